Background: an optimization exercise with open tools, aiming at small area. Do not read the settings as production practice. Where RTL was checked, it was by simulation tests only, not by an equivalence proof against the original. Order is by start time. A run may have started before the one above it ended, and the first run may already hold edits. The series may have gaps, and a smaller design here may also do less where the tests do not look. The RTL of runs 2 to 4, 11 and 12 was laid out without a check of its function. The flow treats the clock pin as an ideal source, which a real chip does not have. No activity file was given, so power comes from the tool's default toggle rates.

## design.v

```verilog
module SERDESDECODE_1(
    input [64*NSLOT-1:0] DATA,
    output [24:0] WFMSUM,
    output ANYNOTPED,
    output [3:0] MAXID,
    output [20:0] MAXWAVEFORM,
    output [7:0] TDCSUM,
    output [4:0] TDCNUM,
    output [15:0] TDCHIT,
    output [3*16-1:0] TDCVAL,
    output [15:0] DISCRSTATE
    );
    parameter SLOT=0;
    parameter NSLOT=1;
    assign WFMSUM = DATA[64*SLOT+:25];
    assign ANYNOTPED = DATA[64*SLOT+63];
    assign MAXID = DATA[64*SLOT+25+:4];
    assign MAXWAVEFORM = DATA[64*SLOT+29+:21];
    assign TDCSUM = DATA[64*SLOT+50+:8];    
    assign TDCNUM = DATA[64*SLOT+58+:5];    
    assign TDCHIT = DATA[64*SLOT+:16];    
    assign TDCVAL = DATA[64*SLOT+16+:3*16];
    assign DISCRSTATE = DATA[64*SLOT+29+:16];
endmodule
module LYCALOBLOCK(
    input CLK,
    input [1023:0] DATA,
    input signed [31:0] LYCALOTHR,
    input [255:0] LYCALOMASK,
    output reg LYCALOTRG,
    output reg LYCALOORTRG,
    output reg signed [(25+4)-1:0] LYCALOQSUM
    );
    wire [25*16-1:0] WFSUM_BOARD;
    wire [255:0] DISCR_BOARD;
    genvar iSlot;
    generate
    for (iSlot = 0; iSlot < 16; iSlot = iSlot + 1) begin
        SERDESDECODE_1 #(
            .SLOT(iSlot),
            .NSLOT(16)
        ) slot_decode (
            .DATA(DATA),
            .WFMSUM(WFSUM_BOARD[iSlot*25+:25]),
            .ANYNOTPED(),
            .MAXID(),
            .MAXWAVEFORM(),
            .TDCSUM(),
            .TDCNUM(),
            .TDCHIT(),
            .TDCVAL(),
            .DISCRSTATE(DISCR_BOARD[iSlot*16+:16])
        );
    end
    endgenerate
    reg [(25+1)*8-1:0] SUM_1;
    reg [(25+2)*4-1:0] SUM_2;
    reg [(25+3)*2-1:0] SUM_3;
    integer i;
    always @ (posedge CLK) begin
        for (i=0; i<8; i=i+1) begin
            SUM_1[i*(25+1)+:25+1] <= $signed(WFSUM_BOARD[i*(25)+:25]) + $signed(WFSUM_BOARD[(i+8)*(25)+:25]);
        end
        for (i=0; i<4; i=i+1) begin
            SUM_2[i*(25+2)+:25+2] <= $signed(SUM_1[i*(25+1)+:25+1]) + $signed(SUM_1[(i+4)*(25+1)+:25+1]);
        end
        for (i=0; i<2; i=i+1) begin
            SUM_3[i*(25+3)+:25+3] <= $signed(SUM_2[i*(25+2)+:25+2]) + $signed(SUM_2[(i+2)*(25+2)+:25+2]);
        end
        LYCALOQSUM <= $signed(SUM_3[0+:25+3]) + $signed(SUM_3[25+3+:25+3]);      
        LYCALOTRG <= (LYCALOQSUM > LYCALOTHR) ? 1 : 0;
        LYCALOORTRG <= |(DISCR_BOARD[255:0]&LYCALOMASK[255:0]);
    end
endmodule 
```

## run.sh

```bash
#!/bin/bash
# synth_recipe.tcl (not shown) runs the flow's synth.tcl, then flattens the netlist and writes it again
# the make line also repeats each setting of config.mk as NAME=value (left out here)
make -C /OpenROAD-flow-scripts/flow DESIGN_CONFIG=/design/flow/config.mk WORK_HOME=/design/flow/orfs CLKGATE_MAP_FILE= SYNTH_SCRIPT=/design/flow/synth_recipe.tcl finish
```

## config.mk

```make
export PLATFORM = sky130hd
export DESIGN_NAME = LYCALOBLOCK
export DESIGN_NICKNAME = LYCALOBLOCK
export VERILOG_FILES = /design/flow/design.v
export SDC_FILE = /design/flow/constraint.sdc
export NUM_CORES = 4
export LEC_CHECK = 0
export CAP_MARGIN = 20
export CORE_AREA = 10 10 470 470
export DIE_AREA = 0 0 480 480
export SLEW_MARGIN = 20
```

## constraint.sdc

```tcl
create_clock -name core_clock -period 4.5 [get_ports {CLK}]
set_input_delay 0.9000 -clock core_clock [delete_from_list [all_inputs] [get_ports {CLK}]]
set_output_delay 0.9000 -clock core_clock [all_outputs]
set_load 0.01 [all_outputs]
```

==> summary.md, run 1 <==
| Metric | Value |
|---|---|
| Outcome | complete, no violations |
| Pre-CTS setup slack | 0.0504 ns |
| Number of flops mapped to enable cells by yosys | 0 |
| Final layout net count | 5,825 |
| Chip width | 480 um |
| Biggest area contributors in the synthesized netlist | dfxtp_1 (29%), ha_1 (19%), xnor2_1 (6.9%), a21o_1 (4.8%), a21oi_1 (4.6%) |
| Synthesized netlist cell count | 3,015 |
| Power Density | 533 mW/mm^2 |
| Clock transition at the registers of the reported paths | 0.06 ns |
| Mapped Nets | 4,761 |
| CP startpoint kind | input port |
| Worst-skew pair later-pin latency | 0.63 ns |
| Number of hold-slack violations in the final timing report | 0 |
| Primary flip-flop cell chosen by synthesis mapping | dfxtp_1 |
| Largest family of logic cells by synthesized area | compound AO/OA/AOI/OAI gates |
| Total core area | 0.210 mm^2 |
| Number of nets with antenna violations after routing | 0 |
| P&R area growth vs syn | 56.4% |
| Synth warnings | 1 |
| Count of cells resized by post-cts repair | 0 |
| Adder-cell share of the synthesized area | 20.1% |
| Area share of xor/xnor cells in the synthesized design | 10.1% |
| Mux cell area share after synthesis | 0.150% |
| Count of unresolved DRC violations after routing | 0 |
| Iteration-0 DRC Markers | 1,290 |
| Remaining Overflow, GRT | 0 |
| Final setup violation count | 0 |
| End point of the critical path | SUM_1[48] |
| Cells on worst reg2reg path | 10 |
| Design Area, Final | 0.0430 mm^2 |
| Htree depth | 2 |
| Total die area | 0.230 mm^2 |
| RD Place Congestion | 0.938 |
| Classification of the worst-slack hold path | flop to flop |
| Global-route wire length before repair | 229,000 um |
| Post-synth top area share | 29.4% |
| Cell taking the most area after synthesis | dfxtp_1 |
| Total power | 22.9 mW |
| Critical path type | input port to flop |
| Hold Crit Depth | 1 |
| Chip height | 480 um |
| Via density per instance | 3.98 |
| Final Skew | 0.0302 ns |
| First-pass iteration count of the detailed router | 5 |
| Basic-gate share of the synthesized area counting and, or, nand and nor cells | 12.5% |
| Clock Sinks | 403 |
| # rows | 168 |
| Fillers | 23,100 |
| Capturing point of the worst reg2reg path | LYCALOQSUM[27] |
| Drt wl/cell | 25.2 um |
| Synth Area in Compound Gates | 26.2% |
| Max cap viols | 0 |
| Synth cell types | 68 |
| Period Utilization, post-route | 84.4% |
| Placed cell areas | 0.0411 mm^2 |
| CP Max Fanout | 3 |
| Flip-flop and latch count after synthesis | 403 |
| Fraction of synthesis flops using an asynchronous set or reset pin | 0% |
| Pin count of the biggest net entering global routing | 16 |
| Post-Synthesis Cell Area | 0.0275 mm^2 |
| Max-slew violation count | 0 |
| Slew at the pin with the worst max-slew slack | 1.04 ns |
| Vias in the first global route | 27,700 |
| Proportion of synthesized chip area in sequential cells | 29.4% |
| Antenna violations before repair | 157 |
| Library cell with the highest instance count after synthesis | ha_1 |
| Number of post-CTS setup repair buffers | 0 |
| Post-Syn Area per Cell | 9.11 um^2 |
| Setup TNS Final | 0 ns |
| Internal reg-to-reg setup slack | 0.90 ns |
| Maximum ir drop on the vdd rail | 0.000372 V |
| Total via count after detailed routing | 27,800 |
| Initial core utilization | 13.1% |
| CTS tree | done |
| Top-Level Pins | 1,344 |
| Worst-case clock buffer depth | 3 |
| Relative max-transition margin | 29.6% |
| Worst path arrival time | 4.35 ns |
| Critical path endpoint category | flop |
| Total routing resource utilization after global routing | 14.3% |
| Hold-fix buffer count after cts | 0 |
| HPWL after detailed placement | 161,000 um |
| Layout cell share with drive strength beyond 1 | 3.93% |
| Total clock buffers created by CTS | 48 |
| Data required, critical path | 5.05 ns |
| PortBufs | 975 |
| Wirelength, routed | 176,000 um |
| Cell at the root of the clock tree | clkbuf_16 |
| Total leakage power | 17.8 nW |
| List of most frequent post-synthesis cells | ha_1 (418), dfxtp_1 (403), a21oi_1 (251) |
| Maximum frequency from static timing analysis | 263 MHz |
| Critical Path Start | DATA[64] |
| Final worst path period need | 3.80 ns |
| Unrepaired setup endpoints after global routing | no |
| Setup slack after layout | 0.701 ns |
| Reg-to-reg startpoint | SUM_3[28] |
==> kinds of logic after synthesis <==
group	count (synthesis)
fa+ha+maj	433
flops	403
mux	4
buf+inv	118
simple gates	684
xor+xnor	316
compound gates	1057
==> layout make-up <==
class	count	area, um^2	area share (%)
diodes	54	135	0.314
clock inverters	30	427	0.992
inverters	104	390	0.908
flip-flops and latches	403	8070	18.8
multi-input cells	2494	19000	44.1
well taps	2805	3510	8.16
clock buffers	60	1320	3.06
repair buffers	1028	10200	23.7
==> cells in the final DEF (no fill, tap or decap), types with 9 or more instances in the layout <==
cell type / n
clkdlybuf4s50_1: 975
nand2_1: 125
o21bai_1: 44
a21oi_1: 251
nor4_1: 10
fa_1: 15
xor2_1: 98
o21a_1: 56
a41o_1: 9
o31ai_1: 15
a2111oi_0: 12
diode_2: 54
or3_1: 24
nor2b_1: 42
and2_1: 13
dfxtp_1: 403
a221oi_1: 49
a31oi_1: 43
or2_2: 12
o21ai_0: 144
nor3_1: 61
a21o_1: 177
xnor2_1: 218
a22o_1: 47
nand2b_1: 35
buf_4: 52
and3_1: 36
nand4_1: 56
nor2_1: 179
a211o_1: 11
o22ai_1: 10
nand3_1: 56
ha_1: 418
inv_1: 104
a211oi_1: 33
a21boi_0: 15
o211ai_1: 16
clkbuf_16: 49
and4_1: 9
a22oi_1: 41
==> critical path, stage by stage <==
cell and delay (ns):
clkdlybuf4s50_1 0.41, ha_1 0.23, fa_1 0.36, buf_4 0.18, a211oi_1 0.24, buf_4 0.16
o211ai_1 0.08, and2_1 0.16, a221o_1 0.33, a41oi_1 0.30, a21oi_1 0.14, a41o_1 0.30
o41ai_1 0.28, buf_4 0.17, xnor2_1 0.10
==> sequential cells by signal, summed over array words and instances (netlist names) <==
signal,cells
SUM_1,208
SUM_2,108
SUM_3,56
LYCALOQSUM,29
LYCALOORTRG,1
LYCALOTRG,1
==> worst min-delay path by stage <==
stage	from	endpoint
2_1_floorplan	SUM_3[28]	LYCALOQSUM[0]
3_3_place_gp	SUM_1[156]	SUM_2[54]
3_5_place_dp	SUM_2[54]	SUM_3[0]
4_1_cts	SUM_2[54]	SUM_3[0]
5_1_grt	SUM_1[156]	SUM_2[54]
6_report	SUM_2[54]	SUM_3[0]
==> per-layer routing <==
layer / vias up / GRT usage, % / share of wire [%]
met5: - / 0 / 0.45
met4: 124 / 4.89 / 5.1
met3: 371 / 5.00 / 8.3
met2: 1015 / 27.7 / 52
met1: 12700 / 14.0 / 35
li1: 13600 / - / -
==> where the power goes <==
| group | total, mW | leakage, nW | switching (mW) | internal (mW) |
|---|---|---|---|---|
| Sequential | 6.13 | 3.40 | 1.06 | 5.07 |
| Combinational | 12.5 | 13.5 | 6.76 | 5.75 |
| Clock | 4.27 | 0.843 | 1.74 | 2.53 |
==> metrics by stage <==
step	instances	hold slack, ns	util (%)
after floorplan	3015	0.420	-
after global placement	6834	0.433	19.6
after detailed placement	6834	0.439	19.6
after CTS	6924	0.460	20.4
after global routing	6940	0.478	20.4
final	6978	0.454	20.5
==> inputs of run 2 (changes only) <==
==> design.v (replaced) <==
module SERDESDECODE_1(
    input [64*NSLOT-1:0] DATA,
    output [24:0] WFMSUM,
    output ANYNOTPED,
    output [3:0] MAXID,
    output [20:0] MAXWAVEFORM,
    output [7:0] TDCSUM,
    output [4:0] TDCNUM,
    output [15:0] TDCHIT,
    output [3*16-1:0] TDCVAL,
    output [15:0] DISCRSTATE
    );
    parameter SLOT=0;
    parameter NSLOT=1;
    assign WFMSUM = DATA[64*SLOT+:25];
    assign ANYNOTPED = DATA[64*SLOT+63];
    assign MAXID = DATA[64*SLOT+25+:4];
    assign MAXWAVEFORM = DATA[64*SLOT+29+:21];
    assign TDCSUM = DATA[64*SLOT+50+:8];    
    assign TDCNUM = DATA[64*SLOT+58+:5];    
    assign TDCHIT = DATA[64*SLOT+:16];    
    assign TDCVAL = DATA[64*SLOT+16+:3*16];
    assign DISCRSTATE = DATA[64*SLOT+29+:16];
endmodule
module LYCALOBLOCK(
    input CLK,
    input [1023:0] DATA,
    input signed [31:0] LYCALOTHR,
    input [255:0] LYCALOMASK,
    output reg LYCALOTRG,
    output reg LYCALOORTRG,
    output reg signed [(25+4)-1:0] LYCALOQSUM
    );
  reg r1_0_0;
  reg r1_0_1;
  reg r1_1_0;
  reg r1_2_0;
  reg r1_3_0;
  reg r1_4_0;
  reg r1_4_1;
  reg r1_5_0;
  reg r1_5_1;
  reg r1_6_0;
  reg r1_6_1;
  reg r1_7_0;
  reg r1_7_1;
  reg r1_8_0;
  reg r1_8_1;
  reg r1_9_0;
  reg r1_9_1;
  reg r1_10_0;
  reg r1_10_1;
  reg r1_11_0;
  reg r1_11_1;
  reg r1_12_0;
  reg r1_12_1;
  reg r1_13_0;
  reg r1_13_1;
  reg r1_14_0;
  reg r1_14_1;
  reg r1_15_0;
  reg r1_15_1;
  reg r1_16_0;
  reg r1_16_1;
  reg r1_17_0;
  reg r1_17_1;
  reg r1_18_0;
  reg r1_18_1;
  reg r1_19_0;
  reg r1_19_1;
  reg r1_20_0;
  reg r1_20_1;
  reg r1_21_0;
  reg r1_21_1;
  reg r1_22_0;
  reg r1_22_1;
  reg r1_23_0;
  reg r1_23_1;
  reg r1_24_0;
  reg r1_24_1;
  reg r1_25_0;
  reg r1_25_1;
  reg r1_26_0;
  reg r1_26_1;
  reg r1_27_0;
  reg r1_27_1;
  reg r2_0_0;
  reg r2_1_0;
  reg r2_2_0;
  reg r2_3_0;
  reg r2_4_0;
  reg r2_5_0;
  reg r2_6_0;
  reg r2_7_0;
  reg r2_8_0;
  reg r2_9_0;
  reg r2_10_0;
  reg r2_10_1;
  reg r2_11_0;
  reg r2_12_0;
  reg r2_13_0;
  reg r2_14_0;
  reg r2_15_0;
  reg r2_16_0;
  reg r2_17_0;
  reg r2_18_0;
  reg r2_19_0;
  reg r2_19_1;
  reg r2_20_0;
  reg r2_21_0;
  reg r2_22_0;
  reg r2_23_0;
  reg r2_24_0;
  reg r2_25_0;
  reg r2_26_0;
  reg r2_27_0;
  reg r2_28_0;
  reg r3_0_0;
  reg r3_1_0;
  reg r3_2_0;
  reg r3_3_0;
  reg r3_4_0;
  reg r3_5_0;
  reg r3_6_0;
  reg r3_7_0;
  reg r3_8_0;
  reg r3_9_0;
  reg r3_10_0;
  reg r3_11_0;
  reg r3_12_0;
  reg r3_13_0;
  reg r3_14_0;
  reg r3_15_0;
  reg r3_16_0;
  reg r3_17_0;
  reg r3_18_0;
  reg r3_19_0;
  reg r3_20_0;
  reg r3_21_0;
  reg r3_21_1;
  reg r3_22_0;
  reg r3_23_0;
  reg r3_24_0;
  reg r3_25_0;
  reg r3_26_0;
  reg r3_27_0;
  reg r3_28_0;
  wire s1, c2;
  assign s1 = DATA[0] ^ DATA[64] ^ DATA[128];
  assign c2 = (DATA[0] & DATA[64]) | (DATA[0] & DATA[128]) | (DATA[64] & DATA[128]);
  wire s3, c4;
  assign s3 = DATA[192] ^ DATA[256] ^ DATA[320];
  assign c4 = (DATA[192] & DATA[256]) | (DATA[192] & DATA[320]) | (DATA[256] & DATA[320]);
  wire s5, c6;
  assign s5 = DATA[384] ^ DATA[448] ^ DATA[512];
  assign c6 = (DATA[384] & DATA[448]) | (DATA[384] & DATA[512]) | (DATA[448] & DATA[512]);
  wire s7, c8;
  assign s7 = DATA[576] ^ DATA[640] ^ DATA[704];
  assign c8 = (DATA[576] & DATA[640]) | (DATA[576] & DATA[704]) | (DATA[640] & DATA[704]);
  wire s9, c10;
  assign s9 = DATA[768] ^ DATA[832] ^ DATA[896];
  assign c10 = (DATA[768] & DATA[832]) | (DATA[768] & DATA[896]) | (DATA[832] & DATA[896]);
  wire s11, c12;
  assign s11 = DATA[960] ^ s1 ^ s3;
  assign c12 = (DATA[960] & s1) | (DATA[960] & s3) | (s1 & s3);
  wire s13, c14;
  assign s13 = s5 ^ s7 ^ s9;
  assign c14 = (s5 & s7) | (s5 & s9) | (s7 & s9);
  wire s15, c16;
  assign s15 = DATA[1] ^ DATA[65] ^ DATA[129];
  assign c16 = (DATA[1] & DATA[65]) | (DATA[1] & DATA[129]) | (DATA[65] & DATA[129]);
  wire s17, c18;
  assign s17 = DATA[193] ^ DATA[257] ^ DATA[321];
  assign c18 = (DATA[193] & DATA[257]) | (DATA[193] & DATA[321]) | (DATA[257] & DATA[321]);
  wire s19, c20;
  assign s19 = DATA[385] ^ DATA[449] ^ DATA[513];
  assign c20 = (DATA[385] & DATA[449]) | (DATA[385] & DATA[513]) | (DATA[449] & DATA[513]);
  wire s21, c22;
  assign s21 = DATA[577] ^ DATA[641] ^ DATA[705];
  assign c22 = (DATA[577] & DATA[641]) | (DATA[577] & DATA[705]) | (DATA[641] & DATA[705]);
  wire s23, c24;
  assign s23 = DATA[769] ^ DATA[833] ^ DATA[897];
  assign c24 = (DATA[769] & DATA[833]) | (DATA[769] & DATA[897]) | (DATA[833] & DATA[897]);
  wire s25, c26;
  assign s25 = DATA[961] ^ c2 ^ c4;
  assign c26 = (DATA[961] & c2) | (DATA[961] & c4) | (c2 & c4);
  wire s27, c28;
  assign s27 = c6 ^ c8 ^ c10;
  assign c28 = (c6 & c8) | (c6 & c10) | (c8 & c10);
  wire s29, c30;
  assign s29 = s15 ^ s17 ^ s19;
  assign c30 = (s15 & s17) | (s15 & s19) | (s17 & s19);
  wire s31, c32;
  assign s31 = s21 ^ s23 ^ c12;
  assign c32 = (s21 & s23) | (s21 & c12) | (s23 & c12);
  wire s33, c34;
  assign s33 = s25 ^ c14 ^ s27;
  assign c34 = (s25 & c14) | (s25 & s27) | (c14 & s27);
  wire s35, c36;
  assign s35 = s29 ^ s31 ^ s33;
  assign c36 = (s29 & s31) | (s29 & s33) | (s31 & s33);
  wire s37, c38;
  assign s37 = DATA[2] ^ DATA[66] ^ DATA[130];
  assign c38 = (DATA[2] & DATA[66]) | (DATA[2] & DATA[130]) | (DATA[66] & DATA[130]);
  wire s39, c40;
  assign s39 = DATA[194] ^ DATA[258] ^ DATA[322];
  assign c40 = (DATA[194] & DATA[258]) | (DATA[194] & DATA[322]) | (DATA[258] & DATA[322]);
  wire s41, c42;
  assign s41 = DATA[386] ^ DATA[450] ^ DATA[514];
  assign c42 = (DATA[386] & DATA[450]) | (DATA[386] & DATA[514]) | (DATA[450] & DATA[514]);
  wire s43, c44;
  assign s43 = DATA[578] ^ DATA[642] ^ DATA[706];
  assign c44 = (DATA[578] & DATA[642]) | (DATA[578] & DATA[706]) | (DATA[642] & DATA[706]);
  wire s45, c46;
  assign s45 = DATA[770] ^ DATA[834] ^ DATA[898];
  assign c46 = (DATA[770] & DATA[834]) | (DATA[770] & DATA[898]) | (DATA[834] & DATA[898]);
  wire s47, c48;
  assign s47 = DATA[962] ^ c16 ^ c18;
  assign c48 = (DATA[962] & c16) | (DATA[962] & c18) | (c16 & c18);
  wire s49, c50;
  assign s49 = c20 ^ c22 ^ c24;
  assign c50 = (c20 & c22) | (c20 & c24) | (c22 & c24);
  wire s51, c52;
  assign s51 = s37 ^ s39 ^ s41;
  assign c52 = (s37 & s39) | (s37 & s41) | (s39 & s41);
  wire s53, c54;
  assign s53 = s43 ^ s45 ^ c26;
  assign c54 = (s43 & s45) | (s43 & c26) | (s45 & c26);
  wire s55, c56;
  assign s55 = c28 ^ s47 ^ c30;
  assign c56 = (c28 & s47) | (c28 & c30) | (s47 & c30);
  wire s57, c58;
  assign s57 = s49 ^ s51 ^ c32;
  assign c58 = (s49 & s51) | (s49 & c32) | (s51 & c32);
  wire s59, c60;
  assign s59 = s53 ^ c34 ^ s55;
  assign c60 = (s53 & c34) | (s53 & s55) | (c34 & s55);
  wire s61, c62;
  assign s61 = s57 ^ c36 ^ s59;
  assign c62 = (s57 & c36) | (s57 & s59) | (c36 & s59);
  wire s63, c64;
  assign s63 = DATA[3] ^ DATA[67] ^ DATA[131];
  assign c64 = (DATA[3] & DATA[67]) | (DATA[3] & DATA[131]) | (DATA[67] & DATA[131]);
  wire s65, c66;
  assign s65 = DATA[195] ^ DATA[259] ^ DATA[323];
  assign c66 = (DATA[195] & DATA[259]) | (DATA[195] & DATA[323]) | (DATA[259] & DATA[323]);
  wire s67, c68;
  assign s67 = DATA[387] ^ DATA[451] ^ DATA[515];
  assign c68 = (DATA[387] & DATA[451]) | (DATA[387] & DATA[515]) | (DATA[451] & DATA[515]);
  wire s69, c70;
  assign s69 = DATA[579] ^ DATA[643] ^ DATA[707];
  assign c70 = (DATA[579] & DATA[643]) | (DATA[579] & DATA[707]) | (DATA[643] & DATA[707]);
  wire s71, c72;
  assign s71 = DATA[771] ^ DATA[835] ^ DATA[899];
  assign c72 = (DATA[771] & DATA[835]) | (DATA[771] & DATA[899]) | (DATA[835] & DATA[899]);
  wire s73, c74;
  assign s73 = DATA[963] ^ c38 ^ c40;
  assign c74 = (DATA[963] & c38) | (DATA[963] & c40) | (c38 & c40);
  wire s75, c76;
  assign s75 = c42 ^ c44 ^ c46;
  assign c76 = (c42 & c44) | (c42 & c46) | (c44 & c46);
  wire s77, c78;
  assign s77 = s63 ^ s65 ^ s67;
  assign c78 = (s63 & s65) | (s63 & s67) | (s65 & s67);
  wire s79, c80;
  assign s79 = s69 ^ s71 ^ c48;
  assign c80 = (s69 & s71) | (s69 & c48) | (s71 & c48);
  wire s81, c82;
  assign s81 = c50 ^ s73 ^ c52;
  assign c82 = (c50 & s73) | (c50 & c52) | (s73 & c52);
  wire s83, c84;
  assign s83 = s75 ^ s77 ^ c54;
  assign c84 = (s75 & s77) | (s75 & c54) | (s77 & c54);
  wire s85, c86;
  assign s85 = s79 ^ c56 ^ s81;
  assign c86 = (s79 & c56) | (s79 & s81) | (c56 & s81);
  wire s87, c88;
  assign s87 = c58 ^ s83 ^ c60;
  assign c88 = (c58 & s83) | (c58 & c60) | (s83 & c60);
  wire s89, c90;
  assign s89 = s85 ^ c62 ^ s87;
  assign c90 = (s85 & c62) | (s85 & s87) | (c62 & s87);
  wire s91, c92;
  assign s91 = DATA[4] ^ DATA[68] ^ DATA[132];
  assign c92 = (DATA[4] & DATA[68]) | (DATA[4] & DATA[132]) | (DATA[68] & DATA[132]);
  wire s93, c94;
  assign s93 = DATA[196] ^ DATA[260] ^ DATA[324];
  assign c94 = (DATA[196] & DATA[260]) | (DATA[196] & DATA[324]) | (DATA[260] & DATA[324]);
  wire s95, c96;
  assign s95 = DATA[388] ^ DATA[452] ^ DATA[516];
  assign c96 = (DATA[388] & DATA[452]) | (DATA[388] & DATA[516]) | (DATA[452] & DATA[516]);
  wire s97, c98;
  assign s97 = DATA[580] ^ DATA[644] ^ DATA[708];
  assign c98 = (DATA[580] & DATA[644]) | (DATA[580] & DATA[708]) | (DATA[644] & DATA[708]);
  wire s99, c100;
  assign s99 = DATA[772] ^ DATA[836] ^ DATA[900];
  assign c100 = (DATA[772] & DATA[836]) | (DATA[772] & DATA[900]) | (DATA[836] & DATA[900]);
  wire s101, c102;
  assign s101 = DATA[964] ^ c64 ^ c66;
  assign c102 = (DATA[964] & c64) | (DATA[964] & c66) | (c64 & c66);
  wire s103, c104;
  assign s103 = c68 ^ c70 ^ c72;
  assign c104 = (c68 & c70) | (c68 & c72) | (c70 & c72);
  wire s105, c106;
  assign s105 = s91 ^ s93 ^ s95;
  assign c106 = (s91 & s93) | (s91 & s95) | (s93 & s95);
  wire s107, c108;
  assign s107 = s97 ^ s99 ^ c74;
  assign c108 = (s97 & s99) | (s97 & c74) | (s99 & c74);
  wire s109, c110;
  assign s109 = c76 ^ s101 ^ c78;
  assign c110 = (c76 & s101) | (c76 & c78) | (s101 & c78);
  wire s111, c112;
  assign s111 = s103 ^ s105 ^ c80;
  assign c112 = (s103 & s105) | (s103 & c80) | (s105 & c80);
  wire s113, c114;
  assign s113 = s107 ^ c82 ^ s109;
  assign c114 = (s107 & c82) | (s107 & s109) | (c82 & s109);
  wire s115, c116;
  assign s115 = c84 ^ s111 ^ c86;
  assign c116 = (c84 & s111) | (c84 & c86) | (s111 & c86);
  wire s117, c118;
  assign s117 = s113 ^ c88 ^ s115;
  assign c118 = (s113 & c88) | (s113 & s115) | (c88 & s115);
  wire s119, c120;
  assign s119 = DATA[5] ^ DATA[69] ^ DATA[133];
  assign c120 = (DATA[5] & DATA[69]) | (DATA[5] & DATA[133]) | (DATA[69] & DATA[133]);
  wire s121, c122;
  assign s121 = DATA[197] ^ DATA[261] ^ DATA[325];
  assign c122 = (DATA[197] & DATA[261]) | (DATA[197] & DATA[325]) | (DATA[261] & DATA[325]);
  wire s123, c124;
  assign s123 = DATA[389] ^ DATA[453] ^ DATA[517];
  assign c124 = (DATA[389] & DATA[453]) | (DATA[389] & DATA[517]) | (DATA[453] & DATA[517]);
  wire s125, c126;
  assign s125 = DATA[581] ^ DATA[645] ^ DATA[709];
  assign c126 = (DATA[581] & DATA[645]) | (DATA[581] & DATA[709]) | (DATA[645] & DATA[709]);
  wire s127, c128;
  assign s127 = DATA[773] ^ DATA[837] ^ DATA[901];
  assign c128 = (DATA[773] & DATA[837]) | (DATA[773] & DATA[901]) | (DATA[837] & DATA[901]);
  wire s129, c130;
  assign s129 = DATA[965] ^ c92 ^ c94;
  assign c130 = (DATA[965] & c92) | (DATA[965] & c94) | (c92 & c94);
  wire s131, c132;
  assign s131 = c96 ^ c98 ^ c100;
  assign c132 = (c96 & c98) | (c96 & c100) | (c98 & c100);
  wire s133, c134;
  assign s133 = s119 ^ s121 ^ s123;
  assign c134 = (s119 & s121) | (s119 & s123) | (s121 & s123);
  wire s135, c136;
  assign s135 = s125 ^ s127 ^ c102;
  assign c136 = (s125 & s127) | (s125 & c102) | (s127 & c102);
  wire s137, c138;
  assign s137 = c104 ^ s129 ^ c106;
  assign c138 = (c104 & s129) | (c104 & c106) | (s129 & c106);
  wire s139, c140;
  assign s139 = s131 ^ s133 ^ c108;
  assign c140 = (s131 & s133) | (s131 & c108) | (s133 & c108);
  wire s141, c142;
  assign s141 = s135 ^ c110 ^ s137;
  assign c142 = (s135 & c110) | (s135 & s137) | (c110 & s137);
  wire s143, c144;
  assign s143 = c112 ^ s139 ^ c114;
  assign c144 = (c112 & s139) | (c112 & c114) | (s139 & c114);
  wire s145, c146;
  assign s145 = s141 ^ c116 ^ s143;
  assign c146 = (s141 & c116) | (s141 & s143) | (c116 & s143);
  wire s147, c148;
  assign s147 = DATA[6] ^ DATA[70] ^ DATA[134];
  assign c148 = (DATA[6] & DATA[70]) | (DATA[6] & DATA[134]) | (DATA[70] & DATA[134]);
  wire s149, c150;
  assign s149 = DATA[198] ^ DATA[262] ^ DATA[326];
  assign c150 = (DATA[198] & DATA[262]) | (DATA[198] & DATA[326]) | (DATA[262] & DATA[326]);
  wire s151, c152;
  assign s151 = DATA[390] ^ DATA[454] ^ DATA[518];
  assign c152 = (DATA[390] & DATA[454]) | (DATA[390] & DATA[518]) | (DATA[454] & DATA[518]);
  wire s153, c154;
  assign s153 = DATA[582] ^ DATA[646] ^ DATA[710];
  assign c154 = (DATA[582] & DATA[646]) | (DATA[582] & DATA[710]) | (DATA[646] & DATA[710]);
  wire s155, c156;
  assign s155 = DATA[774] ^ DATA[838] ^ DATA[902];
  assign c156 = (DATA[774] & DATA[838]) | (DATA[774] & DATA[902]) | (DATA[838] & DATA[902]);
  wire s157, c158;
  assign s157 = DATA[966] ^ c120 ^ c122;
  assign c158 = (DATA[966] & c120) | (DATA[966] & c122) | (c120 & c122);
  wire s159, c160;
  assign s159 = c124 ^ c126 ^ c128;
  assign c160 = (c124 & c126) | (c124 & c128) | (c126 & c128);
  wire s161, c162;
  assign s161 = s147 ^ s149 ^ s151;
  assign c162 = (s147 & s149) | (s147 & s151) | (s149 & s151);
  wire s163, c164;
  assign s163 = s153 ^ s155 ^ c130;
  assign c164 = (s153 & s155) | (s153 & c130) | (s155 & c130);
  wire s165, c166;
  assign s165 = c132 ^ s157 ^ c134;
  assign c166 = (c132 & s157) | (c132 & c134) | (s157 & c134);
  wire s167, c168;
  assign s167 = s159 ^ s161 ^ c136;
  assign c168 = (s159 & s161) | (s159 & c136) | (s161 & c136);
  wire s169, c170;
  assign s169 = s163 ^ c138 ^ s165;
  assign c170 = (s163 & c138) | (s163 & s165) | (c138 & s165);
  wire s171, c172;
  assign s171 = c140 ^ s167 ^ c142;
  assign c172 = (c140 & s167) | (c140 & c142) | (s167 & c142);
  wire s173, c174;
  assign s173 = s169 ^ c144 ^ s171;
  assign c174 = (s169 & c144) | (s169 & s171) | (c144 & s171);
  wire s175, c176;
  assign s175 = DATA[7] ^ DATA[71] ^ DATA[135];
  assign c176 = (DATA[7] & DATA[71]) | (DATA[7] & DATA[135]) | (DATA[71] & DATA[135]);
  wire s177, c178;
  assign s177 = DATA[199] ^ DATA[263] ^ DATA[327];
  assign c178 = (DATA[199] & DATA[263]) | (DATA[199] & DATA[327]) | (DATA[263] & DATA[327]);
  wire s179, c180;
  assign s179 = DATA[391] ^ DATA[455] ^ DATA[519];
  assign c180 = (DATA[391] & DATA[455]) | (DATA[391] & DATA[519]) | (DATA[455] & DATA[519]);
  wire s181, c182;
  assign s181 = DATA[583] ^ DATA[647] ^ DATA[711];
  assign c182 = (DATA[583] & DATA[647]) | (DATA[583] & DATA[711]) | (DATA[647] & DATA[711]);
  wire s183, c184;
  assign s183 = DATA[775] ^ DATA[839] ^ DATA[903];
  assign c184 = (DATA[775] & DATA[839]) | (DATA[775] & DATA[903]) | (DATA[839] & DATA[903]);
  wire s185, c186;
  assign s185 = DATA[967] ^ c148 ^ c150;
  assign c186 = (DATA[967] & c148) | (DATA[967] & c150) | (c148 & c150);
  wire s187, c188;
  assign s187 = c152 ^ c154 ^ c156;
  assign c188 = (c152 & c154) | (c152 & c156) | (c154 & c156);
  wire s189, c190;
  assign s189 = s175 ^ s177 ^ s179;
  assign c190 = (s175 & s177) | (s175 & s179) | (s177 & s179);
  wire s191, c192;
  assign s191 = s181 ^ s183 ^ c158;
  assign c192 = (s181 & s183) | (s181 & c158) | (s183 & c158);
  wire s193, c194;
  assign s193 = c160 ^ s185 ^ c162;
  assign c194 = (c160 & s185) | (c160 & c162) | (s185 & c162);
  wire s195, c196;
  assign s195 = s187 ^ s189 ^ c164;
  assign c196 = (s187 & s189) | (s187 & c164) | (s189 & c164);
  wire s197, c198;
  assign s197 = s191 ^ c166 ^ s193;
  assign c198 = (s191 & c166) | (s191 & s193) | (c166 & s193);
  wire s199, c200;
  assign s199 = c168 ^ s195 ^ c170;
  assign c200 = (c168 & s195) | (c168 & c170) | (s195 & c170);
  wire s201, c202;
  assign s201 = s197 ^ c172 ^ s199;
  assign c202 = (s197 & c172) | (s197 & s199) | (c172 & s199);
  wire s203, c204;
  assign s203 = DATA[8] ^ DATA[72] ^ DATA[136];
  assign c204 = (DATA[8] & DATA[72]) | (DATA[8] & DATA[136]) | (DATA[72] & DATA[136]);
  wire s205, c206;
  assign s205 = DATA[200] ^ DATA[264] ^ DATA[328];
  assign c206 = (DATA[200] & DATA[264]) | (DATA[200] & DATA[328]) | (DATA[264] & DATA[328]);
  wire s207, c208;
  assign s207 = DATA[392] ^ DATA[456] ^ DATA[520];
  assign c208 = (DATA[392] & DATA[456]) | (DATA[392] & DATA[520]) | (DATA[456] & DATA[520]);
  wire s209, c210;
  assign s209 = DATA[584] ^ DATA[648] ^ DATA[712];
  assign c210 = (DATA[584] & DATA[648]) | (DATA[584] & DATA[712]) | (DATA[648] & DATA[712]);
  wire s211, c212;
  assign s211 = DATA[776] ^ DATA[840] ^ DATA[904];
  assign c212 = (DATA[776] & DATA[840]) | (DATA[776] & DATA[904]) | (DATA[840] & DATA[904]);
  wire s213, c214;
  assign s213 = DATA[968] ^ c176 ^ c178;
  assign c214 = (DATA[968] & c176) | (DATA[968] & c178) | (c176 & c178);
  wire s215, c216;
  assign s215 = c180 ^ c182 ^ c184;
  assign c216 = (c180 & c182) | (c180 & c184) | (c182 & c184);
  wire s217, c218;
  assign s217 = s203 ^ s205 ^ s207;
  assign c218 = (s203 & s205) | (s203 & s207) | (s205 & s207);
  wire s219, c220;
  assign s219 = s209 ^ s211 ^ c186;
  assign c220 = (s209 & s211) | (s209 & c186) | (s211 & c186);
  wire s221, c222;
  assign s221 = c188 ^ s213 ^ c190;
  assign c222 = (c188 & s213) | (c188 & c190) | (s213 & c190);
  wire s223, c224;
  assign s223 = s215 ^ s217 ^ c192;
  assign c224 = (s215 & s217) | (s215 & c192) | (s217 & c192);
  wire s225, c226;
  assign s225 = s219 ^ c194 ^ s221;
  assign c226 = (s219 & c194) | (s219 & s221) | (c194 & s221);
  wire s227, c228;
  assign s227 = c196 ^ s223 ^ c198;
  assign c228 = (c196 & s223) | (c196 & c198) | (s223 & c198);
  wire s229, c230;
  assign s229 = s225 ^ c200 ^ s227;
  assign c230 = (s225 & c200) | (s225 & s227) | (c200 & s227);
  wire s231, c232;
  assign s231 = DATA[9] ^ DATA[73] ^ DATA[137];
  assign c232 = (DATA[9] & DATA[73]) | (DATA[9] & DATA[137]) | (DATA[73] & DATA[137]);
  wire s233, c234;
  assign s233 = DATA[201] ^ DATA[265] ^ DATA[329];
  assign c234 = (DATA[201] & DATA[265]) | (DATA[201] & DATA[329]) | (DATA[265] & DATA[329]);
  wire s235, c236;
  assign s235 = DATA[393] ^ DATA[457] ^ DATA[521];
  assign c236 = (DATA[393] & DATA[457]) | (DATA[393] & DATA[521]) | (DATA[457] & DATA[521]);
  wire s237, c238;
  assign s237 = DATA[585] ^ DATA[649] ^ DATA[713];
  assign c238 = (DATA[585] & DATA[649]) | (DATA[585] & DATA[713]) | (DATA[649] & DATA[713]);
  wire s239, c240;
  assign s239 = DATA[777] ^ DATA[841] ^ DATA[905];
  assign c240 = (DATA[777] & DATA[841]) | (DATA[777] & DATA[905]) | (DATA[841] & DATA[905]);
  wire s241, c242;
  assign s241 = DATA[969] ^ c204 ^ c206;
  assign c242 = (DATA[969] & c204) | (DATA[969] & c206) | (c204 & c206);
  wire s243, c244;
  assign s243 = c208 ^ c210 ^ c212;
  assign c244 = (c208 & c210) | (c208 & c212) | (c210 & c212);
  wire s245, c246;
  assign s245 = s231 ^ s233 ^ s235;
  assign c246 = (s231 & s233) | (s231 & s235) | (s233 & s235);
  wire s247, c248;
  assign s247 = s237 ^ s239 ^ c214;
  assign c248 = (s237 & s239) | (s237 & c214) | (s239 & c214);
  wire s249, c250;
  assign s249 = c216 ^ s241 ^ c218;
  assign c250 = (c216 & s241) | (c216 & c218) | (s241 & c218);
  wire s251, c252;
  assign s251 = s243 ^ s245 ^ c220;
  assign c252 = (s243 & s245) | (s243 & c220) | (s245 & c220);
  wire s253, c254;
  assign s253 = s247 ^ c222 ^ s249;
  assign c254 = (s247 & c222) | (s247 & s249) | (c222 & s249);
  wire s255, c256;
  assign s255 = c224 ^ s251 ^ c226;
  assign c256 = (c224 & s251) | (c224 & c226) | (s251 & c226);
  wire s257, c258;
  assign s257 = s253 ^ c228 ^ s255;
  assign c258 = (s253 & c228) | (s253 & s255) | (c228 & s255);
  wire s259, c260;
  assign s259 = DATA[10] ^ DATA[74] ^ DATA[138];
  assign c260 = (DATA[10] & DATA[74]) | (DATA[10] & DATA[138]) | (DATA[74] & DATA[138]);
  wire s261, c262;
  assign s261 = DATA[202] ^ DATA[266] ^ DATA[330];
  assign c262 = (DATA[202] & DATA[266]) | (DATA[202] & DATA[330]) | (DATA[266] & DATA[330]);
  wire s263, c264;
  assign s263 = DATA[394] ^ DATA[458] ^ DATA[522];
  assign c264 = (DATA[394] & DATA[458]) | (DATA[394] & DATA[522]) | (DATA[458] & DATA[522]);
  wire s265, c266;
  assign s265 = DATA[586] ^ DATA[650] ^ DATA[714];
  assign c266 = (DATA[586] & DATA[650]) | (DATA[586] & DATA[714]) | (DATA[650] & DATA[714]);
  wire s267, c268;
  assign s267 = DATA[778] ^ DATA[842] ^ DATA[906];
  assign c268 = (DATA[778] & DATA[842]) | (DATA[778] & DATA[906]) | (DATA[842] & DATA[906]);
  wire s269, c270;
  assign s269 = DATA[970] ^ c232 ^ c234;
  assign c270 = (DATA[970] & c232) | (DATA[970] & c234) | (c232 & c234);
  wire s271, c272;
  assign s271 = c236 ^ c238 ^ c240;
  assign c272 = (c236 & c238) | (c236 & c240) | (c238 & c240);
  wire s273, c274;
  assign s273 = s259 ^ s261 ^ s263;
  assign c274 = (s259 & s261) | (s259 & s263) | (s261 & s263);
  wire s275, c276;
  assign s275 = s265 ^ s267 ^ c242;
  assign c276 = (s265 & s267) | (s265 & c242) | (s267 & c242);
  wire s277, c278;
  assign s277 = c244 ^ s269 ^ c246;
  assign c278 = (c244 & s269) | (c244 & c246) | (s269 & c246);
  wire s279, c280;
  assign s279 = s271 ^ s273 ^ c248;
  assign c280 = (s271 & s273) | (s271 & c248) | (s273 & c248);
  wire s281, c282;
  assign s281 = s275 ^ c250 ^ s277;
  assign c282 = (s275 & c250) | (s275 & s277) | (c250 & s277);
  wire s283, c284;
  assign s283 = c252 ^ s279 ^ c254;
  assign c284 = (c252 & s279) | (c252 & c254) | (s279 & c254);
  wire s285, c286;
  assign s285 = s281 ^ c256 ^ s283;
  assign c286 = (s281 & c256) | (s281 & s283) | (c256 & s283);
  wire s287, c288;
  assign s287 = DATA[11] ^ DATA[75] ^ DATA[139];
  assign c288 = (DATA[11] & DATA[75]) | (DATA[11] & DATA[139]) | (DATA[75] & DATA[139]);
  wire s289, c290;
  assign s289 = DATA[203] ^ DATA[267] ^ DATA[331];
  assign c290 = (DATA[203] & DATA[267]) | (DATA[203] & DATA[331]) | (DATA[267] & DATA[331]);
  wire s291, c292;
  assign s291 = DATA[395] ^ DATA[459] ^ DATA[523];
  assign c292 = (DATA[395] & DATA[459]) | (DATA[395] & DATA[523]) | (DATA[459] & DATA[523]);
  wire s293, c294;
  assign s293 = DATA[587] ^ DATA[651] ^ DATA[715];
  assign c294 = (DATA[587] & DATA[651]) | (DATA[587] & DATA[715]) | (DATA[651] & DATA[715]);
  wire s295, c296;
  assign s295 = DATA[779] ^ DATA[843] ^ DATA[907];
  assign c296 = (DATA[779] & DATA[843]) | (DATA[779] & DATA[907]) | (DATA[843] & DATA[907]);
  wire s297, c298;
  assign s297 = DATA[971] ^ c260 ^ c262;
  assign c298 = (DATA[971] & c260) | (DATA[971] & c262) | (c260 & c262);
  wire s299, c300;
  assign s299 = c264 ^ c266 ^ c268;
  assign c300 = (c264 & c266) | (c264 & c268) | (c266 & c268);
  wire s301, c302;
  assign s301 = s287 ^ s289 ^ s291;
  assign c302 = (s287 & s289) | (s287 & s291) | (s289 & s291);
  wire s303, c304;
  assign s303 = s293 ^ s295 ^ c270;
  assign c304 = (s293 & s295) | (s293 & c270) | (s295 & c270);
  wire s305, c306;
  assign s305 = c272 ^ s297 ^ c274;
  assign c306 = (c272 & s297) | (c272 & c274) | (s297 & c274);
  wire s307, c308;
  assign s307 = s299 ^ s301 ^ c276;
  assign c308 = (s299 & s301) | (s299 & c276) | (s301 & c276);
  wire s309, c310;
  assign s309 = s303 ^ c278 ^ s305;
  assign c310 = (s303 & c278) | (s303 & s305) | (c278 & s305);
  wire s311, c312;
  assign s311 = c280 ^ s307 ^ c282;
  assign c312 = (c280 & s307) | (c280 & c282) | (s307 & c282);
  wire s313, c314;
  assign s313 = s309 ^ c284 ^ s311;
  assign c314 = (s309 & c284) | (s309 & s311) | (c284 & s311);
  wire s315, c316;
  assign s315 = DATA[12] ^ DATA[76] ^ DATA[140];
  assign c316 = (DATA[12] & DATA[76]) | (DATA[12] & DATA[140]) | (DATA[76] & DATA[140]);
  wire s317, c318;
  assign s317 = DATA[204] ^ DATA[268] ^ DATA[332];
  assign c318 = (DATA[204] & DATA[268]) | (DATA[204] & DATA[332]) | (DATA[268] & DATA[332]);
  wire s319, c320;
  assign s319 = DATA[396] ^ DATA[460] ^ DATA[524];
  assign c320 = (DATA[396] & DATA[460]) | (DATA[396] & DATA[524]) | (DATA[460] & DATA[524]);
  wire s321, c322;
  assign s321 = DATA[588] ^ DATA[652] ^ DATA[716];
  assign c322 = (DATA[588] & DATA[652]) | (DATA[588] & DATA[716]) | (DATA[652] & DATA[716]);
  wire s323, c324;
  assign s323 = DATA[780] ^ DATA[844] ^ DATA[908];
  assign c324 = (DATA[780] & DATA[844]) | (DATA[780] & DATA[908]) | (DATA[844] & DATA[908]);
  wire s325, c326;
  assign s325 = DATA[972] ^ c288 ^ c290;
  assign c326 = (DATA[972] & c288) | (DATA[972] & c290) | (c288 & c290);
  wire s327, c328;
  assign s327 = c292 ^ c294 ^ c296;
  assign c328 = (c292 & c294) | (c292 & c296) | (c294 & c296);
  wire s329, c330;
  assign s329 = s315 ^ s317 ^ s319;
  assign c330 = (s315 & s317) | (s315 & s319) | (s317 & s319);
  wire s331, c332;
  assign s331 = s321 ^ s323 ^ c298;
  assign c332 = (s321 & s323) | (s321 & c298) | (s323 & c298);
  wire s333, c334;
  assign s333 = c300 ^ s325 ^ c302;
  assign c334 = (c300 & s325) | (c300 & c302) | (s325 & c302);
  wire s335, c336;
  assign s335 = s327 ^ s329 ^ c304;
  assign c336 = (s327 & s329) | (s327 & c304) | (s329 & c304);
  wire s337, c338;
  assign s337 = s331 ^ c306 ^ s333;
  assign c338 = (s331 & c306) | (s331 & s333) | (c306 & s333);
  wire s339, c340;
  assign s339 = c308 ^ s335 ^ c310;
  assign c340 = (c308 & s335) | (c308 & c310) | (s335 & c310);
  wire s341, c342;
  assign s341 = s337 ^ c312 ^ s339;
  assign c342 = (s337 & c312) | (s337 & s339) | (c312 & s339);
  wire s343, c344;
  assign s343 = DATA[13] ^ DATA[77] ^ DATA[141];
  assign c344 = (DATA[13] & DATA[77]) | (DATA[13] & DATA[141]) | (DATA[77] & DATA[141]);
  wire s345, c346;
  assign s345 = DATA[205] ^ DATA[269] ^ DATA[333];
  assign c346 = (DATA[205] & DATA[269]) | (DATA[205] & DATA[333]) | (DATA[269] & DATA[333]);
  wire s347, c348;
  assign s347 = DATA[397] ^ DATA[461] ^ DATA[525];
  assign c348 = (DATA[397] & DATA[461]) | (DATA[397] & DATA[525]) | (DATA[461] & DATA[525]);
  wire s349, c350;
  assign s349 = DATA[589] ^ DATA[653] ^ DATA[717];
  assign c350 = (DATA[589] & DATA[653]) | (DATA[589] & DATA[717]) | (DATA[653] & DATA[717]);
  wire s351, c352;
  assign s351 = DATA[781] ^ DATA[845] ^ DATA[909];
  assign c352 = (DATA[781] & DATA[845]) | (DATA[781] & DATA[909]) | (DATA[845] & DATA[909]);
  wire s353, c354;
  assign s353 = DATA[973] ^ c316 ^ c318;
  assign c354 = (DATA[973] & c316) | (DATA[973] & c318) | (c316 & c318);
  wire s355, c356;
  assign s355 = c320 ^ c322 ^ c324;
  assign c356 = (c320 & c322) | (c320 & c324) | (c322 & c324);
  wire s357, c358;
  assign s357 = s343 ^ s345 ^ s347;
  assign c358 = (s343 & s345) | (s343 & s347) | (s345 & s347);
  wire s359, c360;
  assign s359 = s349 ^ s351 ^ c326;
  assign c360 = (s349 & s351) | (s349 & c326) | (s351 & c326);
  wire s361, c362;
  assign s361 = c328 ^ s353 ^ c330;
  assign c362 = (c328 & s353) | (c328 & c330) | (s353 & c330);
  wire s363, c364;
  assign s363 = s355 ^ s357 ^ c332;
  assign c364 = (s355 & s357) | (s355 & c332) | (s357 & c332);
  wire s365, c366;
  assign s365 = s359 ^ c334 ^ s361;
  assign c366 = (s359 & c334) | (s359 & s361) | (c334 & s361);
  wire s367, c368;
  assign s367 = c336 ^ s363 ^ c338;
  assign c368 = (c336 & s363) | (c336 & c338) | (s363 & c338);
  wire s369, c370;
  assign s369 = s365 ^ c340 ^ s367;
  assign c370 = (s365 & c340) | (s365 & s367) | (c340 & s367);
  wire s371, c372;
  assign s371 = DATA[14] ^ DATA[78] ^ DATA[142];
  assign c372 = (DATA[14] & DATA[78]) | (DATA[14] & DATA[142]) | (DATA[78] & DATA[142]);
  wire s373, c374;
  assign s373 = DATA[206] ^ DATA[270] ^ DATA[334];
  assign c374 = (DATA[206] & DATA[270]) | (DATA[206] & DATA[334]) | (DATA[270] & DATA[334]);
  wire s375, c376;
  assign s375 = DATA[398] ^ DATA[462] ^ DATA[526];
  assign c376 = (DATA[398] & DATA[462]) | (DATA[398] & DATA[526]) | (DATA[462] & DATA[526]);
  wire s377, c378;
  assign s377 = DATA[590] ^ DATA[654] ^ DATA[718];
  assign c378 = (DATA[590] & DATA[654]) | (DATA[590] & DATA[718]) | (DATA[654] & DATA[718]);
  wire s379, c380;
  assign s379 = DATA[782] ^ DATA[846] ^ DATA[910];
  assign c380 = (DATA[782] & DATA[846]) | (DATA[782] & DATA[910]) | (DATA[846] & DATA[910]);
  wire s381, c382;
  assign s381 = DATA[974] ^ c344 ^ c346;
  assign c382 = (DATA[974] & c344) | (DATA[974] & c346) | (c344 & c346);
  wire s383, c384;
  assign s383 = c348 ^ c350 ^ c352;
  assign c384 = (c348 & c350) | (c348 & c352) | (c350 & c352);
  wire s385, c386;
  assign s385 = s371 ^ s373 ^ s375;
  assign c386 = (s371 & s373) | (s371 & s375) | (s373 & s375);
  wire s387, c388;
  assign s387 = s377 ^ s379 ^ c354;
  assign c388 = (s377 & s379) | (s377 & c354) | (s379 & c354);
  wire s389, c390;
  assign s389 = c356 ^ s381 ^ c358;
  assign c390 = (c356 & s381) | (c356 & c358) | (s381 & c358);
  wire s391, c392;
  assign s391 = s383 ^ s385 ^ c360;
  assign c392 = (s383 & s385) | (s383 & c360) | (s385 & c360);
  wire s393, c394;
  assign s393 = s387 ^ c362 ^ s389;
  assign c394 = (s387 & c362) | (s387 & s389) | (c362 & s389);
  wire s395, c396;
  assign s395 = c364 ^ s391 ^ c366;
  assign c396 = (c364 & s391) | (c364 & c366) | (s391 & c366);
  wire s397, c398;
  assign s397 = s393 ^ c368 ^ s395;
  assign c398 = (s393 & c368) | (s393 & s395) | (c368 & s395);
  wire s399, c400;
  assign s399 = DATA[15] ^ DATA[79] ^ DATA[143];
  assign c400 = (DATA[15] & DATA[79]) | (DATA[15] & DATA[143]) | (DATA[79] & DATA[143]);
  wire s401, c402;
  assign s401 = DATA[207] ^ DATA[271] ^ DATA[335];
  assign c402 = (DATA[207] & DATA[271]) | (DATA[207] & DATA[335]) | (DATA[271] & DATA[335]);
  wire s403, c404;
  assign s403 = DATA[399] ^ DATA[463] ^ DATA[527];
  assign c404 = (DATA[399] & DATA[463]) | (DATA[399] & DATA[527]) | (DATA[463] & DATA[527]);
  wire s405, c406;
  assign s405 = DATA[591] ^ DATA[655] ^ DATA[719];
  assign c406 = (DATA[591] & DATA[655]) | (DATA[591] & DATA[719]) | (DATA[655] & DATA[719]);
  wire s407, c408;
  assign s407 = DATA[783] ^ DATA[847] ^ DATA[911];
  assign c408 = (DATA[783] & DATA[847]) | (DATA[783] & DATA[911]) | (DATA[847] & DATA[911]);
  wire s409, c410;
  assign s409 = DATA[975] ^ c372 ^ c374;
  assign c410 = (DATA[975] & c372) | (DATA[975] & c374) | (c372 & c374);
  wire s411, c412;
  assign s411 = c376 ^ c378 ^ c380;
  assign c412 = (c376 & c378) | (c376 & c380) | (c378 & c380);
  wire s413, c414;
  assign s413 = s399 ^ s401 ^ s403;
  assign c414 = (s399 & s401) | (s399 & s403) | (s401 & s403);
  wire s415, c416;
  assign s415 = s405 ^ s407 ^ c382;
  assign c416 = (s405 & s407) | (s405 & c382) | (s407 & c382);
  wire s417, c418;
  assign s417 = c384 ^ s409 ^ c386;
  assign c418 = (c384 & s409) | (c384 & c386) | (s409 & c386);
  wire s419, c420;
  assign s419 = s411 ^ s413 ^ c388;
  assign c420 = (s411 & s413) | (s411 & c388) | (s413 & c388);
  wire s421, c422;
  assign s421 = s415 ^ c390 ^ s417;
  assign c422 = (s415 & c390) | (s415 & s417) | (c390 & s417);
  wire s423, c424;
  assign s423 = c392 ^ s419 ^ c394;
  assign c424 = (c392 & s419) | (c392 & c394) | (s419 & c394);
  wire s425, c426;
  assign s425 = s421 ^ c396 ^ s423;
  assign c426 = (s421 & c396) | (s421 & s423) | (c396 & s423);
  wire s427, c428;
  assign s427 = DATA[16] ^ DATA[80] ^ DATA[144];
  assign c428 = (DATA[16] & DATA[80]) | (DATA[16] & DATA[144]) | (DATA[80] & DATA[144]);
  wire s429, c430;
  assign s429 = DATA[208] ^ DATA[272] ^ DATA[336];
  assign c430 = (DATA[208] & DATA[272]) | (DATA[208] & DATA[336]) | (DATA[272] & DATA[336]);
  wire s431, c432;
  assign s431 = DATA[400] ^ DATA[464] ^ DATA[528];
  assign c432 = (DATA[400] & DATA[464]) | (DATA[400] & DATA[528]) | (DATA[464] & DATA[528]);
  wire s433, c434;
  assign s433 = DATA[592] ^ DATA[656] ^ DATA[720];
  assign c434 = (DATA[592] & DATA[656]) | (DATA[592] & DATA[720]) | (DATA[656] & DATA[720]);
  wire s435, c436;
  assign s435 = DATA[784] ^ DATA[848] ^ DATA[912];
  assign c436 = (DATA[784] & DATA[848]) | (DATA[784] & DATA[912]) | (DATA[848] & DATA[912]);
  wire s437, c438;
  assign s437 = DATA[976] ^ c400 ^ c402;
  assign c438 = (DATA[976] & c400) | (DATA[976] & c402) | (c400 & c402);
  wire s439, c440;
  assign s439 = c404 ^ c406 ^ c408;
  assign c440 = (c404 & c406) | (c404 & c408) | (c406 & c408);
  wire s441, c442;
  assign s441 = s427 ^ s429 ^ s431;
  assign c442 = (s427 & s429) | (s427 & s431) | (s429 & s431);
  wire s443, c444;
  assign s443 = s433 ^ s435 ^ c410;
  assign c444 = (s433 & s435) | (s433 & c410) | (s435 & c410);
  wire s445, c446;
  assign s445 = c412 ^ s437 ^ c414;
  assign c446 = (c412 & s437) | (c412 & c414) | (s437 & c414);
  wire s447, c448;
  assign s447 = s439 ^ s441 ^ c416;
  assign c448 = (s439 & s441) | (s439 & c416) | (s441 & c416);
  wire s449, c450;
  assign s449 = s443 ^ c418 ^ s445;
  assign c450 = (s443 & c418) | (s443 & s445) | (c418 & s445);
  wire s451, c452;
  assign s451 = c420 ^ s447 ^ c422;
  assign c452 = (c420 & s447) | (c420 & c422) | (s447 & c422);
  wire s453, c454;
  assign s453 = s449 ^ c424 ^ s451;
  assign c454 = (s449 & c424) | (s449 & s451) | (c424 & s451);
  wire s455, c456;
  assign s455 = DATA[17] ^ DATA[81] ^ DATA[145];
  assign c456 = (DATA[17] & DATA[81]) | (DATA[17] & DATA[145]) | (DATA[81] & DATA[145]);
  wire s457, c458;
  assign s457 = DATA[209] ^ DATA[273] ^ DATA[337];
  assign c458 = (DATA[209] & DATA[273]) | (DATA[209] & DATA[337]) | (DATA[273] & DATA[337]);
  wire s459, c460;
  assign s459 = DATA[401] ^ DATA[465] ^ DATA[529];
  assign c460 = (DATA[401] & DATA[465]) | (DATA[401] & DATA[529]) | (DATA[465] & DATA[529]);
  wire s461, c462;
  assign s461 = DATA[593] ^ DATA[657] ^ DATA[721];
  assign c462 = (DATA[593] & DATA[657]) | (DATA[593] & DATA[721]) | (DATA[657] & DATA[721]);
  wire s463, c464;
  assign s463 = DATA[785] ^ DATA[849] ^ DATA[913];
  assign c464 = (DATA[785] & DATA[849]) | (DATA[785] & DATA[913]) | (DATA[849] & DATA[913]);
  wire s465, c466;
  assign s465 = DATA[977] ^ c428 ^ c430;
  assign c466 = (DATA[977] & c428) | (DATA[977] & c430) | (c428 & c430);
  wire s467, c468;
  assign s467 = c432 ^ c434 ^ c436;
  assign c468 = (c432 & c434) | (c432 & c436) | (c434 & c436);
  wire s469, c470;
  assign s469 = s455 ^ s457 ^ s459;
  assign c470 = (s455 & s457) | (s455 & s459) | (s457 & s459);
  wire s471, c472;
  assign s471 = s461 ^ s463 ^ c438;
  assign c472 = (s461 & s463) | (s461 & c438) | (s463 & c438);
  wire s473, c474;
  assign s473 = c440 ^ s465 ^ c442;
  assign c474 = (c440 & s465) | (c440 & c442) | (s465 & c442);
  wire s475, c476;
  assign s475 = s467 ^ s469 ^ c444;
  assign c476 = (s467 & s469) | (s467 & c444) | (s469 & c444);
  wire s477, c478;
  assign s477 = s471 ^ c446 ^ s473;
  assign c478 = (s471 & c446) | (s471 & s473) | (c446 & s473);
  wire s479, c480;
  assign s479 = c448 ^ s475 ^ c450;
  assign c480 = (c448 & s475) | (c448 & c450) | (s475 & c450);
  wire s481, c482;
  assign s481 = s477 ^ c452 ^ s479;
  assign c482 = (s477 & c452) | (s477 & s479) | (c452 & s479);
  wire s483, c484;
  assign s483 = DATA[18] ^ DATA[82] ^ DATA[146];
  assign c484 = (DATA[18] & DATA[82]) | (DATA[18] & DATA[146]) | (DATA[82] & DATA[146]);
  wire s485, c486;
  assign s485 = DATA[210] ^ DATA[274] ^ DATA[338];
  assign c486 = (DATA[210] & DATA[274]) | (DATA[210] & DATA[338]) | (DATA[274] & DATA[338]);
  wire s487, c488;
  assign s487 = DATA[402] ^ DATA[466] ^ DATA[530];
  assign c488 = (DATA[402] & DATA[466]) | (DATA[402] & DATA[530]) | (DATA[466] & DATA[530]);
  wire s489, c490;
  assign s489 = DATA[594] ^ DATA[658] ^ DATA[722];
  assign c490 = (DATA[594] & DATA[658]) | (DATA[594] & DATA[722]) | (DATA[658] & DATA[722]);
  wire s491, c492;
  assign s491 = DATA[786] ^ DATA[850] ^ DATA[914];
  assign c492 = (DATA[786] & DATA[850]) | (DATA[786] & DATA[914]) | (DATA[850] & DATA[914]);
  wire s493, c494;
  assign s493 = DATA[978] ^ c456 ^ c458;
  assign c494 = (DATA[978] & c456) | (DATA[978] & c458) | (c456 & c458);
  wire s495, c496;
  assign s495 = c460 ^ c462 ^ c464;
  assign c496 = (c460 & c462) | (c460 & c464) | (c462 & c464);
  wire s497, c498;
  assign s497 = s483 ^ s485 ^ s487;
  assign c498 = (s483 & s485) | (s483 & s487) | (s485 & s487);
  wire s499, c500;
  assign s499 = s489 ^ s491 ^ c466;
  assign c500 = (s489 & s491) | (s489 & c466) | (s491 & c466);
  wire s501, c502;
  assign s501 = c468 ^ s493 ^ c470;
  assign c502 = (c468 & s493) | (c468 & c470) | (s493 & c470);
  wire s503, c504;
  assign s503 = s495 ^ s497 ^ c472;
  assign c504 = (s495 & s497) | (s495 & c472) | (s497 & c472);
  wire s505, c506;
  assign s505 = s499 ^ c474 ^ s501;
  assign c506 = (s499 & c474) | (s499 & s501) | (c474 & s501);
  wire s507, c508;
  assign s507 = c476 ^ s503 ^ c478;
  assign c508 = (c476 & s503) | (c476 & c478) | (s503 & c478);
  wire s509, c510;
  assign s509 = s505 ^ c480 ^ s507;
  assign c510 = (s505 & c480) | (s505 & s507) | (c480 & s507);
  wire s511, c512;
  assign s511 = DATA[19] ^ DATA[83] ^ DATA[147];
  assign c512 = (DATA[19] & DATA[83]) | (DATA[19] & DATA[147]) | (DATA[83] & DATA[147]);
  wire s513, c514;
  assign s513 = DATA[211] ^ DATA[275] ^ DATA[339];
  assign c514 = (DATA[211] & DATA[275]) | (DATA[211] & DATA[339]) | (DATA[275] & DATA[339]);
  wire s515, c516;
  assign s515 = DATA[403] ^ DATA[467] ^ DATA[531];
  assign c516 = (DATA[403] & DATA[467]) | (DATA[403] & DATA[531]) | (DATA[467] & DATA[531]);
  wire s517, c518;
  assign s517 = DATA[595] ^ DATA[659] ^ DATA[723];
  assign c518 = (DATA[595] & DATA[659]) | (DATA[595] & DATA[723]) | (DATA[659] & DATA[723]);
  wire s519, c520;
  assign s519 = DATA[787] ^ DATA[851] ^ DATA[915];
  assign c520 = (DATA[787] & DATA[851]) | (DATA[787] & DATA[915]) | (DATA[851] & DATA[915]);
  wire s521, c522;
  assign s521 = DATA[979] ^ c484 ^ c486;
  assign c522 = (DATA[979] & c484) | (DATA[979] & c486) | (c484 & c486);
  wire s523, c524;
  assign s523 = c488 ^ c490 ^ c492;
  assign c524 = (c488 & c490) | (c488 & c492) | (c490 & c492);
  wire s525, c526;
  assign s525 = s511 ^ s513 ^ s515;
  assign c526 = (s511 & s513) | (s511 & s515) | (s513 & s515);
  wire s527, c528;
  assign s527 = s517 ^ s519 ^ c494;
  assign c528 = (s517 & s519) | (s517 & c494) | (s519 & c494);
  wire s529, c530;
  assign s529 = c496 ^ s521 ^ c498;
  assign c530 = (c496 & s521) | (c496 & c498) | (s521 & c498);
  wire s531, c532;
  assign s531 = s523 ^ s525 ^ c500;
  assign c532 = (s523 & s525) | (s523 & c500) | (s525 & c500);
  wire s533, c534;
  assign s533 = s527 ^ c502 ^ s529;
  assign c534 = (s527 & c502) | (s527 & s529) | (c502 & s529);
  wire s535, c536;
  assign s535 = c504 ^ s531 ^ c506;
  assign c536 = (c504 & s531) | (c504 & c506) | (s531 & c506);
  wire s537, c538;
  assign s537 = s533 ^ c508 ^ s535;
  assign c538 = (s533 & c508) | (s533 & s535) | (c508 & s535);
  wire s539, c540;
  assign s539 = DATA[20] ^ DATA[84] ^ DATA[148];
  assign c540 = (DATA[20] & DATA[84]) | (DATA[20] & DATA[148]) | (DATA[84] & DATA[148]);
  wire s541, c542;
  assign s541 = DATA[212] ^ DATA[276] ^ DATA[340];
  assign c542 = (DATA[212] & DATA[276]) | (DATA[212] & DATA[340]) | (DATA[276] & DATA[340]);
  wire s543, c544;
  assign s543 = DATA[404] ^ DATA[468] ^ DATA[532];
  assign c544 = (DATA[404] & DATA[468]) | (DATA[404] & DATA[532]) | (DATA[468] & DATA[532]);
  wire s545, c546;
  assign s545 = DATA[596] ^ DATA[660] ^ DATA[724];
  assign c546 = (DATA[596] & DATA[660]) | (DATA[596] & DATA[724]) | (DATA[660] & DATA[724]);
  wire s547, c548;
  assign s547 = DATA[788] ^ DATA[852] ^ DATA[916];
  assign c548 = (DATA[788] & DATA[852]) | (DATA[788] & DATA[916]) | (DATA[852] & DATA[916]);
  wire s549, c550;
  assign s549 = DATA[980] ^ c512 ^ c514;
  assign c550 = (DATA[980] & c512) | (DATA[980] & c514) | (c512 & c514);
  wire s551, c552;
  assign s551 = c516 ^ c518 ^ c520;
  assign c552 = (c516 & c518) | (c516 & c520) | (c518 & c520);
  wire s553, c554;
  assign s553 = s539 ^ s541 ^ s543;
  assign c554 = (s539 & s541) | (s539 & s543) | (s541 & s543);
  wire s555, c556;
  assign s555 = s545 ^ s547 ^ c522;
  assign c556 = (s545 & s547) | (s545 & c522) | (s547 & c522);
  wire s557, c558;
  assign s557 = c524 ^ s549 ^ c526;
  assign c558 = (c524 & s549) | (c524 & c526) | (s549 & c526);
  wire s559, c560;
  assign s559 = s551 ^ s553 ^ c528;
  assign c560 = (s551 & s553) | (s551 & c528) | (s553 & c528);
  wire s561, c562;
  assign s561 = s555 ^ c530 ^ s557;
  assign c562 = (s555 & c530) | (s555 & s557) | (c530 & s557);
  wire s563, c564;
  assign s563 = c532 ^ s559 ^ c534;
  assign c564 = (c532 & s559) | (c532 & c534) | (s559 & c534);
  wire s565, c566;
  assign s565 = s561 ^ c536 ^ s563;
  assign c566 = (s561 & c536) | (s561 & s563) | (c536 & s563);
  wire s567, c568;
  assign s567 = DATA[21] ^ DATA[85] ^ DATA[149];
  assign c568 = (DATA[21] & DATA[85]) | (DATA[21] & DATA[149]) | (DATA[85] & DATA[149]);
  wire s569, c570;
  assign s569 = DATA[213] ^ DATA[277] ^ DATA[341];
  assign c570 = (DATA[213] & DATA[277]) | (DATA[213] & DATA[341]) | (DATA[277] & DATA[341]);
  wire s571, c572;
  assign s571 = DATA[405] ^ DATA[469] ^ DATA[533];
  assign c572 = (DATA[405] & DATA[469]) | (DATA[405] & DATA[533]) | (DATA[469] & DATA[533]);
  wire s573, c574;
  assign s573 = DATA[597] ^ DATA[661] ^ DATA[725];
  assign c574 = (DATA[597] & DATA[661]) | (DATA[597] & DATA[725]) | (DATA[661] & DATA[725]);
  wire s575, c576;
  assign s575 = DATA[789] ^ DATA[853] ^ DATA[917];
  assign c576 = (DATA[789] & DATA[853]) | (DATA[789] & DATA[917]) | (DATA[853] & DATA[917]);
  wire s577, c578;
  assign s577 = DATA[981] ^ c540 ^ c542;
  assign c578 = (DATA[981] & c540) | (DATA[981] & c542) | (c540 & c542);
  wire s579, c580;
  assign s579 = c544 ^ c546 ^ c548;
  assign c580 = (c544 & c546) | (c544 & c548) | (c546 & c548);
  wire s581, c582;
  assign s581 = s567 ^ s569 ^ s571;
  assign c582 = (s567 & s569) | (s567 & s571) | (s569 & s571);
  wire s583, c584;
  assign s583 = s573 ^ s575 ^ c550;
  assign c584 = (s573 & s575) | (s573 & c550) | (s575 & c550);
  wire s585, c586;
  assign s585 = c552 ^ s577 ^ c554;
  assign c586 = (c552 & s577) | (c552 & c554) | (s577 & c554);
  wire s587, c588;
  assign s587 = s579 ^ s581 ^ c556;
  assign c588 = (s579 & s581) | (s579 & c556) | (s581 & c556);
  wire s589, c590;
  assign s589 = s583 ^ c558 ^ s585;
  assign c590 = (s583 & c558) | (s583 & s585) | (c558 & s585);
  wire s591, c592;
  assign s591 = c560 ^ s587 ^ c562;
  assign c592 = (c560 & s587) | (c560 & c562) | (s587 & c562);
  wire s593, c594;
  assign s593 = s589 ^ c564 ^ s591;
  assign c594 = (s589 & c564) | (s589 & s591) | (c564 & s591);
  wire s595, c596;
  assign s595 = DATA[22] ^ DATA[86] ^ DATA[150];
  assign c596 = (DATA[22] & DATA[86]) | (DATA[22] & DATA[150]) | (DATA[86] & DATA[150]);
  wire s597, c598;
  assign s597 = DATA[214] ^ DATA[278] ^ DATA[342];
  assign c598 = (DATA[214] & DATA[278]) | (DATA[214] & DATA[342]) | (DATA[278] & DATA[342]);
  wire s599, c600;
  assign s599 = DATA[406] ^ DATA[470] ^ DATA[534];
  assign c600 = (DATA[406] & DATA[470]) | (DATA[406] & DATA[534]) | (DATA[470] & DATA[534]);
  wire s601, c602;
  assign s601 = DATA[598] ^ DATA[662] ^ DATA[726];
  assign c602 = (DATA[598] & DATA[662]) | (DATA[598] & DATA[726]) | (DATA[662] & DATA[726]);
  wire s603, c604;
  assign s603 = DATA[790] ^ DATA[854] ^ DATA[918];
  assign c604 = (DATA[790] & DATA[854]) | (DATA[790] & DATA[918]) | (DATA[854] & DATA[918]);
  wire s605, c606;
  assign s605 = DATA[982] ^ c568 ^ c570;
  assign c606 = (DATA[982] & c568) | (DATA[982] & c570) | (c568 & c570);
  wire s607, c608;
  assign s607 = c572 ^ c574 ^ c576;
  assign c608 = (c572 & c574) | (c572 & c576) | (c574 & c576);
  wire s609, c610;
  assign s609 = s595 ^ s597 ^ s599;
  assign c610 = (s595 & s597) | (s595 & s599) | (s597 & s599);
  wire s611, c612;
  assign s611 = s601 ^ s603 ^ c578;
  assign c612 = (s601 & s603) | (s601 & c578) | (s603 & c578);
  wire s613, c614;
  assign s613 = c580 ^ s605 ^ c582;
  assign c614 = (c580 & s605) | (c580 & c582) | (s605 & c582);
  wire s615, c616;
  assign s615 = s607 ^ s609 ^ c584;
  assign c616 = (s607 & s609) | (s607 & c584) | (s609 & c584);
  wire s617, c618;
  assign s617 = s611 ^ c586 ^ s613;
  assign c618 = (s611 & c586) | (s611 & s613) | (c586 & s613);
  wire s619, c620;
  assign s619 = c588 ^ s615 ^ c590;
  assign c620 = (c588 & s615) | (c588 & c590) | (s615 & c590);
  wire s621, c622;
  assign s621 = s617 ^ c592 ^ s619;
  assign c622 = (s617 & c592) | (s617 & s619) | (c592 & s619);
  wire s623, c624;
  assign s623 = DATA[23] ^ DATA[87] ^ DATA[151];
  assign c624 = (DATA[23] & DATA[87]) | (DATA[23] & DATA[151]) | (DATA[87] & DATA[151]);
  wire s625, c626;
  assign s625 = DATA[215] ^ DATA[279] ^ DATA[343];
  assign c626 = (DATA[215] & DATA[279]) | (DATA[215] & DATA[343]) | (DATA[279] & DATA[343]);
  wire s627, c628;
  assign s627 = DATA[407] ^ DATA[471] ^ DATA[535];
  assign c628 = (DATA[407] & DATA[471]) | (DATA[407] & DATA[535]) | (DATA[471] & DATA[535]);
  wire s629, c630;
  assign s629 = DATA[599] ^ DATA[663] ^ DATA[727];
  assign c630 = (DATA[599] & DATA[663]) | (DATA[599] & DATA[727]) | (DATA[663] & DATA[727]);
  wire s631, c632;
  assign s631 = DATA[791] ^ DATA[855] ^ DATA[919];
  assign c632 = (DATA[791] & DATA[855]) | (DATA[791] & DATA[919]) | (DATA[855] & DATA[919]);
  wire s633, c634;
  assign s633 = DATA[983] ^ c596 ^ c598;
  assign c634 = (DATA[983] & c596) | (DATA[983] & c598) | (c596 & c598);
  wire s635, c636;
  assign s635 = c600 ^ c602 ^ c604;
  assign c636 = (c600 & c602) | (c600 & c604) | (c602 & c604);
  wire s637, c638;
  assign s637 = s623 ^ s625 ^ s627;
  assign c638 = (s623 & s625) | (s623 & s627) | (s625 & s627);
  wire s639, c640;
  assign s639 = s629 ^ s631 ^ c606;
  assign c640 = (s629 & s631) | (s629 & c606) | (s631 & c606);
  wire s641, c642;
  assign s641 = c608 ^ s633 ^ c610;
  assign c642 = (c608 & s633) | (c608 & c610) | (s633 & c610);
  wire s643, c644;
  assign s643 = s635 ^ s637 ^ c612;
  assign c644 = (s635 & s637) | (s635 & c612) | (s637 & c612);
  wire s645, c646;
  assign s645 = s639 ^ c614 ^ s641;
  assign c646 = (s639 & c614) | (s639 & s641) | (c614 & s641);
  wire s647, c648;
  assign s647 = c616 ^ s643 ^ c618;
  assign c648 = (c616 & s643) | (c616 & c618) | (s643 & c618);
  wire s649, c650;
  assign s649 = s645 ^ c620 ^ s647;
  assign c650 = (s645 & c620) | (s645 & s647) | (c620 & s647);
  wire s651, c652;
  assign s651 = ~DATA[24] ^ ~DATA[88] ^ ~DATA[152];
  assign c652 = (~DATA[24] & ~DATA[88]) | (~DATA[24] & ~DATA[152]) | (~DATA[88] & ~DATA[152]);
  wire s653, c654;
  assign s653 = ~DATA[216] ^ ~DATA[280] ^ ~DATA[344];
  assign c654 = (~DATA[216] & ~DATA[280]) | (~DATA[216] & ~DATA[344]) | (~DATA[280] & ~DATA[344]);
  wire s655, c656;
  assign s655 = ~DATA[408] ^ ~DATA[472] ^ ~DATA[536];
  assign c656 = (~DATA[408] & ~DATA[472]) | (~DATA[408] & ~DATA[536]) | (~DATA[472] & ~DATA[536]);
  wire s657, c658;
  assign s657 = ~DATA[600] ^ ~DATA[664] ^ ~DATA[728];
  assign c658 = (~DATA[600] & ~DATA[664]) | (~DATA[600] & ~DATA[728]) | (~DATA[664] & ~DATA[728]);
  wire s659, c660;
  assign s659 = ~DATA[792] ^ ~DATA[856] ^ ~DATA[920];
  assign c660 = (~DATA[792] & ~DATA[856]) | (~DATA[792] & ~DATA[920]) | (~DATA[856] & ~DATA[920]);
  wire s661, c662;
  assign s661 = ~DATA[984] ^ c624 ^ c626;
  assign c662 = (~DATA[984] & c624) | (~DATA[984] & c626) | (c624 & c626);
  wire s663, c664;
  assign s663 = c628 ^ c630 ^ c632;
  assign c664 = (c628 & c630) | (c628 & c632) | (c630 & c632);
  wire s665, c666;
  assign s665 = s651 ^ s653 ^ s655;
  assign c666 = (s651 & s653) | (s651 & s655) | (s653 & s655);
  wire s667, c668;
  assign s667 = s657 ^ s659 ^ c634;
  assign c668 = (s657 & s659) | (s657 & c634) | (s659 & c634);
  wire s669, c670;
  assign s669 = c636 ^ s661 ^ c638;
  assign c670 = (c636 & s661) | (c636 & c638) | (s661 & c638);
  wire s671, c672;
  assign s671 = s663 ^ s665 ^ c640;
  assign c672 = (s663 & s665) | (s663 & c640) | (s665 & c640);
  wire s673, c674;
  assign s673 = s667 ^ c642 ^ s669;
  assign c674 = (s667 & c642) | (s667 & s669) | (c642 & s669);
  wire s675, c676;
  assign s675 = c644 ^ s671 ^ c646;
  assign c676 = (c644 & s671) | (c644 & c646) | (s671 & c646);
  wire s677, c678;
  assign s677 = s673 ^ c648 ^ s675;
  assign c678 = (s673 & c648) | (s673 & s675) | (c648 & s675);
  wire s679, c680;
  assign s679 = c652 ^ c654 ^ c656;
  assign c680 = (c652 & c654) | (c652 & c656) | (c654 & c656);
  wire s681, c682;
  assign s681 = c658 ^ c660 ^ c662;
  assign c682 = (c658 & c660) | (c658 & c662) | (c660 & c662);
  wire s683, c684;
  assign s683 = c664 ^ c666 ^ s679;
  assign c684 = (c664 & c666) | (c664 & s679) | (c666 & s679);
  wire s685, c686;
  assign s685 = c668 ^ s681 ^ c670;
  assign c686 = (c668 & s681) | (c668 & c670) | (s681 & c670);
  wire s687, c688;
  assign s687 = s683 ^ c672 ^ c674;
  assign c688 = (s683 & c672) | (s683 & c674) | (c672 & c674);
  wire s689, c690;
  assign s689 = s685 ^ c676 ^ s687;
  assign c690 = (s685 & c676) | (s685 & s687) | (c676 & s687);
  wire s691, c692;
  assign s691 = c680 ^ c682 ^ c684;
  assign c692 = (c680 & c682) | (c680 & c684) | (c682 & c684);
  wire s693, c694;
  assign s693 = c686 ^ s691 ^ c688;
  assign c694 = (c686 & s691) | (c686 & c688) | (s691 & c688);
  wire s695, c696;
  assign s695 = r1_0_0 ^ r1_0_1;
  assign c696 = r1_0_0 & r1_0_1;
  wire s697, c698;
  assign s697 = r1_1_0 ^ c696;
  assign c698 = r1_1_0 & c696;
  wire s699, c700;
  assign s699 = r1_2_0 ^ c698;
  assign c700 = r1_2_0 & c698;
  wire s701, c702;
  assign s701 = r1_3_0 ^ c700;
  assign c702 = r1_3_0 & c700;
  wire s703, c704;
  assign s703 = r1_4_0 ^ r1_4_1 ^ c702;
  assign c704 = (r1_4_0 & r1_4_1) | (r1_4_0 & c702) | (r1_4_1 & c702);
  wire s705, c706;
  assign s705 = r1_5_0 ^ r1_5_1 ^ c704;
  assign c706 = (r1_5_0 & r1_5_1) | (r1_5_0 & c704) | (r1_5_1 & c704);
  wire s707, c708;
  assign s707 = r1_6_0 ^ r1_6_1 ^ c706;
  assign c708 = (r1_6_0 & r1_6_1) | (r1_6_0 & c706) | (r1_6_1 & c706);
  wire s709, c710;
  assign s709 = r1_7_0 ^ r1_7_1 ^ c708;
  assign c710 = (r1_7_0 & r1_7_1) | (r1_7_0 & c708) | (r1_7_1 & c708);
  wire s711, c712;
  assign s711 = r1_8_0 ^ r1_8_1 ^ c710;
  assign c712 = (r1_8_0 & r1_8_1) | (r1_8_0 & c710) | (r1_8_1 & c710);
  wire s713, c714;
  assign s713 = r1_9_0 ^ r1_9_1 ^ c712;
  assign c714 = (r1_9_0 & r1_9_1) | (r1_9_0 & c712) | (r1_9_1 & c712);
  wire s715, c716;
  assign s715 = r1_10_0 ^ r1_10_1;
  assign c716 = r1_10_0 & r1_10_1;
  wire s717, c718;
  assign s717 = r1_11_0 ^ r1_11_1 ^ c716;
  assign c718 = (r1_11_0 & r1_11_1) | (r1_11_0 & c716) | (r1_11_1 & c716);
  wire s719, c720;
  assign s719 = r1_12_0 ^ r1_12_1 ^ c718;
  assign c720 = (r1_12_0 & r1_12_1) | (r1_12_0 & c718) | (r1_12_1 & c718);
  wire s721, c722;
  assign s721 = r1_13_0 ^ r1_13_1 ^ c720;
  assign c722 = (r1_13_0 & r1_13_1) | (r1_13_0 & c720) | (r1_13_1 & c720);
  wire s723, c724;
  assign s723 = r1_14_0 ^ r1_14_1 ^ c722;
  assign c724 = (r1_14_0 & r1_14_1) | (r1_14_0 & c722) | (r1_14_1 & c722);
  wire s725, c726;
  assign s725 = r1_15_0 ^ r1_15_1 ^ c724;
  assign c726 = (r1_15_0 & r1_15_1) | (r1_15_0 & c724) | (r1_15_1 & c724);
  wire s727, c728;
  assign s727 = r1_16_0 ^ r1_16_1 ^ c726;
  assign c728 = (r1_16_0 & r1_16_1) | (r1_16_0 & c726) | (r1_16_1 & c726);
  wire s729, c730;
  assign s729 = r1_17_0 ^ r1_17_1 ^ c728;
  assign c730 = (r1_17_0 & r1_17_1) | (r1_17_0 & c728) | (r1_17_1 & c728);
  wire s731, c732;
  assign s731 = r1_18_0 ^ r1_18_1 ^ c730;
  assign c732 = (r1_18_0 & r1_18_1) | (r1_18_0 & c730) | (r1_18_1 & c730);
  wire s733, c734;
  assign s733 = r1_19_0 ^ r1_19_1;
  assign c734 = r1_19_0 & r1_19_1;
  wire s735, c736;
  assign s735 = r1_20_0 ^ r1_20_1 ^ c734;
  assign c736 = (r1_20_0 & r1_20_1) | (r1_20_0 & c734) | (r1_20_1 & c734);
  wire s737, c738;
  assign s737 = r1_21_0 ^ r1_21_1 ^ c736;
  assign c738 = (r1_21_0 & r1_21_1) | (r1_21_0 & c736) | (r1_21_1 & c736);
  wire s739, c740;
  assign s739 = r1_22_0 ^ r1_22_1 ^ c738;
  assign c740 = (r1_22_0 & r1_22_1) | (r1_22_0 & c738) | (r1_22_1 & c738);
  wire s741, c742;
  assign s741 = r1_23_0 ^ r1_23_1 ^ c740;
  assign c742 = (r1_23_0 & r1_23_1) | (r1_23_0 & c740) | (r1_23_1 & c740);
  wire s743, c744;
  assign s743 = r1_24_0 ^ r1_24_1 ^ c742;
  assign c744 = (r1_24_0 & r1_24_1) | (r1_24_0 & c742) | (r1_24_1 & c742);
  wire s745, c746;
  assign s745 = r1_25_0 ^ r1_25_1 ^ c744;
  assign c746 = (r1_25_0 & r1_25_1) | (r1_25_0 & c744) | (r1_25_1 & c744);
  wire s747, c748;
  assign s747 = r1_26_0 ^ r1_26_1 ^ c746;
  assign c748 = (r1_26_0 & r1_26_1) | (r1_26_0 & c746) | (r1_26_1 & c746);
  wire s749, c750;
  assign s749 = r1_27_0 ^ r1_27_1 ^ c748;
  assign c750 = (r1_27_0 & r1_27_1) | (r1_27_0 & c748) | (r1_27_1 & c748);
  wire s751, c752;
  assign s751 = r2_10_0 ^ r2_10_1;
  assign c752 = r2_10_0 & r2_10_1;
  wire s753, c754;
  assign s753 = r2_11_0 ^ c752;
  assign c754 = r2_11_0 & c752;
  wire s755, c756;
  assign s755 = r2_12_0 ^ c754;
  assign c756 = r2_12_0 & c754;
  wire s757, c758;
  assign s757 = r2_13_0 ^ c756;
  assign c758 = r2_13_0 & c756;
  wire s759, c760;
  assign s759 = r2_14_0 ^ c758;
  assign c760 = r2_14_0 & c758;
  wire s761, c762;
  assign s761 = r2_15_0 ^ c760;
  assign c762 = r2_15_0 & c760;
  wire s763, c764;
  assign s763 = r2_16_0 ^ c762;
  assign c764 = r2_16_0 & c762;
  wire s765, c766;
  assign s765 = r2_17_0 ^ c764;
  assign c766 = r2_17_0 & c764;
  wire s767, c768;
  assign s767 = r2_18_0 ^ c766;
  assign c768 = r2_18_0 & c766;
  wire s769, c770;
  assign s769 = r2_19_0 ^ r2_19_1 ^ c768;
  assign c770 = (r2_19_0 & r2_19_1) | (r2_19_0 & c768) | (r2_19_1 & c768);
  wire s771, c772;
  assign s771 = r2_20_0 ^ c770;
  assign c772 = r2_20_0 & c770;
  wire s773, c774;
  assign s773 = r3_21_0 ^ r3_21_1;
  assign c774 = r3_21_0 & r3_21_1;
  wire s775, c776;
  assign s775 = r3_22_0 ^ c774;
  assign c776 = r3_22_0 & c774;
  wire s777, c778;
  assign s777 = r3_23_0 ^ c776;
  assign c778 = r3_23_0 & c776;
  wire s779, c780;
  assign s779 = r3_24_0 ^ c778;
  assign c780 = r3_24_0 & c778;
  wire s781, c782;
  assign s781 = r3_25_0 ^ c780;
  assign c782 = r3_25_0 & c780;
  wire s783, c784;
  assign s783 = r3_26_0 ^ c782;
  assign c784 = r3_26_0 & c782;
  wire s785, c786;
  assign s785 = r3_27_0 ^ c784;
  assign c786 = r3_27_0 & c784;
  wire x787;
  assign x787 = r3_28_0 ^ c786;
  wire [255:0] DISCR;
  genvar g;
  generate
    for (g = 0; g < 16; g = g + 1) begin : discr
      assign DISCR[16*g +: 16] = DATA[64*g+29 +: 16];
    end
  endgenerate
  wire [31:0] CA = {~LYCALOQSUM[28], {3{LYCALOQSUM[28]}}, LYCALOQSUM[27:0]};
  wire [31:0] CB = ~{~LYCALOTHR[31], LYCALOTHR[30:0]};
  wire [32:0] CC;
  assign CC[0] = 1'b0;
  generate
    for (g = 0; g < 32; g = g + 1) begin : cmp
      assign CC[g+1] = (CA[g] & CB[g]) | (CA[g] & CC[g]) | (CB[g] & CC[g]);
    end
  endgenerate
  always @(posedge CLK) begin
    r1_0_0 <= s11;
    r1_0_1 <= s13;
    r1_1_0 <= s35;
    r1_2_0 <= s61;
    r1_3_0 <= s89;
    r1_4_0 <= c90;
    r1_4_1 <= s117;
    r1_5_0 <= c118;
    r1_5_1 <= s145;
    r1_6_0 <= c146;
    r1_6_1 <= s173;
    r1_7_0 <= c174;
    r1_7_1 <= s201;
    r1_8_0 <= c202;
    r1_8_1 <= s229;
    r1_9_0 <= c230;
    r1_9_1 <= s257;
    r1_10_0 <= c258;
    r1_10_1 <= s285;
    r1_11_0 <= c286;
    r1_11_1 <= s313;
    r1_12_0 <= c314;
    r1_12_1 <= s341;
    r1_13_0 <= c342;
    r1_13_1 <= s369;
    r1_14_0 <= c370;
    r1_14_1 <= s397;
    r1_15_0 <= c398;
    r1_15_1 <= s425;
    r1_16_0 <= c426;
    r1_16_1 <= s453;
    r1_17_0 <= c454;
    r1_17_1 <= s481;
    r1_18_0 <= c482;
    r1_18_1 <= s509;
    r1_19_0 <= c510;
    r1_19_1 <= s537;
    r1_20_0 <= c538;
    r1_20_1 <= s565;
    r1_21_0 <= c566;
    r1_21_1 <= s593;
    r1_22_0 <= c594;
    r1_22_1 <= s621;
    r1_23_0 <= c622;
    r1_23_1 <= s649;
    r1_24_0 <= c650;
    r1_24_1 <= s677;
    r1_25_0 <= c678;
    r1_25_1 <= s689;
    r1_26_0 <= c690;
    r1_26_1 <= s693;
    r1_27_0 <= c692;
    r1_27_1 <= c694;
    r2_0_0 <= s695;
    r2_1_0 <= s697;
    r2_2_0 <= s699;
    r2_3_0 <= s701;
    r2_4_0 <= s703;
    r2_5_0 <= s705;
    r2_6_0 <= s707;
    r2_7_0 <= s709;
    r2_8_0 <= s711;
    r2_9_0 <= s713;
    r2_10_0 <= s715;
    r2_10_1 <= c714;
    r2_11_0 <= s717;
    r2_12_0 <= s719;
    r2_13_0 <= s721;
    r2_14_0 <= s723;
    r2_15_0 <= s725;
    r2_16_0 <= s727;
    r2_17_0 <= s729;
    r2_18_0 <= s731;
    r2_19_0 <= s733;
    r2_19_1 <= c732;
    r2_20_0 <= s735;
    r2_21_0 <= s737;
    r2_22_0 <= s739;
    r2_23_0 <= s741;
    r2_24_0 <= s743;
    r2_25_0 <= s745;
    r2_26_0 <= s747;
    r2_27_0 <= s749;
    r2_28_0 <= c750;
    r3_0_0 <= r2_0_0;
    r3_1_0 <= r2_1_0;
    r3_2_0 <= r2_2_0;
    r3_3_0 <= r2_3_0;
    r3_4_0 <= r2_4_0;
    r3_5_0 <= r2_5_0;
    r3_6_0 <= r2_6_0;
    r3_7_0 <= r2_7_0;
    r3_8_0 <= r2_8_0;
    r3_9_0 <= r2_9_0;
    r3_10_0 <= s751;
    r3_11_0 <= s753;
    r3_12_0 <= s755;
    r3_13_0 <= s757;
    r3_14_0 <= s759;
    r3_15_0 <= s761;
    r3_16_0 <= s763;
    r3_17_0 <= s765;
    r3_18_0 <= s767;
    r3_19_0 <= s769;
    r3_20_0 <= s771;
    r3_21_0 <= r2_21_0;
    r3_21_1 <= c772;
    r3_22_0 <= r2_22_0;
    r3_23_0 <= r2_23_0;
    r3_24_0 <= r2_24_0;
    r3_25_0 <= r2_25_0;
    r3_26_0 <= r2_26_0;
    r3_27_0 <= r2_27_0;
    r3_28_0 <= r2_28_0;
    LYCALOQSUM[0] <= r3_0_0;
    LYCALOQSUM[1] <= r3_1_0;
    LYCALOQSUM[2] <= r3_2_0;
    LYCALOQSUM[3] <= r3_3_0;
    LYCALOQSUM[4] <= r3_4_0;
    LYCALOQSUM[5] <= r3_5_0;
    LYCALOQSUM[6] <= r3_6_0;
    LYCALOQSUM[7] <= r3_7_0;
    LYCALOQSUM[8] <= r3_8_0;
    LYCALOQSUM[9] <= r3_9_0;
    LYCALOQSUM[10] <= r3_10_0;
    LYCALOQSUM[11] <= r3_11_0;
    LYCALOQSUM[12] <= r3_12_0;
    LYCALOQSUM[13] <= r3_13_0;
    LYCALOQSUM[14] <= r3_14_0;
    LYCALOQSUM[15] <= r3_15_0;
    LYCALOQSUM[16] <= r3_16_0;
    LYCALOQSUM[17] <= r3_17_0;
    LYCALOQSUM[18] <= r3_18_0;
    LYCALOQSUM[19] <= r3_19_0;
    LYCALOQSUM[20] <= r3_20_0;
    LYCALOQSUM[21] <= s773;
    LYCALOQSUM[22] <= s775;
    LYCALOQSUM[23] <= s777;
    LYCALOQSUM[24] <= s779;
    LYCALOQSUM[25] <= s781;
    LYCALOQSUM[26] <= s783;
    LYCALOQSUM[27] <= s785;
    LYCALOQSUM[28] <= ~x787;
    LYCALOTRG <= CC[32];
    LYCALOORTRG <= |(DISCR & LYCALOMASK);
  end
endmodule
--- a/config.mk
+++ b/config.mk
@@ -7,5 +7,5 @@
 export LEC_CHECK = 0
 export CAP_MARGIN = 20
-export CORE_AREA = 10 10 470 470
-export DIE_AREA = 0 0 480 480
+export CORE_MARGIN = 2
+export CORE_UTILIZATION = 45
 export SLEW_MARGIN = 20
==> run 2 against run 1 <==
Effect of this change: the flow now stops in 3_2_place_iop; synthesized area decreased by 49%; synthesized cell count shrank 59%.
==> summary.md, run 2 <==
| Metric | Value |
|---|---|
| Outcome | aborted with a tool error |
| Last step reached | 3_2_place_iop |
| Stop Error | [ERROR PPL-0024] Number of IO pins (1344) exceeds maximum number of available positions (648). Increase the die perimeter from 724.92um to 1827.84um. |
| Synth Area in Compound Gates | 9.36% |
| Adder-cell share of the synthesized area | 54.7% |
| Post-Syn Area per Cell | 11.4 um^2 |
| Fraction of synthesis flops using an asynchronous set or reset pin | 0% |
| Mux cell area share after synthesis | 0% |
| List of most frequent post-synthesis cells | inv_1 (475), fa_1 (370), dfxtp_1 (145) |
| Post-Synthesis Cell Area | 0.0141 mm^2 |
| Proportion of synthesized chip area in sequential cells | 20.5% |
| # rows | 64 |
| Flip-flop and latch count after synthesis | 145 |
| Initial core utilization | 46.0% |
| Synthesized netlist cell count | 1,239 |
| Primary flip-flop cell chosen by synthesis mapping | dfxtp_1 |
| Chip height | 181 um |
| Number of flops mapped to enable cells by yosys | 0 |
| Post-synth top area share | 52.4% |
| Library cell with the highest instance count after synthesis | inv_1 |
| Area share of xor/xnor cells in the synthesized design | 0.0620% |
| Synth cell types | 35 |
| Largest family of logic cells by synthesized area | adder cells |
| Synth warnings | 1 |
| Mapped Nets | 2,945 |
| Chip width | 181 um |
| Basic-gate share of the synthesized area counting and, or, nand and nor cells | 2.57% |
| Biggest area contributors in the synthesized netlist | fa_1 (52%), dfxtp_1 (21%), inv_1 (13%), a22o_1 (2.8%), a221oi_1 (2.7%) |
| Cell taking the most area after synthesis | fa_1 |
[run 2: cell count changes after synthesis, moves of 177 or more]
| cell | change |
|---|---|
| inv_1 | +371 |
| xnor2_1 | -217 |
| a21o_1 | -177 |
| fa_1 | +355 |
| a21oi_1 | -247 |
| ha_1 | -395 |
| dfxtp_1 | -258 |
| nor2_1 | -179 |
[run 2: kinds of logic after synthesis]
group | Yosys count
fa+ha+maj | 397
buf+inv | 480
simple gates | 56
xor+xnor | 1
compound gates | 160
flops | 145
==> inputs of run 3 (changes only) <==
==> flow/run.sh (new file) <==
#!/bin/bash
# Standard ORFS layout, with single-strength port buffers and pins one track apart.
set -o pipefail
bash standard.sh \
  "BUFFER_PORTS_ARGS=-buffer_cell sky130_fd_sc_hd__buf_1" \
  "PLACE_PINS_ARGS=-min_distance 1 -min_distance_in_tracks" \
  finish > standard.log 2>&1
==> standard.sh (new file) <==
#!/bin/bash
# synth_recipe.tcl (not shown) runs the flow's synth.tcl, then flattens the netlist and writes it again
# the make line also repeats each setting of config.mk as NAME=value (left out here)
make -C /OpenROAD-flow-scripts/flow DESIGN_CONFIG=/design/flow/config.mk WORK_HOME=/design/flow/orfs CLKGATE_MAP_FILE= SYNTH_SCRIPT=/design/flow/synth_recipe.tcl "${@:-finish}"
--- a/config.mk
+++ b/config.mk
@@ -7,5 +7,5 @@
 export LEC_CHECK = 0
 export CAP_MARGIN = 20
-export CORE_MARGIN = 2
-export CORE_UTILIZATION = 45
+export CORE_AREA = 2 2 198 198
+export DIE_AREA = 0 0 200 200
 export SLEW_MARGIN = 20
removed: run.sh
==> run 3 against run 2 <==
Effect of this change: the run fails in 5_1_grt; synthesized cell count unchanged; synthesized area unchanged.
==> summary.md, run 3 <==
| Metric | Value |
|---|---|
| Largest family of logic cells by synthesized area | adder cells |
| Stop Error | [ERROR GRT-0116] Global routing finished with congestion. Check the congestion regions in the DRC Viewer. |
| Pin count of the biggest net entering global routing | 17 |
| Hold-fix buffer count after cts | 0 |
| Flip-flop and latch count after synthesis | 145 |
| Biggest area contributors in the synthesized netlist | fa_1 (52%), dfxtp_1 (21%), inv_1 (13%), a22o_1 (2.8%), a221oi_1 (2.7%) |
| HPWL after detailed placement | 80,500 um |
| Number of post-CTS setup repair buffers | 0 |
| Worst-case clock buffer depth | 2 |
| Post-Syn Area per Cell | 11.4 um^2 |
| Last step reached | 5_1_grt |
| Cell at the root of the clock tree | clkbuf_16 |
| Remaining Overflow, GRT | 26 |
| Library cell with the highest instance count after synthesis | inv_1 |
| Number of flops mapped to enable cells by yosys | 0 |
| Count of cells resized by post-cts repair | 0 |
| Chip width | 200 um |
| Outcome | aborted with a tool error |
| Fraction of synthesis flops using an asynchronous set or reset pin | 0% |
| Area share of xor/xnor cells in the synthesized design | 0.0620% |
| Basic-gate share of the synthesized area counting and, or, nand and nor cells | 2.57% |
| Post-synth top area share | 52.4% |
| Mux cell area share after synthesis | 0% |
| Synth warnings | 1 |
| Htree depth | 4 |
| Initial core utilization | 37.4% |
| Synth cell types | 35 |
| Mapped Nets | 2,945 |
| Synthesized netlist cell count | 1,239 |
| Chip height | 200 um |
| Pre-CTS setup slack | 0.246 ns |
| Primary flip-flop cell chosen by synthesis mapping | dfxtp_1 |
| Adder-cell share of the synthesized area | 54.7% |
| List of most frequent post-synthesis cells | inv_1 (475), fa_1 (370), dfxtp_1 (145) |
| Clock Sinks | 145 |
| Total clock buffers created by CTS | 17 |
| Synth Area in Compound Gates | 9.36% |
| Global-route wire length before repair | 128,000 um |
| RD Place Congestion | 1.13 |
| Post-Synthesis Cell Area | 0.0141 mm^2 |
| Vias in the first global route | 16,700 |
| # rows | 71 |
| Top-Level Pins | 1,344 |
| Cell taking the most area after synthesis | fa_1 |
| Proportion of synthesized chip area in sequential cells | 20.5% |
| PortBufs | 975 |
| Total routing resource utilization after global routing | 48.6% |
[run 3: cell counts after synthesis]
No cell type changed its count.
[run 3: worst max-delay path by stage]
stage                     startpoint       to  slack, ns  cells after the start
after floorplan            DATA[193]   r1_3_0       0.53                      8
after global placement     DATA[193]   r1_3_0       0.32                      9
after detailed placement   DATA[193]   r1_3_0       0.25                      9
after CTS                    r1_19_0  r2_27_0       0.57                     11
[run 3: logic make-up after synthesis]
kind of cell,after synthesis
AOI/OAI and AO/OA,160
DFF,145
xor gates and xnor gates,1
buffers and inverters,480
and+or+nand+nor,56
adders and majority gates,397
[run 3: metal layers]
| layer | GRT usage [%] | overflow |
|---|---|---|
| met1 | 50.5 | 0 |
| met3 | 31.5 | 0 |
| met2 | 69.4 | 21 |
| met5 | 9.75 | 1 |
| met4 | 36.5 | 4 |
[run 3: power by group through the flow]
stage          logic, mW  clock network (mW)  registers, mW
3_5_place_dp        5.36                   0           2.63
4_1_cts             5.41                1.44           2.62
3_3_place_gp        4.80                   0           2.62
2_1_floorplan       3.25                   0           2.47
[run 3: stage by stage]
stage | power, mW | instances | utilization (%) | cell area [um^2]
after CTS | 9.47 | 2757 | 50.4 | 19000
after detailed placement | 7.99 | 2725 | 48.8 | 18400
after global placement | 7.42 | 2725 | 48.8 | 18400
after floorplan | 5.72 | 1239 | - | 14100
==> inputs of run 4 (changes only) <==
==> design.v (replaced) <==
module SERDESDECODE_1(
    input [64*NSLOT-1:0] DATA,
    output [24:0] WFMSUM,
    output ANYNOTPED,
    output [3:0] MAXID,
    output [20:0] MAXWAVEFORM,
    output [7:0] TDCSUM,
    output [4:0] TDCNUM,
    output [15:0] TDCHIT,
    output [3*16-1:0] TDCVAL,
    output [15:0] DISCRSTATE
    );
    parameter SLOT=0;
    parameter NSLOT=1;
    assign WFMSUM = DATA[64*SLOT+:25];
    assign ANYNOTPED = DATA[64*SLOT+63];
    assign MAXID = DATA[64*SLOT+25+:4];
    assign MAXWAVEFORM = DATA[64*SLOT+29+:21];
    assign TDCSUM = DATA[64*SLOT+50+:8];    
    assign TDCNUM = DATA[64*SLOT+58+:5];    
    assign TDCHIT = DATA[64*SLOT+:16];    
    assign TDCVAL = DATA[64*SLOT+16+:3*16];
    assign DISCRSTATE = DATA[64*SLOT+29+:16];
endmodule
module LYCALOBLOCK(
    input CLK,
    input [1023:0] DATA,
    input signed [31:0] LYCALOTHR,
    input [255:0] LYCALOMASK,
    output reg LYCALOTRG,
    output reg LYCALOORTRG,
    output reg signed [(25+4)-1:0] LYCALOQSUM
    );
  reg r1_0_0;
  reg r1_0_1;
  reg r1_1_0;
  reg r1_2_0;
  reg r1_3_0;
  reg r1_4_0;
  reg r1_4_1;
  reg r1_5_0;
  reg r1_5_1;
  reg r1_6_0;
  reg r1_6_1;
  reg r1_7_0;
  reg r1_7_1;
  reg r1_8_0;
  reg r1_8_1;
  reg r1_9_0;
  reg r1_9_1;
  reg r1_10_0;
  reg r1_10_1;
  reg r1_11_0;
  reg r1_11_1;
  reg r1_12_0;
  reg r1_12_1;
  reg r1_13_0;
  reg r1_13_1;
  reg r1_14_0;
  reg r1_14_1;
  reg r1_15_0;
  reg r1_15_1;
  reg r1_16_0;
  reg r1_16_1;
  reg r1_17_0;
  reg r1_17_1;
  reg r1_18_0;
  reg r1_18_1;
  reg r1_19_0;
  reg r1_19_1;
  reg r1_20_0;
  reg r1_20_1;
  reg r1_21_0;
  reg r1_21_1;
  reg r1_22_0;
  reg r1_22_1;
  reg r1_23_0;
  reg r1_23_1;
  reg r1_24_0;
  reg r1_24_1;
  reg r1_25_0;
  reg r1_25_1;
  reg r1_26_0;
  reg r1_26_1;
  reg r1_27_0;
  reg r1_27_1;
  reg r2_0_0;
  reg r2_1_0;
  reg r2_2_0;
  reg r2_3_0;
  reg r2_4_0;
  reg r2_5_0;
  reg r2_6_0;
  reg r2_7_0;
  reg r2_8_0;
  reg r2_9_0;
  reg r2_10_0;
  reg r2_10_1;
  reg r2_11_0;
  reg r2_12_0;
  reg r2_13_0;
  reg r2_14_0;
  reg r2_15_0;
  reg r2_16_0;
  reg r2_17_0;
  reg r2_18_0;
  reg r2_19_0;
  reg r2_19_1;
  reg r2_20_0;
  reg r2_21_0;
  reg r2_22_0;
  reg r2_23_0;
  reg r2_24_0;
  reg r2_25_0;
  reg r2_26_0;
  reg r2_27_0;
  reg r2_28_0;
  reg r3_0_0;
  reg r3_1_0;
  reg r3_2_0;
  reg r3_3_0;
  reg r3_4_0;
  reg r3_5_0;
  reg r3_6_0;
  reg r3_7_0;
  reg r3_8_0;
  reg r3_9_0;
  reg r3_10_0;
  reg r3_11_0;
  reg r3_12_0;
  reg r3_13_0;
  reg r3_14_0;
  reg r3_15_0;
  reg r3_16_0;
  reg r3_17_0;
  reg r3_18_0;
  reg r3_19_0;
  reg r3_20_0;
  reg r3_21_0;
  reg r3_21_1;
  reg r3_22_0;
  reg r3_23_0;
  reg r3_24_0;
  reg r3_25_0;
  reg r3_26_0;
  reg r3_27_0;
  reg r3_28_0;
  wire s1, c2;
  LYFA us1 (.a(DATA[0]), .b(DATA[64]), .c(DATA[128]), .s(s1), .co(c2));
  wire s3, c4;
  LYFA us3 (.a(DATA[192]), .b(DATA[256]), .c(DATA[320]), .s(s3), .co(c4));
  wire s5, c6;
  LYFA us5 (.a(DATA[384]), .b(DATA[448]), .c(DATA[512]), .s(s5), .co(c6));
  wire s7, c8;
  LYFA us7 (.a(DATA[576]), .b(DATA[640]), .c(DATA[704]), .s(s7), .co(c8));
  wire s9, c10;
  LYFA us9 (.a(DATA[768]), .b(DATA[832]), .c(DATA[896]), .s(s9), .co(c10));
  wire s11, c12;
  LYFA us11 (.a(DATA[960]), .b(s1), .c(s3), .s(s11), .co(c12));
  wire s13, c14;
  LYFA us13 (.a(s5), .b(s7), .c(s9), .s(s13), .co(c14));
  wire s15, c16;
  LYFA us15 (.a(DATA[1]), .b(DATA[65]), .c(DATA[129]), .s(s15), .co(c16));
  wire s17, c18;
  LYFA us17 (.a(DATA[193]), .b(DATA[257]), .c(DATA[321]), .s(s17), .co(c18));
  wire s19, c20;
  LYFA us19 (.a(DATA[385]), .b(DATA[449]), .c(DATA[513]), .s(s19), .co(c20));
  wire s21, c22;
  LYFA us21 (.a(DATA[577]), .b(DATA[641]), .c(DATA[705]), .s(s21), .co(c22));
  wire s23, c24;
  LYFA us23 (.a(DATA[769]), .b(DATA[833]), .c(DATA[897]), .s(s23), .co(c24));
  wire s25, c26;
  LYFA us25 (.a(DATA[961]), .b(c2), .c(c4), .s(s25), .co(c26));
  wire s27, c28;
  LYFA us27 (.a(c6), .b(c8), .c(c10), .s(s27), .co(c28));
  wire s29, c30;
  LYFA us29 (.a(s15), .b(s17), .c(s19), .s(s29), .co(c30));
  wire s31, c32;
  LYFA us31 (.a(s21), .b(s23), .c(c12), .s(s31), .co(c32));
  wire s33, c34;
  LYFA us33 (.a(s25), .b(c14), .c(s27), .s(s33), .co(c34));
  wire s35, c36;
  LYFA us35 (.a(s29), .b(s31), .c(s33), .s(s35), .co(c36));
  wire s37, c38;
  LYFA us37 (.a(DATA[2]), .b(DATA[66]), .c(DATA[130]), .s(s37), .co(c38));
  wire s39, c40;
  LYFA us39 (.a(DATA[194]), .b(DATA[258]), .c(DATA[322]), .s(s39), .co(c40));
  wire s41, c42;
  LYFA us41 (.a(DATA[386]), .b(DATA[450]), .c(DATA[514]), .s(s41), .co(c42));
  wire s43, c44;
  LYFA us43 (.a(DATA[578]), .b(DATA[642]), .c(DATA[706]), .s(s43), .co(c44));
  wire s45, c46;
  LYFA us45 (.a(DATA[770]), .b(DATA[834]), .c(DATA[898]), .s(s45), .co(c46));
  wire s47, c48;
  LYFA us47 (.a(DATA[962]), .b(c16), .c(c18), .s(s47), .co(c48));
  wire s49, c50;
  LYFA us49 (.a(c20), .b(c22), .c(c24), .s(s49), .co(c50));
  wire s51, c52;
  LYFA us51 (.a(s37), .b(s39), .c(s41), .s(s51), .co(c52));
  wire s53, c54;
  LYFA us53 (.a(s43), .b(s45), .c(c26), .s(s53), .co(c54));
  wire s55, c56;
  LYFA us55 (.a(c28), .b(s47), .c(c30), .s(s55), .co(c56));
  wire s57, c58;
  LYFA us57 (.a(s49), .b(s51), .c(c32), .s(s57), .co(c58));
  wire s59, c60;
  LYFA us59 (.a(s53), .b(c34), .c(s55), .s(s59), .co(c60));
  wire s61, c62;
  LYFA us61 (.a(s57), .b(c36), .c(s59), .s(s61), .co(c62));
  wire s63, c64;
  LYFA us63 (.a(DATA[3]), .b(DATA[67]), .c(DATA[131]), .s(s63), .co(c64));
  wire s65, c66;
  LYFA us65 (.a(DATA[195]), .b(DATA[259]), .c(DATA[323]), .s(s65), .co(c66));
  wire s67, c68;
  LYFA us67 (.a(DATA[387]), .b(DATA[451]), .c(DATA[515]), .s(s67), .co(c68));
  wire s69, c70;
  LYFA us69 (.a(DATA[579]), .b(DATA[643]), .c(DATA[707]), .s(s69), .co(c70));
  wire s71, c72;
  LYFA us71 (.a(DATA[771]), .b(DATA[835]), .c(DATA[899]), .s(s71), .co(c72));
  wire s73, c74;
  LYFA us73 (.a(DATA[963]), .b(c38), .c(c40), .s(s73), .co(c74));
  wire s75, c76;
  LYFA us75 (.a(c42), .b(c44), .c(c46), .s(s75), .co(c76));
  wire s77, c78;
  LYFA us77 (.a(s63), .b(s65), .c(s67), .s(s77), .co(c78));
  wire s79, c80;
  LYFA us79 (.a(s69), .b(s71), .c(c48), .s(s79), .co(c80));
  wire s81, c82;
  LYFA us81 (.a(c50), .b(s73), .c(c52), .s(s81), .co(c82));
  wire s83, c84;
  LYFA us83 (.a(s75), .b(s77), .c(c54), .s(s83), .co(c84));
  wire s85, c86;
  LYFA us85 (.a(s79), .b(c56), .c(s81), .s(s85), .co(c86));
  wire s87, c88;
  LYFA us87 (.a(c58), .b(s83), .c(c60), .s(s87), .co(c88));
  wire s89, c90;
  LYFA us89 (.a(s85), .b(c62), .c(s87), .s(s89), .co(c90));
  wire s91, c92;
  LYFA us91 (.a(DATA[4]), .b(DATA[68]), .c(DATA[132]), .s(s91), .co(c92));
  wire s93, c94;
  LYFA us93 (.a(DATA[196]), .b(DATA[260]), .c(DATA[324]), .s(s93), .co(c94));
  wire s95, c96;
  LYFA us95 (.a(DATA[388]), .b(DATA[452]), .c(DATA[516]), .s(s95), .co(c96));
  wire s97, c98;
  LYFA us97 (.a(DATA[580]), .b(DATA[644]), .c(DATA[708]), .s(s97), .co(c98));
  wire s99, c100;
  LYFA us99 (.a(DATA[772]), .b(DATA[836]), .c(DATA[900]), .s(s99), .co(c100));
  wire s101, c102;
  LYFA us101 (.a(DATA[964]), .b(c64), .c(c66), .s(s101), .co(c102));
  wire s103, c104;
  LYFA us103 (.a(c68), .b(c70), .c(c72), .s(s103), .co(c104));
  wire s105, c106;
  LYFA us105 (.a(s91), .b(s93), .c(s95), .s(s105), .co(c106));
  wire s107, c108;
  LYFA us107 (.a(s97), .b(s99), .c(c74), .s(s107), .co(c108));
  wire s109, c110;
  LYFA us109 (.a(c76), .b(s101), .c(c78), .s(s109), .co(c110));
  wire s111, c112;
  LYFA us111 (.a(s103), .b(s105), .c(c80), .s(s111), .co(c112));
  wire s113, c114;
  LYFA us113 (.a(s107), .b(c82), .c(s109), .s(s113), .co(c114));
  wire s115, c116;
  LYFA us115 (.a(c84), .b(s111), .c(c86), .s(s115), .co(c116));
  wire s117, c118;
  LYFA us117 (.a(s113), .b(c88), .c(s115), .s(s117), .co(c118));
  wire s119, c120;
  LYFA us119 (.a(DATA[5]), .b(DATA[69]), .c(DATA[133]), .s(s119), .co(c120));
  wire s121, c122;
  LYFA us121 (.a(DATA[197]), .b(DATA[261]), .c(DATA[325]), .s(s121), .co(c122));
  wire s123, c124;
  LYFA us123 (.a(DATA[389]), .b(DATA[453]), .c(DATA[517]), .s(s123), .co(c124));
  wire s125, c126;
  LYFA us125 (.a(DATA[581]), .b(DATA[645]), .c(DATA[709]), .s(s125), .co(c126));
  wire s127, c128;
  LYFA us127 (.a(DATA[773]), .b(DATA[837]), .c(DATA[901]), .s(s127), .co(c128));
  wire s129, c130;
  LYFA us129 (.a(DATA[965]), .b(c92), .c(c94), .s(s129), .co(c130));
  wire s131, c132;
  LYFA us131 (.a(c96), .b(c98), .c(c100), .s(s131), .co(c132));
  wire s133, c134;
  LYFA us133 (.a(s119), .b(s121), .c(s123), .s(s133), .co(c134));
  wire s135, c136;
  LYFA us135 (.a(s125), .b(s127), .c(c102), .s(s135), .co(c136));
  wire s137, c138;
  LYFA us137 (.a(c104), .b(s129), .c(c106), .s(s137), .co(c138));
  wire s139, c140;
  LYFA us139 (.a(s131), .b(s133), .c(c108), .s(s139), .co(c140));
  wire s141, c142;
  LYFA us141 (.a(s135), .b(c110), .c(s137), .s(s141), .co(c142));
  wire s143, c144;
  LYFA us143 (.a(c112), .b(s139), .c(c114), .s(s143), .co(c144));
  wire s145, c146;
  LYFA us145 (.a(s141), .b(c116), .c(s143), .s(s145), .co(c146));
  wire s147, c148;
  LYFA us147 (.a(DATA[6]), .b(DATA[70]), .c(DATA[134]), .s(s147), .co(c148));
  wire s149, c150;
  LYFA us149 (.a(DATA[198]), .b(DATA[262]), .c(DATA[326]), .s(s149), .co(c150));
  wire s151, c152;
  LYFA us151 (.a(DATA[390]), .b(DATA[454]), .c(DATA[518]), .s(s151), .co(c152));
  wire s153, c154;
  LYFA us153 (.a(DATA[582]), .b(DATA[646]), .c(DATA[710]), .s(s153), .co(c154));
  wire s155, c156;
  LYFA us155 (.a(DATA[774]), .b(DATA[838]), .c(DATA[902]), .s(s155), .co(c156));
  wire s157, c158;
  LYFA us157 (.a(DATA[966]), .b(c120), .c(c122), .s(s157), .co(c158));
  wire s159, c160;
  LYFA us159 (.a(c124), .b(c126), .c(c128), .s(s159), .co(c160));
  wire s161, c162;
  LYFA us161 (.a(s147), .b(s149), .c(s151), .s(s161), .co(c162));
  wire s163, c164;
  LYFA us163 (.a(s153), .b(s155), .c(c130), .s(s163), .co(c164));
  wire s165, c166;
  LYFA us165 (.a(c132), .b(s157), .c(c134), .s(s165), .co(c166));
  wire s167, c168;
  LYFA us167 (.a(s159), .b(s161), .c(c136), .s(s167), .co(c168));
  wire s169, c170;
  LYFA us169 (.a(s163), .b(c138), .c(s165), .s(s169), .co(c170));
  wire s171, c172;
  LYFA us171 (.a(c140), .b(s167), .c(c142), .s(s171), .co(c172));
  wire s173, c174;
  LYFA us173 (.a(s169), .b(c144), .c(s171), .s(s173), .co(c174));
  wire s175, c176;
  LYFA us175 (.a(DATA[7]), .b(DATA[71]), .c(DATA[135]), .s(s175), .co(c176));
  wire s177, c178;
  LYFA us177 (.a(DATA[199]), .b(DATA[263]), .c(DATA[327]), .s(s177), .co(c178));
  wire s179, c180;
  LYFA us179 (.a(DATA[391]), .b(DATA[455]), .c(DATA[519]), .s(s179), .co(c180));
  wire s181, c182;
  LYFA us181 (.a(DATA[583]), .b(DATA[647]), .c(DATA[711]), .s(s181), .co(c182));
  wire s183, c184;
  LYFA us183 (.a(DATA[775]), .b(DATA[839]), .c(DATA[903]), .s(s183), .co(c184));
  wire s185, c186;
  LYFA us185 (.a(DATA[967]), .b(c148), .c(c150), .s(s185), .co(c186));
  wire s187, c188;
  LYFA us187 (.a(c152), .b(c154), .c(c156), .s(s187), .co(c188));
  wire s189, c190;
  LYFA us189 (.a(s175), .b(s177), .c(s179), .s(s189), .co(c190));
  wire s191, c192;
  LYFA us191 (.a(s181), .b(s183), .c(c158), .s(s191), .co(c192));
  wire s193, c194;
  LYFA us193 (.a(c160), .b(s185), .c(c162), .s(s193), .co(c194));
  wire s195, c196;
  LYFA us195 (.a(s187), .b(s189), .c(c164), .s(s195), .co(c196));
  wire s197, c198;
  LYFA us197 (.a(s191), .b(c166), .c(s193), .s(s197), .co(c198));
  wire s199, c200;
  LYFA us199 (.a(c168), .b(s195), .c(c170), .s(s199), .co(c200));
  wire s201, c202;
  LYFA us201 (.a(s197), .b(c172), .c(s199), .s(s201), .co(c202));
  wire s203, c204;
  LYFA us203 (.a(DATA[8]), .b(DATA[72]), .c(DATA[136]), .s(s203), .co(c204));
  wire s205, c206;
  LYFA us205 (.a(DATA[200]), .b(DATA[264]), .c(DATA[328]), .s(s205), .co(c206));
  wire s207, c208;
  LYFA us207 (.a(DATA[392]), .b(DATA[456]), .c(DATA[520]), .s(s207), .co(c208));
  wire s209, c210;
  LYFA us209 (.a(DATA[584]), .b(DATA[648]), .c(DATA[712]), .s(s209), .co(c210));
  wire s211, c212;
  LYFA us211 (.a(DATA[776]), .b(DATA[840]), .c(DATA[904]), .s(s211), .co(c212));
  wire s213, c214;
  LYFA us213 (.a(DATA[968]), .b(c176), .c(c178), .s(s213), .co(c214));
  wire s215, c216;
  LYFA us215 (.a(c180), .b(c182), .c(c184), .s(s215), .co(c216));
  wire s217, c218;
  LYFA us217 (.a(s203), .b(s205), .c(s207), .s(s217), .co(c218));
  wire s219, c220;
  LYFA us219 (.a(s209), .b(s211), .c(c186), .s(s219), .co(c220));
  wire s221, c222;
  LYFA us221 (.a(c188), .b(s213), .c(c190), .s(s221), .co(c222));
  wire s223, c224;
  LYFA us223 (.a(s215), .b(s217), .c(c192), .s(s223), .co(c224));
  wire s225, c226;
  LYFA us225 (.a(s219), .b(c194), .c(s221), .s(s225), .co(c226));
  wire s227, c228;
  LYFA us227 (.a(c196), .b(s223), .c(c198), .s(s227), .co(c228));
  wire s229, c230;
  LYFA us229 (.a(s225), .b(c200), .c(s227), .s(s229), .co(c230));
  wire s231, c232;
  LYFA us231 (.a(DATA[9]), .b(DATA[73]), .c(DATA[137]), .s(s231), .co(c232));
  wire s233, c234;
  LYFA us233 (.a(DATA[201]), .b(DATA[265]), .c(DATA[329]), .s(s233), .co(c234));
  wire s235, c236;
  LYFA us235 (.a(DATA[393]), .b(DATA[457]), .c(DATA[521]), .s(s235), .co(c236));
  wire s237, c238;
  LYFA us237 (.a(DATA[585]), .b(DATA[649]), .c(DATA[713]), .s(s237), .co(c238));
  wire s239, c240;
  LYFA us239 (.a(DATA[777]), .b(DATA[841]), .c(DATA[905]), .s(s239), .co(c240));
  wire s241, c242;
  LYFA us241 (.a(DATA[969]), .b(c204), .c(c206), .s(s241), .co(c242));
  wire s243, c244;
  LYFA us243 (.a(c208), .b(c210), .c(c212), .s(s243), .co(c244));
  wire s245, c246;
  LYFA us245 (.a(s231), .b(s233), .c(s235), .s(s245), .co(c246));
  wire s247, c248;
  LYFA us247 (.a(s237), .b(s239), .c(c214), .s(s247), .co(c248));
  wire s249, c250;
  LYFA us249 (.a(c216), .b(s241), .c(c218), .s(s249), .co(c250));
  wire s251, c252;
  LYFA us251 (.a(s243), .b(s245), .c(c220), .s(s251), .co(c252));
  wire s253, c254;
  LYFA us253 (.a(s247), .b(c222), .c(s249), .s(s253), .co(c254));
  wire s255, c256;
  LYFA us255 (.a(c224), .b(s251), .c(c226), .s(s255), .co(c256));
  wire s257, c258;
  LYFA us257 (.a(s253), .b(c228), .c(s255), .s(s257), .co(c258));
  wire s259, c260;
  LYFA us259 (.a(DATA[10]), .b(DATA[74]), .c(DATA[138]), .s(s259), .co(c260));
  wire s261, c262;
  LYFA us261 (.a(DATA[202]), .b(DATA[266]), .c(DATA[330]), .s(s261), .co(c262));
  wire s263, c264;
  LYFA us263 (.a(DATA[394]), .b(DATA[458]), .c(DATA[522]), .s(s263), .co(c264));
  wire s265, c266;
  LYFA us265 (.a(DATA[586]), .b(DATA[650]), .c(DATA[714]), .s(s265), .co(c266));
  wire s267, c268;
  LYFA us267 (.a(DATA[778]), .b(DATA[842]), .c(DATA[906]), .s(s267), .co(c268));
  wire s269, c270;
  LYFA us269 (.a(DATA[970]), .b(c232), .c(c234), .s(s269), .co(c270));
  wire s271, c272;
  LYFA us271 (.a(c236), .b(c238), .c(c240), .s(s271), .co(c272));
  wire s273, c274;
  LYFA us273 (.a(s259), .b(s261), .c(s263), .s(s273), .co(c274));
  wire s275, c276;
  LYFA us275 (.a(s265), .b(s267), .c(c242), .s(s275), .co(c276));
  wire s277, c278;
  LYFA us277 (.a(c244), .b(s269), .c(c246), .s(s277), .co(c278));
  wire s279, c280;
  LYFA us279 (.a(s271), .b(s273), .c(c248), .s(s279), .co(c280));
  wire s281, c282;
  LYFA us281 (.a(s275), .b(c250), .c(s277), .s(s281), .co(c282));
  wire s283, c284;
  LYFA us283 (.a(c252), .b(s279), .c(c254), .s(s283), .co(c284));
  wire s285, c286;
  LYFA us285 (.a(s281), .b(c256), .c(s283), .s(s285), .co(c286));
  wire s287, c288;
  LYFA us287 (.a(DATA[11]), .b(DATA[75]), .c(DATA[139]), .s(s287), .co(c288));
  wire s289, c290;
  LYFA us289 (.a(DATA[203]), .b(DATA[267]), .c(DATA[331]), .s(s289), .co(c290));
  wire s291, c292;
  LYFA us291 (.a(DATA[395]), .b(DATA[459]), .c(DATA[523]), .s(s291), .co(c292));
  wire s293, c294;
  LYFA us293 (.a(DATA[587]), .b(DATA[651]), .c(DATA[715]), .s(s293), .co(c294));
  wire s295, c296;
  LYFA us295 (.a(DATA[779]), .b(DATA[843]), .c(DATA[907]), .s(s295), .co(c296));
  wire s297, c298;
  LYFA us297 (.a(DATA[971]), .b(c260), .c(c262), .s(s297), .co(c298));
  wire s299, c300;
  LYFA us299 (.a(c264), .b(c266), .c(c268), .s(s299), .co(c300));
  wire s301, c302;
  LYFA us301 (.a(s287), .b(s289), .c(s291), .s(s301), .co(c302));
  wire s303, c304;
  LYFA us303 (.a(s293), .b(s295), .c(c270), .s(s303), .co(c304));
  wire s305, c306;
  LYFA us305 (.a(c272), .b(s297), .c(c274), .s(s305), .co(c306));
  wire s307, c308;
  LYFA us307 (.a(s299), .b(s301), .c(c276), .s(s307), .co(c308));
  wire s309, c310;
  LYFA us309 (.a(s303), .b(c278), .c(s305), .s(s309), .co(c310));
  wire s311, c312;
  LYFA us311 (.a(c280), .b(s307), .c(c282), .s(s311), .co(c312));
  wire s313, c314;
  LYFA us313 (.a(s309), .b(c284), .c(s311), .s(s313), .co(c314));
  wire s315, c316;
  LYFA us315 (.a(DATA[12]), .b(DATA[76]), .c(DATA[140]), .s(s315), .co(c316));
  wire s317, c318;
  LYFA us317 (.a(DATA[204]), .b(DATA[268]), .c(DATA[332]), .s(s317), .co(c318));
  wire s319, c320;
  LYFA us319 (.a(DATA[396]), .b(DATA[460]), .c(DATA[524]), .s(s319), .co(c320));
  wire s321, c322;
  LYFA us321 (.a(DATA[588]), .b(DATA[652]), .c(DATA[716]), .s(s321), .co(c322));
  wire s323, c324;
  LYFA us323 (.a(DATA[780]), .b(DATA[844]), .c(DATA[908]), .s(s323), .co(c324));
  wire s325, c326;
  LYFA us325 (.a(DATA[972]), .b(c288), .c(c290), .s(s325), .co(c326));
  wire s327, c328;
  LYFA us327 (.a(c292), .b(c294), .c(c296), .s(s327), .co(c328));
  wire s329, c330;
  LYFA us329 (.a(s315), .b(s317), .c(s319), .s(s329), .co(c330));
  wire s331, c332;
  LYFA us331 (.a(s321), .b(s323), .c(c298), .s(s331), .co(c332));
  wire s333, c334;
  LYFA us333 (.a(c300), .b(s325), .c(c302), .s(s333), .co(c334));
  wire s335, c336;
  LYFA us335 (.a(s327), .b(s329), .c(c304), .s(s335), .co(c336));
  wire s337, c338;
  LYFA us337 (.a(s331), .b(c306), .c(s333), .s(s337), .co(c338));
  wire s339, c340;
  LYFA us339 (.a(c308), .b(s335), .c(c310), .s(s339), .co(c340));
  wire s341, c342;
  LYFA us341 (.a(s337), .b(c312), .c(s339), .s(s341), .co(c342));
  wire s343, c344;
  LYFA us343 (.a(DATA[13]), .b(DATA[77]), .c(DATA[141]), .s(s343), .co(c344));
  wire s345, c346;
  LYFA us345 (.a(DATA[205]), .b(DATA[269]), .c(DATA[333]), .s(s345), .co(c346));
  wire s347, c348;
  LYFA us347 (.a(DATA[397]), .b(DATA[461]), .c(DATA[525]), .s(s347), .co(c348));
  wire s349, c350;
  LYFA us349 (.a(DATA[589]), .b(DATA[653]), .c(DATA[717]), .s(s349), .co(c350));
  wire s351, c352;
  LYFA us351 (.a(DATA[781]), .b(DATA[845]), .c(DATA[909]), .s(s351), .co(c352));
  wire s353, c354;
  LYFA us353 (.a(DATA[973]), .b(c316), .c(c318), .s(s353), .co(c354));
  wire s355, c356;
  LYFA us355 (.a(c320), .b(c322), .c(c324), .s(s355), .co(c356));
  wire s357, c358;
  LYFA us357 (.a(s343), .b(s345), .c(s347), .s(s357), .co(c358));
  wire s359, c360;
  LYFA us359 (.a(s349), .b(s351), .c(c326), .s(s359), .co(c360));
  wire s361, c362;
  LYFA us361 (.a(c328), .b(s353), .c(c330), .s(s361), .co(c362));
  wire s363, c364;
  LYFA us363 (.a(s355), .b(s357), .c(c332), .s(s363), .co(c364));
  wire s365, c366;
  LYFA us365 (.a(s359), .b(c334), .c(s361), .s(s365), .co(c366));
  wire s367, c368;
  LYFA us367 (.a(c336), .b(s363), .c(c338), .s(s367), .co(c368));
  wire s369, c370;
  LYFA us369 (.a(s365), .b(c340), .c(s367), .s(s369), .co(c370));
  wire s371, c372;
  LYFA us371 (.a(DATA[14]), .b(DATA[78]), .c(DATA[142]), .s(s371), .co(c372));
  wire s373, c374;
  LYFA us373 (.a(DATA[206]), .b(DATA[270]), .c(DATA[334]), .s(s373), .co(c374));
  wire s375, c376;
  LYFA us375 (.a(DATA[398]), .b(DATA[462]), .c(DATA[526]), .s(s375), .co(c376));
  wire s377, c378;
  LYFA us377 (.a(DATA[590]), .b(DATA[654]), .c(DATA[718]), .s(s377), .co(c378));
  wire s379, c380;
  LYFA us379 (.a(DATA[782]), .b(DATA[846]), .c(DATA[910]), .s(s379), .co(c380));
  wire s381, c382;
  LYFA us381 (.a(DATA[974]), .b(c344), .c(c346), .s(s381), .co(c382));
  wire s383, c384;
  LYFA us383 (.a(c348), .b(c350), .c(c352), .s(s383), .co(c384));
  wire s385, c386;
  LYFA us385 (.a(s371), .b(s373), .c(s375), .s(s385), .co(c386));
  wire s387, c388;
  LYFA us387 (.a(s377), .b(s379), .c(c354), .s(s387), .co(c388));
  wire s389, c390;
  LYFA us389 (.a(c356), .b(s381), .c(c358), .s(s389), .co(c390));
  wire s391, c392;
  LYFA us391 (.a(s383), .b(s385), .c(c360), .s(s391), .co(c392));
  wire s393, c394;
  LYFA us393 (.a(s387), .b(c362), .c(s389), .s(s393), .co(c394));
  wire s395, c396;
  LYFA us395 (.a(c364), .b(s391), .c(c366), .s(s395), .co(c396));
  wire s397, c398;
  LYFA us397 (.a(s393), .b(c368), .c(s395), .s(s397), .co(c398));
  wire s399, c400;
  LYFA us399 (.a(DATA[15]), .b(DATA[79]), .c(DATA[143]), .s(s399), .co(c400));
  wire s401, c402;
  LYFA us401 (.a(DATA[207]), .b(DATA[271]), .c(DATA[335]), .s(s401), .co(c402));
  wire s403, c404;
  LYFA us403 (.a(DATA[399]), .b(DATA[463]), .c(DATA[527]), .s(s403), .co(c404));
  wire s405, c406;
  LYFA us405 (.a(DATA[591]), .b(DATA[655]), .c(DATA[719]), .s(s405), .co(c406));
  wire s407, c408;
  LYFA us407 (.a(DATA[783]), .b(DATA[847]), .c(DATA[911]), .s(s407), .co(c408));
  wire s409, c410;
  LYFA us409 (.a(DATA[975]), .b(c372), .c(c374), .s(s409), .co(c410));
  wire s411, c412;
  LYFA us411 (.a(c376), .b(c378), .c(c380), .s(s411), .co(c412));
  wire s413, c414;
  LYFA us413 (.a(s399), .b(s401), .c(s403), .s(s413), .co(c414));
  wire s415, c416;
  LYFA us415 (.a(s405), .b(s407), .c(c382), .s(s415), .co(c416));
  wire s417, c418;
  LYFA us417 (.a(c384), .b(s409), .c(c386), .s(s417), .co(c418));
  wire s419, c420;
  LYFA us419 (.a(s411), .b(s413), .c(c388), .s(s419), .co(c420));
  wire s421, c422;
  LYFA us421 (.a(s415), .b(c390), .c(s417), .s(s421), .co(c422));
  wire s423, c424;
  LYFA us423 (.a(c392), .b(s419), .c(c394), .s(s423), .co(c424));
  wire s425, c426;
  LYFA us425 (.a(s421), .b(c396), .c(s423), .s(s425), .co(c426));
  wire s427, c428;
  LYFA us427 (.a(DATA[16]), .b(DATA[80]), .c(DATA[144]), .s(s427), .co(c428));
  wire s429, c430;
  LYFA us429 (.a(DATA[208]), .b(DATA[272]), .c(DATA[336]), .s(s429), .co(c430));
  wire s431, c432;
  LYFA us431 (.a(DATA[400]), .b(DATA[464]), .c(DATA[528]), .s(s431), .co(c432));
  wire s433, c434;
  LYFA us433 (.a(DATA[592]), .b(DATA[656]), .c(DATA[720]), .s(s433), .co(c434));
  wire s435, c436;
  LYFA us435 (.a(DATA[784]), .b(DATA[848]), .c(DATA[912]), .s(s435), .co(c436));
  wire s437, c438;
  LYFA us437 (.a(DATA[976]), .b(c400), .c(c402), .s(s437), .co(c438));
  wire s439, c440;
  LYFA us439 (.a(c404), .b(c406), .c(c408), .s(s439), .co(c440));
  wire s441, c442;
  LYFA us441 (.a(s427), .b(s429), .c(s431), .s(s441), .co(c442));
  wire s443, c444;
  LYFA us443 (.a(s433), .b(s435), .c(c410), .s(s443), .co(c444));
  wire s445, c446;
  LYFA us445 (.a(c412), .b(s437), .c(c414), .s(s445), .co(c446));
  wire s447, c448;
  LYFA us447 (.a(s439), .b(s441), .c(c416), .s(s447), .co(c448));
  wire s449, c450;
  LYFA us449 (.a(s443), .b(c418), .c(s445), .s(s449), .co(c450));
  wire s451, c452;
  LYFA us451 (.a(c420), .b(s447), .c(c422), .s(s451), .co(c452));
  wire s453, c454;
  LYFA us453 (.a(s449), .b(c424), .c(s451), .s(s453), .co(c454));
  wire s455, c456;
  LYFA us455 (.a(DATA[17]), .b(DATA[81]), .c(DATA[145]), .s(s455), .co(c456));
  wire s457, c458;
  LYFA us457 (.a(DATA[209]), .b(DATA[273]), .c(DATA[337]), .s(s457), .co(c458));
  wire s459, c460;
  LYFA us459 (.a(DATA[401]), .b(DATA[465]), .c(DATA[529]), .s(s459), .co(c460));
  wire s461, c462;
  LYFA us461 (.a(DATA[593]), .b(DATA[657]), .c(DATA[721]), .s(s461), .co(c462));
  wire s463, c464;
  LYFA us463 (.a(DATA[785]), .b(DATA[849]), .c(DATA[913]), .s(s463), .co(c464));
  wire s465, c466;
  LYFA us465 (.a(DATA[977]), .b(c428), .c(c430), .s(s465), .co(c466));
  wire s467, c468;
  LYFA us467 (.a(c432), .b(c434), .c(c436), .s(s467), .co(c468));
  wire s469, c470;
  LYFA us469 (.a(s455), .b(s457), .c(s459), .s(s469), .co(c470));
  wire s471, c472;
  LYFA us471 (.a(s461), .b(s463), .c(c438), .s(s471), .co(c472));
  wire s473, c474;
  LYFA us473 (.a(c440), .b(s465), .c(c442), .s(s473), .co(c474));
  wire s475, c476;
  LYFA us475 (.a(s467), .b(s469), .c(c444), .s(s475), .co(c476));
  wire s477, c478;
  LYFA us477 (.a(s471), .b(c446), .c(s473), .s(s477), .co(c478));
  wire s479, c480;
  LYFA us479 (.a(c448), .b(s475), .c(c450), .s(s479), .co(c480));
  wire s481, c482;
  LYFA us481 (.a(s477), .b(c452), .c(s479), .s(s481), .co(c482));
  wire s483, c484;
  LYFA us483 (.a(DATA[18]), .b(DATA[82]), .c(DATA[146]), .s(s483), .co(c484));
  wire s485, c486;
  LYFA us485 (.a(DATA[210]), .b(DATA[274]), .c(DATA[338]), .s(s485), .co(c486));
  wire s487, c488;
  LYFA us487 (.a(DATA[402]), .b(DATA[466]), .c(DATA[530]), .s(s487), .co(c488));
  wire s489, c490;
  LYFA us489 (.a(DATA[594]), .b(DATA[658]), .c(DATA[722]), .s(s489), .co(c490));
  wire s491, c492;
  LYFA us491 (.a(DATA[786]), .b(DATA[850]), .c(DATA[914]), .s(s491), .co(c492));
  wire s493, c494;
  LYFA us493 (.a(DATA[978]), .b(c456), .c(c458), .s(s493), .co(c494));
  wire s495, c496;
  LYFA us495 (.a(c460), .b(c462), .c(c464), .s(s495), .co(c496));
  wire s497, c498;
  LYFA us497 (.a(s483), .b(s485), .c(s487), .s(s497), .co(c498));
  wire s499, c500;
  LYFA us499 (.a(s489), .b(s491), .c(c466), .s(s499), .co(c500));
  wire s501, c502;
  LYFA us501 (.a(c468), .b(s493), .c(c470), .s(s501), .co(c502));
  wire s503, c504;
  LYFA us503 (.a(s495), .b(s497), .c(c472), .s(s503), .co(c504));
  wire s505, c506;
  LYFA us505 (.a(s499), .b(c474), .c(s501), .s(s505), .co(c506));
  wire s507, c508;
  LYFA us507 (.a(c476), .b(s503), .c(c478), .s(s507), .co(c508));
  wire s509, c510;
  LYFA us509 (.a(s505), .b(c480), .c(s507), .s(s509), .co(c510));
  wire s511, c512;
  LYFA us511 (.a(DATA[19]), .b(DATA[83]), .c(DATA[147]), .s(s511), .co(c512));
  wire s513, c514;
  LYFA us513 (.a(DATA[211]), .b(DATA[275]), .c(DATA[339]), .s(s513), .co(c514));
  wire s515, c516;
  LYFA us515 (.a(DATA[403]), .b(DATA[467]), .c(DATA[531]), .s(s515), .co(c516));
  wire s517, c518;
  LYFA us517 (.a(DATA[595]), .b(DATA[659]), .c(DATA[723]), .s(s517), .co(c518));
  wire s519, c520;
  LYFA us519 (.a(DATA[787]), .b(DATA[851]), .c(DATA[915]), .s(s519), .co(c520));
  wire s521, c522;
  LYFA us521 (.a(DATA[979]), .b(c484), .c(c486), .s(s521), .co(c522));
  wire s523, c524;
  LYFA us523 (.a(c488), .b(c490), .c(c492), .s(s523), .co(c524));
  wire s525, c526;
  LYFA us525 (.a(s511), .b(s513), .c(s515), .s(s525), .co(c526));
  wire s527, c528;
  LYFA us527 (.a(s517), .b(s519), .c(c494), .s(s527), .co(c528));
  wire s529, c530;
  LYFA us529 (.a(c496), .b(s521), .c(c498), .s(s529), .co(c530));
  wire s531, c532;
  LYFA us531 (.a(s523), .b(s525), .c(c500), .s(s531), .co(c532));
  wire s533, c534;
  LYFA us533 (.a(s527), .b(c502), .c(s529), .s(s533), .co(c534));
  wire s535, c536;
  LYFA us535 (.a(c504), .b(s531), .c(c506), .s(s535), .co(c536));
  wire s537, c538;
  LYFA us537 (.a(s533), .b(c508), .c(s535), .s(s537), .co(c538));
  wire s539, c540;
  LYFA us539 (.a(DATA[20]), .b(DATA[84]), .c(DATA[148]), .s(s539), .co(c540));
  wire s541, c542;
  LYFA us541 (.a(DATA[212]), .b(DATA[276]), .c(DATA[340]), .s(s541), .co(c542));
  wire s543, c544;
  LYFA us543 (.a(DATA[404]), .b(DATA[468]), .c(DATA[532]), .s(s543), .co(c544));
  wire s545, c546;
  LYFA us545 (.a(DATA[596]), .b(DATA[660]), .c(DATA[724]), .s(s545), .co(c546));
  wire s547, c548;
  LYFA us547 (.a(DATA[788]), .b(DATA[852]), .c(DATA[916]), .s(s547), .co(c548));
  wire s549, c550;
  LYFA us549 (.a(DATA[980]), .b(c512), .c(c514), .s(s549), .co(c550));
  wire s551, c552;
  LYFA us551 (.a(c516), .b(c518), .c(c520), .s(s551), .co(c552));
  wire s553, c554;
  LYFA us553 (.a(s539), .b(s541), .c(s543), .s(s553), .co(c554));
  wire s555, c556;
  LYFA us555 (.a(s545), .b(s547), .c(c522), .s(s555), .co(c556));
  wire s557, c558;
  LYFA us557 (.a(c524), .b(s549), .c(c526), .s(s557), .co(c558));
  wire s559, c560;
  LYFA us559 (.a(s551), .b(s553), .c(c528), .s(s559), .co(c560));
  wire s561, c562;
  LYFA us561 (.a(s555), .b(c530), .c(s557), .s(s561), .co(c562));
  wire s563, c564;
  LYFA us563 (.a(c532), .b(s559), .c(c534), .s(s563), .co(c564));
  wire s565, c566;
  LYFA us565 (.a(s561), .b(c536), .c(s563), .s(s565), .co(c566));
  wire s567, c568;
  LYFA us567 (.a(DATA[21]), .b(DATA[85]), .c(DATA[149]), .s(s567), .co(c568));
  wire s569, c570;
  LYFA us569 (.a(DATA[213]), .b(DATA[277]), .c(DATA[341]), .s(s569), .co(c570));
  wire s571, c572;
  LYFA us571 (.a(DATA[405]), .b(DATA[469]), .c(DATA[533]), .s(s571), .co(c572));
  wire s573, c574;
  LYFA us573 (.a(DATA[597]), .b(DATA[661]), .c(DATA[725]), .s(s573), .co(c574));
  wire s575, c576;
  LYFA us575 (.a(DATA[789]), .b(DATA[853]), .c(DATA[917]), .s(s575), .co(c576));
  wire s577, c578;
  LYFA us577 (.a(DATA[981]), .b(c540), .c(c542), .s(s577), .co(c578));
  wire s579, c580;
  LYFA us579 (.a(c544), .b(c546), .c(c548), .s(s579), .co(c580));
  wire s581, c582;
  LYFA us581 (.a(s567), .b(s569), .c(s571), .s(s581), .co(c582));
  wire s583, c584;
  LYFA us583 (.a(s573), .b(s575), .c(c550), .s(s583), .co(c584));
  wire s585, c586;
  LYFA us585 (.a(c552), .b(s577), .c(c554), .s(s585), .co(c586));
  wire s587, c588;
  LYFA us587 (.a(s579), .b(s581), .c(c556), .s(s587), .co(c588));
  wire s589, c590;
  LYFA us589 (.a(s583), .b(c558), .c(s585), .s(s589), .co(c590));
  wire s591, c592;
  LYFA us591 (.a(c560), .b(s587), .c(c562), .s(s591), .co(c592));
  wire s593, c594;
  LYFA us593 (.a(s589), .b(c564), .c(s591), .s(s593), .co(c594));
  wire s595, c596;
  LYFA us595 (.a(DATA[22]), .b(DATA[86]), .c(DATA[150]), .s(s595), .co(c596));
  wire s597, c598;
  LYFA us597 (.a(DATA[214]), .b(DATA[278]), .c(DATA[342]), .s(s597), .co(c598));
  wire s599, c600;
  LYFA us599 (.a(DATA[406]), .b(DATA[470]), .c(DATA[534]), .s(s599), .co(c600));
  wire s601, c602;
  LYFA us601 (.a(DATA[598]), .b(DATA[662]), .c(DATA[726]), .s(s601), .co(c602));
  wire s603, c604;
  LYFA us603 (.a(DATA[790]), .b(DATA[854]), .c(DATA[918]), .s(s603), .co(c604));
  wire s605, c606;
  LYFA us605 (.a(DATA[982]), .b(c568), .c(c570), .s(s605), .co(c606));
  wire s607, c608;
  LYFA us607 (.a(c572), .b(c574), .c(c576), .s(s607), .co(c608));
  wire s609, c610;
  LYFA us609 (.a(s595), .b(s597), .c(s599), .s(s609), .co(c610));
  wire s611, c612;
  LYFA us611 (.a(s601), .b(s603), .c(c578), .s(s611), .co(c612));
  wire s613, c614;
  LYFA us613 (.a(c580), .b(s605), .c(c582), .s(s613), .co(c614));
  wire s615, c616;
  LYFA us615 (.a(s607), .b(s609), .c(c584), .s(s615), .co(c616));
  wire s617, c618;
  LYFA us617 (.a(s611), .b(c586), .c(s613), .s(s617), .co(c618));
  wire s619, c620;
  LYFA us619 (.a(c588), .b(s615), .c(c590), .s(s619), .co(c620));
  wire s621, c622;
  LYFA us621 (.a(s617), .b(c592), .c(s619), .s(s621), .co(c622));
  wire s623, c624;
  LYFA us623 (.a(DATA[23]), .b(DATA[87]), .c(DATA[151]), .s(s623), .co(c624));
  wire s625, c626;
  LYFA us625 (.a(DATA[215]), .b(DATA[279]), .c(DATA[343]), .s(s625), .co(c626));
  wire s627, c628;
  LYFA us627 (.a(DATA[407]), .b(DATA[471]), .c(DATA[535]), .s(s627), .co(c628));
  wire s629, c630;
  LYFA us629 (.a(DATA[599]), .b(DATA[663]), .c(DATA[727]), .s(s629), .co(c630));
  wire s631, c632;
  LYFA us631 (.a(DATA[791]), .b(DATA[855]), .c(DATA[919]), .s(s631), .co(c632));
  wire s633, c634;
  LYFA us633 (.a(DATA[983]), .b(c596), .c(c598), .s(s633), .co(c634));
  wire s635, c636;
  LYFA us635 (.a(c600), .b(c602), .c(c604), .s(s635), .co(c636));
  wire s637, c638;
  LYFA us637 (.a(s623), .b(s625), .c(s627), .s(s637), .co(c638));
  wire s639, c640;
  LYFA us639 (.a(s629), .b(s631), .c(c606), .s(s639), .co(c640));
  wire s641, c642;
  LYFA us641 (.a(c608), .b(s633), .c(c610), .s(s641), .co(c642));
  wire s643, c644;
  LYFA us643 (.a(s635), .b(s637), .c(c612), .s(s643), .co(c644));
  wire s645, c646;
  LYFA us645 (.a(s639), .b(c614), .c(s641), .s(s645), .co(c646));
  wire s647, c648;
  LYFA us647 (.a(c616), .b(s643), .c(c618), .s(s647), .co(c648));
  wire s649, c650;
  LYFA us649 (.a(s645), .b(c620), .c(s647), .s(s649), .co(c650));
  wire s651, c652;
  LYFA us651 (.a(~DATA[24]), .b(~DATA[88]), .c(~DATA[152]), .s(s651), .co(c652));
  wire s653, c654;
  LYFA us653 (.a(~DATA[216]), .b(~DATA[280]), .c(~DATA[344]), .s(s653), .co(c654));
  wire s655, c656;
  LYFA us655 (.a(~DATA[408]), .b(~DATA[472]), .c(~DATA[536]), .s(s655), .co(c656));
  wire s657, c658;
  LYFA us657 (.a(~DATA[600]), .b(~DATA[664]), .c(~DATA[728]), .s(s657), .co(c658));
  wire s659, c660;
  LYFA us659 (.a(~DATA[792]), .b(~DATA[856]), .c(~DATA[920]), .s(s659), .co(c660));
  wire s661, c662;
  LYFA us661 (.a(~DATA[984]), .b(c624), .c(c626), .s(s661), .co(c662));
  wire s663, c664;
  LYFA us663 (.a(c628), .b(c630), .c(c632), .s(s663), .co(c664));
  wire s665, c666;
  LYFA us665 (.a(s651), .b(s653), .c(s655), .s(s665), .co(c666));
  wire s667, c668;
  LYFA us667 (.a(s657), .b(s659), .c(c634), .s(s667), .co(c668));
  wire s669, c670;
  LYFA us669 (.a(c636), .b(s661), .c(c638), .s(s669), .co(c670));
  wire s671, c672;
  LYFA us671 (.a(s663), .b(s665), .c(c640), .s(s671), .co(c672));
  wire s673, c674;
  LYFA us673 (.a(s667), .b(c642), .c(s669), .s(s673), .co(c674));
  wire s675, c676;
  LYFA us675 (.a(c644), .b(s671), .c(c646), .s(s675), .co(c676));
  wire s677, c678;
  LYFA us677 (.a(s673), .b(c648), .c(s675), .s(s677), .co(c678));
  wire s679, c680;
  LYFA us679 (.a(c652), .b(c654), .c(c656), .s(s679), .co(c680));
  wire s681, c682;
  LYFA us681 (.a(c658), .b(c660), .c(c662), .s(s681), .co(c682));
  wire s683, c684;
  LYFA us683 (.a(c664), .b(c666), .c(s679), .s(s683), .co(c684));
  wire s685, c686;
  LYFA us685 (.a(c668), .b(s681), .c(c670), .s(s685), .co(c686));
  wire s687, c688;
  LYFA us687 (.a(s683), .b(c672), .c(c674), .s(s687), .co(c688));
  wire s689, c690;
  LYFA us689 (.a(s685), .b(c676), .c(s687), .s(s689), .co(c690));
  wire s691, c692;
  LYFA us691 (.a(c680), .b(c682), .c(c684), .s(s691), .co(c692));
  wire s693, c694;
  LYFA us693 (.a(c686), .b(s691), .c(c688), .s(s693), .co(c694));
  wire s695, c696;
  LYHA us695 (.a(r1_0_0), .b(r1_0_1), .s(s695), .co(c696));
  wire s697, c698;
  LYHA us697 (.a(r1_1_0), .b(c696), .s(s697), .co(c698));
  wire s699, c700;
  LYHA us699 (.a(r1_2_0), .b(c698), .s(s699), .co(c700));
  wire s701, c702;
  LYHA us701 (.a(r1_3_0), .b(c700), .s(s701), .co(c702));
  wire s703, c704;
  LYFA us703 (.a(r1_4_0), .b(r1_4_1), .c(c702), .s(s703), .co(c704));
  wire s705, c706;
  LYFA us705 (.a(r1_5_0), .b(r1_5_1), .c(c704), .s(s705), .co(c706));
  wire s707, c708;
  LYFA us707 (.a(r1_6_0), .b(r1_6_1), .c(c706), .s(s707), .co(c708));
  wire s709, c710;
  LYFA us709 (.a(r1_7_0), .b(r1_7_1), .c(c708), .s(s709), .co(c710));
  wire s711, c712;
  LYFA us711 (.a(r1_8_0), .b(r1_8_1), .c(c710), .s(s711), .co(c712));
  wire s713, c714;
  LYFA us713 (.a(r1_9_0), .b(r1_9_1), .c(c712), .s(s713), .co(c714));
  wire s715, c716;
  LYHA us715 (.a(r1_10_0), .b(r1_10_1), .s(s715), .co(c716));
  wire s717, c718;
  LYFA us717 (.a(r1_11_0), .b(r1_11_1), .c(c716), .s(s717), .co(c718));
  wire s719, c720;
  LYFA us719 (.a(r1_12_0), .b(r1_12_1), .c(c718), .s(s719), .co(c720));
  wire s721, c722;
  LYFA us721 (.a(r1_13_0), .b(r1_13_1), .c(c720), .s(s721), .co(c722));
  wire s723, c724;
  LYFA us723 (.a(r1_14_0), .b(r1_14_1), .c(c722), .s(s723), .co(c724));
  wire s725, c726;
  LYFA us725 (.a(r1_15_0), .b(r1_15_1), .c(c724), .s(s725), .co(c726));
  wire s727, c728;
  LYFA us727 (.a(r1_16_0), .b(r1_16_1), .c(c726), .s(s727), .co(c728));
  wire s729, c730;
  LYFA us729 (.a(r1_17_0), .b(r1_17_1), .c(c728), .s(s729), .co(c730));
  wire s731, c732;
  LYFA us731 (.a(r1_18_0), .b(r1_18_1), .c(c730), .s(s731), .co(c732));
  wire s733, c734;
  LYHA us733 (.a(r1_19_0), .b(r1_19_1), .s(s733), .co(c734));
  wire s735, c736;
  LYFA us735 (.a(r1_20_0), .b(r1_20_1), .c(c734), .s(s735), .co(c736));
  wire s737, c738;
  LYFA us737 (.a(r1_21_0), .b(r1_21_1), .c(c736), .s(s737), .co(c738));
  wire s739, c740;
  LYFA us739 (.a(r1_22_0), .b(r1_22_1), .c(c738), .s(s739), .co(c740));
  wire s741, c742;
  LYFA us741 (.a(r1_23_0), .b(r1_23_1), .c(c740), .s(s741), .co(c742));
  wire s743, c744;
  LYFA us743 (.a(r1_24_0), .b(r1_24_1), .c(c742), .s(s743), .co(c744));
  wire s745, c746;
  LYFA us745 (.a(r1_25_0), .b(r1_25_1), .c(c744), .s(s745), .co(c746));
  wire s747, c748;
  LYFA us747 (.a(r1_26_0), .b(r1_26_1), .c(c746), .s(s747), .co(c748));
  wire s749, c750;
  LYFA us749 (.a(r1_27_0), .b(r1_27_1), .c(c748), .s(s749), .co(c750));
  wire s751, c752;
  LYHA us751 (.a(r2_10_0), .b(r2_10_1), .s(s751), .co(c752));
  wire s753, c754;
  LYHA us753 (.a(r2_11_0), .b(c752), .s(s753), .co(c754));
  wire s755, c756;
  LYHA us755 (.a(r2_12_0), .b(c754), .s(s755), .co(c756));
  wire s757, c758;
  LYHA us757 (.a(r2_13_0), .b(c756), .s(s757), .co(c758));
  wire s759, c760;
  LYHA us759 (.a(r2_14_0), .b(c758), .s(s759), .co(c760));
  wire s761, c762;
  LYHA us761 (.a(r2_15_0), .b(c760), .s(s761), .co(c762));
  wire s763, c764;
  LYHA us763 (.a(r2_16_0), .b(c762), .s(s763), .co(c764));
  wire s765, c766;
  LYHA us765 (.a(r2_17_0), .b(c764), .s(s765), .co(c766));
  wire s767, c768;
  LYHA us767 (.a(r2_18_0), .b(c766), .s(s767), .co(c768));
  wire s769, c770;
  LYFA us769 (.a(r2_19_0), .b(r2_19_1), .c(c768), .s(s769), .co(c770));
  wire s771, c772;
  LYHA us771 (.a(r2_20_0), .b(c770), .s(s771), .co(c772));
  wire s773, c774;
  LYHA us773 (.a(r3_21_0), .b(r3_21_1), .s(s773), .co(c774));
  wire s775, c776;
  LYHA us775 (.a(r3_22_0), .b(c774), .s(s775), .co(c776));
  wire s777, c778;
  LYHA us777 (.a(r3_23_0), .b(c776), .s(s777), .co(c778));
  wire s779, c780;
  LYHA us779 (.a(r3_24_0), .b(c778), .s(s779), .co(c780));
  wire s781, c782;
  LYHA us781 (.a(r3_25_0), .b(c780), .s(s781), .co(c782));
  wire s783, c784;
  LYHA us783 (.a(r3_26_0), .b(c782), .s(s783), .co(c784));
  wire s785, c786;
  LYHA us785 (.a(r3_27_0), .b(c784), .s(s785), .co(c786));
  wire x787;
  assign x787 = r3_28_0 ^ c786;
  wire [255:0] DISCR;
  genvar g;
  generate
    for (g = 0; g < 16; g = g + 1) begin : discr
      assign DISCR[16*g +: 16] = DATA[64*g+29 +: 16];
    end
  endgenerate
  wire [31:0] CA = {~LYCALOQSUM[28], {3{LYCALOQSUM[28]}}, LYCALOQSUM[27:0]};
  wire [31:0] CB = ~{~LYCALOTHR[31], LYCALOTHR[30:0]};
  wire [32:0] CC;
  assign CC[0] = 1'b0;
  generate
    for (g = 0; g < 32; g = g + 1) begin : cmp
      assign CC[g+1] = (CA[g] & CB[g]) | (CA[g] & CC[g]) | (CB[g] & CC[g]);
    end
  endgenerate
  always @(posedge CLK) begin
    r1_0_0 <= s11;
    r1_0_1 <= s13;
    r1_1_0 <= s35;
    r1_2_0 <= s61;
    r1_3_0 <= s89;
    r1_4_0 <= c90;
    r1_4_1 <= s117;
    r1_5_0 <= c118;
    r1_5_1 <= s145;
    r1_6_0 <= c146;
    r1_6_1 <= s173;
    r1_7_0 <= c174;
    r1_7_1 <= s201;
    r1_8_0 <= c202;
    r1_8_1 <= s229;
    r1_9_0 <= c230;
    r1_9_1 <= s257;
    r1_10_0 <= c258;
    r1_10_1 <= s285;
    r1_11_0 <= c286;
    r1_11_1 <= s313;
    r1_12_0 <= c314;
    r1_12_1 <= s341;
    r1_13_0 <= c342;
    r1_13_1 <= s369;
    r1_14_0 <= c370;
    r1_14_1 <= s397;
    r1_15_0 <= c398;
    r1_15_1 <= s425;
    r1_16_0 <= c426;
    r1_16_1 <= s453;
    r1_17_0 <= c454;
    r1_17_1 <= s481;
    r1_18_0 <= c482;
    r1_18_1 <= s509;
    r1_19_0 <= c510;
    r1_19_1 <= s537;
    r1_20_0 <= c538;
    r1_20_1 <= s565;
    r1_21_0 <= c566;
    r1_21_1 <= s593;
    r1_22_0 <= c594;
    r1_22_1 <= s621;
    r1_23_0 <= c622;
    r1_23_1 <= s649;
    r1_24_0 <= c650;
    r1_24_1 <= s677;
    r1_25_0 <= c678;
    r1_25_1 <= s689;
    r1_26_0 <= c690;
    r1_26_1 <= s693;
    r1_27_0 <= c692;
    r1_27_1 <= c694;
    r2_0_0 <= s695;
    r2_1_0 <= s697;
    r2_2_0 <= s699;
    r2_3_0 <= s701;
    r2_4_0 <= s703;
    r2_5_0 <= s705;
    r2_6_0 <= s707;
    r2_7_0 <= s709;
    r2_8_0 <= s711;
    r2_9_0 <= s713;
    r2_10_0 <= s715;
    r2_10_1 <= c714;
    r2_11_0 <= s717;
    r2_12_0 <= s719;
    r2_13_0 <= s721;
    r2_14_0 <= s723;
    r2_15_0 <= s725;
    r2_16_0 <= s727;
    r2_17_0 <= s729;
    r2_18_0 <= s731;
    r2_19_0 <= s733;
    r2_19_1 <= c732;
    r2_20_0 <= s735;
    r2_21_0 <= s737;
    r2_22_0 <= s739;
    r2_23_0 <= s741;
    r2_24_0 <= s743;
    r2_25_0 <= s745;
    r2_26_0 <= s747;
    r2_27_0 <= s749;
    r2_28_0 <= c750;
    r3_0_0 <= r2_0_0;
    r3_1_0 <= r2_1_0;
    r3_2_0 <= r2_2_0;
    r3_3_0 <= r2_3_0;
    r3_4_0 <= r2_4_0;
    r3_5_0 <= r2_5_0;
    r3_6_0 <= r2_6_0;
    r3_7_0 <= r2_7_0;
    r3_8_0 <= r2_8_0;
    r3_9_0 <= r2_9_0;
    r3_10_0 <= s751;
    r3_11_0 <= s753;
    r3_12_0 <= s755;
    r3_13_0 <= s757;
    r3_14_0 <= s759;
    r3_15_0 <= s761;
    r3_16_0 <= s763;
    r3_17_0 <= s765;
    r3_18_0 <= s767;
    r3_19_0 <= s769;
    r3_20_0 <= s771;
    r3_21_0 <= r2_21_0;
    r3_21_1 <= c772;
    r3_22_0 <= r2_22_0;
    r3_23_0 <= r2_23_0;
    r3_24_0 <= r2_24_0;
    r3_25_0 <= r2_25_0;
    r3_26_0 <= r2_26_0;
    r3_27_0 <= r2_27_0;
    r3_28_0 <= r2_28_0;
    LYCALOQSUM[0] <= r3_0_0;
    LYCALOQSUM[1] <= r3_1_0;
    LYCALOQSUM[2] <= r3_2_0;
    LYCALOQSUM[3] <= r3_3_0;
    LYCALOQSUM[4] <= r3_4_0;
    LYCALOQSUM[5] <= r3_5_0;
    LYCALOQSUM[6] <= r3_6_0;
    LYCALOQSUM[7] <= r3_7_0;
    LYCALOQSUM[8] <= r3_8_0;
    LYCALOQSUM[9] <= r3_9_0;
    LYCALOQSUM[10] <= r3_10_0;
    LYCALOQSUM[11] <= r3_11_0;
    LYCALOQSUM[12] <= r3_12_0;
    LYCALOQSUM[13] <= r3_13_0;
    LYCALOQSUM[14] <= r3_14_0;
    LYCALOQSUM[15] <= r3_15_0;
    LYCALOQSUM[16] <= r3_16_0;
    LYCALOQSUM[17] <= r3_17_0;
    LYCALOQSUM[18] <= r3_18_0;
    LYCALOQSUM[19] <= r3_19_0;
    LYCALOQSUM[20] <= r3_20_0;
    LYCALOQSUM[21] <= s773;
    LYCALOQSUM[22] <= s775;
    LYCALOQSUM[23] <= s777;
    LYCALOQSUM[24] <= s779;
    LYCALOQSUM[25] <= s781;
    LYCALOQSUM[26] <= s783;
    LYCALOQSUM[27] <= s785;
    LYCALOQSUM[28] <= ~x787;
    LYCALOTRG <= CC[32];
    LYCALOORTRG <= |(DISCR & LYCALOMASK);
  end
endmodule
module LYFA(input a, input b, input c, output s, output co);
  assign s = a ^ b ^ c;
  assign co = (a & b) | (a & c) | (b & c);
endmodule
module LYHA(input a, input b, output s, output co);
  assign s = a ^ b;
  assign co = a & b;
endmodule
--- a/config.mk
+++ b/config.mk
@@ -7,5 +7,8 @@
 export LEC_CHECK = 0
 export CAP_MARGIN = 20
-export CORE_AREA = 2 2 198 198
-export DIE_AREA = 0 0 200 200
+export CORE_AREA = 2 2 278 148
+export CTS_BUF_LIST = sky130_fd_sc_hd__clkbuf_4
+export DIE_AREA = 0 0 280 150
 export SLEW_MARGIN = 20
+export SYNTH_HIERARCHICAL = 1
+export SYNTH_MINIMUM_KEEP_SIZE = 0
==> run 4 against run 3 <==
Effect of this change: the run again fails in 5_1_grt; synthesized cell count down 36%; synthesized area down 12%.
==> summary.md, run 4 <==
| Metric | Value |
|---|---|
| Number of post-CTS setup repair buffers | 0 |
| Synth cell types | 41 |
| List of most frequent post-synthesis cells | fa_1 (370), dfxtp_1 (145), a221oi_1 (45) |
| RD Place Congestion | 1.28 |
| Biggest area contributors in the synthesized netlist | fa_1 (59%), dfxtp_1 (23%), a221oi_1 (3.2%), a22o_1 (3.1%), a22oi_1 (2.6%) |
| Htree depth | 4 |
| Worst-case clock buffer depth | 2 |
| Pin count of the biggest net entering global routing | 17 |
| Chip width | 280 um |
| PortBufs | 975 |
| Mux cell area share after synthesis | 0% |
| Proportion of synthesized chip area in sequential cells | 23.3% |
| Cell taking the most area after synthesis | fa_1 |
| Top-Level Pins | 1,344 |
| Flip-flop and latch count after synthesis | 145 |
| Chip height | 150 um |
| Synthesized netlist cell count | 798 |
| Total routing resource utilization after global routing | 50.2% |
| Post-Syn Area per Cell | 15.6 um^2 |
| Largest family of logic cells by synthesized area | adder cells |
| Outcome | aborted with a tool error |
| Vias in the first global route | 14,200 |
| Library cell with the highest instance count after synthesis | fa_1 |
| Initial core utilization | 31.4% |
| Synth warnings | 7 |
| Primary flip-flop cell chosen by synthesis mapping | dfxtp_1 |
| Number of flops mapped to enable cells by yosys | 0 |
| Stop Error | [ERROR GRT-0116] Global routing finished with congestion. Check the congestion regions in the DRC Viewer. |
| Post-Synthesis Cell Area | 0.0125 mm^2 |
| Clock Sinks | 145 |
| Last step reached | 5_1_grt |
| Basic-gate share of the synthesized area counting and, or, nand and nor cells | 2.93% |
| Post-synth top area share | 59.4% |
| Adder-cell share of the synthesized area | 62.0% |
| # rows | 53 |
| Total clock buffers created by CTS | 17 |
| HPWL after detailed placement | 100,000 um |
| Remaining Overflow, GRT | 1 |
| Pre-CTS setup slack | 0.378 ns |
| Synth Area in Compound Gates | 10.6% |
| Cell at the root of the clock tree | clkbuf_4 |
| Count of cells resized by post-cts repair | 0 |
| Placed cell count | 2,295 |
| Mapped Nets | 2,504 |
| Hold-fix buffer count after cts | 0 |
| Global-route wire length before repair | 130,000 um |
| Fraction of synthesis flops using an asynchronous set or reset pin | 0% |
| Area share of xor/xnor cells in the synthesized design | 0.0702% |
-- run 4: power groups by stage --
stage	Sequential [mW]	Clock [mW]	Combinational, mW
floorplan	2.49	0	2.99
global placement	2.56	0	5.09
detailed placement	2.59	0	5.25
CTS	2.56	0.789	5.29
-- run 4: per-stage QoR --
step | instance area, um^2 | utilization, % | power (mW)
4_1_cts | 17100 | 43.0 | 8.64
3_5_place_dp | 16800 | 42.3 | 7.85
3_3_place_gp | 16800 | 42.3 | 7.66
2_1_floorplan | 12500 | - | 5.48
-- run 4: routing by layer --
metal | GRT overflow | global-route usage (%)
met1 | 0 | 52.5
met4 | 0 | 45.6
met5 | 0 | 7.81
met3 | 0 | 32.5
met2 | 1 | 68.1
-- run 4: per-module statistics from Yosys, one instance, submodules excluded --
module       area (um^2)  copies in the design  cells inside
LYCALOBLOCK         4780                     1           405
LYFA                20.0                   370             1
LYHA                12.5                    23             1
-- run 4: worst max-delay path by stage --
stage | cells after the start | end | slack, ns
floorplan | 6 | r1_3_0 | 0.77
global placement | 7 | r1_25_1 | 0.37
detailed placement | 7 | r1_15_1 | 0.38
CTS | 9 | r2_27_0 | 0.63
-- run 4: logic make-up after synthesis --
logic type | count (synthesis)
flops | 145
xor+xnor | 1
buf+inv | 38
fa+ha+maj | 397
simple gates | 58
compound gates | 159
==> inputs of run 5 (changes only) <==
--- a/design.v
+++ b/design.v
@@ -941,4 +941,12 @@
     end
   endgenerate
+  wire [85:0] ORN;
+  generate
+    for (g = 0; g < 85; g = g + 1) begin : aoi
+      LYAOI3 u (.a1(DISCR[3*g]), .a2(LYCALOMASK[3*g]), .b1(DISCR[3*g+1]), .b2(LYCALOMASK[3*g+1]),
+                .c1(DISCR[3*g+2]), .c2(LYCALOMASK[3*g+2]), .y(ORN[g]));
+    end
+  endgenerate
+  assign ORN[85] = ~(DISCR[255] & LYCALOMASK[255]);
   wire [31:0] CA = {~LYCALOQSUM[28], {3{LYCALOQSUM[28]}}, LYCALOQSUM[27:0]};
   wire [31:0] CB = ~{~LYCALOTHR[31], LYCALOTHR[30:0]};
@@ -1095,5 +1103,5 @@
     LYCALOQSUM[28] <= ~x787;
     LYCALOTRG <= CC[32];
-    LYCALOORTRG <= |(DISCR & LYCALOMASK);
+    LYCALOORTRG <= ~&ORN;
   end
 endmodule
@@ -1106,2 +1114,5 @@
   assign co = a & b;
 endmodule
+module LYAOI3(input a1, input a2, input b1, input b2, input c1, input c2, output y);
+  assign y = ~((a1 & a2) | (b1 & b2) | (c1 & c2));
+endmodule
--- a/config.mk
+++ b/config.mk
@@ -7,7 +7,7 @@
 export LEC_CHECK = 0
 export CAP_MARGIN = 20
-export CORE_AREA = 2 2 278 148
-export CTS_BUF_LIST = sky130_fd_sc_hd__clkbuf_4
-export DIE_AREA = 0 0 280 150
+export CORE_AREA = 2 2 218 218
+export CTS_BUF_LIST = sky130_fd_sc_hd__clkbuf_8
+export DIE_AREA = 0 0 220 220
 export SLEW_MARGIN = 20
 export SYNTH_HIERARCHICAL = 1
==> run 5 against run 4 <==
Effect of this change: synthesized area shrank 1.5%; now clean on timing, DRC and antenna; synthesized cell count decreased by 5.1%.
==> summary.md, run 5 <==
| Metric | Value |
|---|---|
| Final worst path period need | 3.81 ns |
| Total via count after detailed routing | 11,800 |
| Most used cells in the layout excluding fill and tap cells | buf_1 (975), fa_1 (370), dfxtp_1 (145) |
| CP dominant cell by count | fa_1 |
| Clock transition at the registers of the reported paths | 0.10 ns |
| Synth warnings | 7 |
| Largest register FFs | 29 |
| Flip-flop and latch count after synthesis | 145 |
| Library cell with the highest instance count after synthesis | fa_1 |
| CP Max Fanout | 1 |
| Count of unresolved DRC violations after routing | 0 |
| P&R area growth vs syn | 40.0% |
| Max-slew violation count | 0 |
| HPWL after detailed placement | 69,100 um |
| Pin count of the biggest net entering global routing | 17 |
| Htree depth | 4 |
| Count of cells resized by post-cts repair | 0 |
| Total clock buffers created by CTS | 17 |
| Primary flip-flop cell chosen by synthesis mapping | dfxtp_1 |
| Sequence of cells on the critical path | ha_1, fa_1, fa_1, fa_1, fa_1, fa_1, fa_1, fa_1, fa_1 |
| RD Place Congestion | 1.15 |
| Fraction of synthesis flops using an asynchronous set or reset pin | 0% |
| Maximum ir drop on the vdd rail | 0.000322 V |
| Post-Synthesis Cell Area | 0.0123 mm^2 |
| Via density per instance | 4.88 |
| Wirelength, routed | 72,500 um |
| Post-Syn Area per Cell | 16.2 um^2 |
| Unrepaired setup endpoints after global routing | no |
| Antenna violations before repair | 73 |
| Final layout net count | 3,458 |
| Hold-fix buffer count after cts | 0 |
| Worst-skew pair later-pin latency | 0.45 ns |
| Max cap viols | 0 |
| Outcome | complete, no violations |
| Power Density | 490 mW/mm^2 |
| Cell taking the most area after synthesis | fa_1 |
| Global-route wire length before repair | 93,300 um |
| CTS tree | done |
| Worst path top cell family by delay | adder cells |
| Classification of the worst-slack hold path | flop to flop |
| First-pass iteration count of the detailed router | 10 |
| Final setup violation count | 0 |
| Critical path type | flop to flop |
| Top-Level Pins | 1,344 |
| PortBufs | 975 |
| Setup TNS Final | 0 ns |
| Biggest area contributors in the synthesized netlist | fa_1 (60%), dfxtp_1 (24%), a222oi_1 (6.9%), ha_1 (2.3%), inv_1 (1.3%) |
| Number of nets with antenna violations after routing | 0 |
| Area of the multi-input gates | 0.00923 mm^2 |
| Slew at the pin with the worst max-slew slack | 0.982 ns |
| Initial core utilization | 26.6% |
| Post-synth top area share | 60.3% |
| Layout cell share with drive strength beyond 1 | 2.21% |
| Placed cell count | 2,340 |
| Total leakage power | 6.05 nW |
| Fillers | 4,765 |
| List of most frequent post-synthesis cells | fa_1 (370), dfxtp_1 (145), a222oi_1 (85) |
| Final Skew | 0.0167 ns |
| Total routing resource utilization after global routing | 28.9% |
| Proportion of synthesized chip area in sequential cells | 23.6% |
| Synthesized netlist cell count | 757 |
| Peak per-stage delay on the critical path | 0.44 ns |
| Area occupied by registers | 0.00290 mm^2 |
| Relative max-transition margin | 34.6% |
| Commonest non-fill, non-tap cell in the layout | buf_1 |
| # rows | 79 |
| Max stage delay cell, worst path | fa_1 |
| Period Utilization, post-route | 84.6% |
| Buf+Inv Stages, Crit Path | 0 |
| Worst-case clock buffer depth | 2 |
| Post-route insts no fill | 2,419 |
| Biggest register | LYCALOQSUM |
| Number of hold-slack violations in the final timing report | 0 |
| Cell at the root of the clock tree | clkbuf_8 |
| Critical path endpoint category | flop |
| Drt wl/cell | 30.0 um |
| Maximum frequency from static timing analysis | 263 MHz |
| Clock Sinks | 145 |
| Iteration-0 DRC Markers | 1,204 |
| Number of post-CTS setup repair buffers | 0 |
| Number of flops mapped to enable cells by yosys | 0 |
| Vias in the first global route | 12,900 |
| Chip width | 220 um |
| CP startpoint kind | flop |
| Worst path arrival time | 4.13 ns |
| Mapped Nets | 2,463 |
| Chip height | 220 um |
| Data required, critical path | 4.82 ns |
| Synth cell types | 31 |
| Total core area | 0.0463 mm^2 |
| Total die area | 0.0484 mm^2 |
| Remaining Overflow, GRT | 0 |
[run 5: cell types whose count changed after synthesis, moves of 4 or more]
cell       before  now
a22o_1         44    2
a22oi_1        43    3
a221oi_1       45    0
inv_1          34   41
o21ai_0         0    5
maj3_1          4    8
o2111ai_1       4    0
o221ai_1        0    4
a222oi_1        2   85
[run 5: modules after synthesis, one instance, submodules excluded]
module       cells  copies in the design  area, um^2  flops+latches
LYAOI3           1                    85        10.0              0
LYHA             1                    23        12.5              0
LYCALOBLOCK    279                     1        3740            145
LYFA             1                   370        20.0              0
[run 5: cells by family after synthesis]
logic type / after synthesis / share of synthesized area [%]
compound gates: 112 / 8.95
simple gates: 57 / 2.83
fa+ha+maj: 401 / 63.3
flops: 145 / 23.6
buf+inv: 41 / 1.25
xor+xnor: 1 / 0.0713
[run 5: final cells by class]
class                   instances  share of cell area [%]
repair buffers                976                    21.3
clock inverters                15                   0.822
flip-flops and latches        145                    16.9
diodes                         47                   0.683
inverters                      41                   0.894
multi-input cells             571                    53.6
well taps                     607                    4.41
clock buffers                  17                    1.36
[run 5: final timing paths]
kind / slack [ns] / cells after the start / startpoint / end
setup / recovery: 0.69 / 9 / r1_10_0 / r2_18_0
hold / removal: 0.32 / 0 / r3_9_0 / LYCALOQSUM[9]
setup reg to reg: 0.69 / 9 / r1_10_0 / r2_18_0
hold reg to reg: 0.32 / 0 / r3_9_0 / LYCALOQSUM[9]
[run 5: power by group]
group	switching [mW]	internal, mW
Clock	0.560	0.410
Combinational	2.56	2.33
Sequential	0.445	2.14
[run 5: per-layer routing]
metal / GRT usage [%] / share of wire, % / up-vias
li1: - / - / 4781
met1: 31.1 / 33 / 5643
met2: 47.7 / 47 / 1018
met3: 13.3 / 13 / 337
met4: 14.8 / 6.0 / 36
met5: 0 / 0.31 / -
[run 5: per-stage QoR]
stage          hold WS, ns  cell area, um^2  worst slack [ns]  utilization, %  power, mW
3_3_place_gp         0.312            16700             0.412            36.1       7.53
5_1_grt              0.329            17200             0.528            37.1       9.44
2_1_floorplan        0.310            12300             0.774               -       5.47
6_report             0.323            17200             0.692            37.2       8.44
4_1_cts              0.329            17100             0.639            36.9       8.70
3_5_place_dp         0.312            16700             0.401            36.1       7.70
==> inputs of run 6 (changes only) <==
==> flow/run.sh (replaced) <==
#!/bin/bash
# Standard ORFS layout, with single-strength port buffers, pins one track apart
# and a clock tree without dummy loads.
set -o pipefail
bash standard.sh \
  "BUFFER_PORTS_ARGS=-buffer_cell sky130_fd_sc_hd__buf_1" \
  "PLACE_PINS_ARGS=-min_distance 1 -min_distance_in_tracks" \
  "CTS_ARGS=-sink_clustering_enable -repair_clock_nets -dont_use_dummy_load -buf_list sky130_fd_sc_hd__clkbuf_8" \
  finish > standard.log 2>&1
==> run 6 against run 5 <==
Effect of this change: still clean; sequential power about the same; sequential cell count unchanged; register-to-register slack is essentially flat; via count grew 0.23%; synthesized cell count stayed put; synthesized area did not move; non-clock buffer count is the same; largest cell class unchanged.
==> summary.md, run 6 <==
| Metric | Value |
|---|---|
| Initial core utilization | 26.6% |
| Biggest area contributors in the synthesized netlist | fa_1 (60%), dfxtp_1 (24%), a222oi_1 (6.9%), ha_1 (2.3%), inv_1 (1.3%) |
| Vias in the first global route | 12,900 |
| Worst-case clock buffer depth | 2 |
| Proportion of synthesized chip area in sequential cells | 23.6% |
| Pre-CTS setup slack | 0.401 ns |
| Chip width | 220 um |
| Maximum ir drop on the vdd rail | 0.000297 V |
| Worst path arrival time | 4.12 ns |
| Flip-flop and latch count after synthesis | 145 |
| Final layout net count | 3,458 |
| Net switching power of the design | 3.41 mW |
| Synth cell types | 31 |
| Comb pwr share | 59.4% |
| Slew at the pin with the worst max-slew slack | 0.955 ns |
| Max stage delay cell, worst path | fa_1 |
| RD Place Congestion | 1.15 |
| Final Skew | 0.0337 ns |
| P&R area growth vs syn | 39.0% |
| CP Max Fanout | 1 |
| Internal reg-to-reg setup slack | 0.69 ns |
| Critical path endpoint category | flop |
| Worst-skew pair later-pin latency | 0.44 ns |
| PortBufs | 975 |
| Switching part of the total power | 41.6% |
| Outcome | complete, no violations |
| Critical path type | flop to flop |
| Peak per-stage delay on the critical path | 0.43 ns |
| Drt wl/cell | 30.1 um |
| Global-route wire length before repair | 93,100 um |
| Hold Crit Depth | 0 |
| Largest register FFs | 29 |
| Setup slack after layout | 0.691 ns |
| Via density per instance | 4.92 |
| Htree depth | 4 |
| Part of the power in registers | 31.6% |
| Share of total power in the clock network | 9.0% |
| Internal cell power | 4.80 mW |
| Number of flops mapped to enable cells by yosys | 0 |
| Total via count after detailed routing | 11,800 |
| Post-Syn Area per Cell | 16.2 um^2 |
| Max cap viols | 0 |
| Iteration-0 DRC Markers | 1,172 |
| Worst Hold Path EP | r3_8_0 |
| Antenna violations before repair | 75 |
| Commonest non-fill, non-tap cell in the layout | buf_1 |
| Total routing resource utilization after global routing | 28.9% |
| Post-Synthesis Cell Area | 0.0123 mm^2 |
| Total die area | 0.0484 mm^2 |
| Final setup violation count | 0 |
| Biggest register | LYCALOQSUM |
| Capturing point of the worst reg2reg path | r2_27_0 |
| Clock transition at the registers of the reported paths | 0.09 ns |
| Number of nets with antenna violations after routing | 0 |
| First-pass iteration count of the detailed router | 6 |
| Remaining Overflow, GRT | 0 |
| Max-slew violation count | 0 |
| Total power | 8.21 mW |
| Synthesized netlist cell count | 757 |
| Final worst path period need | 3.81 ns |
| Count of cells resized by post-cts repair | 0 |
| Maximum frequency from static timing analysis | 263 MHz |
| Number of post-CTS setup repair buffers | 0 |
| Most used cells in the layout excluding fill and tap cells | buf_1 (975), fa_1 (370), dfxtp_1 (145) |
| Post-synth top area share | 60.3% |
| CP dominant cell by count | fa_1 |
| Unrepaired setup endpoints after global routing | no |
| Chip height | 220 um |
| HPWL after detailed placement | 69,100 um |
| Data required, critical path | 4.81 ns |
| Top-Level Pins | 1,344 |
| Mapped Nets | 2,463 |
| Pin count of the biggest net entering global routing | 17 |
| Relative max-transition margin | 36.3% |
| Number of hold-slack violations in the final timing report | 0 |
| Worst Min Path Start | r2_8_0 |
| Clock Sinks | 145 |
| Count of unresolved DRC violations after routing | 0 |
| List of most frequent post-synthesis cells | fa_1 (370), dfxtp_1 (145), a222oi_1 (85) |
| Fraction of synthesis flops using an asynchronous set or reset pin | 0% |
| CTS tree | done |
| Period Utilization, post-route | 84.7% |
| Synth warnings | 7 |
| Reg-to-reg startpoint | r1_19_0 |
| Total clock buffers created by CTS | 17 |
| CP startpoint kind | flop |
| Classification of the worst-slack hold path | flop to flop |
| Primary flip-flop cell chosen by synthesis mapping | dfxtp_1 |
| Power Density | 481 mW/mm^2 |
| Hold-fix buffer count after cts | 0 |
| Setup TNS Final | 0 ns |
| Cells on worst reg2reg path | 9 |
| Total core area | 0.0463 mm^2 |
| Library cell with the highest instance count after synthesis | fa_1 |
| Wirelength, routed | 72,400 um |
| # rows | 79 |
| Cell at the root of the clock tree | clkbuf_8 |
| Cell taking the most area after synthesis | fa_1 |
| Layout cell share with drive strength beyond 1 | 1.43% |
| Total leakage power | 5.98 nW |
| Sequence of cells on the critical path | ha_1, fa_1, fa_1, fa_1, fa_1, fa_1, fa_1, fa_1, fa_1 |
run 6: logic make-up (layout without fill, tap and decap cells):
group,Yosys count,after routing,share of synthesized area [%]
xor+xnor,1,1,0.0713
fa+ha+maj,401,401,63.3
flops,145,145,23.6
compound gates,112,112,8.95
other cells,0,52,0
simple gates,57,57,2.83
buf+inv,41,1034,1.25
run 6: how the worst max path moves through the flow:
stage	startpoint	to	slack, ns	depth (start not counted)
finish	r1_19_0	r2_27_0	0.69	9
global route	r1_19_0	r2_27_0	0.53	9
CTS	r1_10_0	r2_18_0	0.65	9
detailed placement	DATA[64]	r1_3_0	0.40	7
global placement	DATA[64]	r1_3_0	0.41	7
floorplan	DATA[384]	r1_3_0	0.77	6
run 6: power by group through the flow:
stage	registers, mW	logic [mW]	clock network (mW)
after floorplan	2.48	2.98	0
after global placement	2.63	4.90	0
after detailed placement	2.64	5.06	0
after CTS	2.61	5.08	0.777
after global routing	2.66	5.72	0.819
final	2.59	4.88	0.739
run 6: per-stage QoR:
step                      hold slack (ns)  cells  cell area (um^2)  utilization, %
after global routing                0.313   2384             17000            36.8
after CTS                           0.313   2357             16900            36.6
after floorplan                     0.310    757             12300               -
after detailed placement            0.312   2340             16700            36.1
after global placement              0.312   2340             16700            36.1
final                               0.308   2409             17100            36.9
run 6: area by class of cell:
cell class	instances	area [um^2]
fillers	4760	29200
repair buffers	976	3670
diodes	52	130
flip-flops and latches	145	2900
clock buffers	17	234
inverters	41	154
multi-input cells	571	9230
well taps	607	759
run 6: critical path: cells and delay by family (launching register included):
family | cells | cell delay (ns)
flops | 1 | 0.31
fa+ha+maj | 9 | 3.39
run 6: per-module statistics from Yosys, one instance, submodules excluded:
module,cells,cell area (um^2)
LYHA,1,12.5
LYCALOBLOCK,279,3740
LYFA,1,20.0
LYAOI3,1,10.0
run 6: routing by layer:
metal,routed length (um),GRT usage [%],up-vias
li1,-,-,4773
met5,228,0,-
met2,34200,47.4,1043
met3,9060,13.4,350
met1,24300,31.0,5640
met4,4560,15.4,36
==> inputs of run 7 (changes only) <==
==> flow/run.sh (replaced) <==
#!/bin/bash
# Standard ORFS layout, with single-strength port buffers, pins one track apart
# on met2/met4 (top and bottom edges) and met3 (left and right edges), and a
# clock tree without dummy loads.
set -o pipefail
bash standard.sh \
  "BUFFER_PORTS_ARGS=-buffer_cell sky130_fd_sc_hd__buf_1" \
  "IO_PLACER_V=met2 met4" \
  "PLACE_PINS_ARGS=-min_distance 1 -min_distance_in_tracks" \
  "CTS_ARGS=-sink_clustering_enable -repair_clock_nets -dont_use_dummy_load -buf_list sky130_fd_sc_hd__clkbuf_8" \
  finish > standard.log 2>&1
--- a/config.mk
+++ b/config.mk
@@ -7,7 +7,6 @@
 export LEC_CHECK = 0
 export CAP_MARGIN = 20
-export CORE_AREA = 2 2 218 218
-export CTS_BUF_LIST = sky130_fd_sc_hd__clkbuf_8
-export DIE_AREA = 0 0 220 220
+export CORE_AREA = 2 2 168 168
+export DIE_AREA = 0 0 170 170
 export SLEW_MARGIN = 20
 export SYNTH_HIERARCHICAL = 1
==> run 7 against run 6 <==
Effect of this change: the flow now stops in 5_1_grt; synthesized area stayed put; synthesized cell count stayed put.
==> summary.md, run 7 <==
| Metric | Value |
|---|---|
| Outcome | aborted with a tool error |
| Last step reached | 5_1_grt |
| Stop Error | [ERROR GRT-0116] Global routing finished with congestion. Check the congestion regions in the DRC Viewer. |
| Post-synth top area share | 60.3% |
| Synth warnings | 7 |
| Count of cells resized by post-cts repair | 0 |
| Pre-CTS setup slack | 0.407 ns |
| Total routing resource utilization after global routing | 51.4% |
| Global-route wire length before repair | 100,000 um |
| Flip-flop and latch count after synthesis | 145 |
| Synthesized netlist cell count | 757 |
| Worst-case clock buffer depth | 2 |
| HPWL after detailed placement | 61,500 um |
| Mapped Nets | 2,463 |
| Area share of xor/xnor cells in the synthesized design | 0.0713% |
| Chip width | 170 um |
| Chip height | 170 um |
| Initial core utilization | 45.5% |
| # rows | 60 |
| Adder-cell share of the synthesized area | 63.3% |
| Number of flops mapped to enable cells by yosys | 0 |
| Top-Level Pins | 1,344 |
| Clock Sinks | 145 |
| PortBufs | 975 |
| Remaining Overflow, GRT | 68 |
| Number of post-CTS setup repair buffers | 0 |
| RD Place Congestion | 1.37 |
| List of most frequent post-synthesis cells | fa_1 (370), dfxtp_1 (145), a222oi_1 (85) |
| Hold-fix buffer count after cts | 0 |
| Total clock buffers created by CTS | 17 |
| Largest family of logic cells by synthesized area | adder cells |
| Fraction of synthesis flops using an asynchronous set or reset pin | 0% |
| Placed cell count | 2,073 |
| Htree depth | 4 |
| Library cell with the highest instance count after synthesis | fa_1 |
| Cell at the root of the clock tree | clkbuf_8 |
| Pin count of the biggest net entering global routing | 17 |
| Mux cell area share after synthesis | 0% |
| Post-Syn Area per Cell | 16.2 um^2 |
| Post-Synthesis Cell Area | 0.0123 mm^2 |
| Biggest area contributors in the synthesized netlist | fa_1 (60%), dfxtp_1 (24%), a222oi_1 (6.9%), ha_1 (2.3%), inv_1 (1.3%) |
| Synth Area in Compound Gates | 8.95% |
| Basic-gate share of the synthesized area counting and, or, nand and nor cells | 2.83% |
| Vias in the first global route | 14,900 |
| Proportion of synthesized chip area in sequential cells | 23.6% |
| Synth cell types | 31 |
| Cell taking the most area after synthesis | fa_1 |
| Primary flip-flop cell chosen by synthesis mapping | dfxtp_1 |
==> run 7: logic make-up after synthesis <==
| group | after synthesis |
|---|---|
| flip-flops | 145 |
| XOR/XNOR | 1 |
| AO/OA/AOI/OAI | 112 |
| adder cells (fa/ha/maj) | 401 |
| AND/OR/NAND/NOR | 57 |
| buffers and inverters | 41 |
==> run 7: Yosys stat by module, one instance, submodules excluded <==
module | cells | times used
LYFA | 1 | 370
LYHA | 1 | 23
LYAOI3 | 1 | 85
LYCALOBLOCK | 279 | 1
==> run 7: per-layer routing <==
metal / GRT overflow / track usage, %
met1: 0 / 49.7
met2: 47 / 77.4
met3: 0 / 30.2
met4: 21 / 45.4
met5: 0 / 1.74
==> run 7: stage by stage <==
step | area [um^2] | total power, mW | utilization (%)
2_1_floorplan | 12300 | 5.47 | -
3_3_place_gp | 16400 | 7.45 | 60.6
3_5_place_dp | 16400 | 7.92 | 60.6
4_1_cts | 16600 | 8.65 | 61.5
==> run 7: power groups by stage <==
| stage | clock [mW] | combinational, mW | sequential [mW] |
|---|---|---|---|
| 4_1_cts | 0.731 | 5.39 | 2.53 |
| 3_5_place_dp | 0 | 5.36 | 2.56 |
| 3_3_place_gp | 0 | 4.94 | 2.51 |
| 2_1_floorplan | 0 | 2.98 | 2.48 |
==> run 7: how the worst max path moves through the flow <==
stage | from | endpoint | slack, ns | depth (start not counted)
2_1_floorplan | DATA[384] | r1_3_0 | 0.77 | 6
3_3_place_gp | DATA[403] | r1_23_1 | 0.43 | 7
3_5_place_dp | DATA[403] | r1_23_1 | 0.41 | 7
4_1_cts | r1_10_0 | r2_18_0 | 0.60 | 9
==> inputs of run 8 (changes only) <==
--- a/config.mk
+++ b/config.mk
@@ -7,6 +7,6 @@
 export LEC_CHECK = 0
 export CAP_MARGIN = 20
-export CORE_AREA = 2 2 168 168
-export DIE_AREA = 0 0 170 170
+export CORE_AREA = 2 2 193 193
+export DIE_AREA = 0 0 195 195
 export SLEW_MARGIN = 20
 export SYNTH_HIERARCHICAL = 1
==> run 8 against run 7 <==
Effect of this change: the run again fails in 5_1_grt; synthesized cell count unchanged; synthesized area unchanged.
==> summary.md, run 8 <==
| Metric | Value |
|---|---|
| Primary flip-flop cell chosen by synthesis mapping | dfxtp_1 |
| Cell at the root of the clock tree | clkbuf_8 |
| Remaining Overflow, GRT | 16 |
| Placed cell areas | 0.0166 mm^2 |
| Top-Level Pins | 1,344 |
| Count of cells resized by post-cts repair | 0 |
| Post-Syn Area per Cell | 16.2 um^2 |
| Fraction of synthesis flops using an asynchronous set or reset pin | 0% |
| Chip width | 195 um |
| Pre-CTS setup slack | 0.451 ns |
| Synth cell types | 31 |
| Proportion of synthesized chip area in sequential cells | 23.6% |
| Post-synth top area share | 60.3% |
| List of most frequent post-synthesis cells | fa_1 (370), dfxtp_1 (145), a222oi_1 (85) |
| RD Place Congestion | 1.26 |
| Outcome | aborted with a tool error |
| Hold-fix buffer count after cts | 0 |
| Biggest area contributors in the synthesized netlist | fa_1 (60%), dfxtp_1 (24%), a222oi_1 (6.9%), ha_1 (2.3%), inv_1 (1.3%) |
| Total clock buffers created by CTS | 17 |
| Post-Synthesis Cell Area | 0.0123 mm^2 |
| HPWL after detailed placement | 58,500 um |
| Cell taking the most area after synthesis | fa_1 |
| Clock Sinks | 145 |
| PortBufs | 975 |
| Chip height | 195 um |
| Mapped Nets | 2,463 |
| Synth warnings | 7 |
| Number of post-CTS setup repair buffers | 0 |
| Last step reached | 5_1_grt |
| Vias in the first global route | 14,200 |
| Initial core utilization | 34.4% |
| Worst-case clock buffer depth | 2 |
| Placed cell count | 2,198 |
| Synthesized netlist cell count | 757 |
| Number of flops mapped to enable cells by yosys | 0 |
| Htree depth | 4 |
| Total routing resource utilization after global routing | 32.5% |
| # rows | 69 |
| Flip-flop and latch count after synthesis | 145 |
| Global-route wire length before repair | 86,200 um |
| Stop Error | [ERROR GRT-0116] Global routing finished with congestion. Check the congestion regions in the DRC Viewer. |
| Library cell with the highest instance count after synthesis | fa_1 |
| Pin count of the biggest net entering global routing | 17 |
-- run 8: cell counts after synthesis --
Identical to the previous run, type by type.
-- run 8: per-layer routing --
metal  overflow  GRT usage [%]
met5          0           3.83
met4          4           22.4
met3          1           20.7
met2         11           49.5
met1          0           32.4
-- run 8: modules after synthesis, one instance, submodules excluded --
module / area, um^2 / cells / flops+latches
LYFA: 20.0 / 1 / 0
LYHA: 12.5 / 1 / 0
LYCALOBLOCK: 3740 / 279 / 145
LYAOI3: 10.0 / 1 / 0
-- run 8: kinds of logic after synthesis --
kind of cell / count (synthesis) / share of synthesized area, %
buffers and inverters: 41 / 1.25
xor gates and xnor gates: 1 / 0.0713
adders and majority gates: 401 / 63.3
and+or+nand+nor: 57 / 2.83
AOI/OAI and AO/OA: 112 / 8.95
DFF: 145 / 23.6
-- run 8: how the worst max path moves through the flow --
| stage | startpoint | end | slack (ns) | cells past startpoint |
|---|---|---|---|---|
| 2_1_floorplan | DATA[384] | r1_3_0 | 0.77 | 6 |
| 3_3_place_gp | DATA[22] | r1_24_1 | 0.45 | 7 |
| 3_5_place_dp | DATA[22] | r1_24_1 | 0.45 | 7 |
| 4_1_cts | r1_19_0 | r2_27_0 | 0.61 | 9 |
-- run 8: power by group through the flow --
stage / Sequential [mW] / Clock (mW) / Combinational [mW]
3_3_place_gp: 2.50 / 0 / 5.23
2_1_floorplan: 2.48 / 0 / 2.98
3_5_place_dp: 2.51 / 0 / 5.26
4_1_cts: 2.49 / 0.745 / 5.28
==> inputs of run 9 (changes only) <==
--- a/flow/run.sh
+++ b/flow/run.sh
@@ -7,4 +7,5 @@
   "BUFFER_PORTS_ARGS=-buffer_cell sky130_fd_sc_hd__buf_1" \
   "IO_PLACER_V=met2 met4" \
+  "ROUTING_LAYER_ADJUSTMENT=0.10" \
   "PLACE_PINS_ARGS=-min_distance 1 -min_distance_in_tracks" \
   "CTS_ARGS=-sink_clustering_enable -repair_clock_nets -dont_use_dummy_load -buf_list sky130_fd_sc_hd__clkbuf_8" \
==> run 9 against run 8 <==
Effect of this change: the run again fails in 5_1_grt; synthesized cell count is the same; synthesized area is the same.
==> summary.md, run 9 <==
| Metric | Value |
|---|---|
| Outcome | aborted with a tool error |
| Last step reached | 5_1_grt |
| Stop Error | [ERROR GRT-0116] Global routing finished with congestion. Check the congestion regions in the DRC Viewer. |
| Number of post-CTS setup repair buffers | 0 |
| Cell at the root of the clock tree | clkbuf_8 |
| Chip height | 195 um |
| PortBufs | 975 |
| Primary flip-flop cell chosen by synthesis mapping | dfxtp_1 |
| Remaining Overflow, GRT | 16 |
| Fraction of synthesis flops using an asynchronous set or reset pin | 0% |
| Biggest area contributors in the synthesized netlist | fa_1 (60%), dfxtp_1 (24%), a222oi_1 (6.9%), ha_1 (2.3%), inv_1 (1.3%) |
| Synth cell types | 31 |
| Chip width | 195 um |
| Synth warnings | 7 |
| Number of flops mapped to enable cells by yosys | 0 |
| Initial core utilization | 34.4% |
| Htree depth | 4 |
| Top-Level Pins | 1,344 |
| Mapped Nets | 2,463 |
| Clock Sinks | 145 |
| Flip-flop and latch count after synthesis | 145 |
| Post-Synthesis Cell Area | 0.0123 mm^2 |
| Pin count of the biggest net entering global routing | 17 |
| Synthesized netlist cell count | 757 |
| Post-Syn Area per Cell | 16.2 um^2 |
| Worst-case clock buffer depth | 2 |
| Total clock buffers created by CTS | 17 |
| List of most frequent post-synthesis cells | fa_1 (370), dfxtp_1 (145), a222oi_1 (85) |
| Library cell with the highest instance count after synthesis | fa_1 |
| Cell taking the most area after synthesis | fa_1 |
| Total routing resource utilization after global routing | 32.5% |
| Vias in the first global route | 14,200 |
| Post-synth top area share | 60.3% |
| Hold-fix buffer count after cts | 0 |
| HPWL after detailed placement | 58,500 um |
| Global-route wire length before repair | 86,200 um |
| # rows | 69 |
| Count of cells resized by post-cts repair | 0 |
| RD Place Congestion | 1.26 |
| Proportion of synthesized chip area in sequential cells | 23.6% |
| Placed cell areas | 0.0166 mm^2 |
[run 9: metrics by stage]
| step | power (mW) | std cells | hold slack, ns | setup slack (ns) |
|---|---|---|---|---|
| after CTS | 8.51 | 2215 | 0.303 | 0.611 |
| after global placement | 7.73 | 2197 | 0.310 | 0.449 |
| after detailed placement | 7.77 | 2198 | 0.312 | 0.451 |
| after floorplan | 5.47 | 757 | 0.310 | 0.774 |
[run 9: per-module statistics from Yosys (local to each module, per instance)]
module       area (um^2)  cells inside
LYCALOBLOCK         3740           279
LYAOI3              10.0             1
LYHA                12.5             1
LYFA                20.0             1
[run 9: routing by layer]
| layer | GRT overflow | global-route usage, % |
|---|---|---|
| met1 | 0 | 32.4 |
| met2 | 11 | 49.5 |
| met3 | 1 | 20.7 |
| met4 | 4 | 22.4 |
| met5 | 0 | 3.83 |
[run 9: worst max-delay path by stage]
stage	startpoint	endpoint	slack, ns	cells after the start
after global placement	DATA[22]	r1_24_1	0.45	7
after detailed placement	DATA[22]	r1_24_1	0.45	7
after floorplan	DATA[384]	r1_3_0	0.77	6
after CTS	r1_19_0	r2_27_0	0.61	9
[run 9: logic make-up after synthesis]
kind of cell    after synthesis  synth area share (%)
xor+xnor                      1                0.0713
buf+inv                      41                  1.25
simple gates                 57                  2.83
flops                       145                  23.6
compound gates              112                  8.95
fa+ha+maj                   401                  63.3
[run 9: power groups by stage]
| stage | clock network, mW | registers [mW] | logic, mW |
|---|---|---|---|
| detailed placement | 0 | 2.51 | 5.26 |
| global placement | 0 | 2.50 | 5.23 |
| floorplan | 0 | 2.48 | 2.98 |
| CTS | 0.745 | 2.49 | 5.28 |
==> inputs of run 10 (changes only) <==
==> flow/run.sh (replaced) <==
#!/bin/bash
# Standard ORFS layout, with single-strength port buffers, pins one track apart
# on met2/met4 (top and bottom edges) and met3 (left and right edges), global
# routing that reserves 10% of each layer instead of 20%, and a clock tree
# without dummy loads.
set -o pipefail
bash standard.sh \
  "BUFFER_PORTS_ARGS=-buffer_cell sky130_fd_sc_hd__buf_1" \
  "IO_PLACER_V=met2 met4" \
  "FASTROUTE_TCL=$PWD/flow/fastroute.tcl" \
  "PLACE_PINS_ARGS=-min_distance 1 -min_distance_in_tracks" \
  "CTS_ARGS=-sink_clustering_enable -repair_clock_nets -dont_use_dummy_load -buf_list sky130_fd_sc_hd__clkbuf_8" \
  finish > standard.log 2>&1
==> flow/fastroute.tcl (new file) <==
set_global_routing_layer_adjustment $::env(MIN_ROUTING_LAYER)-$::env(MAX_ROUTING_LAYER) 0.1

set_routing_layers -clock $::env(MIN_CLK_ROUTING_LAYER)-$::env(MAX_ROUTING_LAYER)
set_routing_layers -signal $::env(MIN_ROUTING_LAYER)-$::env(MAX_ROUTING_LAYER)
==> run 10 against run 9 <==
Effect of this change: synthesized cell count unchanged; the flow again stops in 5_1_grt; synthesized area unchanged.
==> summary.md, run 10 <==
| Metric | Value |
|---|---|
| Number of post-CTS setup repair buffers | 0 |
| Cell at the root of the clock tree | clkbuf_8 |
| Post-Syn Area per Cell | 16.2 um^2 |
| Number of flops mapped to enable cells by yosys | 0 |
| Total routing resource utilization after global routing | 30.3% |
| HPWL after detailed placement | 60,800 um |
| Synth warnings | 7 |
| Fraction of synthesis flops using an asynchronous set or reset pin | 0% |
| # rows | 69 |
| Flip-flop and latch count after synthesis | 145 |
| Mapped Nets | 2,463 |
| Top-Level Pins | 1,344 |
| Chip height | 195 um |
| Worst-case clock buffer depth | 2 |
| Synthesized netlist cell count | 757 |
| Chip width | 195 um |
| Stop Error | [ERROR GRT-0116] Global routing finished with congestion. Check the congestion regions in the DRC Viewer. |
| PortBufs | 975 |
| Proportion of synthesized chip area in sequential cells | 23.6% |
| Pre-CTS setup slack | 0.436 ns |
| Remaining Overflow, GRT | 12 |
| Post-synth top area share | 60.3% |
| Initial core utilization | 34.4% |
| Htree depth | 4 |
| Global-route wire length before repair | 89,200 um |
| Pin count of the biggest net entering global routing | 17 |
| Hold-fix buffer count after cts | 0 |
| List of most frequent post-synthesis cells | fa_1 (370), dfxtp_1 (145), a222oi_1 (85) |
| Library cell with the highest instance count after synthesis | fa_1 |
| Clock Sinks | 145 |
| Biggest area contributors in the synthesized netlist | fa_1 (60%), dfxtp_1 (24%), a222oi_1 (6.9%), ha_1 (2.3%), inv_1 (1.3%) |
| RD Place Congestion | 1.12 |
| Total clock buffers created by CTS | 17 |
| Count of cells resized by post-cts repair | 0 |
| Outcome | aborted with a tool error |
| Vias in the first global route | 14,200 |
| Primary flip-flop cell chosen by synthesis mapping | dfxtp_1 |
| Last step reached | 5_1_grt |
| Synth cell types | 31 |
| Cell taking the most area after synthesis | fa_1 |
| Post-Synthesis Cell Area | 0.0123 mm^2 |
## run 10: worst max path at each step
| stage | startpoint | to | depth (start not counted) |
|---|---|---|---|
| after CTS | r1_19_0 | r2_27_0 | 9 |
| after detailed placement | DATA[992] | LYCALOORTRG | 8 |
| after global placement | DATA[992] | LYCALOORTRG | 8 |
| after floorplan | DATA[384] | r1_3_0 | 6 |
## run 10: logic make-up after synthesis
kind of cell / count (synthesis) / synth area share [%]
compound gates: 112 / 8.95
simple gates: 57 / 2.83
flops: 145 / 23.6
xor+xnor: 1 / 0.0713
fa+ha+maj: 401 / 63.3
buf+inv: 41 / 1.25
## run 10: layer usage
| layer | global-route usage [%] | GRT overflow |
|---|---|---|
| met5 | 1.02 | 0 |
| met4 | 16.6 | 1 |
| met3 | 16.7 | 0 |
| met2 | 50.3 | 11 |
| met1 | 30.6 | 0 |
## run 10: Yosys stat by module (local to each module, per instance)
module       cells inside  cell area, um^2  copies in the design
LYCALOBLOCK           279             3740                     1
LYFA                    1             20.0                   370
LYHA                    1             12.5                    23
LYAOI3                  1             10.0                    85
## run 10: per-stage QoR
stage	area [um^2]	total power, mW	utilization, %	std cells
after floorplan	12300	5.47	-	757
after global placement	16600	8.02	46.3	2197
after detailed placement	16600	8.07	46.3	2197
after CTS	16800	8.79	47.0	2214
## run 10: power groups by stage
stage / registers, mW / logic [mW] / clock network, mW
2_1_floorplan: 2.48 / 2.98 / 0
3_3_place_gp: 2.50 / 5.52 / 0
3_5_place_dp: 2.53 / 5.54 / 0
4_1_cts: 2.50 / 5.56 / 0.734
==> inputs of run 11 (changes only) <==
--- a/design.v
+++ b/design.v
@@ -33,8 +33,8 @@
     );
   reg r1_0_0;
-  reg r1_0_1;
   reg r1_1_0;
   reg r1_2_0;
   reg r1_3_0;
+  reg r1_3_1;
   reg r1_4_0;
   reg r1_4_1;
@@ -96,8 +96,8 @@
   reg r2_9_0;
   reg r2_10_0;
-  reg r2_10_1;
   reg r2_11_0;
   reg r2_12_0;
   reg r2_13_0;
+  reg r2_13_1;
   reg r2_14_0;
   reg r2_15_0;
@@ -106,9 +106,9 @@
   reg r2_18_0;
   reg r2_19_0;
-  reg r2_19_1;
   reg r2_20_0;
   reg r2_21_0;
   reg r2_22_0;
   reg r2_23_0;
+  reg r2_23_1;
   reg r2_24_0;
   reg r2_25_0;
@@ -138,5 +138,4 @@
   reg r3_20_0;
   reg r3_21_0;
-  reg r3_21_1;
   reg r3_22_0;
   reg r3_23_0;
@@ -144,4 +143,5 @@
   reg r3_25_0;
   reg r3_26_0;
+  reg r3_26_1;
   reg r3_27_0;
   reg r3_28_0;
@@ -797,55 +797,55 @@
   LYFA us649 (.a(s645), .b(c620), .c(s647), .s(s649), .co(c650));
   wire s651, c652;
-  LYFA us651 (.a(~DATA[24]), .b(~DATA[88]), .c(~DATA[152]), .s(s651), .co(c652));
+  LYFA us651 (.a(DATA[24]), .b(DATA[88]), .c(DATA[152]), .s(s651), .co(c652));
   wire s653, c654;
-  LYFA us653 (.a(~DATA[216]), .b(~DATA[280]), .c(~DATA[344]), .s(s653), .co(c654));
+  LYFA us653 (.a(DATA[216]), .b(DATA[280]), .c(DATA[344]), .s(s653), .co(c654));
   wire s655, c656;
-  LYFA us655 (.a(~DATA[408]), .b(~DATA[472]), .c(~DATA[536]), .s(s655), .co(c656));
+  LYFA us655 (.a(DATA[408]), .b(DATA[472]), .c(DATA[536]), .s(s655), .co(c656));
   wire s657, c658;
-  LYFA us657 (.a(~DATA[600]), .b(~DATA[664]), .c(~DATA[728]), .s(s657), .co(c658));
+  LYFA us657 (.a(DATA[600]), .b(DATA[664]), .c(DATA[728]), .s(s657), .co(c658));
   wire s659, c660;
-  LYFA us659 (.a(~DATA[792]), .b(~DATA[856]), .c(~DATA[920]), .s(s659), .co(c660));
+  LYFA us659 (.a(DATA[792]), .b(DATA[856]), .c(DATA[920]), .s(s659), .co(c660));
   wire s661, c662;
-  LYFA us661 (.a(~DATA[984]), .b(c624), .c(c626), .s(s661), .co(c662));
+  LYFA us661 (.a(c624), .b(c626), .c(c628), .s(s661), .co(c662));
   wire s663, c664;
-  LYFA us663 (.a(c628), .b(c630), .c(c632), .s(s663), .co(c664));
+  LYFA us663 (.a(DATA[984]), .b(s651), .c(s653), .s(s663), .co(c664));
   wire s665, c666;
-  LYFA us665 (.a(s651), .b(s653), .c(s655), .s(s665), .co(c666));
+  LYFA us665 (.a(s655), .b(s657), .c(s659), .s(s665), .co(c666));
   wire s667, c668;
-  LYFA us667 (.a(s657), .b(s659), .c(c634), .s(s667), .co(c668));
+  LYFA us667 (.a(c630), .b(c632), .c(c634), .s(s667), .co(c668));
   wire s669, c670;
-  LYFA us669 (.a(c636), .b(s661), .c(c638), .s(s669), .co(c670));
+  LYFA us669 (.a(c636), .b(c638), .c(s661), .s(s669), .co(c670));
   wire s671, c672;
-  LYFA us671 (.a(s663), .b(s665), .c(c640), .s(s671), .co(c672));
+  LYFA us671 (.a(c640), .b(s667), .c(c642), .s(s671), .co(c672));
   wire s673, c674;
-  LYFA us673 (.a(s667), .b(c642), .c(s669), .s(s673), .co(c674));
+  LYFA us673 (.a(s669), .b(c644), .c(c646), .s(s673), .co(c674));
   wire s675, c676;
-  LYFA us675 (.a(c644), .b(s671), .c(c646), .s(s675), .co(c676));
+  LYFA us675 (.a(s671), .b(c648), .c(s673), .s(s675), .co(c676));
   wire s677, c678;
-  LYFA us677 (.a(s673), .b(c648), .c(s675), .s(s677), .co(c678));
+  LYFA us677 (.a(s663), .b(s665), .c(~c650), .s(s677), .co(c678));
   wire s679, c680;
   LYFA us679 (.a(c652), .b(c654), .c(c656), .s(s679), .co(c680));
   wire s681, c682;
-  LYFA us681 (.a(c658), .b(c660), .c(c662), .s(s681), .co(c682));
+  LYFA us681 (.a(c658), .b(c660), .c(c664), .s(s681), .co(c682));
   wire s683, c684;
-  LYFA us683 (.a(c664), .b(c666), .c(s679), .s(s683), .co(c684));
+  LYFA us683 (.a(c662), .b(c668), .c(c670), .s(s683), .co(c684));
   wire s685, c686;
-  LYFA us685 (.a(c668), .b(s681), .c(c670), .s(s685), .co(c686));
+  LYFA us685 (.a(c666), .b(s679), .c(s681), .s(s685), .co(c686));
   wire s687, c688;
-  LYFA us687 (.a(s683), .b(c672), .c(c674), .s(s687), .co(c688));
+  LYFA us687 (.a(c672), .b(s683), .c(c674), .s(s687), .co(c688));
   wire s689, c690;
-  LYFA us689 (.a(s685), .b(c676), .c(s687), .s(s689), .co(c690));
+  LYFA us689 (.a(~s685), .b(c676), .c(s687), .s(s689), .co(c690));
   wire s691, c692;
-  LYFA us691 (.a(c680), .b(c682), .c(c684), .s(s691), .co(c692));
+  LYFA us691 (.a(c680), .b(c682), .c(c686), .s(s691), .co(c692));
   wire s693, c694;
-  LYFA us693 (.a(c686), .b(s691), .c(c688), .s(s693), .co(c694));
+  LYFA us693 (.a(c684), .b(~s691), .c(c688), .s(s693), .co(c694));
   wire s695, c696;
-  LYHA us695 (.a(r1_0_0), .b(r1_0_1), .s(s695), .co(c696));
+  LYHA us695 (.a(s11), .b(s13), .s(s695), .co(c696));
   wire s697, c698;
-  LYHA us697 (.a(r1_1_0), .b(c696), .s(s697), .co(c698));
+  LYHA us697 (.a(c696), .b(s35), .s(s697), .co(c698));
   wire s699, c700;
-  LYHA us699 (.a(r1_2_0), .b(c698), .s(s699), .co(c700));
+  LYHA us699 (.a(c698), .b(s61), .s(s699), .co(c700));
   wire s701, c702;
-  LYHA us701 (.a(r1_3_0), .b(c700), .s(s701), .co(c702));
+  LYHA us701 (.a(r1_3_0), .b(r1_3_1), .s(s701), .co(c702));
   wire s703, c704;
   LYFA us703 (.a(r1_4_0), .b(r1_4_1), .c(c702), .s(s703), .co(c704));
@@ -861,5 +861,5 @@
   LYFA us713 (.a(r1_9_0), .b(r1_9_1), .c(c712), .s(s713), .co(c714));
   wire s715, c716;
-  LYHA us715 (.a(r1_10_0), .b(r1_10_1), .s(s715), .co(c716));
+  LYFA us715 (.a(r1_10_0), .b(r1_10_1), .c(c714), .s(s715), .co(c716));
   wire s717, c718;
   LYFA us717 (.a(r1_11_0), .b(r1_11_1), .c(c716), .s(s717), .co(c718));
@@ -867,5 +867,5 @@
   LYFA us719 (.a(r1_12_0), .b(r1_12_1), .c(c718), .s(s719), .co(c720));
   wire s721, c722;
-  LYFA us721 (.a(r1_13_0), .b(r1_13_1), .c(c720), .s(s721), .co(c722));
+  LYHA us721 (.a(r1_13_0), .b(r1_13_1), .s(s721), .co(c722));
   wire s723, c724;
   LYFA us723 (.a(r1_14_0), .b(r1_14_1), .c(c722), .s(s723), .co(c724));
@@ -879,5 +879,5 @@
   LYFA us731 (.a(r1_18_0), .b(r1_18_1), .c(c730), .s(s731), .co(c732));
   wire s733, c734;
-  LYHA us733 (.a(r1_19_0), .b(r1_19_1), .s(s733), .co(c734));
+  LYFA us733 (.a(r1_19_0), .b(r1_19_1), .c(c732), .s(s733), .co(c734));
   wire s735, c736;
   LYFA us735 (.a(r1_20_0), .b(r1_20_1), .c(c734), .s(s735), .co(c736));
@@ -887,51 +887,45 @@
   LYFA us739 (.a(r1_22_0), .b(r1_22_1), .c(c738), .s(s739), .co(c740));
   wire s741, c742;
-  LYFA us741 (.a(r1_23_0), .b(r1_23_1), .c(c740), .s(s741), .co(c742));
+  LYHA us741 (.a(r1_23_0), .b(r1_23_1), .s(s741), .co(c742));
   wire s743, c744;
-  LYFA us743 (.a(r1_24_0), .b(r1_24_1), .c(c742), .s(s743), .co(c744));
+  LYFA us743 (.a(r1_24_0), .b(~r1_24_1), .c(c742), .s(s743), .co(c744));
   wire s745, c746;
-  LYFA us745 (.a(r1_25_0), .b(r1_25_1), .c(c744), .s(s745), .co(c746));
+  LYFA us745 (.a(~r1_25_0), .b(r1_25_1), .c(c744), .s(s745), .co(c746));
   wire s747, c748;
   LYFA us747 (.a(r1_26_0), .b(r1_26_1), .c(c746), .s(s747), .co(c748));
   wire s749, c750;
-  LYFA us749 (.a(r1_27_0), .b(r1_27_1), .c(c748), .s(s749), .co(c750));
+  LYFA us749 (.a(~r1_27_0), .b(r1_27_1), .c(c748), .s(s749), .co(c750));
   wire s751, c752;
-  LYHA us751 (.a(r2_10_0), .b(r2_10_1), .s(s751), .co(c752));
+  LYHA us751 (.a(r2_13_0), .b(r2_13_1), .s(s751), .co(c752));
   wire s753, c754;
-  LYHA us753 (.a(r2_11_0), .b(c752), .s(s753), .co(c754));
+  LYHA us753 (.a(r2_14_0), .b(c752), .s(s753), .co(c754));
   wire s755, c756;
-  LYHA us755 (.a(r2_12_0), .b(c754), .s(s755), .co(c756));
+  LYHA us755 (.a(r2_15_0), .b(c754), .s(s755), .co(c756));
   wire s757, c758;
-  LYHA us757 (.a(r2_13_0), .b(c756), .s(s757), .co(c758));
+  LYHA us757 (.a(r2_16_0), .b(c756), .s(s757), .co(c758));
   wire s759, c760;
-  LYHA us759 (.a(r2_14_0), .b(c758), .s(s759), .co(c760));
+  LYHA us759 (.a(r2_17_0), .b(c758), .s(s759), .co(c760));
   wire s761, c762;
-  LYHA us761 (.a(r2_15_0), .b(c760), .s(s761), .co(c762));
+  LYHA us761 (.a(r2_18_0), .b(c760), .s(s761), .co(c762));
   wire s763, c764;
-  LYHA us763 (.a(r2_16_0), .b(c762), .s(s763), .co(c764));
+  LYHA us763 (.a(r2_19_0), .b(c762), .s(s763), .co(c764));
   wire s765, c766;
-  LYHA us765 (.a(r2_17_0), .b(c764), .s(s765), .co(c766));
+  LYHA us765 (.a(r2_20_0), .b(c764), .s(s765), .co(c766));
   wire s767, c768;
-  LYHA us767 (.a(r2_18_0), .b(c766), .s(s767), .co(c768));
+  LYHA us767 (.a(r2_21_0), .b(c766), .s(s767), .co(c768));
   wire s769, c770;
-  LYFA us769 (.a(r2_19_0), .b(r2_19_1), .c(c768), .s(s769), .co(c770));
+  LYHA us769 (.a(r2_22_0), .b(c768), .s(s769), .co(c770));
   wire s771, c772;
-  LYHA us771 (.a(r2_20_0), .b(c770), .s(s771), .co(c772));
+  LYFA us771 (.a(r2_23_0), .b(r2_23_1), .c(c770), .s(s771), .co(c772));
   wire s773, c774;
-  LYHA us773 (.a(r3_21_0), .b(r3_21_1), .s(s773), .co(c774));
+  LYHA us773 (.a(r2_24_0), .b(c772), .s(s773), .co(c774));
   wire s775, c776;
-  LYHA us775 (.a(r3_22_0), .b(c774), .s(s775), .co(c776));
+  LYHA us775 (.a(r2_25_0), .b(c774), .s(s775), .co(c776));
   wire s777, c778;
-  LYHA us777 (.a(r3_23_0), .b(c776), .s(s777), .co(c778));
+  LYHA us777 (.a(r3_26_0), .b(r3_26_1), .s(s777), .co(c778));
   wire s779, c780;
-  LYHA us779 (.a(r3_24_0), .b(c778), .s(s779), .co(c780));
-  wire s781, c782;
-  LYHA us781 (.a(r3_25_0), .b(c780), .s(s781), .co(c782));
-  wire s783, c784;
-  LYHA us783 (.a(r3_26_0), .b(c782), .s(s783), .co(c784));
-  wire s785, c786;
-  LYHA us785 (.a(r3_27_0), .b(c784), .s(s785), .co(c786));
-  wire x787;
-  assign x787 = r3_28_0 ^ c786;
+  LYHA us779 (.a(r3_27_0), .b(c778), .s(s779), .co(c780));
+  wire x781;
+  assign x781 = r3_28_0 ^ c780;
   wire [255:0] DISCR;
   genvar g;
@@ -959,9 +953,9 @@
   endgenerate
   always @(posedge CLK) begin
-    r1_0_0 <= s11;
-    r1_0_1 <= s13;
-    r1_1_0 <= s35;
-    r1_2_0 <= s61;
-    r1_3_0 <= s89;
+    r1_0_0 <= s695;
+    r1_1_0 <= s697;
+    r1_2_0 <= s699;
+    r1_3_0 <= c700;
+    r1_3_1 <= s89;
     r1_4_0 <= c90;
     r1_4_1 <= s117;
@@ -1004,15 +998,15 @@
     r1_23_0 <= c622;
     r1_23_1 <= s649;
-    r1_24_0 <= c650;
+    r1_24_0 <= s675;
     r1_24_1 <= s677;
     r1_25_0 <= c678;
     r1_25_1 <= s689;
-    r1_26_0 <= c690;
-    r1_26_1 <= s693;
+    r1_26_0 <= s693;
+    r1_26_1 <= c690;
     r1_27_0 <= c692;
     r1_27_1 <= c694;
-    r2_0_0 <= s695;
-    r2_1_0 <= s697;
-    r2_2_0 <= s699;
+    r2_0_0 <= r1_0_0;
+    r2_1_0 <= r1_1_0;
+    r2_2_0 <= r1_2_0;
     r2_3_0 <= s701;
     r2_4_0 <= s703;
@@ -1023,8 +1017,8 @@
     r2_9_0 <= s713;
     r2_10_0 <= s715;
-    r2_10_1 <= c714;
     r2_11_0 <= s717;
     r2_12_0 <= s719;
     r2_13_0 <= s721;
+    r2_13_1 <= c720;
     r2_14_0 <= s723;
     r2_15_0 <= s725;
@@ -1033,9 +1027,9 @@
     r2_18_0 <= s731;
     r2_19_0 <= s733;
-    r2_19_1 <= c732;
     r2_20_0 <= s735;
     r2_21_0 <= s737;
     r2_22_0 <= s739;
     r2_23_0 <= s741;
+    r2_23_1 <= c740;
     r2_24_0 <= s743;
     r2_25_0 <= s745;
@@ -1053,22 +1047,22 @@
     r3_8_0 <= r2_8_0;
     r3_9_0 <= r2_9_0;
-    r3_10_0 <= s751;
-    r3_11_0 <= s753;
-    r3_12_0 <= s755;
-    r3_13_0 <= s757;
-    r3_14_0 <= s759;
-    r3_15_0 <= s761;
-    r3_16_0 <= s763;
-    r3_17_0 <= s765;
-    r3_18_0 <= s767;
-    r3_19_0 <= s769;
-    r3_20_0 <= s771;
-    r3_21_0 <= r2_21_0;
-    r3_21_1 <= c772;
-    r3_22_0 <= r2_22_0;
-    r3_23_0 <= r2_23_0;
-    r3_24_0 <= r2_24_0;
-    r3_25_0 <= r2_25_0;
+    r3_10_0 <= r2_10_0;
+    r3_11_0 <= r2_11_0;
+    r3_12_0 <= r2_12_0;
+    r3_13_0 <= s751;
+    r3_14_0 <= s753;
+    r3_15_0 <= s755;
+    r3_16_0 <= s757;
+    r3_17_0 <= s759;
+    r3_18_0 <= s761;
+    r3_19_0 <= s763;
+    r3_20_0 <= s765;
+    r3_21_0 <= s767;
+    r3_22_0 <= s769;
+    r3_23_0 <= s771;
+    r3_24_0 <= s773;
+    r3_25_0 <= s775;
     r3_26_0 <= r2_26_0;
+    r3_26_1 <= c776;
     r3_27_0 <= r2_27_0;
     r3_28_0 <= r2_28_0;
@@ -1094,12 +1088,12 @@
     LYCALOQSUM[19] <= r3_19_0;
     LYCALOQSUM[20] <= r3_20_0;
-    LYCALOQSUM[21] <= s773;
-    LYCALOQSUM[22] <= s775;
-    LYCALOQSUM[23] <= s777;
-    LYCALOQSUM[24] <= s779;
-    LYCALOQSUM[25] <= s781;
-    LYCALOQSUM[26] <= s783;
-    LYCALOQSUM[27] <= s785;
-    LYCALOQSUM[28] <= ~x787;
+    LYCALOQSUM[21] <= r3_21_0;
+    LYCALOQSUM[22] <= r3_22_0;
+    LYCALOQSUM[23] <= r3_23_0;
+    LYCALOQSUM[24] <= r3_24_0;
+    LYCALOQSUM[25] <= r3_25_0;
+    LYCALOQSUM[26] <= s777;
+    LYCALOQSUM[27] <= s779;
+    LYCALOQSUM[28] <= ~x781;
     LYCALOTRG <= CC[32];
     LYCALOORTRG <= ~&ORN;
@@ -1114,4 +1108,8 @@
   assign co = a & b;
 endmodule
+module LYHO(input a, input b, output s, output co);
+  assign s = a ^ b;
+  assign co = a | b;
+endmodule
 module LYAOI3(input a1, input a2, input b1, input b2, input c1, input c2, output y);
   assign y = ~((a1 & a2) | (b1 & b2) | (c1 & c2));
==> flow/run.sh (replaced) <==
#!/bin/bash
# Standard ORFS layout, with single-strength port buffers, pins one track apart
# (the clock pin alone in the middle of the left edge), and a clock tree
# without dummy loads.
set -o pipefail
bash standard.sh \
  "BUFFER_PORTS_ARGS=-buffer_cell sky130_fd_sc_hd__buf_1" \
  "PRE_IO_PLACEMENT_TCL=$PWD/flow/pre_io.tcl" \
  "PLACE_PINS_ARGS=-min_distance 1 -min_distance_in_tracks -exclude left:104.0-116.0" \
  "CTS_ARGS=-sink_clustering_enable -repair_clock_nets -dont_use_dummy_load -buf_list sky130_fd_sc_hd__clkbuf_8" \
  finish > standard.log 2>&1
==> flow/pre_io.tcl (new file) <==
# Put the clock pin in the middle of the left edge; the other pins keep clear of it.
place_pin -pin_name CLK -layer met3 -location {0 110.0} -pin_size {0.8 0.3} -force_to_die_boundary
--- a/config.mk
+++ b/config.mk
@@ -7,6 +7,6 @@
 export LEC_CHECK = 0
 export CAP_MARGIN = 20
-export CORE_AREA = 2 2 193 193
-export DIE_AREA = 0 0 195 195
+export CORE_AREA = 2 2 218 218
+export DIE_AREA = 0 0 220 220
 export SLEW_MARGIN = 20
 export SYNTH_HIERARCHICAL = 1
removed: flow/fastroute.tcl
==> run 11 against run 10 <==
Effect of this change: now clean on timing, DRC and antenna; synthesized cell count fell by 1.7%; synthesized area fell by 0.61%.
==> summary.md, run 11 <==
| Metric | Value |
|---|---|
| Outcome | complete, no violations |
| # rows | 79 |
| Total die area | 0.0484 mm^2 |
| Library cell with the highest instance count after synthesis | fa_1 |
| End point of the critical path | r2_12_0 |
| Synth warnings | 7 |
| List of most frequent post-synthesis cells | fa_1 (370), dfxtp_1 (145), a222oi_1 (85) |
| Largest register FFs | 29 |
| Chip height | 220 um |
| Biggest register | LYCALOQSUM |
| Reg-to-reg startpoint | r1_3_0 |
| Final worst path period need | 4.21 ns |
| Synth Area in Compound Gates | 9.01% |
| Cell taking the most area after synthesis | fa_1 |
| Critical path type | flop to flop |
| Worst Min Path Start | r2_5_0 |
| PortBufs | 975 |
| Data required, critical path | 4.82 ns |
| Number of hold-slack violations in the final timing report | 0 |
| Final layout net count | 3,441 |
| Basic-gate share of the synthesized area counting and, or, nand and nor cells | 2.85% |
| Largest family of logic cells by synthesized area | adder cells |
| Utilization after layout | 36.7% |
| Fraction of synthesis flops using an asynchronous set or reset pin | 0% |
| Commonest non-fill, non-tap cell in the layout | buf_1 |
| Total core area | 0.0463 mm^2 |
| Flip-flop and latch count after synthesis | 145 |
| Number of post-CTS setup repair buffers | 0 |
| Maximum frequency from static timing analysis | 237 MHz |
| Max cap viols | 0 |
| Critical Path Start | r1_3_0 |
| CP Max Fanout | 1 |
| Max-slew violation count | 0 |
| Post-synth top area share | 60.6% |
| Htree depth | 4 |
| Slew at the pin with the worst max-slew slack | 0.768 ns |
| Pin count of the biggest net entering global routing | 17 |
| Initial core utilization | 26.4% |
| Unrepaired setup endpoints after global routing | no |
| Number of flops mapped to enable cells by yosys | 0 |
| First-pass iteration count of the detailed router | 16 |
| Hold Crit Depth | 0 |
| Setup TNS Final | 0 ns |
| Total via count after detailed routing | 11,800 |
| Synth cell types | 31 |
| Count of unresolved DRC violations after routing | 0 |
| Classification of the worst-slack hold path | flop to flop |
| Iteration-0 DRC Markers | 1,577 |
| Antenna violations before repair | 75 |
| Primary flip-flop cell chosen by synthesis mapping | dfxtp_1 |
| Mux cell area share after synthesis | 0% |
| Wirelength, routed | 70,700 um |
| Clock transition at the registers of the reported paths | 0.07 ns |
| Fillers | 4,703 |
| Final setup violation count | 0 |
| Cells on worst reg2reg path | 10 |
| Mapped Nets | 2,447 |
| Area share of xor/xnor cells in the synthesized design | 0.0717% |
| Global-route wire length before repair | 90,400 um |
| Worst path arrival time | 4.53 ns |
| Post-Syn Area per Cell | 16.4 um^2 |
| Number of nets with antenna violations after routing | 0 |
| Top-Level Pins | 1,343 |
| Total routing resource utilization after global routing | 28.1% |
| Synthesized netlist cell count | 744 |
| CP startpoint kind | flop |
| Chip width | 220 um |
| Relative max-transition margin | 48.3% |
| CTS tree | done |
| Worst-skew pair later-pin latency | 0.45 ns |
| Max stage delay cell, worst path | fa_1 |
| P&R area growth vs syn | 39.2% |
| Drt wl/cell | 29.5 um |
| Maximum ir drop on the vdd rail | 0.000251 V |
| Layout cell share with drive strength beyond 1 | 1.38% |
| Proportion of synthesized chip area in sequential cells | 23.8% |
| Final Skew | 0.0259 ns |
| Capturing point of the worst reg2reg path | r2_12_0 |
| HPWL after detailed placement | 67,500 um |
| Biggest area contributors in the synthesized netlist | fa_1 (61%), dfxtp_1 (24%), a222oi_1 (7.0%), ha_1 (2.0%), nand4_1 (1.0%) |
| Adder-cell share of the synthesized area | 63.4% |
| Cell at the root of the clock tree | clkbuf_8 |
| Peak per-stage delay on the critical path | 0.42 ns |
| Post-Synthesis Cell Area | 0.0122 mm^2 |
| Total leakage power | 5.90 nW |
| Worst-case clock buffer depth | 2 |
| Most used cells in the layout excluding fill and tap cells | buf_1 (975), fa_1 (370), dfxtp_1 (145) |
| Internal reg-to-reg setup slack | 0.29 ns |
| Vias in the first global route | 12,600 |
| RD Place Congestion | 1.05 |
| Via density per instance | 4.91 |
| Power Density | 478 mW/mm^2 |
| Remaining Overflow, GRT | 0 |
| Hold-fix buffer count after cts | 0 |
| Total clock buffers created by CTS | 17 |
| CP dominant cell by count | fa_1 |
| Count of cells resized by post-cts repair | 0 |
| Clock Sinks | 145 |
| Period Utilization, post-route | 93.7% |
| Sequence of cells on the critical path | ha_1, fa_1, fa_1, fa_1, fa_1, fa_1, fa_1, fa_1, fa_1, fa_1 |
| Critical path endpoint category | flop |
[run 11: cell types whose count changed after synthesis]
cell,before,now
ha_1,23,20
inv_1,41,31
[run 11: area by class of cell]
class,instances,area (um^2),area share [%]
sequential,145,2900,17.1
inverter,31,116,0.685
timing repair buffer,975,3660,21.5
clock buffer,17,234,1.38
antenna,52,130,0.766
tap,607,759,4.47
multi-input combinational,568,9190,54.1
[run 11: layer usage]
layer,up-vias,track usage [%],wire [um]
met4,36,16.8,4570
met3,319,15.5,9700
met1,5582,30.1,24100
met5,-,0,246
li1,4738,-,-
met2,1080,43.2,32100
[run 11: worst max-delay path, delay by kind of cell, from the launching register on]
kind	cells	cell delay (ns)
fa+ha+maj	10	3.79
flops	1	0.30
[run 11: per-module statistics from Yosys, one instance, submodules excluded]
| module | copies in the design | cell area, um^2 |
|---|---|---|
| LYAOI3 | 85 | 10.0 |
| LYCALOBLOCK | 1 | 3700 |
| LYFA | 370 | 20.0 |
| LYHA | 20 | 12.5 |
[run 11: kinds of logic after synthesis]
kind of cell,Yosys count
adders and majority gates,398
DFF,145
AOI/OAI and AO/OA,112
and+or+nand+nor,57
buffers and inverters,31
xor gates and xnor gates,1
[run 11: how the worst min path moves through the flow]
stage | end | slack [ns]
finish | r3_5_0 | 0.31
global route | r3_5_0 | 0.31
CTS | r3_5_0 | 0.31
detailed placement | r3_2_0 | 0.31
global placement | r3_27_0 | 0.31
floorplan | LYCALOQSUM[0] | 0.31
[run 11: through the flow]
step | instance area [um^2] | setup slack, ns | power [mW] | instances | hold slack, ns
after CTS | 16900 | 0.231 | 8.36 | 2343 | 0.311
after global placement | 16600 | 0.164 | 7.42 | 2326 | 0.310
after global routing | 16900 | 0.144 | 9.11 | 2371 | 0.311
after floorplan | 12200 | 0.413 | 5.50 | 744 | 0.310
final | 17000 | 0.285 | 8.13 | 2395 | 0.309
after detailed placement | 16600 | 0.132 | 7.57 | 2326 | 0.312
[run 11: power breakdown]
group	leakage (nW)	switching [mW]	internal [mW]	total (mW)
Sequential	1.22	0.383	2.14	2.52
Clock	0.123	0.398	0.332	0.729
Combinational	4.55	2.57	2.31	4.88
Total	5.90	3.35	4.78	8.13
==> inputs of run 12 (changes only) <==
--- a/flow/run.sh
+++ b/flow/run.sh
@@ -7,5 +7,5 @@
   "BUFFER_PORTS_ARGS=-buffer_cell sky130_fd_sc_hd__buf_1" \
   "PRE_IO_PLACEMENT_TCL=$PWD/flow/pre_io.tcl" \
-  "PLACE_PINS_ARGS=-min_distance 1 -min_distance_in_tracks -exclude left:104.0-116.0" \
+  "PLACE_PINS_ARGS=-min_distance 1 -min_distance_in_tracks -exclude left:96.5-108.5" \
   "CTS_ARGS=-sink_clustering_enable -repair_clock_nets -dont_use_dummy_load -buf_list sky130_fd_sc_hd__clkbuf_8" \
   finish > standard.log 2>&1
==> flow/pre_io.tcl (replaced) <==
# Put the clock pin in the middle of the left edge; the other pins keep clear of it.
place_pin -pin_name CLK -layer met3 -location {0 102.5} -pin_size {0.8 0.3} -force_to_die_boundary
--- a/config.mk
+++ b/config.mk
@@ -7,6 +7,6 @@
 export LEC_CHECK = 0
 export CAP_MARGIN = 20
-export CORE_AREA = 2 2 218 218
-export DIE_AREA = 0 0 220 220
+export CORE_AREA = 2 2 203 203
+export DIE_AREA = 0 0 205 205
 export SLEW_MARGIN = 20
 export SYNTH_HIERARCHICAL = 1
==> run 12 against run 11 <==
Effect of this change: sequential cell count unchanged; largest cell class unchanged; still clean on timing, DRC and antenna; sequential power hardly changed; combinational power is 3% higher; final cell count fell by 0.75%; clock power increased by 1%; die area is 13% lower; largest power group unchanged; routed wire length grew 18%.
==> summary.md, run 12 <==
| Metric | Value |
|---|---|
| Initial core utilization | 30.7% |
| Top-Level Pins | 1,343 |
| Wirelength, routed | 83,300 um |
| Pin count of the biggest net entering global routing | 19 |
| Sequence of cells on the critical path | ha_1, fa_1, fa_1, fa_1, fa_1, fa_1, fa_1, fa_1, fa_1, fa_1 |
| Reg-to-reg startpoint | r1_3_0 |
| Mapped Nets | 2,447 |
| Total via count after detailed routing | 12,400 |
| Cell taking the most area after synthesis | fa_1 |
| CP dominant cell by count | fa_1 |
| Slew at the pin with the worst max-slew slack | 0.786 ns |
| Number of hold-slack violations in the final timing report | 0 |
| Area of the multi-input gates | 0.00919 mm^2 |
| Relative max-transition margin | 47.1% |
| Drt wl/cell | 35.1 um |
| Clock Sinks | 145 |
| Primary flip-flop cell chosen by synthesis mapping | dfxtp_1 |
| Total core area | 0.0398 mm^2 |
| Proportion of synthesized chip area in sequential cells | 23.8% |
| Critical path endpoint category | flop |
| Unrepaired setup endpoints after global routing | no |
| Global-route wire length before repair | 106,000 um |
| Setup TNS Final | 0 ns |
| Chip width | 205 um |
| Critical path type | flop to flop |
| Cell at the root of the clock tree | clkbuf_8 |
| Final Skew | 0.0576 ns |
| CP Max Fanout | 1 |
| Layout cell share with drive strength beyond 1 | 1.38% |
| Via density per instance | 5.21 |
| Final worst path period need | 4.32 ns |
| Chip height | 205 um |
| Classification of the worst-slack hold path | flop to flop |
| Number of nets with antenna violations after routing | 0 |
| Buf+Inv Stages, Crit Path | 0 |
| Basic-gate share of the synthesized area counting and, or, nand and nor cells | 2.85% |
| Fillers | 4,032 |
| Data required, critical path | 4.79 ns |
| Vias in the first global route | 13,200 |
| Maximum frequency from static timing analysis | 232 MHz |
| PortBufs | 975 |
| Number of flops mapped to enable cells by yosys | 0 |
| Count of cells resized by post-cts repair | 0 |
| Worst path arrival time | 4.61 ns |
| Cells on worst reg2reg path | 10 |
| Commonest non-fill, non-tap cell in the layout | buf_1 |
| Total leakage power | 5.90 nW |
| Iteration-0 DRC Markers | 1,768 |
| Library cell with the highest instance count after synthesis | fa_1 |
| Outcome | complete, no violations |
| Adder-cell share of the synthesized area | 63.4% |
| Worst Hold Path EP | r3_8_0 |
| Number of post-CTS setup repair buffers | 0 |
| Worst-skew pair later-pin latency | 0.45 ns |
| Internal reg-to-reg setup slack | 0.18 ns |
| First-pass iteration count of the detailed router | 11 |
| CTS tree | done |
| Hold-fix buffer count after cts | 0 |
| Remaining Overflow, GRT | 0 |
| Maximum ir drop on the vdd rail | 0.000207 V |
| Power Density | 485 mW/mm^2 |
| Total die area | 0.0420 mm^2 |
| HPWL after detailed placement | 78,900 um |
| Max stage delay cell, worst path | fa_1 |
| Total routing resource utilization after global routing | 38.8% |
| Placed cell count | 2,244 |
| Final layout net count | 3,441 |
| Post-route insts no fill | 2,377 |
| Synth warnings | 7 |
| Period Utilization, post-route | 95.9% |
| Mux cell area share after synthesis | 0% |
| Htree depth | 4 |
| Synthesized netlist cell count | 744 |
| Max cap viols | 0 |
| List of most frequent post-synthesis cells | fa_1 (370), dfxtp_1 (145), a222oi_1 (85) |
| Biggest register | LYCALOQSUM |
| Worst Min Path Start | r2_8_0 |
| Peak per-stage delay on the critical path | 0.48 ns |
| Post-Synthesis Cell Area | 0.0122 mm^2 |
| P&R area growth vs syn | 39.6% |
| Count of unresolved DRC violations after routing | 0 |
| Worst-case clock buffer depth | 2 |
| Hold Crit Depth | 0 |
| Area occupied by registers | 0.00290 mm^2 |
| Capturing point of the worst reg2reg path | r2_12_0 |
| Post-Syn Area per Cell | 16.4 um^2 |
| Synth cell types | 31 |
| RD Place Congestion | 1.21 |
| Post-synth top area share | 60.6% |
| # rows | 73 |
| Clock transition at the registers of the reported paths | 0.07 ns |
| Largest family of logic cells by synthesized area | adder cells |
| Most used cells in the layout excluding fill and tap cells | buf_1 (975), fa_1 (370), dfxtp_1 (145) |
| Area share of xor/xnor cells in the synthesized design | 0.0717% |
| CP startpoint kind | flop |
| Biggest area contributors in the synthesized netlist | fa_1 (61%), dfxtp_1 (24%), a222oi_1 (7.0%), ha_1 (2.0%), nand4_1 (1.0%) |
| Max-slew violation count | 0 |
| Final setup violation count | 0 |
| Total clock buffers created by CTS | 17 |
| Synth Area in Compound Gates | 9.01% |
| Largest register FFs | 29 |
| Flip-flop and latch count after synthesis | 145 |
| Antenna violations before repair | 162 |
| Worst path top cell family by delay | adder cells |
| Fraction of synthesis flops using an asynchronous set or reset pin | 0% |
[run 12: cell counts after synthesis]
Identical to the previous run, type by type.
[run 12: how the worst max path moves through the flow]
stage / to / startpoint / slack, ns / cells past startpoint
global placement: r1_25_1 / DATA[22] / 0.15 / 8
finish: r2_12_0 / r1_3_0 / 0.18 / 10
CTS: r2_12_0 / r1_3_0 / 0.16 / 10
detailed placement: r1_25_1 / DATA[22] / 0.13 / 8
floorplan: r1_25_1 / DATA[22] / 0.41 / 7
global route: r2_12_0 / r1_3_0 / 0.08 / 10
[run 12: metrics by stage]
step | power [mW] | utilization, % | worst slack, ns | instance area (um^2) | hold slack, ns
2_1_floorplan | 5.50 | - | 0.413 | 12200 | 0.310
3_3_place_gp | 7.52 | 41.5 | 0.153 | 16500 | 0.311
3_5_place_dp | 7.65 | 41.5 | 0.132 | 16500 | 0.312
4_1_cts | 8.39 | 42.1 | 0.161 | 16800 | 0.307
5_1_grt | 9.16 | 42.6 | 0.0799 | 17000 | 0.309
6_report | 8.28 | 42.8 | 0.183 | 17100 | 0.306
[run 12: final cells by class]
class / instances / area share [%]
Multi-Input combinational cell: 568 / 53.9
Antenna cell: 116 / 1.70
Timing Repair Buffer: 975 / 21.5
Sequential cell: 145 / 17.0
Clock buffer: 17 / 1.37
Tap cell: 525 / 3.85
Inverter: 31 / 0.682
[run 12: per-layer routing]
layer / part of all wire (%) / vias up / wire [um] / track usage, %
met5: 0.28 / - / 236 / 0
met1: 29 / 5919 / 24500 / 36.1
li1: - / 4820 / - / -
met3: 14 / 434 / 11800 / 22.3
met4: 11 / 34 / 8770 / 31.6
met2: 46 / 1185 / 38000 / 61.8
[run 12: logic make-up (layout without fill, tap and decap cells)]
family / after synthesis / after routing
AOI/OAI and AO/OA: 112 / 112
DFF: 145 / 145
adders and majority gates: 398 / 398
xor gates and xnor gates: 1 / 1
buffers and inverters: 31 / 1023
other: 0 / 116
and+or+nand+nor: 57 / 57
[run 12: Yosys stat by module (local to each module, per instance)]
module / copies in the design / area, um^2 / cells / flip-flops and latches
LYFA: 370 / 20.0 / 1 / 0
LYHA: 20 / 12.5 / 1 / 0
LYCALOBLOCK: 1 / 3700 / 269 / 145
LYAOI3: 85 / 10.0 / 1 / 0
[run 12: worst reg2reg max path, cell delays in order, from the launching register on]
cell     delay, ns
dfxtp_1       0.30
ha_1          0.20
fa_1          0.38
fa_1          0.39
fa_1          0.43
fa_1          0.40
fa_1          0.38
fa_1          0.39
fa_1          0.39
fa_1          0.42
fa_1          0.48
[run 12: where the power goes]
part           internal (mW)  switching, mW  leakage [nW]
Clock                  0.332          0.406         0.123
Combinational           2.37           2.67          4.55
Sequential              2.14          0.365          1.22
==> inputs of run 13 (changes only) <==
--- a/design.v
+++ b/design.v
@@ -98,6 +98,6 @@
   reg r2_11_0;
   reg r2_12_0;
+  reg r2_12_1;
   reg r2_13_0;
-  reg r2_13_1;
   reg r2_14_0;
   reg r2_15_0;
@@ -108,7 +108,7 @@
   reg r2_20_0;
   reg r2_21_0;
+  reg r2_21_1;
   reg r2_22_0;
   reg r2_23_0;
-  reg r2_23_1;
   reg r2_24_0;
   reg r2_25_0;
@@ -141,7 +141,7 @@
   reg r3_23_0;
   reg r3_24_0;
+  reg r3_24_1;
   reg r3_25_0;
   reg r3_26_0;
-  reg r3_26_1;
   reg r3_27_0;
   reg r3_28_0;
@@ -865,7 +865,7 @@
   LYFA us717 (.a(r1_11_0), .b(r1_11_1), .c(c716), .s(s717), .co(c718));
   wire s719, c720;
-  LYFA us719 (.a(r1_12_0), .b(r1_12_1), .c(c718), .s(s719), .co(c720));
+  LYHA us719 (.a(r1_12_0), .b(r1_12_1), .s(s719), .co(c720));
   wire s721, c722;
-  LYHA us721 (.a(r1_13_0), .b(r1_13_1), .s(s721), .co(c722));
+  LYFA us721 (.a(r1_13_0), .b(r1_13_1), .c(c720), .s(s721), .co(c722));
   wire s723, c724;
   LYFA us723 (.a(r1_14_0), .b(r1_14_1), .c(c722), .s(s723), .co(c724));
@@ -883,9 +883,9 @@
   LYFA us735 (.a(r1_20_0), .b(r1_20_1), .c(c734), .s(s735), .co(c736));
   wire s737, c738;
-  LYFA us737 (.a(r1_21_0), .b(r1_21_1), .c(c736), .s(s737), .co(c738));
+  LYHA us737 (.a(r1_21_0), .b(r1_21_1), .s(s737), .co(c738));
   wire s739, c740;
   LYFA us739 (.a(r1_22_0), .b(r1_22_1), .c(c738), .s(s739), .co(c740));
   wire s741, c742;
-  LYHA us741 (.a(r1_23_0), .b(r1_23_1), .s(s741), .co(c742));
+  LYFA us741 (.a(r1_23_0), .b(r1_23_1), .c(c740), .s(s741), .co(c742));
   wire s743, c744;
   LYFA us743 (.a(r1_24_0), .b(~r1_24_1), .c(c742), .s(s743), .co(c744));
@@ -897,35 +897,37 @@
   LYFA us749 (.a(~r1_27_0), .b(r1_27_1), .c(c748), .s(s749), .co(c750));
   wire s751, c752;
-  LYHA us751 (.a(r2_13_0), .b(r2_13_1), .s(s751), .co(c752));
+  LYHA us751 (.a(r2_12_0), .b(r2_12_1), .s(s751), .co(c752));
   wire s753, c754;
-  LYHA us753 (.a(r2_14_0), .b(c752), .s(s753), .co(c754));
+  LYHA us753 (.a(r2_13_0), .b(c752), .s(s753), .co(c754));
   wire s755, c756;
-  LYHA us755 (.a(r2_15_0), .b(c754), .s(s755), .co(c756));
+  LYHA us755 (.a(r2_14_0), .b(c754), .s(s755), .co(c756));
   wire s757, c758;
-  LYHA us757 (.a(r2_16_0), .b(c756), .s(s757), .co(c758));
+  LYHA us757 (.a(r2_15_0), .b(c756), .s(s757), .co(c758));
   wire s759, c760;
-  LYHA us759 (.a(r2_17_0), .b(c758), .s(s759), .co(c760));
+  LYHA us759 (.a(r2_16_0), .b(c758), .s(s759), .co(c760));
   wire s761, c762;
-  LYHA us761 (.a(r2_18_0), .b(c760), .s(s761), .co(c762));
+  LYHA us761 (.a(r2_17_0), .b(c760), .s(s761), .co(c762));
   wire s763, c764;
-  LYHA us763 (.a(r2_19_0), .b(c762), .s(s763), .co(c764));
+  LYHA us763 (.a(r2_18_0), .b(c762), .s(s763), .co(c764));
   wire s765, c766;
-  LYHA us765 (.a(r2_20_0), .b(c764), .s(s765), .co(c766));
+  LYHA us765 (.a(r2_19_0), .b(c764), .s(s765), .co(c766));
   wire s767, c768;
-  LYHA us767 (.a(r2_21_0), .b(c766), .s(s767), .co(c768));
+  LYHA us767 (.a(r2_20_0), .b(c766), .s(s767), .co(c768));
   wire s769, c770;
-  LYHA us769 (.a(r2_22_0), .b(c768), .s(s769), .co(c770));
+  LYFA us769 (.a(r2_21_0), .b(r2_21_1), .c(c768), .s(s769), .co(c770));
   wire s771, c772;
-  LYFA us771 (.a(r2_23_0), .b(r2_23_1), .c(c770), .s(s771), .co(c772));
+  LYHA us771 (.a(r2_22_0), .b(c770), .s(s771), .co(c772));
   wire s773, c774;
-  LYHA us773 (.a(r2_24_0), .b(c772), .s(s773), .co(c774));
+  LYHA us773 (.a(r2_23_0), .b(c772), .s(s773), .co(c774));
   wire s775, c776;
-  LYHA us775 (.a(r2_25_0), .b(c774), .s(s775), .co(c776));
+  LYHA us775 (.a(r3_24_0), .b(r3_24_1), .s(s775), .co(c776));
   wire s777, c778;
-  LYHA us777 (.a(r3_26_0), .b(r3_26_1), .s(s777), .co(c778));
+  LYHA us777 (.a(r3_25_0), .b(c776), .s(s777), .co(c778));
   wire s779, c780;
-  LYHA us779 (.a(r3_27_0), .b(c778), .s(s779), .co(c780));
-  wire x781;
-  assign x781 = r3_28_0 ^ c780;
+  LYHA us779 (.a(r3_26_0), .b(c778), .s(s779), .co(c780));
+  wire s781, c782;
+  LYHA us781 (.a(r3_27_0), .b(c780), .s(s781), .co(c782));
+  wire x783;
+  assign x783 = r3_28_0 ^ c782;
   wire [255:0] DISCR;
   genvar g;
@@ -1019,6 +1021,6 @@
     r2_11_0 <= s717;
     r2_12_0 <= s719;
+    r2_12_1 <= c718;
     r2_13_0 <= s721;
-    r2_13_1 <= c720;
     r2_14_0 <= s723;
     r2_15_0 <= s725;
@@ -1029,7 +1031,7 @@
     r2_20_0 <= s735;
     r2_21_0 <= s737;
+    r2_21_1 <= c736;
     r2_22_0 <= s739;
     r2_23_0 <= s741;
-    r2_23_1 <= c740;
     r2_24_0 <= s743;
     r2_25_0 <= s745;
@@ -1049,20 +1051,20 @@
     r3_10_0 <= r2_10_0;
     r3_11_0 <= r2_11_0;
-    r3_12_0 <= r2_12_0;
-    r3_13_0 <= s751;
-    r3_14_0 <= s753;
-    r3_15_0 <= s755;
-    r3_16_0 <= s757;
-    r3_17_0 <= s759;
-    r3_18_0 <= s761;
-    r3_19_0 <= s763;
-    r3_20_0 <= s765;
-    r3_21_0 <= s767;
-    r3_22_0 <= s769;
-    r3_23_0 <= s771;
-    r3_24_0 <= s773;
-    r3_25_0 <= s775;
+    r3_12_0 <= s751;
+    r3_13_0 <= s753;
+    r3_14_0 <= s755;
+    r3_15_0 <= s757;
+    r3_16_0 <= s759;
+    r3_17_0 <= s761;
+    r3_18_0 <= s763;
+    r3_19_0 <= s765;
+    r3_20_0 <= s767;
+    r3_21_0 <= s769;
+    r3_22_0 <= s771;
+    r3_23_0 <= s773;
+    r3_24_0 <= r2_24_0;
+    r3_24_1 <= c774;
+    r3_25_0 <= r2_25_0;
     r3_26_0 <= r2_26_0;
-    r3_26_1 <= c776;
     r3_27_0 <= r2_27_0;
     r3_28_0 <= r2_28_0;
@@ -1091,9 +1093,9 @@
     LYCALOQSUM[22] <= r3_22_0;
     LYCALOQSUM[23] <= r3_23_0;
-    LYCALOQSUM[24] <= r3_24_0;
-    LYCALOQSUM[25] <= r3_25_0;
-    LYCALOQSUM[26] <= s777;
-    LYCALOQSUM[27] <= s779;
-    LYCALOQSUM[28] <= ~x781;
+    LYCALOQSUM[24] <= s775;
+    LYCALOQSUM[25] <= s777;
+    LYCALOQSUM[26] <= s779;
+    LYCALOQSUM[27] <= s781;
+    LYCALOQSUM[28] <= ~x783;
     LYCALOTRG <= CC[32];
     LYCALOORTRG <= ~&ORN;
==> flow/run.sh (replaced) <==
#!/bin/bash
# Standard ORFS layout, with single-strength port buffers, pins one track apart
# (the clock pin alone in the middle of the left edge), a clock tree without
# dummy loads, and clock buffers downsized where the clock slew allows.
set -o pipefail
bash standard.sh \
  "BUFFER_PORTS_ARGS=-buffer_cell sky130_fd_sc_hd__buf_1" \
  "PRE_IO_PLACEMENT_TCL=$PWD/flow/pre_io.tcl" \
  "PLACE_PINS_ARGS=-min_distance 1 -min_distance_in_tracks -exclude left:96.5-108.5" \
  "CTS_ARGS=-sink_clustering_enable -repair_clock_nets -dont_use_dummy_load -buf_list sky130_fd_sc_hd__clkbuf_8" \
  "POST_CTS_TCL=$PWD/flow/post_cts.tcl" \
  finish > standard.log 2>&1
==> flow/post_cts.tcl (new file) <==
# Downsize clock buffers whose flip-flops keep a clock slew below 110 ps with
# the smaller buffer.
proc lyc_worst_sink_slew {inst} {
  set worst 0
  set out [get_nets -of_objects [get_pins -of_objects $inst -filter "direction==output"]]
  foreach p [get_pins -of_objects $out -filter "direction==input"] {
    set s [get_property $p slew_max]
    if {$s > $worst} { set worst $s }
  }
  return $worst
}
estimate_parasitics -placement
set lyc_n 0
foreach inst [get_cells -filter "ref_name == sky130_fd_sc_hd__clkbuf_8"] {
  replace_cell $inst sky130_fd_sc_hd__clkbuf_4
  estimate_parasitics -placement
  if {[lyc_worst_sink_slew $inst] > 0.110} {
    replace_cell $inst sky130_fd_sc_hd__clkbuf_8
    estimate_parasitics -placement
  } else {
    incr lyc_n
  }
}
puts "post_cts: downsized $lyc_n clock buffers"
detailed_placement
check_placement -verbose
estimate_parasitics -placement
==> run 13 against run 12 <==
Effect of this change: the run now fails in 5_1_grt; synthesized cell count grew 0.13%; synthesized area grew 0.10%.
==> summary.md, run 13 <==
| Metric | Value |
|---|---|
| Chip height | 205 um |
| HPWL after detailed placement | 82,600 um |
| Proportion of synthesized chip area in sequential cells | 23.7% |
| List of most frequent post-synthesis cells | fa_1 (370), dfxtp_1 (145), a222oi_1 (85) |
| Biggest area contributors in the synthesized netlist | fa_1 (61%), dfxtp_1 (24%), a222oi_1 (7.0%), ha_1 (2.1%), nand4_1 (1.0%) |
| PortBufs | 975 |
| Global-route wire length before repair | 111,000 um |
| Pin count of the biggest net entering global routing | 17 |
| Mapped Nets | 2,449 |
| Clock Sinks | 145 |
| Synth cell types | 31 |
| Cell taking the most area after synthesis | fa_1 |
| # rows | 73 |
| Synthesized netlist cell count | 745 |
| Fraction of synthesis flops using an asynchronous set or reset pin | 0% |
| Library cell with the highest instance count after synthesis | fa_1 |
| Primary flip-flop cell chosen by synthesis mapping | dfxtp_1 |
| Number of flops mapped to enable cells by yosys | 0 |
| Post-Syn Area per Cell | 16.4 um^2 |
| Synth warnings | 7 |
| Initial core utilization | 30.7% |
| Remaining Overflow, GRT | 3 |
| Outcome | aborted with a tool error |
| Flip-flop and latch count after synthesis | 145 |
| Last step reached | 5_1_grt |
| Chip width | 205 um |
| Post-synth top area share | 60.6% |
| Total routing resource utilization after global routing | 41.2% |
| Post-Synthesis Cell Area | 0.0122 mm^2 |
| Top-Level Pins | 1,343 |
| Stop Error | [ERROR GRT-0116] Global routing finished with congestion. Check the congestion regions in the DRC Viewer. |
| RD Place Congestion | 1.11 |
| Vias in the first global route | 14,000 |
==> run 13: changes by cell type after synthesis <==
| cell | delta |
|---|---|
| ha_1 | +1 |
==> run 13: logic make-up after synthesis <==
| group | count (synthesis) | synth area share, % |
|---|---|---|
| xor+xnor | 1 | 0.0717 |
| simple gates | 57 | 2.85 |
| flops | 145 | 23.7 |
| compound gates | 112 | 9.00 |
| fa+ha+maj | 399 | 63.4 |
| buf+inv | 31 | 0.952 |
==> run 13: metal layers <==
layer  GRT overflow  global-route usage, %
met1              0                   35.8
met5              0                   5.36
met2              3                   64.4
met4              0                   43.5
met3              0                   22.5
==> run 13: per-module statistics from Yosys, one instance, submodules excluded <==
module	flip-flops and latches	cell area, um^2	copies in the design
LYCALOBLOCK	145	3700	1
LYAOI3	0	10.0	85
LYHA	0	12.5	21
LYFA	0	20.0	370
==> run 13: power by group through the flow <==
stage / Clock [mW] / Combinational (mW) / Sequential [mW]
3_3_place_gp: 0 / 5.14 / 2.62
3_5_place_dp: 0 / 5.23 / 2.64
2_1_floorplan: 0 / 3.02 / 2.48
==> run 13: how the worst min path moves through the flow <==
stage	cells after the start	endpoint	slack, ns
floorplan	0	LYCALOQSUM[0]	0.31
global placement	0	LYCALOQSUM[4]	0.31
detailed placement	0	r3_4_0	0.31
==> run 13: metrics by stage <==
stage	hold WS [ns]	setup WS [ns]	std cells	power (mW)	cell area [um^2]
after floorplan	0.310	0.413	745	5.50	12200
after global placement	0.311	0.115	2248	7.76	16600
after detailed placement	0.312	0.113	2248	7.87	16600
==> inputs of run 14 (changes only) <==
--- a/design.v
+++ b/design.v
@@ -945,10 +945,11 @@
   endgenerate
   assign ORN[85] = ~(DISCR[255] & LYCALOMASK[255]);
-  wire [31:0] CA = {~LYCALOQSUM[28], {3{LYCALOQSUM[28]}}, LYCALOQSUM[27:0]};
-  wire [31:0] CB = ~{~LYCALOTHR[31], LYCALOTHR[30:0]};
-  wire [32:0] CC;
+  wire THRIN = (LYCALOTHR[31:28] == 4'b0000) | (LYCALOTHR[31:28] == 4'b1111);
+  wire [28:0] CA = {~LYCALOQSUM[28], LYCALOQSUM[27:0]};
+  wire [28:0] CB = ~{~LYCALOTHR[28], LYCALOTHR[27:0]};
+  wire [29:0] CC;
   assign CC[0] = 1'b0;
   generate
-    for (g = 0; g < 32; g = g + 1) begin : cmp
+    for (g = 0; g < 29; g = g + 1) begin : cmp
       assign CC[g+1] = (CA[g] & CB[g]) | (CA[g] & CC[g]) | (CB[g] & CC[g]);
     end
@@ -1098,5 +1099,5 @@
     LYCALOQSUM[27] <= s781;
     LYCALOQSUM[28] <= ~x783;
-    LYCALOTRG <= CC[32];
+    LYCALOTRG <= THRIN ? CC[29] : LYCALOTHR[31];
     LYCALOORTRG <= ~&ORN;
   end
==> flow/run.sh (replaced) <==
#!/bin/bash
# Standard ORFS layout with:
#  - single-strength (buf_1) port buffers,
#  - pins one routing track apart, the clock pin alone in the middle of the
#    left edge,
#  - a clock tree without dummy loads, with clock buffers downsized after CTS
#    where the flip-flops' clock slew stays below 110 ps.
# The die is square; if the layout fails (routing congestion), it is retried
# on a larger die.  Each attempt's ORFS folder and log are kept.
set -o pipefail
for d in 220 240 260; do
  lo=$(awk -v d=$d 'BEGIN{print d/2-6}'); hi=$(awk -v d=$d 'BEGIN{print d/2+6}')
  bash standard.sh \
    "DIE_AREA=0 0 $d $d" "CORE_AREA=2 2 $((d-2)) $((d-2))" \
    "BUFFER_PORTS_ARGS=-buffer_cell sky130_fd_sc_hd__buf_1" \
    "PRE_IO_PLACEMENT_TCL=$PWD/flow/pre_io.tcl" \
    "PLACE_PINS_ARGS=-min_distance 1 -min_distance_in_tracks -exclude left:$lo-$hi" \
    "CTS_ARGS=-sink_clustering_enable -repair_clock_nets -dont_use_dummy_load -buf_list sky130_fd_sc_hd__clkbuf_8" \
    "POST_CTS_TCL=$PWD/flow/post_cts.tcl" \
    finish > standard_$d.log 2>&1 && [[ -f out/final.def ]] &&
    ! grep -q 'violation type' orfs/reports/sky130hd/LYCALOBLOCK/base/5_route_drc.rpt 2>/dev/null && exit 0
  mv orfs orfs_failed_$d
  rm -f out/final.def
done
exit 1
--- a/flow/post_cts.tcl
+++ b/flow/post_cts.tcl
@@ -1,4 +1,4 @@
-# Downsize clock buffers whose flip-flops keep a clock slew below 110 ps with
-# the smaller buffer.
+# Downsize clock buffers: each one takes the smallest of clkbuf_2/clkbuf_4
+# that keeps the clock slew at the pins it drives below 110 ps.
 proc lyc_worst_sink_slew {inst} {
   set worst 0
@@ -13,11 +13,10 @@
 set lyc_n 0
 foreach inst [get_cells -filter "ref_name == sky130_fd_sc_hd__clkbuf_8"] {
-  replace_cell $inst sky130_fd_sc_hd__clkbuf_4
-  estimate_parasitics -placement
-  if {[lyc_worst_sink_slew $inst] > 0.110} {
+  foreach small {sky130_fd_sc_hd__clkbuf_2 sky130_fd_sc_hd__clkbuf_4} {
+    replace_cell $inst $small
+    estimate_parasitics -placement
+    if {[lyc_worst_sink_slew $inst] <= 0.110} { incr lyc_n; break }
     replace_cell $inst sky130_fd_sc_hd__clkbuf_8
     estimate_parasitics -placement
-  } else {
-    incr lyc_n
   }
 }
==> flow/pre_io.tcl (replaced) <==
# Put the clock pin in the middle of the left edge; place_pins keeps the other
# pins clear of it (PLACE_PINS_ARGS excludes that stretch of the edge).
set lyc_die [[ord::get_db_block] getDieArea]
set lyc_ymid [expr {([$lyc_die yMin] + [$lyc_die yMax]) / 2000.0}]
place_pin -pin_name CLK -layer met3 -location [list 0 $lyc_ymid] -pin_size {0.8 0.3} -force_to_die_boundary
--- a/config.mk
+++ b/config.mk
@@ -7,6 +7,6 @@
 export LEC_CHECK = 0
 export CAP_MARGIN = 20
-export CORE_AREA = 2 2 203 203
-export DIE_AREA = 0 0 205 205
+export CORE_AREA = 2 2 218 218
+export DIE_AREA = 0 0 220 220
 export SLEW_MARGIN = 20
 export SYNTH_HIERARCHICAL = 1
==> run 14 against run 13 <==
Effect of this change: synthesized cell count rose by 0.13%; now clean on timing, DRC and antenna; synthesized area fell by 0.31%.
==> summary.md, run 14 <==
| Metric | Value |
|---|---|
| Initial core utilization | 22.1% |
| Mux cell area share after synthesis | 0% |
| Period Utilization, post-route | 90.3% |
| Final setup violation count | 0 |
| Post-synth top area share | 60.8% |
| Setup slack after layout | 0.435 ns |
| CP startpoint kind | input port |
| Final worst path period need | 4.07 ns |
| Placed cell areas | 0.0168 mm^2 |
| Remaining Overflow, GRT | 0 |
| Pre-CTS setup slack | -0.0185 ns |
| Fillers | 5,895 |
| Pin count of the biggest net entering global routing | 17 |
| Via density per instance | 4.73 |
| Adder-cell share of the synthesized area | 63.4% |
| Commonest non-fill, non-tap cell in the layout | buf_1 |
| Layout cell share with drive strength beyond 1 | 1.32% |
| Number of flops mapped to enable cells by yosys | 0 |
| Top-Level Pins | 1,343 |
| Post-Syn Area per Cell | 16.3 um^2 |
| Worst-skew pair later-pin latency | 0.42 ns |
| List of most frequent post-synthesis cells | fa_1 (370), dfxtp_1 (145), a222oi_1 (87) |
| HPWL after detailed placement | 83,300 um |
| Final layout net count | 3,445 |
| Total routing resource utilization after global routing | 29.5% |
| Chip height | 240 um |
| Synthesized netlist cell count | 746 |
| Critical path type | input port to flop |
| Vias in the first global route | 13,400 |
| Biggest register | LYCALOQSUM |
| Max-slew violation count | 0 |
| Largest register FFs | 29 |
| Power Density | 485 mW/mm^2 |
| Unrepaired setup endpoints after global routing | no |
| Proportion of synthesized chip area in sequential cells | 23.8% |
| RD Place Congestion | 1.10 |
| Most used cells in the layout excluding fill and tap cells | buf_1 (975), fa_1 (370), dfxtp_1 (145) |
| First-pass iteration count of the detailed router | 9 |
| Chip width | 240 um |
| P&R area growth vs syn | 40.3% |
| Post-route insts no fill | 2,546 |
| Largest family of logic cells by synthesized area | adder cells |
| Wirelength, routed | 86,700 um |
| Total core area | 0.0551 mm^2 |
| CTS tree | done |
| Global-route wire length before repair | 111,000 um |
| Synth Area in Compound Gates | 8.78% |
| Critical path endpoint category | flop |
| Data required, critical path | 4.80 ns |
| Count of unresolved DRC violations after routing | 0 |
| Antenna violations before repair | 97 |
| Number of hold-slack violations in the final timing report | 0 |
| Outcome | complete, no violations |
| Worst path arrival time | 4.37 ns |
| Max cap viols | 0 |
| Clock Sinks | 145 |
| Synth warnings | 7 |
| Placed cell count | 2,470 |
| Relative max-transition margin | 40.2% |
| Total via count after detailed routing | 12,000 |
| Number of nets with antenna violations after routing | 0 |
| Maximum ir drop on the vdd rail | 0.000186 V |
| Total leakage power | 5.86 nW |
| # rows | 86 |
| Total die area | 0.0576 mm^2 |
| Slew at the pin with the worst max-slew slack | 0.897 ns |
| Maximum frequency from static timing analysis | 246 MHz |
| CP Max Fanout | 1 |
| Flip-flop and latch count after synthesis | 145 |
| Iteration-0 DRC Markers | 1,490 |
| Final Skew | 0.0311 ns |
| Biggest area contributors in the synthesized netlist | fa_1 (61%), dfxtp_1 (24%), a222oi_1 (7.1%), ha_1 (2.2%), nand4_1 (1.1%) |
| Design Area, Final | 0.0171 mm^2 |
| Mapped Nets | 2,450 |
| Post-Synthesis Cell Area | 0.0122 mm^2 |
| Area share of xor/xnor cells in the synthesized design | 0.0719% |
| Clock transition at the registers of the reported paths | 0.10 ns |
| Library cell with the highest instance count after synthesis | fa_1 |
| Drt wl/cell | 34.1 um |
| PortBufs | 975 |
| Fraction of synthesis flops using an asynchronous set or reset pin | 0% |
| Primary flip-flop cell chosen by synthesis mapping | dfxtp_1 |
| Cell taking the most area after synthesis | fa_1 |
| Basic-gate share of the synthesized area counting and, or, nand and nor cells | 2.97% |
| Total power | 8.29 mW |
| Synth cell types | 35 |
| Classification of the worst-slack hold path | flop to flop |
-- run 14: cell families after synthesis --
logic type / Yosys count
buf+inv: 30
simple gates: 60
xor+xnor: 1
fa+ha+maj: 397
compound gates: 113
flops: 145
-- run 14: layer usage --
layer,vias to the layer above,GRT usage [%],share of wire [%]
met3,261,15.3,15
li1,4771,-,-
met4,46,16.1,6.3
met1,5813,34.4,38
met5,-,4.50,0.35
met2,1156,43.0,41
-- run 14: worst max-delay path, cell delays in order --
cell   delay [ns]
buf_1        0.13
fa_1         0.51
fa_1         0.51
fa_1         0.54
fa_1         0.45
fa_1         0.40
fa_1         0.42
inv_1        0.09
fa_1         0.40
-- run 14: where the power goes --
part / switching [mW] / internal [mW]
registers: 0.377 / 2.14
logic: 2.79 / 2.38
clock network: 0.386 / 0.223
-- run 14: worst paths after layout --
| path | start | to | slack [ns] | depth (start not counted) |
|---|---|---|---|---|
| max | DATA[466] | r1_24_1 | 0.43 | 9 |
| min | r2_27_0 | r3_27_0 | 0.33 | 0 |
| max reg2reg | r1_12_0 | r2_20_0 | 0.68 | 9 |
| min reg2reg | r2_27_0 | r3_27_0 | 0.33 | 0 |
-- run 14: layout make-up --
cell class / count / area [um^2] / share of cell area, %
Clock buffer: 17 / 159 / 0.929
Tap cell: 748 / 936 / 5.47
Multi-Input combinational cell: 571 / 9170 / 53.6
Sequential cell: 145 / 2900 / 17.0
Antenna cell: 59 / 148 / 0.864
Timing Repair Buffer: 976 / 3670 / 21.4
Inverter: 30 / 113 / 0.659
-- run 14: modules after synthesis (local to each module, per instance) --
module	cells	flip-flops and latches	times used	cell area, um^2
LYAOI3	1	0	85	10.0
LYCALOBLOCK	270	145	1	3670
LYFA	1	0	370	20.0
LYHA	1	0	21	12.5
-- run 14: metrics by stage --
stage               TNS, ns  utilization, %  hold WS, ns
global route              0            30.9        0.333
floorplan                 0               -        0.310
global placement          0            30.5        0.311
detailed placement  -0.0185            30.5        0.312
finish                    0            31.0        0.330

==> static timing again, ports no longer ideal <==
No port has a modelled driver above. Below, the same layouts with a new extraction and two added sets of constraints.
Step 1, drivers: a clkbuf_16 drives CLK and a buf_2 each remaining input, both assumed.
Step 2 times the ports against the registers' clock, not the clock port: input delays grow and output delays shrink by t, the midpoint of the rising clock arrivals with the driver on.
Three values: no drivers, after step 1, after step 2; two values: the first two.
run | t (ns) | slack for setup (ns) | latest minus earliest clock arrival (ns)
run 1 | 0.673 | 0.701 / 0.731 / 0.058 | 0.033 / 0.032
run 5 | 0.475 | 0.692 / 0.692 / 0.406 | 0.020 / 0.020
run 6 | 0.468 | 0.691 / 0.691 / 0.457 | 0.035 / 0.034
run 11 | 0.469 | 0.285 / 0.285 / 0.139 | 0.037 / 0.037
run 12 | 0.467 | 0.183 / 0.183 / 0.119 | 0.058 / 0.057
run 14 | 0.448 | 0.435 / 0.459 / 0.011 | 0.031 / 0.031
After both steps setup and hold are still met in every run listed. The setup slack of run 1, which loses most, moves by +0.030 ns with the drivers and by -0.643 ns with both steps.
